This is an optimization exercise on Yosys and OpenROAD, whose aim is small area, not a production implementation.
RTL that was checked went through simulation tests only; none was proved equivalent to the original.
Runs are listed by start time; runs that overlapped did not see each other's results, and the first one shown may already differ from the original design.
The series may have gaps, and a smaller design here may also do less where the tests do not look.
No functional check of the RTL was part of run 1.
Power and IR drop assume default switching activity.

<file path="flow/design.v">
`timescale 1ns / 1ps
module RNG(
    input               CLK,
    input               RST,
    input               RND_IN,
    output reg [7:0]    OUT,
    output reg          WE,
    input               FULL
);
reg [7:0]           RND_DAT;
reg [2:0]           RND_SHIFT;
reg                 RND_CNT;
reg [15:0]          start;
reg                 tog;
reg                 rd;
reg                 rd_ok;
reg                 init;
reg [63:0]          l0_0;
reg [64:0]          l0_1;
reg [65:0]          l0_2;
reg [63:0]          l1_0;
reg [64:0]          l1_1;
reg [65:0]          l1_2;
reg [63:0]          l2_0;
reg [64:0]          l2_1;
reg [65:0]          l2_2;
reg [63:0]          l3_0;
reg [64:0]          l3_1;
reg [65:0]          l3_2;
reg [63:0]          l4_0;
reg [64:0]          l4_1;
reg [65:0]          l4_2;
reg [63:0]          l5_0;
reg [64:0]          l5_1;
reg [65:0]          l5_2;
reg [63:0]          l6_0;
reg [64:0]          l6_1;
reg [65:0]          l6_2;
reg [63:0]          l7_0;
reg [64:0]          l7_1;
reg [65:0]          l7_2;
reg [15:0]          i_cnt;
reg [3:0]           upd;
always @(posedge CLK)
begin
    if (!RST) begin
        rd_ok <= 0;
        i_cnt <= 0;
        init <= 0;
        upd <= 0;
        WE <= 0;
    end else begin
        if (init == 0) begin
            rd_ok <= 0;
            if (i_cnt == 208)
                init = 1;
            else if (rd == 1) begin
                rd_ok <= 1;
                i_cnt <= i_cnt + 1;
                case (i_cnt)
                    0:   l0_0[7:0]   <= RND_DAT;
                    1:   l0_0[15:8]  <= RND_DAT;
                    2:   l0_0[23:16] <= RND_DAT;
                    3:   l0_0[31:24] <= RND_DAT;
                    4:   l0_0[39:32] <= RND_DAT;
                    5:   l0_0[47:40] <= RND_DAT;
                    6:   l0_0[55:48] <= RND_DAT;
                    7:   l0_0[63:56] <= RND_DAT;
                    8:   l0_1[7:0]   <= RND_DAT;
                    9:   l0_1[15:8]  <= RND_DAT;
                    10:  l0_1[23:16] <= RND_DAT;
                    11:  l0_1[31:24] <= RND_DAT;
                    12:  l0_1[39:32] <= RND_DAT;
                    13:  l0_1[47:40] <= RND_DAT;
                    14:  l0_1[55:48] <= RND_DAT;
                    15:  l0_1[63:56] <= RND_DAT;
                    16:  l0_1[64]    <= RND_DAT[3];
                    17:  l0_2[7:0]   <= RND_DAT;
                    18:  l0_2[15:8]  <= RND_DAT;
                    19:  l0_2[23:16] <= RND_DAT;
                    20:  l0_2[31:24] <= RND_DAT;
                    21:  l0_2[39:32] <= RND_DAT;
                    22:  l0_2[47:40] <= RND_DAT;
                    23:  l0_2[55:48] <= RND_DAT;
                    24:  l0_2[63:56] <= RND_DAT;
                    25:  l0_2[65:64] <= RND_DAT[5:4];
                    26:  l1_0[7:0]   <= RND_DAT;
                    27:  l1_0[15:8]  <= RND_DAT;
                    28:  l1_0[23:16] <= RND_DAT;
                    29:  l1_0[31:24] <= RND_DAT;
                    30:  l1_0[39:32] <= RND_DAT;
                    31:  l1_0[47:40] <= RND_DAT;
                    32:  l1_0[55:48] <= RND_DAT;
                    33:  l1_0[63:56] <= RND_DAT;
                    34:  l1_1[7:0]   <= RND_DAT;
                    35:  l1_1[15:8]  <= RND_DAT;
                    36:  l1_1[23:16] <= RND_DAT;
                    37:  l1_1[31:24] <= RND_DAT;
                    38:  l1_1[39:32] <= RND_DAT;
                    39:  l1_1[47:40] <= RND_DAT;
                    40:  l1_1[55:48] <= RND_DAT;
                    41:  l1_1[63:56] <= RND_DAT;
                    42:  l1_1[64]    <= RND_DAT[1];
                    43:  l1_2[7:0]   <= RND_DAT;
                    44:  l1_2[15:8]  <= RND_DAT;
                    45:  l1_2[23:16] <= RND_DAT;
                    46:  l1_2[31:24] <= RND_DAT;
                    47:  l1_2[39:32] <= RND_DAT;
                    48:  l1_2[47:40] <= RND_DAT;
                    49:  l1_2[55:48] <= RND_DAT;
                    50:  l1_2[63:56] <= RND_DAT;
                    51:  l1_2[65:64] <= RND_DAT[7:6];
                    52:  l2_0[7:0]   <= RND_DAT;
                    53:  l2_0[15:8]  <= RND_DAT;
                    54:  l2_0[23:16] <= RND_DAT;
                    55:  l2_0[31:24] <= RND_DAT;
                    56:  l2_0[39:32] <= RND_DAT;
                    57:  l2_0[47:40] <= RND_DAT;
                    58:  l2_0[55:48] <= RND_DAT;
                    59:  l2_0[63:56] <= RND_DAT;
                    60:  l2_1[7:0]   <= RND_DAT;
                    61:  l2_1[15:8]  <= RND_DAT;
                    62:  l2_1[23:16] <= RND_DAT;
                    63:  l2_1[31:24] <= RND_DAT;
                    64:  l2_1[39:32] <= RND_DAT;
                    65:  l2_1[47:40] <= RND_DAT;
                    66:  l2_1[55:48] <= RND_DAT;
                    67:  l2_1[63:56] <= RND_DAT;
                    68:  l2_1[64]    <= RND_DAT[0];
                    69:  l2_2[7:0]   <= RND_DAT;
                    70:  l2_2[15:8]  <= RND_DAT;
                    71:  l2_2[23:16] <= RND_DAT;
                    72:  l2_2[31:24] <= RND_DAT;
                    73:  l2_2[39:32] <= RND_DAT;
                    74:  l2_2[47:40] <= RND_DAT;
                    75:  l2_2[55:48] <= RND_DAT;
                    76:  l2_2[63:56] <= RND_DAT;
                    77:  l2_2[65:64] <= RND_DAT[3:2];
                    78:  l3_0[7:0]   <= RND_DAT;
                    79:  l3_0[15:8]  <= RND_DAT;
                    80:  l3_0[23:16] <= RND_DAT;
                    81:  l3_0[31:24] <= RND_DAT;
                    82:  l3_0[39:32] <= RND_DAT;
                    83:  l3_0[47:40] <= RND_DAT;
                    84:  l3_0[55:48] <= RND_DAT;
                    85:  l3_0[63:56] <= RND_DAT;
                    86:  l3_1[7:0]   <= RND_DAT;
                    87:  l3_1[15:8]  <= RND_DAT;
                    88:  l3_1[23:16] <= RND_DAT;
                    89:  l3_1[31:24] <= RND_DAT;
                    90:  l3_1[39:32] <= RND_DAT;
                    91:  l3_1[47:40] <= RND_DAT;
                    92:  l3_1[55:48] <= RND_DAT;
                    93:  l3_1[63:56] <= RND_DAT;
                    94:  l3_1[64]    <= RND_DAT[7];
                    95:  l3_2[7:0]   <= RND_DAT;
                    96:  l3_2[15:8]  <= RND_DAT;
                    97:  l3_2[23:16] <= RND_DAT;
                    98:  l3_2[31:24] <= RND_DAT;
                    99:  l3_2[39:32] <= RND_DAT;
                    100: l3_2[47:40] <= RND_DAT;
                    101: l3_2[55:48] <= RND_DAT;
                    102: l3_2[63:56] <= RND_DAT;
                    103: l3_2[65:64] <= RND_DAT[1:0];
                    104:  l4_0[7:0]   <= RND_DAT;
                    105: l4_0[15:8]  <= RND_DAT;
                    106: l4_0[23:16] <= RND_DAT;
                    107: l4_0[31:24] <= RND_DAT;
                    108: l4_0[39:32] <= RND_DAT;
                    109: l4_0[47:40] <= RND_DAT;
                    110: l4_0[55:48] <= RND_DAT;
                    111: l4_0[63:56] <= RND_DAT;
                    112: l4_1[7:0]   <= RND_DAT;
                    113: l4_1[15:8]  <= RND_DAT;
                    114: l4_1[23:16] <= RND_DAT;
                    115: l4_1[31:24] <= RND_DAT;
                    116: l4_1[39:32] <= RND_DAT;
                    117: l4_1[47:40] <= RND_DAT;
                    118: l4_1[55:48] <= RND_DAT;
                    119: l4_1[63:56] <= RND_DAT;
                    120: l4_1[64]    <= RND_DAT[3];
                    121: l4_2[7:0]   <= RND_DAT;
                    122: l4_2[15:8]  <= RND_DAT;
                    123: l4_2[23:16] <= RND_DAT;
                    124: l4_2[31:24] <= RND_DAT;
                    125: l4_2[39:32] <= RND_DAT;
                    126: l4_2[47:40] <= RND_DAT;
                    127: l4_2[55:48] <= RND_DAT;
                    128: l4_2[63:56] <= RND_DAT;
                    129: l4_2[65:64] <= RND_DAT[5:4];
                    130: l5_0[7:0]   <= RND_DAT;
                    131: l5_0[15:8]  <= RND_DAT;
                    132: l5_0[23:16] <= RND_DAT;
                    133: l5_0[31:24] <= RND_DAT;
                    134: l5_0[39:32] <= RND_DAT;
                    135: l5_0[47:40] <= RND_DAT;
                    136: l5_0[55:48] <= RND_DAT;
                    137: l5_0[63:56] <= RND_DAT;
                    138: l5_1[7:0]   <= RND_DAT;
                    139: l5_1[15:8]  <= RND_DAT;
                    140: l5_1[23:16] <= RND_DAT;
                    141: l5_1[31:24] <= RND_DAT;
                    142: l5_1[39:32] <= RND_DAT;
                    143: l5_1[47:40] <= RND_DAT;
                    144: l5_1[55:48] <= RND_DAT;
                    145: l5_1[63:56] <= RND_DAT;
                    146: l5_1[64]    <= RND_DAT[1];
                    147: l5_2[7:0]   <= RND_DAT;
                    148: l5_2[15:8]  <= RND_DAT;
                    149: l5_2[23:16] <= RND_DAT;
                    150: l5_2[31:24] <= RND_DAT;
                    151: l5_2[39:32] <= RND_DAT;
                    152: l5_2[47:40] <= RND_DAT;
                    153: l5_2[55:48] <= RND_DAT;
                    154: l5_2[63:56] <= RND_DAT;
                    155: l5_2[65:64] <= RND_DAT[7:6];
                    156: l6_0[7:0]   <= RND_DAT;
                    157: l6_0[15:8]  <= RND_DAT;
                    158: l6_0[23:16] <= RND_DAT;
                    159: l6_0[31:24] <= RND_DAT;
                    160: l6_0[39:32] <= RND_DAT;
                    161: l6_0[47:40] <= RND_DAT;
                    162: l6_0[55:48] <= RND_DAT;
                    163: l6_0[63:56] <= RND_DAT;
                    164: l6_1[7:0]   <= RND_DAT;
                    165: l6_1[15:8]  <= RND_DAT;
                    166: l6_1[23:16] <= RND_DAT;
                    167: l6_1[31:24] <= RND_DAT;
                    168: l6_1[39:32] <= RND_DAT;
                    169: l6_1[47:40] <= RND_DAT;
                    170: l6_1[55:48] <= RND_DAT;
                    171: l6_1[63:56] <= RND_DAT;
                    172: l6_1[64]    <= RND_DAT[0];
                    173: l6_2[7:0]   <= RND_DAT;
                    174: l6_2[15:8]  <= RND_DAT;
                    175: l6_2[23:16] <= RND_DAT;
                    176: l6_2[31:24] <= RND_DAT;
                    177: l6_2[39:32] <= RND_DAT;
                    178: l6_2[47:40] <= RND_DAT;
                    179: l6_2[55:48] <= RND_DAT;
                    180: l6_2[63:56] <= RND_DAT;
                    181: l6_2[65:64] <= RND_DAT[3:2];
                    182: l7_0[7:0]   <= RND_DAT;
                    183: l7_0[15:8]  <= RND_DAT;
                    184: l7_0[23:16] <= RND_DAT;
                    185: l7_0[31:24] <= RND_DAT;
                    186: l7_0[39:32] <= RND_DAT;
                    187: l7_0[47:40] <= RND_DAT;
                    188: l7_0[55:48] <= RND_DAT;
                    189: l7_0[63:56] <= RND_DAT;
                    190: l7_1[7:0]   <= RND_DAT;
                    191: l7_1[15:8]  <= RND_DAT;
                    192: l7_1[23:16] <= RND_DAT;
                    193: l7_1[31:24] <= RND_DAT;
                    194: l7_1[39:32] <= RND_DAT;
                    195: l7_1[47:40] <= RND_DAT;
                    196: l7_1[55:48] <= RND_DAT;
                    197: l7_1[63:56] <= RND_DAT;
                    198: l7_1[64]    <= RND_DAT[7];
                    199: l7_2[7:0]   <= RND_DAT;
                    200: l7_2[15:8]  <= RND_DAT;
                    201: l7_2[23:16] <= RND_DAT;
                    202: l7_2[31:24] <= RND_DAT;
                    203: l7_2[39:32] <= RND_DAT;
                    204: l7_2[47:40] <= RND_DAT;
                    205: l7_2[55:48] <= RND_DAT;
                    206: l7_2[63:56] <= RND_DAT;
                    207: l7_2[65:64] <= RND_DAT[1:0];
                endcase
            end
        end else begin
            rd_ok <= 0;
            WE <= 0;
            if (FULL == 0) begin
                WE <= 1;
                OUT <= { l7_0[0] ^ l7_1[0], l6_0[0] ^ l6_1[0], l5_0[0] ^ l5_1[0], l4_0[0] ^ l4_1[0], l3_0[0] ^ l3_1[0], l2_0[0] ^ l2_1[0], l1_0[0] ^ l1_1[0], l0_0[0] ^ l0_1[0]};
                l7_2 <= (l7_2 >> 1) | ((l7_2[0] ^ l7_2[1] ^ l7_2[9] ^ l7_2[10]) << 65);
                l6_2 <= (l6_2 >> 1) | ((l6_2[0] ^ l6_2[1] ^ l6_2[9] ^ l6_2[10]) << 65);
                l5_2 <= (l5_2 >> 1) | ((l5_2[0] ^ l5_2[1] ^ l5_2[9] ^ l5_2[10]) << 65);
                l4_2 <= (l4_2 >> 1) | ((l4_2[0] ^ l4_2[1] ^ l4_2[9] ^ l4_2[10]) << 65);
                l3_2 <= (l3_2 >> 1) | ((l3_2[0] ^ l3_2[1] ^ l3_2[9] ^ l3_2[10]) << 65);
                l2_2 <= (l2_2 >> 1) | ((l2_2[0] ^ l2_2[1] ^ l2_2[9] ^ l2_2[10]) << 65);
                l1_2 <= (l1_2 >> 1) | ((l1_2[0] ^ l1_2[1] ^ l1_2[9] ^ l1_2[10]) << 65);
                l0_2 <= (l0_2 >> 1) | ((l0_2[0] ^ l0_2[1] ^ l0_2[9] ^ l0_2[10]) << 65);
                if (l7_2[0] == 0)
                    l7_0 <= (l7_0 >> 1) | ((l7_0[0] ^ l7_0[1] ^ l7_0[3] ^ l7_0[4]) << 63);
                else
                    l7_1 <= (l7_1 >> 1) | ((l7_1[0] ^ l7_1[18]) << 64);
                if (l6_2[0] == 0)
                    l6_0 <= (l6_0 >> 1) | ((l6_0[0] ^ l6_0[1] ^ l6_0[3] ^ l6_0[4]) << 63);
                else
                    l6_1 <= (l6_1 >> 1) | ((l6_1[0] ^ l6_1[18]) << 64);
                if (l5_2[0] == 0)
                    l5_0 <= (l5_0 >> 1) | ((l5_0[0] ^ l5_0[1] ^ l5_0[3] ^ l5_0[4]) << 63);
                else
                    l5_1 <= (l5_1 >> 1) | ((l5_1[0] ^ l5_1[18]) << 64);
                if (l4_2[0] == 0)
                    l4_0 <= (l4_0 >> 1) | ((l4_0[0] ^ l4_0[1] ^ l4_0[3] ^ l4_0[4]) << 63);
                else
                    l4_1 <= (l4_1 >> 1) | ((l4_1[0] ^ l4_1[18]) << 64);
                if (l3_2[0] == 0)
                    l3_0 <= (l3_0 >> 1) | ((l3_0[0] ^ l3_0[1] ^ l3_0[3] ^ l3_0[4]) << 63);
                else
                    l3_1 <= (l3_1 >> 1) | ((l3_1[0] ^ l3_1[18]) << 64);
                if (l2_2[0] == 0)
                    l2_0 <= (l2_0 >> 1) | ((l2_0[0] ^ l2_0[1] ^ l2_0[3] ^ l2_0[4]) << 63);
                else
                    l2_1 <= (l2_1 >> 1) | ((l2_1[0] ^ l2_1[18]) << 64);
                if (l1_2[0] == 0)
                    l1_0 <= (l1_0 >> 1) | ((l1_0[0] ^ l1_0[1] ^ l1_0[3] ^ l1_0[4]) << 63);
                else
                    l1_1 <= (l1_1 >> 1) | ((l1_1[0] ^ l1_1[18]) << 64);
                if (l0_2[0] == 0)
                    l0_0 <= (l0_0 >> 1) | ((l0_0[0] ^ l0_0[1] ^ l0_0[3] ^ l0_0[4]) << 63);
                else
                    l0_1 <= (l0_1 >> 1) | ((l0_1[0] ^ l0_1[18]) << 64);
            end else begin
                if (rd == 1) begin
                    rd_ok <= 1;
                    upd <= upd + 1;
                    case (upd)
                        0:  l0_0[9:2] <= RND_DAT;
                        1:  l1_0[9:2] <= RND_DAT;
                        2:  l2_0[9:2] <= RND_DAT;
                        3:  l3_0[9:2] <= RND_DAT;
                        4:  l4_0[9:2] <= RND_DAT;
                        5:  l5_0[9:2] <= RND_DAT;
                        6:  l6_0[9:2] <= RND_DAT;
                        7:  l7_0[9:2] <= RND_DAT;
                        8:  l0_1[9:2] <= RND_DAT;
                        9:  l1_1[9:2] <= RND_DAT;
                        10: l2_1[9:2] <= RND_DAT;
                        11: l3_1[9:2] <= RND_DAT;
                        12: l4_1[9:2] <= RND_DAT;
                        13: l5_1[9:2] <= RND_DAT;
                        14: l6_1[9:2] <= RND_DAT;
                        15: l7_1[9:2] <= RND_DAT;
                    endcase
                end
            end
        end
    end
end
always @(posedge CLK)
begin
    if (!RST) begin
        RND_SHIFT <= 0;
        start <= 0;
        tog <= 0;
        rd <= 0;
        RND_CNT <= 0;
        RND_DAT <= 0;
    end else begin
        RND_CNT <= !RND_CNT;
        if (rd_ok)
            rd <= 0;
        if (RND_IN == 0) begin
            tog <= 0;
        end else if (tog == 0) begin
            tog <= 1;
            RND_SHIFT <= RND_SHIFT + 1;
            RND_DAT[RND_SHIFT] <= RND_DAT[RND_SHIFT] ^ RND_CNT;
            if (RND_SHIFT == 0) begin
                if (start < 1024)
                    start <= start + 1;
                else begin
                    rd <= 1;
                end
            end
        end
    end
end
endmodule
</file>
<file path="flow/run.sh">
#!/bin/bash
# synth_recipe.tcl (not shown) runs the flow's synth.tcl, then flattens the netlist and writes it again
# the make line also repeats each setting of config.mk as NAME=value (left out here)
make -C /OpenROAD-flow-scripts/flow DESIGN_CONFIG=/design/flow/config.mk WORK_HOME=/design/flow/orfs CLKGATE_MAP_FILE= SYNTH_SCRIPT=/design/flow/synth_recipe.tcl finish
</file>
<file path="flow/config.mk">
export PLATFORM = sky130hd
export DESIGN_NAME = RNG
export DESIGN_NICKNAME = RNG
export VERILOG_FILES = /design/flow/design.v
export SDC_FILE = /design/flow/constraint.sdc
export NUM_CORES = 4
export LEC_CHECK = 0
export CAP_MARGIN = 20
export CORE_MARGIN = 2
export CORE_UTILIZATION = 40
export PLACE_DENSITY = 0.6
export SLEW_MARGIN = 20
</file>
<file path="flow/constraint.sdc">
create_clock -name core_clock -period 5.0 [get_ports {CLK}]
set_input_delay 1.0000 -clock core_clock [delete_from_list [all_inputs] [get_ports {CLK}]]
set_output_delay 1.0000 -clock core_clock [all_outputs]
set_load 0.01 [all_outputs]
</file>
==> metrics.csv, run 1 <==
stage,metric,value,unit
clock_network,cts_root_buffer,clkbuf_16,
power,p_leak,32.4,nW
grt,grt_max_degree,184,
synthesis,ys_warn_count,1,
synthesis,ys_seq_area_frac,0.719,
die,fp.dieW,413,um
grt,grt_pass1_vias,41300,
synthesis,synth_nets,6018,
routing,viasPerCell,5.22,
critical_path,worstPathMaxFanout,15,
worst_hold_path,hp-class,flip-flop to flip-flop,
finish,nets,5851,
grt,grt.overflow.total,0,
critical_path,crit_slowest_cell,or4_1,
synthesis,yosysMostFrequentCell,nand2_1,
routing,wirelength,164000,um
critical_path,arrival,3.99,ns
timing,skew,0.0256,ns
timing,period_needed,3.57,ns
timing,fin_crit_sh,0.715,
synthesis,synth_top_area_frac,0.703,
synthesis,ys.flop_type,edfxtp_1,
synthesis,yosys_register_bits,1621,
timing,tightest_slew,1.20,ns
status,status,no timing/DRC/antenna violations,
routing,drc_errors,0,
die,start_util,0.402,
routing,vias,42700,
synthesis,syn_inst,5999,
synthesis,synth_common_cells,"nand2_1, edfxtp_1, clkbuf_1, a21oi_1, nor2_1",
critical_path,critPathMaxStageDelay,0.94,ns
timing,hold_violations,0,
grt,grt_pass1_wl,251000,um
power,p_per_area,365,nW/um2
critical_path,worstPathCellList,or4_1 > nor4_2 > buf_12 > nand2_1 > a21oi_1,
clock_network,post_cts_buffers,0,
timing,maxSlewViolCount,0,
placement,io_buffers,12,
routing,firstDrtPassIters,6,
die,dieArea,171000,um2
clock_network,clk_latency,0.80,ns
finish,syn2layout_area_growth,11.1,%
timing,finalSetupViolCount,0,
die,core_area,167000,um2
clock_network,clk_path_buf_depth,3,
grt,grt_usage,0.191,
routing,drt-wirelength-per-cell,20.1,um
grt,grt_antenna_before_repair,1,
synthesis,yosys.area.top_type,edfxtp_1,
clock_network,cts_buffers,164,
power,ir_worst_vdd,0.000278,V
routing,drt_iter0_drc,4187,
synthesis,syn_area,67000,um2
die,ios,13,
synthesis,ys_async_sr_fraction,0,
critical_path,worst-setup-path-type,flip-flop to flip-flop,
timing,rsz0062_at_grt,no,
synthesis,synth_edf_count,1568,
timing,slew-limit-headroom,0.202,
placement,dp_hpwl,89100,um
finish,post-route-util,0.446,
clock_network,cts_num_sinks,1621,
synthesis,postSynthAreaPerCell,11.2,um2
clock_network,clkTransAtPathRegs,0.06,ns
die,rows,150,
clock_network,cts-hold-fix-buffers,0,
finish,diodes,0,
die,die_h,413,um
critical_path,worstSetupEndpointType,flip-flop,
placement,place_congestion,0.835,
run,max_cap_viol_count,0,
critical_path,required,5.42,ns
synthesis,synth_area_leaders,"edfxtp_1, nand2_1, clkbuf_1",
finish,drive_gt1_frac,0.0617,
synthesis,ys_types,52,
timing,tns,0,ns
clock_network,cts_resized,0,
timing,max_freq,280,MHz
clock_network,h-tree-depth,4,
routing,antenna_left,0,
clock_network,cts_tree,built,
critical_path,critPathLaunchType,flip-flop,
finish,n_fill_cell,15600,
per-stage QoR:
stage	cell area [um2]	std cells	hold slack [ns]	total power (W)	worst slack, ns
finish	74400	8168	0.462	0.0271	1.43
global route	74400	8168	0.473	0.0279	1.32
CTS	74400	8168	0.460	0.0273	1.41
detailed placement	69200	7870	0.447	0.0155	1.12
global placement	69200	7870	0.442	0.0154	1.10
floorplan	67000	5999	0.430	0.0153	2.24
layer usage:
layer / track usage / part of all wire
met4: 0.0534 / 0.022
met1: 0.275 / 0.45
met3: 0.0274 / 0.066
met2: 0.301 / 0.46
met5: 0 / 0
layout by cell type (no fill, tap or decap), types with 52 or more instances in the layout:
master,instances
buf_4,86
nor2_1,172
clkbuf_16,172
and2_1,54
edfxtp_1,1568
a21oi_1,190
a21o_1,128
dfxtp_1,52
o21ai_0,56
nand2_1,2959
worst paths after layout:
| path | from | end | slack (ns) | cells after the start |
|---|---|---|---|---|
| setup / recovery | i_cnt[8] | l7_1[51] | 1.43 | 5 |
| hold / removal | start[13] | start[13] | 0.46 | 1 |
| setup reg to reg | i_cnt[8] | l7_1[51] | 1.43 | 5 |
| hold reg to reg | start[13] | start[13] | 0.46 | 1 |
layout make-up:
type | count | area [um2] | area share
clock inverters | 91 | 738 | 0.00992
well taps | 2204 | 2760 | 0.0371
flip-flops and latches | 1621 | 48100 | 0.647
repair buffers | 111 | 1030 | 0.0138
clock buffers | 207 | 4440 | 0.0596
multi-input cells | 3912 | 17200 | 0.231
inverters | 22 | 82.6 | 0.00111
critical path, delay by kind of cell, from the launching register on:
family,cells,cell delay [ns]
and+or+nand+nor,3,1.90
AOI/OAI and AO/OA,1,0.68
DFF,1,0.36
buffers and inverters,1,0.25
flip-flops by register name, indices dropped and copies added, names as in the netlist, 64 cells and up:
register  flops
l0_2         66
l1_2         66
l2_2         66
l3_2         66
l4_2         66
l5_2         66
l6_2         66
l7_2         66
l0_1         65
l1_1         65
l2_1         65
l3_1         65
l4_1         65
l5_1         65
l6_1         65
l7_1         65
l0_0         64
l1_0         64
l2_0         64
l3_0         64
l4_0         64
l5_0         64
l6_0         64
l7_0         64
cell families (layout without fill, tap and decap cells):
| logic type | count (synthesis) | in the layout | share of synthesized area |
|---|---|---|---|
| XOR/XNOR | 81 | 81 | 0.0106 |
| flip-flops | 1621 | 1621 | 0.719 |
| AND/OR/NAND/NOR | 3365 | 3365 | 0.199 |
| adder cells (fa/ha/maj) | 15 | 15 | 0.00280 |
| AO/OA/AOI/OAI | 441 | 441 | 0.0406 |
| buffers and inverters | 466 | 431 | 0.0266 |
| multiplexers | 10 | 10 | 0.00189 |
power by group:
group	leakage [nW]	total, W	switching, W	internal [W]
combinational	14.9	0.000391	0.000289	0.000102
clock	2.54	0.0120	0.00519	0.00679
sequential	14.9	0.0148	0.0000119	0.0148
==> run 2: changes to the inputs <==
==> flow/design.v (replaced) <==
`timescale 1ns / 1ps
module RNG(
    input               CLK,
    input               RST,
    input               RND_IN,
    output reg [7:0]    OUT,
    output reg          WE,
    input               FULL
);
reg [7:0]           RND_DAT;
reg [2:0]           RND_SHIFT;
reg                 RND_CNT;
reg                 tog;
reg                 rd;
reg                 rd_ok;
reg                 init;
reg [10:0]          C;
wire                h    = C[0];
wire [3:0]          Q    = C[4:1];
wire [3:0]          G    = C[8:5];
wire                warm = C[10];
reg [7:0]           sbuf;        
reg [3:0]           sc;          
reg                 sact;        
wire edge_in  = RND_IN && !tog;
wire done     = warm && G[3];
wire cons     = !init && !done && rd;
wire cap      = cons && h;
wire cap_last = cap && (Q == 4'd12) && (G == 4'd7);
wire step     = init && !FULL;
wire mix      = init && FULL && rd;
always @(posedge CLK)
begin
    if (!RST) begin
        rd_ok <= 0;
        init <= 0;
        WE <= 0;
    end else begin
        rd_ok <= cons | mix;
        WE <= step;
        if (done)
            init <= 1;
    end
end
always @(posedge CLK)
begin
    if (!RST)
        C <= 0;
    else if (edge_in && RND_SHIFT == 0 && !warm)
        C <= C + 1;
    else if (cons) begin
        C[0] <= !h;
        if (h) begin
            if (Q == 4'd12) begin
                C[4:1] <= 0;
                C[8:5] <= G + 1;
            end else
                C[4:1] <= Q + 1;
        end
    end else if (mix)
        C[4:1] <= Q + 1;
end
always @(posedge CLK)
begin
    if (!RST) begin
        RND_SHIFT <= 0;
        tog <= 0;
        rd <= 0;
        RND_CNT <= 0;
        RND_DAT <= 0;
    end else begin
        RND_CNT <= !RND_CNT;
        if (rd_ok)
            rd <= 0;
        if (RND_IN == 0) begin
            tog <= 0;
        end else if (tog == 0) begin
            tog <= 1;
            RND_SHIFT <= RND_SHIFT + 1;
            RND_DAT[RND_SHIFT] <= RND_DAT[RND_SHIFT] ^ RND_CNT;
            if (RND_SHIFT == 0 && warm)
                rd <= 1;
        end
    end
end
always @(posedge CLK)
begin
    if (!RST)
        sact <= 0;
    else if (cap)
        sact <= 1;
    else if (sc == 4'd15)
        sact <= 0;
end
always @(posedge CLK)
begin
    sc <= cap ? 4'd0 : sc + 4'd1;
    sbuf <= cap ? RND_DAT : {sbuf[0], sbuf[7:1]};
end
wire [7:0] o_bit;
genvar g;
generate
for (g = 0; g < 8; g = g + 1) begin : gen
    localparam [3:0] B1 = (g % 4 == 0) ? 3 : (g % 4 == 1) ? 1 : (g % 4 == 2) ? 0 : 7;
    localparam [3:0] B2 = (g % 4 == 0) ? 4 : (g % 4 == 1) ? 6 : (g % 4 == 2) ? 2 : 0;
    reg [63:0] r0;
    reg [64:0] r1;
    reg [65:0] r2;
    wire here  = sact && (G == g) && (Q != 0);
    wire here12 = sact && (G == g + 1) && (Q == 0);
    wire s0 = here && (Q <= 4'd4);
    wire s1 = here && ((Q >= 4'd5 && Q <= 4'd8) || (Q == 4'd9 && sc == B1));
    wire s2 = (here && ((Q == 4'd9 && !sc[3]) || Q >= 4'd10)) ||
              (g != 7 && here12 && (!sc[3] || sc == B2 + 8 || sc == B2 + 9));
    wire e2 = step || s2;
    wire e0 = (step && !r2[0]) || s0;
    wire e1 = (step && r2[0]) || s1;
    wire m0 = mix && (Q == g);
    wire m1 = mix && (Q == g + 8);
    wire f0 = r0[0] ^ r0[1] ^ r0[3] ^ r0[4];
    wire f1 = r1[0] ^ r1[18];
    wire f2 = r2[0] ^ r2[1] ^ r2[9] ^ r2[10];
    assign o_bit[g] = r0[0] ^ r1[0];
    always @(posedge CLK) begin
        if (e0) begin
            r0[63] <= init ? f0 : sbuf[0];
            r0[62:10] <= r0[63:11];
            r0[1:0] <= r0[2:1];
        end
        if (e0 || m0)
            r0[9:2] <= ({8{e0}} & r0[10:3]) | ({8{m0}} & RND_DAT);
        if (e1) begin
            r1[64] <= init ? f1 : sbuf[0];
            r1[63:10] <= r1[64:11];
            r1[1:0] <= r1[2:1];
        end
        if (e1 || m1)
            r1[9:2] <= ({8{e1}} & r1[10:3]) | ({8{m1}} & RND_DAT);
    end
    if (g != 7) begin : l2
        always @(posedge CLK)
            if (e2)
                r2 <= {init ? f2 : sbuf[0], r2[65:1]};
    end else begin : l2
        always @(posedge CLK) begin
            if (e2)
                r2[55:0] <= {init ? r2[56] : sbuf[0], r2[55:1]};
            if (cap_last)
                r2[65:56] <= {RND_DAT[1:0], RND_DAT};
            else if (e2)
                r2[65:56] <= {f2, r2[65:57]};
        end
    end
end
endgenerate
always @(posedge CLK)
    OUT <= o_bit;
endmodule
--- a/flow/config.mk
+++ b/flow/config.mk
@@ -8,5 +8,8 @@
 export CAP_MARGIN = 20
 export CORE_MARGIN = 2
 export CORE_UTILIZATION = 40
+export CTS_BUF_LIST = sky130_fd_sc_hd__clkbuf_8
+export CTS_CLUSTER_DIAMETER = 80
+export CTS_CLUSTER_SIZE = 16
 export PLACE_DENSITY = 0.6
 export SLEW_MARGIN = 20
==> metrics.csv, run 2 <==
stage,metric,value,unit
finish,layout_common_cells,"edfxtp_1, a22o_1, clkbuf_8",
clock_network,post_cts_buffers,0,
synthesis,synth_top_area_frac,0.897,
power,p_per_area,365,nW/um2
synthesis,yosys.area.top_type,edfxtp_1,
finish,drive_gt1_frac,0.102,
synthesis,ys_seq_area_frac,0.916,
synthesis,yosysMostFrequentCell,edfxtp_1,
critical_path,worst-r2r-cell-count,7,
worst_hold_path,min_from,gen[4].r1[16],
finish,nets,2322,
run,max_cap_viol_count,0,
critical_path,critPathMaxStageDelay,0.76,ns
die,rows,132,
grt,grt.overflow.total,0,
grt,grt_pass1_wl,111000,um
timing,skew,0.0681,ns
critical_path,arrival,3.89,ns
routing,vias,19500,
die,start_util,0.403,
clock_network,cts_tree,built,
clock_network,cts-hold-fix-buffers,0,
routing,drt_iter0_drc,1934,
timing,fin_ws,1.56,ns
routing,firstDrtPassIters,5,
placement,postPlaceCellArea,54600,um2
synthesis,syn_area,52200,um2
grt,grt_usage,0.106,
synthesis,postSynthAreaPerCell,23.8,um2
finish,regMostFlops,gen.r2,
worst_hold_path,hp-class,flip-flop to flip-flop,
synthesis,ys_types,68,
critical_path,crit_slowest_cell,o41ai_2,
synthesis,ys_warn_count,1,
finish,largest_reg_flops,528,
synthesis,ys.flop_type,edfxtp_1,
power,p_leak,16.7,nW
synthesis,synth_nets,2218,
critical_path,worstPathMaxFanout,66,
timing,tns,0,ns
synthesis,synth_edf_count,1560,
placement,io_buffers,12,
clock_network,clkTransAtPathRegs,0.12,ns
routing,drt-wirelength-per-cell,17.2,um
critical_path,r2r_setup_slack,1.56,ns
timing,holdWs,0.396,ns
power,p_total,0.0206,W
synthesis,syn_inst,2195,
timing,period_needed,3.44,ns
power,ir_worst_vdd,0.000196,V
critical_path,reg2reg_to,gen[6].r2[34],
routing,antenna_left,0,
finish,reg.largest.list,"gen.r2 (528), gen.r1 (520), gen.r0 (512)",
timing,slew-limit-headroom,0.361,
timing,fin_crit_sh,0.689,
critical_path,required,5.44,ns
critical_path,reg2reg_from,C[2],
finish,syn2layout_area_growth,8.21,%
finish,mostFrequentLayoutCell,edfxtp_1,
timing,maxSlewViolCount,0,
grt,grt_max_degree,67,
grt,grt_pass1_vias,19300,
die,core_area,129000,um2
worst_hold_path,holdPathEnd,gen[4].r1[15],
critical_path,worst-setup-path-type,flip-flop to flip-flop,
routing,drc_errors,0,
timing,finalSetupViolCount,0,
grt,grt_antenna_before_repair,2,
finish,final_area,56500,um2
synthesis,synth_common_cells,"edfxtp_1, a22o_1, dfxtp_1, xor2_1, nand2_1",
die,ios,13,
clock_network,cts_resized,0,
die,dieArea,133000,um2
placement,place_ws,1.30,ns
critical_path,worstSetupEndpointType,flip-flop,
timing,tightest_slew,0.945,ns
placement,place_congestion,0.820,
die,die_h,365,um
clock_network,clk_path_buf_depth,3,
die,fp.dieW,365,um
critical_path,critPathLaunchType,flip-flop,
worst_hold_path,holdPathStages,0,
timing,max_freq,290,MHz
clock_network,h-tree-depth,3,
clock_network,cts_num_sinks,1609,
placement,dp_hpwl,35200,um
status,status,no timing/DRC/antenna violations,
timing,rsz0062_at_grt,no,
critical_path,worstPathCellList,inv_1 > ha_1 > nor2b_1 > o41ai_2 > nor2_1 > a221o_2 > buf_4,
synthesis,synth_area_leaders,"edfxtp_1, a22o_1, dfxtp_1",
clock_network,clk_latency,0.84,ns
clock_network,cts_root_buffer,clkbuf_8,
routing,viasPerCell,4.72,
timing,hold_violations,0,
clock_network,cts_buffers,111,
synthesis,ys_async_sr_fraction,0,
routing,wirelength,71100,um
synthesis,yosys_register_bits,1609,
-- run 2: cell types whose count changed after synthesis, sizes merged, moves of 21 or more --
cell,previous run,this run
nand2,2960,40
clkbuf,383,31
a21oi,190,32
nor2,172,25
a22o,0,129
a21o,128,0
buf,61,27
o21ai,56,24
o21a,28,1
and2,54,28
nand4,27,3
nor4,23,2
-- run 2: critical path: cells and delay by family, from the launching register on --
family,cells,cell delay (ns)
adders and majority gates,1,0.30
DFF,1,0.60
and+or+nand+nor,2,0.36
buffers and inverters,2,0.48
AOI/OAI and AO/OA,2,1.24
-- run 2: metal layers --
metal,routed length (um),part of all wire,vias to the layer above,track usage
met5,13,0.00018,-,0
met4,2060,0.029,2,0.0433
met3,3380,0.048,140,0.0230
met2,30400,0.43,393,0.150
met1,35300,0.50,10000,0.159
li1,-,-,8894,-
-- run 2: through the flow --
stage / std cells / utilization
after floorplan: 2195 / -
after global placement: 3928 / 0.422
after detailed placement: 3928 / 0.422
after CTS: 4124 / 0.436
after global routing: 4125 / 0.436
final: 4125 / 0.436
-- run 2: worst max-delay path by stage --
stage | start | end | slack [ns] | cells past startpoint
floorplan | C[1] | gen[3].r2[0] | 0.18 | 6
global placement | FULL | gen[0].r0[43] | 1.45 | 5
detailed placement | FULL | gen[0].r0[42] | 1.30 | 5
CTS | C[2] | gen[6].r2[23] | 1.62 | 7
global route | C[2] | gen[3].r2[42] | 1.37 | 7
finish | C[2] | gen[6].r2[34] | 1.56 | 7
-- run 2: power by group --
| part | internal [W] | leakage (nW) | switching [W] |
|---|---|---|---|
| clock | 0.00212 | 1.24 | 0.00382 |
| sequential | 0.0145 | 13.7 | 0.0000196 |
| combinational | 0.0000391 | 1.71 | 0.0000691 |
| total | 0.0167 | 16.7 | 0.00391 |
-- run 2: layout make-up --
| cell class | instances | area (um2) |
|---|---|---|
| fillers | 10800 | 73000 |
| flip-flops and latches | 1609 | 47800 |
| multi-input cells | 514 | 4150 |
| well taps | 1742 | 2180 |
| clock buffers | 113 | 1560 |
| repair buffers | 49 | 398 |
| clock inverters | 83 | 344 |
| inverters | 14 | 52.6 |
| diodes | 1 | 2.50 |
-- run 2: cells by family after synthesis --
logic type | Yosys count | synth area share
DFF | 1609 | 0.916
AOI/OAI and AO/OA | 223 | 0.0370
and+or+nand+nor | 175 | 0.0188
xor gates and xnor gates | 74 | 0.0126
buffers and inverters | 72 | 0.00597
muxes | 23 | 0.00537
adders and majority gates | 19 | 0.00455
==> run 3: changes to the inputs <==
--- a/flow/config.mk
+++ b/flow/config.mk
@@ -10,6 +10,6 @@
 export CORE_UTILIZATION = 40
 export CTS_BUF_LIST = sky130_fd_sc_hd__clkbuf_8
 export CTS_CLUSTER_DIAMETER = 80
-export CTS_CLUSTER_SIZE = 16
+export CTS_CLUSTER_SIZE = 14
 export PLACE_DENSITY = 0.6
 export SLEW_MARGIN = 20
==> metrics.csv, run 3 <==
stage,metric,value,unit
synthesis,synth_nets,2218,
timing,tns,0,ns
worst_hold_path,hp-class,flip-flop to flip-flop,
clock_network,cts_tree,built,
timing,skew,0.0493,ns
finish,layout_common_cells,"edfxtp_1, clkbuf_8, a22o_1",
run,max_cap_viol_count,0,
grt,grt_pass1_wl,112000,um
critical_path,worst-setup-path-type,flip-flop to flip-flop,
timing,finalSetupViolCount,0,
synthesis,synth_edf_count,1560,
clock_network,cts_buffers,133,
finish,nets,2344,
die,core_area,129000,um2
routing,wirelength,71300,um
die,die_h,365,um
finish,drive_gt1_frac,0.113,
power,p_per_area,373,nW/um2
power,ir_worst_vdd,0.000252,V
grt,grt_max_degree,67,
routing,antenna_left,0,
clock_network,clk_latency,0.85,ns
routing,drt-wirelength-per-cell,17.2,um
timing,holdWs,0.390,ns
synthesis,ys_warn_count,1,
placement,io_buffers,12,
clock_network,cts_root_buffer,clkbuf_8,
critical_path,required,5.49,ns
die,fp.dieW,365,um
clock_network,cts-hold-fix-buffers,0,
critical_path,reg2reg_from,C[2],
timing,slew-limit-headroom,0.367,
timing,fin_crit_sh,0.686,
synthesis,synth_area_leaders,"edfxtp_1, a22o_1, dfxtp_1",
clock_network,clk_path_buf_depth,3,
synthesis,ys_types,68,
worst_hold_path,holdPathEnd,gen[3].r1[31],
worst_hold_path,min_from,gen[3].r1[32],
grt,grt_pass1_vias,19400,
finish,regMostFlops,gen.r2,
status,status,no timing/DRC/antenna violations,
critical_path,worstPathMaxFanout,66,
synthesis,yosys_register_bits,1609,
clock_network,h-tree-depth,4,
synthesis,ys_seq_area_frac,0.916,
critical_path,critPathMaxStageDelay,0.76,ns
critical_path,worst-r2r-cell-count,7,
clock_network,clkTransAtPathRegs,0.10,ns
placement,place_congestion,0.820,
timing,maxSlewViolCount,0,
synthesis,yosysMostFrequentCell,edfxtp_1,
clock_network,cts_num_sinks,1609,
synthesis,yosys.area.top_type,edfxtp_1,
routing,drc_errors,0,
die,dieArea,133000,um2
synthesis,postSynthAreaPerCell,23.8,um2
synthesis,syn_inst,2195,
routing,firstDrtPassIters,5,
timing,rsz0062_at_grt,no,
die,ios,13,
critical_path,r2r_setup_slack,1.57,ns
critical_path,reg2reg_to,gen[6].r2[34],
placement,dp_hpwl,35200,um
finish,mostFrequentLayoutCell,edfxtp_1,
finish,reg.largest.list,"gen.r2 (528), gen.r1 (520), gen.r0 (512)",
timing,fin_ws,1.57,ns
timing,hold_violations,0,
routing,viasPerCell,4.72,
synthesis,synth_common_cells,"edfxtp_1, a22o_1, dfxtp_1, xor2_1, nand2_1",
grt,grt_usage,0.107,
die,start_util,0.403,
clock_network,cts_resized,0,
worst_hold_path,holdPathStages,0,
finish,largest_reg_flops,528,
critical_path,crit_slowest_cell,o41ai_2,
grt,grt.overflow.total,0,
grt,grt_antenna_before_repair,2,
routing,drt_iter0_drc,1926,
synthesis,ys_async_sr_fraction,0,
finish,finalNonFillerCells,4141,
synthesis,ys.flop_type,edfxtp_1,
synthesis,syn_area,52200,um2
placement,dp_cells,3928,
synthesis,synth_top_area_frac,0.897,
clock_network,post_cts_buffers,0,
placement,place_ws,1.30,ns
critical_path,critPathLaunchType,flip-flop,
critical_path,worstSetupEndpointType,flip-flop,
critical_path,worstPathCellList,inv_1 > ha_1 > nor2b_1 > o41ai_2 > nor2_1 > a221o_2 > buf_4,
die,rows,132,
power,p_leak,16.8,nW
finish,syn2layout_area_growth,8.84,%
routing,vias,19500,
critical_path,arrival,3.92,ns
timing,period_needed,3.43,ns
timing,max_freq,292,MHz
timing,tightest_slew,0.939,ns
==> run 3: cell counts after synthesis <==
Identical to the previous run, type by type.
==> run 3: worst max path at each step <==
stage / from / slack, ns / to
after CTS: C[2] / 1.65 / gen[6].r2[54]
after floorplan: C[1] / 0.18 / gen[3].r2[0]
after detailed placement: FULL / 1.30 / gen[0].r0[42]
final: C[2] / 1.57 / gen[6].r2[34]
after global placement: FULL / 1.45 / gen[0].r0[43]
after global routing: C[2] / 1.43 / gen[3].r2[43]
==> run 3: where the power goes <==
| group | total (W) | leakage, nW | switching, W | internal (W) |
|---|---|---|---|---|
| Combinational | 0.000107 | 1.71 | 0.0000684 | 0.0000391 |
| Clock | 0.00652 | 1.36 | 0.00398 | 0.00254 |
| Sequential | 0.0146 | 13.7 | 0.0000197 | 0.0145 |
==> run 3: logic make-up after synthesis <==
group                      count (synthesis)  synth area share
xor gates and xnor gates                  74            0.0126
muxes                                     23           0.00537
DFF                                     1609             0.916
buffers and inverters                     72           0.00597
adders and majority gates                 19           0.00455
AOI/OAI and AO/OA                        223            0.0370
and+or+nand+nor                          175            0.0188
==> run 3: final cells by class <==
class	instances	area, um2
clock inverter	77	374
fill	10800	72600
sequential	1609	47800
timing repair buffer	49	398
multi-input combinational	514	4150
inverter	14	52.6
tap	1742	2180
antenna	1	2.50
clock buffer	135	1860
==> run 3: worst max-delay path, delay by kind of cell (launching register included) <==
kind | cells | cell delay (ns)
AOI/OAI and AO/OA | 2 | 1.25
DFF | 1 | 0.60
buffers and inverters | 2 | 0.50
and+or+nand+nor | 2 | 0.38
adders and majority gates | 1 | 0.30
==> run 3: metal layers <==
layer / global-route usage / vias to the layer above / share of wire
met2: 0.150 / 423 / 0.43
li1: - / 8930 / -
met4: 0.0474 / 2 / 0.031
met1: 0.160 / 10000 / 0.49
met5: 0 / - / 0.00018
met3: 0.0260 / 159 / 0.046
==> run 3: through the flow <==
stage               area, um2  total power (W)  utilization
global placement        54600           0.0150        0.422
CTS                     56800           0.0216        0.439
global route            56800           0.0220        0.439
finish                  56800           0.0212        0.439
floorplan               52200           0.0149            -
detailed placement      54600           0.0150        0.422
==> run 4: changes to the inputs <==
--- a/flow/design.v
+++ b/flow/design.v
@@ -19,6 +19,7 @@
 wire [3:0]          Q    = C[4:1];
 wire [3:0]          G    = C[8:5];
 wire                warm = C[10];
+wire                P    = RND_CNT;
 reg [7:0]           sbuf;        
 reg [3:0]           sc;          
 reg                 sact;        
@@ -29,6 +30,8 @@
 wire cap_last = cap && (Q == 4'd12) && (G == 4'd7);
 wire step     = init && !FULL;
 wire mix      = init && FULL && rd;
+wire [7:0] RP = RND_DAT ^ {8{P}};
+wire       SP = sbuf[0] ^ P;
 always @(posedge CLK)
 begin
     if (!RST) begin
@@ -112,43 +115,36 @@
     wire s1 = here && ((Q >= 4'd5 && Q <= 4'd8) || (Q == 4'd9 && sc == B1));
     wire s2 = (here && ((Q == 4'd9 && !sc[3]) || Q >= 4'd10)) ||
               (g != 7 && here12 && (!sc[3] || sc == B2 + 8 || sc == B2 + 9));
+    wire sel = r2[0] ^ P;
     wire e2 = step || s2;
-    wire e0 = (step && !r2[0]) || s0;
-    wire e1 = (step && r2[0]) || s1;
+    wire e0 = (step && !sel) || s0;
+    wire e1 = (step && sel) || s1;
     wire m0 = mix && (Q == g);
     wire m1 = mix && (Q == g + 8);
     wire f0 = r0[0] ^ r0[1] ^ r0[3] ^ r0[4];
     wire f1 = r1[0] ^ r1[18];
     wire f2 = r2[0] ^ r2[1] ^ r2[9] ^ r2[10];
     assign o_bit[g] = r0[0] ^ r1[0];
+    wire [63:0] n0 = {init ? f0 ^ P : SP, r0[63:1]};
+    wire [64:0] n1 = {init ? f1 ^ P : SP, r1[64:1]};
     always @(posedge CLK) begin
-        if (e0) begin
-            r0[63] <= init ? f0 : sbuf[0];
-            r0[62:10] <= r0[63:11];
-            r0[1:0] <= r0[2:1];
-        end
-        if (e0 || m0)
-            r0[9:2] <= ({8{e0}} & r0[10:3]) | ({8{m0}} & RND_DAT);
-        if (e1) begin
-            r1[64] <= init ? f1 : sbuf[0];
-            r1[63:10] <= r1[64:11];
-            r1[1:0] <= r1[2:1];
-        end
-        if (e1 || m1)
-            r1[9:2] <= ({8{e1}} & r1[10:3]) | ({8{m1}} & RND_DAT);
+        r0[63:10] <= ~(e0 ? n0[63:10] : r0[63:10]);
+        r0[1:0]   <= ~(e0 ? n0[1:0]   : r0[1:0]);
+        r0[9:2]   <= ~(e0 ? n0[9:2]   : m0 ? RP : r0[9:2]);
+        r1[64:10] <= ~(e1 ? n1[64:10] : r1[64:10]);
+        r1[1:0]   <= ~(e1 ? n1[1:0]   : r1[1:0]);
+        r1[9:2]   <= ~(e1 ? n1[9:2]   : m1 ? RP : r1[9:2]);
     end
     if (g != 7) begin : l2
+        wire [65:0] n2 = {init ? f2 ^ P : SP, r2[65:1]};
         always @(posedge CLK)
-            if (e2)
-                r2 <= {init ? f2 : sbuf[0], r2[65:1]};
+            r2 <= ~(e2 ? n2 : r2);
     end else begin : l2
+        wire [55:0] n2l = {init ? r2[56] : SP, r2[55:1]};
+        wire [9:0]  n2h = {f2 ^ P, r2[65:57]};
         always @(posedge CLK) begin
-            if (e2)
-                r2[55:0] <= {init ? r2[56] : sbuf[0], r2[55:1]};
-            if (cap_last)
-                r2[65:56] <= {RND_DAT[1:0], RND_DAT};
-            else if (e2)
-                r2[65:56] <= {f2, r2[65:57]};
+            r2[55:0] <= ~(e2 ? n2l : r2[55:0]);
+            r2[65:56] <= ~(cap_last ? {RP[1:0], RP} : e2 ? n2h : r2[65:56]);
         end
     end
 end
==> flow/flow/run.sh (new file) <==
#!/bin/bash
# Standard layout, with one extra step between synthesis and floorplan:
# flow/remap.py maps each 2:1 mux of the synthesized netlist (mostly the
# flip-flops' next-state muxes) to an OR-AND-invert cell with a shared
# select inverter, which is smaller than the mux cell ABC picks.
# Registers and the rest of the flow are the standard ones.
set -euo pipefail
R=orfs/results/sky130hd/RNG/base

bash standard.sh synth > synth.log 2>&1
cp $R/1_2_yosys.v 1_2_yosys.orig.v
python3 flow/remap.py $R/1_2_yosys.v > remap.log 2>&1
rm -f $R/1_synth.odb $R/1_synth.sdc
bash standard.sh > layout.log 2>&1
==> flow/flow/remap.py (new file) <==
#!/usr/bin/env python3
"""Remap 2:1 muxes of a synthesized sky130hd netlist to OR-AND cells.

mux2i_N (Y = ~(S ? A1 : A0)) becomes o22ai_1 (Y = ~((A1|A2) & (B1|B2)))
with A1 = ~S, A2 = A1, B1 = S, B2 = A0; mux2_N becomes o22a_1 the same way.
~S comes from one inverter per select net, shared by all its muxes.
The function of every cell output is unchanged; registers are untouched.
usage: remap.py NETLIST (rewritten in place)
"""
import re
import sys

path = sys.argv[1]
text = open(path).read()

inst_re = re.compile(r"^(\s*)sky130_fd_sc_hd__(mux2i|mux2)_(\d+)\s+(\S+)\s*\((.*?)\);",
                     re.M | re.S)
pin_re = re.compile(r"\.(\w+)\((.*?)\)\s*(?:,|$)", re.S)

inv_of = {}
counts = {"mux2i": 0, "mux2": 0}


def net(v):
    # an escaped identifier keeps the space that ends it
    v = v.strip()
    return v + " " if v.startswith("\\") else v


def sn(net):
    if net not in inv_of:
        inv_of[net] = "remap_sn_%d" % len(inv_of)
    return inv_of[net]


def repl(m):
    ind, kind, _, name, body = m.groups()
    pins = {p: net(v) for p, v in pin_re.findall(body.strip())}
    s, a0, a1 = pins["S"], pins["A0"], pins["A1"]
    counts[kind] += 1
    if kind == "mux2i":
        cell, out = "o22ai_1", ("Y", pins["Y"])
    else:
        cell, out = "o22a_1", ("X", pins["X"])
    conn = [("A1", sn(s)), ("A2", a1), ("B1", s), ("B2", a0), out]
    body = ",\n".join("%s    .%s(%s)" % (ind, p, v) for p, v in conn)
    return "%ssky130_fd_sc_hd__%s %s (\n%s\n%s);" % (ind, cell, name, body, ind)


text = inst_re.sub(repl, text)

decl = "".join("  wire %s;\n" % w for w in inv_of.values())
invs = "".join(
    "  sky130_fd_sc_hd__inv_1 remap_inv_%d (\n    .A(%s),\n    .Y(%s)\n  );\n" % (i, net, w)
    for i, (net, w) in enumerate(inv_of.items()))
m = re.search(r"^module\s+\w+\s*\(.*?\);\n", text, re.M | re.S)
text = text[:m.end()] + decl + text[m.end():]
text = re.sub(r"^endmodule", invs + "endmodule", text, count=1, flags=re.M)
open(path, "w").write(text)
print("remapped %d mux2i and %d mux2 cells, added %d inverters"
      % (counts["mux2i"], counts["mux2"], len(inv_of)))
==> flow/standard.sh (new file) <==
#!/bin/bash
# synth_recipe.tcl (not shown) runs the flow's synth.tcl, then flattens the netlist and writes it again
# the make line also repeats each setting of config.mk as NAME=value (left out here)
make -C /OpenROAD-flow-scripts/flow DESIGN_CONFIG=/design/flow/config.mk WORK_HOME=/design/flow/orfs CLKGATE_MAP_FILE= SYNTH_SCRIPT=/design/flow/synth_recipe.tcl "${@:-finish}"
removed: flow/run.sh
==> metrics.csv, run 4 <==
stage,metric,value,unit
clock_network,clk_path_buf_depth,3,
clock_network,clkTransAtPathRegs,0.09,ns
power,p_sw_frac,0.222,
routing,drt-wirelength-per-cell,14.2,um
critical_path,required,5.72,ns
routing,antenna_left,0,
timing,skew,0.0335,ns
grt,grt_usage,0.133,
die,core_area,119000,um2
status,status,no timing/DRC/antenna violations,
critical_path,critPathTopFamily,simple AND/OR/NAND/NOR gates,
synthesis,synth_nets,4204,
clock_network,cts_buffers,134,
placement,io_buffers,12,
die,start_util,0.402,
critical_path,critPathMaxStageDelay,0.73,ns
clock_network,clk_latency,0.81,ns
finish,drive_gt1_frac,0.0649,
power,switching_power,0.00470,W
timing,tns,0,ns
power,p_per_area,409,nW/um2
routing,vias,31100,
power,internal_power,0.0165,W
critical_path,crit_path_frequent_cell,inv_1,
clock_network,h-tree-depth,4,
critical_path,critPathLaunchType,flip-flop,
timing,tightest_slew,1.15,ns
finish,largest_reg_flops,528,
synthesis,ys_warn_count,1,
finish,syn2layout_area_growth,7.90,%
timing,fin_ws,1.37,ns
clock_network,post_cts_buffers,0,
finish,reg.largest.list,"gen.r2 (528), gen.r1 (520), gen.r0 (512)",
grt,grt_antenna_before_repair,3,
finish,n_fill_cell,11300,
die,fp.dieW,351,um
finish,nets,4214,
routing,viasPerCell,5.33,
critical_path,worstPathCellList,inv_1 > ha_1 > nor3b_2 > nor3_2 > nand2_1 > o221ai_4 > inv_1 > o22ai_1,
critical_path,worst-setup-path-type,flip-flop to flip-flop,
timing,rsz0062_at_grt,no,
clock_network,cts_resized,0,
finish,layout_common_cells,"dfxtp_1, o22ai_1, inv_1",
critical_path,worstPathMaxFanout,32,
critical_path,critical_path_buf_inv_count,2,
timing,max_freq,275,MHz
placement,place_congestion,0.823,
grt,grt_pass1_wl,141000,um
clock_network,cts_root_buffer,clkbuf_8,
timing,hold_violations,0,
die,dieArea,123000,um2
placement,postPlaceCellArea,49800,um2
timing,maxSlewViolCount,0,
die,die_h,351,um
timing,period_needed,3.63,ns
power,p_total,0.0212,W
routing,drc_errors,0,
routing,firstDrtPassIters,5,
timing,slew-limit-headroom,0.227,
synthesis,syn_area,48000,um2
synthesis,postSynthAreaPerCell,11.5,um2
timing,finalSetupViolCount,0,
synthesis,syn_inst,4181,
worst_hold_path,hp-class,flip-flop to flip-flop,
die,rows,127,
critical_path,crit_slowest_cell,o221ai_4,
clock_network,cts-hold-fix-buffers,0,
clock_network,cts_tree,built,
placement,place_ws,1.17,ns
placement,dp_hpwl,51700,um
grt,grt_pass1_vias,29000,
finish,mostFrequentLayoutCell,dfxtp_1,
run,max_cap_viol_count,0,
power,p_clk_frac,0.307,
routing,drt_iter0_drc,1660,
grt,grt_max_degree,74,
critical_path,worstSetupEndpointType,flip-flop,
power,ir_worst_vdd,0.000224,V
routing,wirelength,82900,um
finish,final_area,51800,um2
timing,fin_crit_sh,0.726,
finish,regMostFlops,gen.r2,
power,p_leak,19.7,nW
critical_path,arrival,4.35,ns
grt,grt.overflow.total,0,
die,ios,13,
power,p_comb_frac,0.036,
power,pwr-share-seq,0.656,
clock_network,cts_num_sinks,1609,
## run 4: area by class of cell
type                    instances  area (um2)  share of cell area
repair buffers                 90         768              0.0148
multi-input cells            2156       14000               0.270
inverters                     200         751              0.0145
well taps                    1612        2020              0.0389
flip-flops and latches       1609       32200               0.621
diodes                          5        12.5            0.000241
clock inverters                17         184             0.00355
clock buffers                 137        1890              0.0364
## run 4: final timing paths
check	cells past startpoint	to	startpoint	slack, ns
min	1	gen[1].r1[28]	gen[1].r1[29]	0.41
max reg2reg	8	gen[2].r2[8]	C[2]	1.37
max	8	gen[2].r2[8]	C[2]	1.37
min reg2reg	1	gen[1].r1[28]	gen[1].r1[29]	0.41
## run 4: through the flow
stage,cells,hold slack (ns),utilization
finish,5826,0.407,0.434
global route,5826,0.423,0.434
CTS,5821,0.402,0.434
detailed placement,5667,0.422,0.416
global placement,5667,0.415,0.416
floorplan,4181,0.409,-
## run 4: worst reg2reg max path, stage by stage, from the launching register on
cell and delay [ns]:
dfxtp_1 0.45, inv_1 0.17, ha_1 0.33, nor3b_2 0.25
nor3_2 0.68, nand2_1 0.29, o221ai_4 0.73, inv_1 0.37
o22ai_1 0.26
## run 4: layer usage
layer	part of all wire	global-route usage	vias to the layer above
met4	0.026	0.0499	4
met1	0.52	0.187	14500
met2	0.42	0.201	331
met5	0.00033	0	-
li1	-	-	16100
met3	0.035	0.0263	150
## run 4: power by group through the flow
stage	logic [W]	clock network, W	registers, W
finish	0.000772	0.00651	0.0139
global placement	0.000742	0	0.0142
detailed placement	0.000778	0	0.0142
floorplan	0.000604	0	0.0141
CTS	0.000778	0.00687	0.0139
global route	0.000870	0.00732	0.0140
==> run 5: changes to the inputs <==
==> flow/flow/remap.py (replaced) <==
#!/usr/bin/env python3
"""Remap 2:1 muxes of a synthesized sky130hd netlist to OR-AND cells.

mux2i_N (Y = ~(S ? A1 : A0)) becomes o22ai_1 (Y = ~((A1|A2) & (B1|B2)))
with A1 = ~S, A2 = A1, B1 = S, B2 = A0; mux2_N becomes o22a_1 the same way.
A select net driven through a tree of buffers is traced back to the
tree's root, which then drives the muxes directly, and ~S comes from one
inverter per root; buffers left without loads are removed.  The placer's
repair step buffers these nets again as their loads need.
The function of every cell output is unchanged; registers are untouched.
usage: remap.py NETLIST (rewritten in place)
"""
import re
import sys

path = sys.argv[1]
text = open(path).read()

inst_re = re.compile(r"^([ \t]*)sky130_fd_sc_hd__(\w+)\s+(\\\S+\s|\S+)\s*\((.*?)\);[ \t]*\n",
                     re.M | re.S)
pin_re = re.compile(r"\.(\w+)\((.*?)\)\s*(?:,|$)", re.S)
OUTS = ("X", "Y", "Q", "Q_N", "HI", "LO", "COUT", "SUM")


def net(v):
    # an escaped identifier keeps the space that ends it
    v = v.strip()
    return v + " " if v.startswith("\\") else v


insts = []
for m in inst_re.finditer(text):
    ind, cell, name, body = m.groups()
    pins = [(p, net(v)) for p, v in pin_re.findall(body.strip())]
    insts.append({"span": m.span(), "ind": ind, "cell": cell, "name": name.strip(),
                  "pins": pins, "keep": True})

driver = {}
loads = {}
for i, ins in enumerate(insts):
    for p, v in ins["pins"]:
        if p in OUTS:
            driver[v] = i
        else:
            loads.setdefault(v, []).append(i)

# nets used outside cell instances (ports, assigns) must stay
other = "\n".join(re.findall(r"^\s*(?:assign|input|output)\b.*$", text, re.M))


def is_buf(i):
    return re.fullmatch(r"(clk)?buf_\d+", insts[i]["cell"]) is not None


def root(s):
    while s in driver and is_buf(driver[s]):
        s = dict(insts[driver[s]]["pins"])["A"]
    return s


inv_of = {}
counts = {"mux2i": 0, "mux2": 0}


def sn(r):
    if r not in inv_of:
        inv_of[r] = "remap_sn_%d" % len(inv_of)
    return inv_of[r]


for ins in insts:
    kind = ins["cell"].rsplit("_", 1)[0]
    if kind not in counts:
        continue
    pins = dict(ins["pins"])
    counts[kind] += 1
    s = pins["S"]
    r = root(s)
    if r != s:
        loads[s].remove(insts.index(ins))
        loads.setdefault(r, []).append(insts.index(ins))
    if kind == "mux2i":
        ins["cell"], out = "o22ai_1", ("Y", pins["Y"])
    else:
        ins["cell"], out = "o22a_1", ("X", pins["X"])
    ins["pins"] = [("A1", sn(r)), ("A2", pins["A1"]), ("B1", r), ("B2", pins["A0"]), out]

# drop buffers that no longer drive anything
removed = 0
changed = True
while changed:
    changed = False
    for i, ins in enumerate(insts):
        if not ins["keep"] or not is_buf(i):
            continue
        o = dict(ins["pins"])
        o = o.get("X", o.get("Y"))
        if loads.get(o) or re.search(r"(?<![\w$\\.\[])" + re.escape(o.strip()) + r"(?![\w$\[])", other):
            continue
        ins["keep"] = False
        removed += 1
        a = dict(ins["pins"])["A"]
        loads[a] = [j for j in loads[a] if j != i]
        changed = True

out = []
pos = 0
for ins in insts:
    a, b = ins["span"]
    out.append(text[pos:a])
    pos = b
    if ins["keep"]:
        body = ",\n".join("%s    .%s(%s)" % (ins["ind"], p, v) for p, v in ins["pins"])
        out.append("%ssky130_fd_sc_hd__%s %s (\n%s\n%s);\n"
                   % (ins["ind"], ins["cell"], ins["name"] + (" " if ins["name"].startswith("\\") else ""),
                      body, ins["ind"]))
out.append(text[pos:])
text = "".join(out)

decl = "".join("  wire %s;\n" % w for w in inv_of.values())
invs = "".join(
    "  sky130_fd_sc_hd__inv_1 remap_inv_%d (\n    .A(%s),\n    .Y(%s)\n  );\n" % (i, r, w)
    for i, (r, w) in enumerate(inv_of.items()))
m = re.search(r"^module\s+\w+\s*\(.*?\);\n", text, re.M | re.S)
text = text[:m.end()] + decl + text[m.end():]
m = re.search(r"^endmodule", text, re.M)
text = text[:m.start()] + invs + text[m.start():]
open(path, "w").write(text)
print("remapped %d mux2i and %d mux2 cells, added %d inverters, removed %d buffers"
      % (counts["mux2i"], counts["mux2"], len(inv_of), removed))
==> metrics.csv, run 5 <==
stage,metric,value,unit
status,status,no timing/DRC/antenna violations,
timing,max_freq,293,MHz
die,die_h,345,um
timing,hold_violations,0,
timing,tns,0,ns
finish,nets,4056,
die,start_util,0.405,
die,ios,13,
synthesis,synth_nets,3899,
critical_path,arrival,4.07,ns
timing,finalSetupViolCount,0,
worst_hold_path,min_from,gen[6].r1[7],
timing,holdWs,0.406,ns
timing,skew,0.0351,ns
routing,firstDrtPassIters,6,
finish,reg.largest.list,"gen.r2 (528), gen.r1 (520), gen.r0 (512)",
critical_path,worst-setup-path-type,flip-flop to flip-flop,
power,pwr-share-seq,0.658,
finish,syn2layout_area_growth,10.1,%
die,fp.dieW,345,um
clock_network,cts_tree,built,
clock_network,h-tree-depth,4,
synthesis,ys_warn_count,1,
clock_network,cts_num_sinks,1609,
placement,place_congestion,0.831,
critical_path,required,5.66,ns
clock_network,cts_resized,0,
routing,viasPerCell,5.50,
timing,slew-limit-headroom,0.292,
critical_path,crit_start,C[4],
grt,grt_antenna_before_repair,3,
critical_path,worstPathMaxFanout,50,
placement,io_buffers,12,
routing,vias,30600,
die,rows,124,
finish,largest_reg_flops,528,
die,core_area,115000,um2
synthesis,postSynthAreaPerCell,12.0,um2
timing,fin_crit_sh,0.683,
finish,drive_gt1_frac,0.0674,
grt,grt_usage,0.136,
timing,rsz0062_at_grt,no,
clock_network,clkTransAtPathRegs,0.09,ns
placement,dp_hpwl,47700,um
grt,grt_max_degree,73,
power,internal_power,0.0165,W
critical_path,critPathLaunchType,flip-flop,
routing,antenna_left,0,
power,p_leak,18.8,nW
finish,mostFrequentLayoutCell,dfxtp_1,
clock_network,cts-hold-fix-buffers,0,
routing,drt_iter0_drc,1740,
power,switching_power,0.00467,W
clock_network,post_cts_buffers,0,
power,p_per_area,414,nW/um2
grt,grt_pass1_wl,138000,um
clock_network,cts_buffers,133,
synthesis,syn_area,46400,um2
clock_network,clk_path_buf_depth,3,
critical_path,worstSetupEndpointType,flip-flop,
timing,maxSlewViolCount,0,
power,p_clk_frac,0.304,
worst_hold_path,hp-class,flip-flop to flip-flop,
clock_network,cts_root_buffer,clkbuf_8,
power,ir_worst_vdd,0.000179,V
routing,wirelength,82900,um
run,max_cap_viol_count,0,
finish,final_area,51100,um2
critical_path,reg2reg_from,C[4],
grt,grt.overflow.total,0,
routing,drt-wirelength-per-cell,14.9,um
routing,drc_errors,0,
placement,postPlaceCellArea,49000,um2
power,p_comb_frac,0.038,
timing,period_needed,3.42,ns
finish,n_fill_cell,10700,
timing,tightest_slew,1.06,ns
power,p_sw_frac,0.221,
finish,regMostFlops,gen.r2,
grt,grt_pass1_vias,28300,
synthesis,syn_inst,3876,
die,dieArea,119000,um2
finish,layout_common_cells,"dfxtp_1, o22ai_1, clkbuf_8",
clock_network,clk_latency,0.82,ns
power,p_total,0.0212,W
-- run 5: power by group through the flow --
stage	Clock (W)	Combinational [W]	Sequential, W
floorplan	0	0.000609	0.0141
global placement	0	0.000766	0.0142
detailed placement	0	0.000799	0.0142
CTS	0.00678	0.000802	0.0139
global route	0.00720	0.000894	0.0140
finish	0.00644	0.000794	0.0139
-- run 5: cell type report --
class / instances / area (um2) / area share
clock inverter: 18 / 176 / 0.00345
multi-input combinational: 2156 / 14100 / 0.275
inverter: 54 / 208 / 0.00407
sequential: 1609 / 32200 / 0.631
clock buffer: 135 / 1860 / 0.0364
antenna: 2 / 5.00 / 0.0000980
tap: 1512 / 1890 / 0.0370
timing repair buffer: 79 / 656 / 0.0128
-- run 5: final timing paths --
path	to	slack [ns]	depth (start not counted)
min reg2reg	gen[6].r1[6]	0.41	1
max reg2reg	gen[2].r2[35]	1.58	6
max	gen[2].r2[35]	1.58	6
min	gen[6].r1[6]	0.41	1
-- run 5: critical path, stage by stage, from the launching register on --
cell and delay (ns):
dfxtp_1 0.78, nor3b_4 0.18, nor3_2 0.69, nand2_1 0.30, o221ai_4 0.59, buf_4 0.54, o22ai_1 0.16
-- run 5: per-stage QoR --
stage               std cells  setup WS [ns]  utilization
floorplan                3876          -1.06            -
detailed placement       5409           1.16        0.427
CTS                      5562           1.61        0.445
global placement         5409           1.20        0.427
finish                   5565           1.58        0.445
global route             5564           1.38        0.445
-- run 5: per-layer routing --
layer	vias up	routed length, um	GRT usage
met3	144	3150	0.0274
met5	-	27	0
met4	4	1990	0.0484
met2	367	35500	0.210
met1	14300	42300	0.190
li1	15800	-	-
==> run 6: changes to the inputs <==
--- a/flow/config.mk
+++ b/flow/config.mk
@@ -7,9 +7,9 @@
 export LEC_CHECK = 0
 export CAP_MARGIN = 20
 export CORE_MARGIN = 2
-export CORE_UTILIZATION = 40
+export CORE_UTILIZATION = 55
 export CTS_BUF_LIST = sky130_fd_sc_hd__clkbuf_8
-export CTS_CLUSTER_DIAMETER = 80
-export CTS_CLUSTER_SIZE = 14
-export PLACE_DENSITY = 0.6
+export CTS_CLUSTER_DIAMETER = 60
+export CTS_CLUSTER_SIZE = 18
+export PLACE_DENSITY = 0.7
 export SLEW_MARGIN = 20
==> metrics.csv, run 6 <==
stage,metric,value,unit
finish,n_fill_cell,6808,
clock_network,h-tree-depth,3,
routing,vias,30700,
critical_path,critical_path_buf_inv_count,3,
routing,firstDrtPassIters,5,
clock_network,clkTransAtPathRegs,0.10,ns
placement,dp_hpwl,47200,um
power,p_leak,18.8,nW
clock_network,cts_resized,0,
placement,place_congestion,0.861,
routing,viasPerCell,5.98,
timing,hold_violations,0,
clock_network,cts_buffers,106,
finish,regMostFlops,gen.r2,
timing,skew,0.0375,ns
grt,grt_pass1_vias,28200,
grt,grt.overflow.total,0,
finish,syn2layout_area_growth,8.78,%
die,dieArea,86700,um2
timing,fin_crit_sh,0.700,
finish,drive_gt1_frac,0.0638,
routing,drc_errors,0,
critical_path,arrival,4.15,ns
timing,finalSetupViolCount,0,
clock_network,clk_path_buf_depth,3,
worst_hold_path,hp-class,flip-flop to flip-flop,
routing,antenna_left,0,
finish,reg.largest.list,"gen.r2 (528), gen.r1 (520), gen.r0 (512)",
critical_path,critPathMaxStageDelay,0.66,ns
critical_path,critPathLaunchType,flip-flop,
die,start_util,0.555,
clock_network,cts_root_buffer,clkbuf_8,
clock_network,clk_latency,0.76,ns
run,max_cap_viol_count,0,
critical_path,worst-setup-path-type,flip-flop to flip-flop,
timing,maxSlewViolCount,0,
synthesis,postSynthAreaPerCell,12.0,um2
clock_network,cts_tree,built,
synthesis,ys_warn_count,1,
routing,drt_iter0_drc,1769,
critical_path,worstPathCellList,inv_4 > ha_1 > nand2b_1 > a31oi_2 > nand2_1 > o221ai_4 > clkinv_1 > buf_4 > o22ai_1,
die,core_area,83600,um2
grt,grt_pass1_wl,136000,um
finish,final_area,50500,um2
finish,mostFrequentLayoutCell,dfxtp_1,
timing,rsz0062_at_grt,no,
routing,drt-wirelength-per-cell,15.8,um
finish,nets,4030,
placement,dp_cells,4978,
status,status,no timing/DRC/antenna violations,
synthesis,syn_area,46400,um2
die,rows,106,
critical_path,required,5.65,ns
power,p_per_area,416,nW/um2
critical_path,worstPathMaxFanout,37,
critical_path,worstSetupEndpointType,flip-flop,
critical_path,critPathTopFamily,buffers and inverters,
timing,tightest_slew,1.13,ns
die,die_h,294,um
grt,grt_usage,0.183,
routing,wirelength,81200,um
placement,postPlaceCellArea,48500,um2
clock_network,cts-hold-fix-buffers,0,
grt,grt_antenna_before_repair,2,
timing,slew-limit-headroom,0.244,
power,ir_worst_vdd,0.000249,V
timing,max_freq,286,MHz
grt,grt_max_degree,73,
die,fp.dieW,294,um
finish,finalNonFillerCells,5127,
finish,post-route-util,0.604,
synthesis,synth_nets,3899,
critical_path,crit_slowest_cell,clkinv_1,
timing,period_needed,3.50,ns
placement,io_buffers,12,
synthesis,syn_inst,3876,
die,ios,13,
finish,layout_common_cells,"dfxtp_1, o22ai_1, clkbuf_8",
finish,largest_reg_flops,528,
clock_network,post_cts_buffers,0,
clock_network,cts_num_sinks,1609,
run 6: worst paths after layout:
kind / startpoint / endpoint / slack [ns] / cells past startpoint
hold reg to reg: gen[0].r1[45] / gen[0].r1[44] / 0.42 / 1
hold / removal: gen[0].r1[45] / gen[0].r1[44] / 0.42 / 1
setup / recovery: C[2] / gen[2].r2[21] / 1.50 / 9
setup reg to reg: C[2] / gen[2].r2[21] / 1.50 / 9
run 6: final cells by class:
class | count | area [um2] | share of cell area
multi-input combinational | 2156 | 14000 | 0.278
clock inverter | 31 | 373 | 0.00739
inverter | 54 | 208 | 0.00412
timing repair buffer | 80 | 668 | 0.0132
sequential | 1609 | 32200 | 0.638
tap | 1080 | 1350 | 0.0268
clock buffer | 116 | 1600 | 0.0316
antenna | 1 | 2.50 | 0.0000496
run 6: report_power, final:
| group | total, W | internal (W) | switching [W] | leakage, nW |
|---|---|---|---|---|
| Sequential | 0.0139 | 0.0135 | 0.000395 | 14.4 |
| Clock | 0.00628 | 0.00250 | 0.00378 | 1.03 |
| Combinational | 0.000794 | 0.000422 | 0.000372 | 3.33 |
run 6: routing by layer:
| layer | GRT usage | vias up | share of wire |
|---|---|---|---|
| met4 | 0.0508 | 2 | 0.022 |
| li1 | - | 15700 | - |
| met2 | 0.292 | 324 | 0.44 |
| met5 | 0 | - | 0.00016 |
| met1 | 0.259 | 14500 | 0.51 |
| met3 | 0.0298 | 125 | 0.031 |
run 6: worst register-to-register path: cells and delay by family, from the launching register on:
family	cells	cell delay [ns]
buffers and inverters	3	1.30
AO/OA/AOI/OAI	3	0.95
AND/OR/NAND/NOR	2	0.40
flip-flops	1	0.39
adder cells (fa/ha/maj)	1	0.36
run 6: through the flow:
stage	TNS (ns)	power (W)	setup slack (ns)	hold slack, ns
2_1_floorplan	-294.53	0.0147	-1.06	0.408
3_3_place_gp	0	0.0150	1.05	0.415
3_5_place_dp	0	0.0150	1.02	0.420
4_1_cts	0	0.0212	1.50	0.419
5_1_grt	0	0.0219	1.23	0.428
6_report	0	0.0210	1.50	0.419
==> run 7: changes to the inputs <==
--- a/flow/design.v
+++ b/flow/design.v
@@ -121,6 +121,8 @@
     wire e1 = (step && sel) || s1;
     wire m0 = mix && (Q == g);
     wire m1 = mix && (Q == g + 8);
+    wire h0 = !(e0 || m0);
+    wire h1 = !(e1 || m1);
     wire f0 = r0[0] ^ r0[1] ^ r0[3] ^ r0[4];
     wire f1 = r1[0] ^ r1[18];
     wire f2 = r2[0] ^ r2[1] ^ r2[9] ^ r2[10];
@@ -130,10 +132,10 @@
     always @(posedge CLK) begin
         r0[63:10] <= ~(e0 ? n0[63:10] : r0[63:10]);
         r0[1:0]   <= ~(e0 ? n0[1:0]   : r0[1:0]);
-        r0[9:2]   <= ~(e0 ? n0[9:2]   : m0 ? RP : r0[9:2]);
+        r0[9:2]   <= ~(({8{e0}} & n0[9:2]) | ({8{m0}} & RP) | ({8{h0}} & r0[9:2]));
         r1[64:10] <= ~(e1 ? n1[64:10] : r1[64:10]);
         r1[1:0]   <= ~(e1 ? n1[1:0]   : r1[1:0]);
-        r1[9:2]   <= ~(e1 ? n1[9:2]   : m1 ? RP : r1[9:2]);
+        r1[9:2]   <= ~(({8{e1}} & n1[9:2]) | ({8{m1}} & RP) | ({8{h1}} & r1[9:2]));
     end
     if (g != 7) begin : l2
         wire [65:0] n2 = {init ? f2 ^ P : SP, r2[65:1]};
==> metrics.csv, run 7 <==
stage,metric,value,unit
status,status,no timing/DRC/antenna violations,
power,p_total,0.0209,W
timing,slew-limit-headroom,0.248,
finish,layout_common_cells,"dfxtp_1, o22ai_1, nor2_1",
finish,nets,3999,
routing,antenna_left,0,
power,p_clk_frac,0.296,
critical_path,arrival,4.46,ns
timing,skew,0.0526,ns
timing,fin_crit_sh,0.754,
timing,rsz0062_at_grt,no,
routing,viasPerCell,5.99,
power,ir_worst_vdd,0.000274,V
power,p_comb_frac,0.035,
timing,max_freq,265,MHz
clock_network,cts_buffers,106,
critical_path,worstSetupEndpointType,flip-flop,
die,start_util,0.555,
grt,grt_pass1_wl,136000,um
routing,drt_iter0_drc,1658,
clock_network,cts_resized,0,
power,internal_power,0.0163,W
placement,dp_hpwl,47500,um
grt,grt_max_degree,68,
timing,maxSlewViolCount,0,
die,core_area,83600,um2
grt,grt.overflow.total,0,
worst_hold_path,hp-class,flip-flop to flip-flop,
routing,wirelength,80800,um
clock_network,cts-hold-fix-buffers,0,
power,p_per_area,415,nW/um2
synthesis,syn_inst,3855,
clock_network,cts_root_buffer,clkbuf_8,
power,p_leak,18.6,nW
die,fp.dieW,294,um
timing,tightest_slew,1.11,ns
clock_network,cts_tree,built,
power,switching_power,0.00455,W
routing,drt-wirelength-per-cell,15.9,um
synthesis,postSynthAreaPerCell,12.0,um2
clock_network,post_cts_buffers,0,
grt,grt_pass1_vias,28500,
critical_path,worstPathMaxFanout,37,
placement,place_congestion,0.864,
critical_path,worst-setup-path-type,flip-flop to flip-flop,
finish,drive_gt1_frac,0.0664,
placement,postPlaceCellArea,48400,um2
routing,drc_errors,0,
synthesis,syn_area,46300,um2
run,max_cap_viol_count,0,
critical_path,required,5.69,ns
power,pwr-share-seq,0.669,
routing,firstDrtPassIters,7,
die,ios,13,
finish,largest_reg_flops,528,
die,die_h,294,um
critical_path,reg2reg_from,C[2],
grt,grt_usage,0.182,
critical_path,crit_start,C[2],
finish,final_area,50300,um2
worst_hold_path,min_from,gen[6].r1[43],
timing,finalSetupViolCount,0,
clock_network,cts_num_sinks,1609,
timing,hold_violations,0,
clock_network,clkTransAtPathRegs,0.10,ns
critical_path,critPathLaunchType,flip-flop,
synthesis,ys_warn_count,1,
finish,syn2layout_area_growth,8.53,%
die,dieArea,86600,um2
grt,grt_antenna_before_repair,2,
routing,vias,30500,
finish,n_fill_cell,6748,
finish,post-route-util,0.602,
die,rows,106,
finish,mostFrequentLayoutCell,dfxtp_1,
placement,io_buffers,12,
finish,regMostFlops,gen.r2,
timing,period_needed,3.77,ns
finish,reg.largest.list,"gen.r2 (528), gen.r1 (520), gen.r0 (512)",
synthesis,synth_nets,3877,
clock_network,h-tree-depth,3,
power,p_sw_frac,0.218,
clock_network,clk_path_buf_depth,3,
clock_network,clk_latency,0.76,ns
==> run 7: worst paths after layout <==
kind	to	slack [ns]	cells after the start
hold / removal	gen[6].r1[42]	0.41	1
setup reg to reg	gen[4].r2[21]	1.23	10
hold reg to reg	gen[6].r1[42]	0.41	1
setup / recovery	gen[4].r2[21]	1.23	10
==> run 7: critical path: stages, from the launching register on <==
cell and delay (ns):
dfxtp_1 0.57, inv_1 0.12, ha_1 0.35, nor2b_1 0.22
o41ai_4 0.21, buf_4 0.26, o21ai_1 0.17, a21oi_4 0.29
clkinv_1 0.77, buf_4 0.53, o22ai_1 0.20
==> run 7: layout make-up <==
type / count / area [um2] / area share
multi-input cells: 2117 / 13900 / 0.276
well taps: 1080 / 1350 / 0.0269
clock buffers: 111 / 1530 / 0.0304
clock inverters: 29 / 375 / 0.00746
flip-flops and latches: 1609 / 32200 / 0.640
inverters: 53 / 199 / 0.00396
diodes: 2 / 5.00 / 0.0000995
repair buffers: 90 / 751 / 0.0149
==> run 7: power by group through the flow <==
| stage | clock network [W] | registers (W) | logic [W] |
|---|---|---|---|
| 2_1_floorplan | 0 | 0.0141 | 0.000565 |
| 3_3_place_gp | 0 | 0.0142 | 0.000697 |
| 3_5_place_dp | 0 | 0.0143 | 0.000733 |
| 4_1_cts | 0.00640 | 0.0140 | 0.000736 |
| 5_1_grt | 0.00687 | 0.0141 | 0.000820 |
| 6_report | 0.00617 | 0.0140 | 0.000732 |
==> run 7: per-layer routing <==
layer,global-route usage,part of all wire,routed length (um),vias up
met3,0.0324,0.036,2940,116
met4,0.0495,0.022,1800,0
met5,0,0,0,-
met2,0.289,0.43,35100,380
met1,0.256,0.51,41000,14400
li1,-,-,-,15500
==> run 7: per-stage QoR <==
step / setup slack, ns / hold slack (ns) / std cells / TNS [ns]
global route: 0.937 / 0.425 / 5090 / 0
detailed placement: 1.07 / 0.423 / 4948 / 0
finish: 1.23 / 0.407 / 5091 / 0
CTS: 1.24 / 0.402 / 5088 / 0
global placement: 1.08 / 0.416 / 4948 / 0
floorplan: -1.21 / 0.412 / 3855 / -387.87
==> run 8: changes to the inputs <==
==> flow/flow/run.sh (replaced) <==
#!/bin/bash
# Standard layout, with one extra step between synthesis and floorplan:
# flow/resyn.ys re-maps the combinational logic of the standard synthesis
# for area (see there); the registers and the rest of the flow are
# the standard ones.
set -euo pipefail
R=orfs/results/sky130hd/RNG/base
YOSYS=$FLOW_HOME/../tools/install/yosys/bin/yosys
[[ -x $YOSYS ]] || YOSYS=yosys

bash standard.sh synth > synth.log 2>&1
cp $R/1_2_yosys.v 1_2_yosys.std.v
$YOSYS -l resyn.log -s flow/resyn.ys > /dev/null 2>&1
cp 1_2_yosys.resyn.v $R/1_2_yosys.v
rm -f $R/1_synth.odb $R/1_synth.sdc
bash standard.sh > layout.log 2>&1
==> flow/flow/area.abc (new file) <==
strash; dch; amap; topo
==> flow/flow/resyn.ys (new file) <==
# Re-map the combinational logic of the standard synthesis for area.
# The flip-flops are kept as they are (same instances, names and cells):
# their cells are read as black boxes, every other cell as its liberty
# function, and ABC maps the logic between them with an area-oriented
# script.  The 2:1 mux cells are left out of the mapping, which makes ABC
# build the flip-flops' next-state muxes from OR-AND-invert cells with a
# shared inverted select, which are smaller.
read_liberty -ignore_miss_func /OpenROAD-flow-scripts/flow/platforms/sky130hd/lib/sky130_fd_sc_hd__tt_025C_1v80.lib
blackbox sky130_fd_sc_hd__df* sky130_fd_sc_hd__edf* sky130_fd_sc_hd__sdf* sky130_fd_sc_hd__dl*
read_verilog 1_2_yosys.std.v
hierarchy -top RNG
flatten
opt_clean
stat
abc -liberty /OpenROAD-flow-scripts/flow/platforms/sky130hd/lib/sky130_fd_sc_hd__tt_025C_1v80.lib -dont_use *mux2* -dont_use *lpflow* -dont_use *probe* -script flow/area.abc
opt_clean
stat -liberty /OpenROAD-flow-scripts/flow/platforms/sky130hd/lib/sky130_fd_sc_hd__tt_025C_1v80.lib
write_verilog -noattr 1_2_yosys.resyn.v
removed: flow/flow/remap.py
==> metrics.csv, run 8 <==
stage,metric,value,unit
placement,dp_hpwl,44600,um
finish,drive_gt1_frac,0.0587,
synthesis,postSynthAreaPerCell,12.2,um2
die,rows,104,
timing,skew,0.0414,ns
routing,firstDrtPassIters,13,
placement,postPlaceCellArea,47300,um2
synthesis,syn_inst,3697,
synthesis,ys_warn_count,1,
die,dieArea,84100,um2
clock_network,cts-hold-fix-buffers,0,
grt,grt_antenna_before_repair,4,
clock_network,cts_num_sinks,1609,
die,core_area,80700,um2
placement,place_ws,0.765,ns
routing,vias,30300,
routing,antenna_left,0,
critical_path,critPathLaunchType,flip-flop,
routing,drt_iter0_drc,2292,
clock_network,post_cts_buffers,0,
clock_network,cts_tree,built,
placement,place_congestion,0.825,
synthesis,synth_nets,3701,
grt,grt_max_degree,69,
worst_hold_path,min_from,sbuf[2],
status,status,no timing/DRC/antenna violations,
routing,viasPerCell,6.10,
finish,nets,3881,
finish,regMostFlops,gen.r2,
timing,fin_crit_sh,0.724,
grt,grt.overflow.total,0,
finish,largest_reg_flops,528,
critical_path,worst-setup-path-type,flip-flop to flip-flop,
clock_network,cts_resized,0,
die,fp.dieW,290,um
timing,maxSlewViolCount,0,
power,p_per_area,422,nW/um2
finish,syn2layout_area_growth,8.99,%
critical_path,reg2reg_from,C[1],
clock_network,h-tree-depth,3,
critical_path,arrival,4.21,ns
critical_path,worstSetupEndpointType,flip-flop,
clock_network,cts_buffers,103,
power,p_leak,18.0,nW
timing,fin_ws,1.38,ns
critical_path,worstPathMaxFanout,38,
clock_network,cts_root_buffer,clkbuf_8,
die,die_h,290,um
timing,tightest_slew,1.15,ns
grt,grt_usage,0.180,
timing,holdWs,0.433,ns
run,max_cap_viol_count,0,
timing,finalSetupViolCount,0,
timing,period_needed,3.62,ns
timing,slew-limit-headroom,0.233,
placement,io_buffers,12,
grt,grt_pass1_wl,133000,um
die,ios,13,
finish,layout_common_cells,"dfxtp_1, o22ai_1, nor2_1",
finish,mostFrequentLayoutCell,dfxtp_1,
grt,grt_pass1_vias,27900,
critical_path,required,5.59,ns
routing,wirelength,77600,um
clock_network,clk_path_buf_depth,3,
routing,drc_errors,0,
finish,post-route-util,0.607,
clock_network,clk_latency,0.77,ns
critical_path,crit_start,C[1],
critical_path,worst-r2r-cell-count,12,
timing,max_freq,276,MHz
synthesis,syn_area,45000,um2
die,start_util,0.557,
timing,hold_violations,0,
power,ir_worst_vdd,0.000276,V
worst_hold_path,hp-class,flip-flop to flip-flop,
finish,final_area,49000,um2
worst_hold_path,holdPathStages,2,
timing,rsz0062_at_grt,no,
clock_network,clkTransAtPathRegs,0.12,ns
finish,reg.largest.list,"gen.r2 (528), gen.r1 (520), gen.r0 (512)",
routing,drt-wirelength-per-cell,15.6,um
run 8: where the power goes:
part	internal [W]	total [W]	switching, W
logic	0.000405	0.000752	0.000347
registers	0.0137	0.0141	0.000450
clock network	0.00210	0.00580	0.00370
run 8: final timing paths:
path	to	slack, ns
worst max-delay path	gen[0].r1[4]	1.38
worst min-delay path	sbuf[1]	0.43
worst min register to register	sbuf[1]	0.43
worst max register to register	gen[0].r1[4]	1.38
run 8: final cells by class:
type | count | area, um2
flip-flops and latches | 1609 | 32200
clock buffers | 108 | 1490
clock inverters | 21 | 213
fillers | 6609 | 31700
multi-input cells | 2004 | 12800
diodes | 1 | 2.50
inverters | 84 | 319
repair buffers | 75 | 612
well taps | 1060 | 1330
run 8: critical path: stages (launching register included):
cell and delay [ns]:
dfxtp_1 0.41, nor2_1 0.25, clkinv_1 0.22, nor2_1 0.19
nand2_1 0.22, clkinv_1 0.12, nor2_1 0.07, nand2_1 0.13
nor2_1 0.09, a21oi_4 0.16, clkinv_1 0.74, nor2_1 0.72
a222oi_1 0.14
run 8: per-layer routing:
metal,global-route usage,share of wire,vias to the layer above
met4,0.0485,0.020,4
met1,0.260,0.50,14300
met3,0.0290,0.045,118
li1,-,-,15400
met5,0,0.00034,-
met2,0.282,0.43,459
run 8: stage by stage:
stage | power [W] | setup TNS (ns) | instances
5_1_grt | 0.0216 | 0 | 4962
2_1_floorplan | 0.0149 | -295.30 | 3697
6_report | 0.0207 | 0 | 4962
3_5_place_dp | 0.0151 | 0 | 4830
3_3_place_gp | 0.0151 | 0 | 4829
4_1_cts | 0.0209 | 0 | 4959
==> run 9: changes to the inputs <==
--- a/flow/config.mk
+++ b/flow/config.mk
@@ -7,9 +7,9 @@
 export LEC_CHECK = 0
 export CAP_MARGIN = 20
 export CORE_MARGIN = 2
-export CORE_UTILIZATION = 55
+export CORE_UTILIZATION = 62
 export CTS_BUF_LIST = sky130_fd_sc_hd__clkbuf_8
-export CTS_CLUSTER_DIAMETER = 60
-export CTS_CLUSTER_SIZE = 18
-export PLACE_DENSITY = 0.7
+export CTS_CLUSTER_DIAMETER = 50
+export CTS_CLUSTER_SIZE = 22
+export PLACE_DENSITY = 0.75
 export SLEW_MARGIN = 20
==> metrics.csv, run 9 <==
stage,metric,value,unit
routing,vias,30700,
clock_network,post_cts_buffers,0,
power,p_total,0.0221,W
finish,regMostFlops,gen.r2,
critical_path,critPathMaxStageDelay,0.52,ns
clock_network,cts_root_buffer,clkbuf_8,
routing,drt_iter0_drc,2371,
clock_network,cts_num_sinks,1609,
run,max_cap_viol_count,0,
worst_hold_path,holdPathEnd,gen[6].r2[65],
clock_network,cts_buffers,109,
clock_network,cts_tree,built,
finish,reg.largest.list,"gen.r2 (528), gen.r1 (520), gen.r0 (512)",
timing,finalSetupViolCount,0,
critical_path,reg2reg_to,gen[1].r2[60],
worst_hold_path,holdPathStages,1,
die,ios,13,
grt,grt_antenna_before_repair,5,
finish,nets,3887,
timing,rsz0062_at_grt,no,
synthesis,syn_area,45000,um2
grt,grt.overflow.total,0,
clock_network,clk_path_buf_depth,3,
clock_network,clk_latency,0.75,ns
timing,fin_crit_sh,0.710,
critical_path,worstSetupEndpointType,flip-flop,
grt,grt_usage,0.208,
placement,place_ws,0.763,ns
critical_path,r2r_setup_slack,1.49,ns
clock_network,h-tree-depth,3,
power,p_leak,18.4,nW
timing,tns,0,ns
critical_path,critPathLaunchType,input port,
critical_path,worst-r2r-cell-count,10,
die,dieArea,74700,um2
grt,grt_max_degree,69,
routing,viasPerCell,6.24,
die,core_area,71600,um2
critical_path,worst-setup-path-type,input port to flip-flop,
finish,largest_reg_flops,528,
grt,grt_pass1_vias,28200,
placement,dp_hpwl,45600,um
timing,hold_violations,0,
synthesis,synth_nets,3701,
routing,wirelength,79800,um
timing,slew-limit-headroom,0.218,
timing,skew,0.0418,ns
finish,drive_gt1_frac,0.0755,
die,die_h,273,um
timing,max_freq,282,MHz
clock_network,clkTransAtPathRegs,0.12,ns
critical_path,worstPathMaxFanout,7,
power,ir_worst_vdd,0.000435,V
finish,syn2layout_area_growth,10.7,%
timing,period_needed,3.55,ns
routing,drt-wirelength-per-cell,16.2,um
worst_hold_path,hp-class,flip-flop to flip-flop,
timing,fin_ws,1.45,ns
clock_network,cts-hold-fix-buffers,0,
power,p_per_area,445,nW/um2
die,fp.dieW,273,um
worst_hold_path,min_from,gen[6].r2[65],
synthesis,syn_inst,3697,
synthesis,ys_warn_count,1,
critical_path,worstPathCellList,clkdlybuf4s50_1 > clkinv_1 > nor2_1 > clkinv_1 > or2_0 > nor3_1 > clkinv_1 > nor2_1 > nand3_1 > o21ai_0 > and3_1 > nand2_1 > a221oi_1,
routing,antenna_left,0,
placement,place_congestion,0.856,
routing,firstDrtPassIters,10,
critical_path,reg2reg_from,C[1],
die,rows,98,
clock_network,cts_resized,0,
die,start_util,0.628,
critical_path,crit_path_frequent_cell,clkinv_1,
finish,n_fill_cell,5169,
critical_path,arrival,4.20,ns
finish,seq_area,32200,um2
critical_path,crit_slowest_cell,clkdlybuf4s50_1,
placement,io_buffers,12,
routing,drc_errors,0,
synthesis,postSynthAreaPerCell,12.2,um2
timing,tightest_slew,1.17,ns
timing,maxSlewViolCount,0,
finish,multi_input_area,12800,um2
critical_path,required,5.65,ns
finish,mostFrequentLayoutCell,dfxtp_1,
grt,grt_pass1_wl,134000,um
finish,layout_common_cells,"dfxtp_1, o22ai_1, nor2_1",
status,status,no timing/DRC/antenna violations,
## run 9: cell types whose count changed in the layout (fill, tap and decap cells not counted), moves of 2 or more
cell,delta
inv_12,+2
clkinv_2,+5
bufinv_16,+9
clkbuf_8,+10
buf_8,-2
inv_8,+11
clkinv_4,+5
clkinv_8,+2
inv_6,+19
clkinvlp_4,+8
## run 9: cell type report
class,count,area share
flip-flops and latches,1609,0.647
multi-input cells,2004,0.258
clock buffers,118,0.0326
well taps,950,0.0239
clock inverters,81,0.0194
repair buffers,75,0.0126
inverters,84,0.00641
diodes,1,0.0000503
## run 9: metal layers
metal  part of all wire  GRT usage  vias up  wire length, um
met5            0.00051          0        -               41
met4              0.023     0.0627        6             1860
met3              0.050     0.0371      134             3960
met2               0.44      0.327      580            35300
met1               0.48      0.294    14500            38600
li1                   -          -    15500                -
## run 9: how the worst max path moves through the flow
stage,from,slack [ns],to
6_report,RND_IN,1.45,C[8]
5_1_grt,RND_IN,1.08,C[8]
4_1_cts,C[1],1.24,gen[6].r2[19]
3_5_place_dp,RND_IN,0.76,C[8]
3_3_place_gp,RND_IN,0.84,C[8]
2_1_floorplan,FULL,-0.66,gen[2].r0[63]
## run 9: per-stage QoR
step	instance area (um2)	std cells	utilization	hold WS, ns
3_3_place_gp	47100	4721	0.658	0.409
6_report	49800	4922	0.695	0.438
2_1_floorplan	45200	3697	-	0.401
3_5_place_dp	47100	4721	0.658	0.418
4_1_cts	49700	4920	0.695	0.444
5_1_grt	49800	4922	0.695	0.459
## run 9: worst max-delay path: cells and delay by family
family / cells / cell delay (ns)
AND/OR/NAND/NOR: 7 / 1.68
buffers and inverters: 4 / 0.92
AO/OA/AOI/OAI: 2 / 0.58
## run 9: where the power goes
part	internal, W	switching, W	leakage, nW
clock network	0.00298	0.00428	1.29
registers	0.0137	0.000457	14.3
logic	0.000402	0.000358	2.78
==> run 10: changes to the inputs <==
==> flow/config.mk (replaced) <==
export PLATFORM = sky130hd
export DESIGN_NAME = RNG
export DESIGN_NICKNAME = RNG
export VERILOG_FILES = /design/flow/design.v
export SDC_FILE = /design/flow/constraint.sdc
export NUM_CORES = 4
export LEC_CHECK = 0
export CAP_MARGIN = 0
export CORE_MARGIN = 2
export CORE_UTILIZATION = 62
export CTS_BUF_LIST = sky130_fd_sc_hd__clkbuf_8
export CTS_CLUSTER_DIAMETER = 50
export CTS_CLUSTER_SIZE = 20
export PLACE_DENSITY = 0.75
export SLEW_MARGIN = 0
==> metrics.csv, run 10 <==
stage,metric,value,unit
clock_network,cts_tree,built,
critical_path,critPathLaunchType,flip-flop,
die,ios,13,
finish,regMostFlops,gen.r2,
finish,nets,3888,
clock_network,cts_root_buffer,clkbuf_8,
die,die_h,273,um
die,core_area,71600,um2
status,status,no timing/DRC/antenna violations,
timing,period_needed,3.85,ns
synthesis,syn_area,45000,um2
routing,drt-wirelength-per-cell,16.3,um
critical_path,crit_path_frequent_cell,clkinv_1,
synthesis,syn_inst,3697,
worst_hold_path,hp-class,flip-flop to flip-flop,
grt,grt_usage,0.208,
routing,viasPerCell,6.23,
finish,reg.largest.list,"gen.r2 (528), gen.r1 (520), gen.r0 (512)",
routing,wl_met1,38800,um
routing,wl_met2,35300,um
timing,fin_crit_sh,0.770,
critical_path,critPathMaxStageDelay,0.84,ns
critical_path,worstPathCellList,nor2_1 > clkinv_1 > nor2_1 > nand2_1 > clkinv_1 > o21ai_0 > nand3b_1 > o221ai_4 > clkinv_1 > buf_4 > o22ai_1,
routing,wl_met3,3700,um
die,start_util,0.628,
critical_path,required,5.65,ns
finish,syn2layout_area_growth,10.4,%
finish,n_fill_cell,5200,
critical_path,worst-setup-path-type,flip-flop to flip-flop,
clock_network,cts_buffers,111,
routing,vias,30600,
finish,drive_gt1_frac,0.0734,
synthesis,ys_warn_count,1,
clock_network,clkTransAtPathRegs,0.12,ns
critical_path,arrival,4.50,ns
clock_network,cts-hold-fix-buffers,0,
synthesis,postSynthAreaPerCell,12.2,um2
clock_network,post_cts_buffers,0,
grt,grt_pass1_vias,28100,
clock_network,clk_path_buf_depth,3,
routing,wirelength,79900,um
grt,grt_antenna_before_repair,5,
timing,tns,0,ns
power,ir_worst_vdd,0.000377,V
clock_network,cts_num_sinks,1609,
critical_path,worstSetupEndpointType,flip-flop,
finish,mostFrequentLayoutCell,dfxtp_1,
finish,post-route-util,0.693,
clock_network,clk_latency,0.76,ns
routing,highest_layer,met5,
finish,largest_reg_flops,528,
placement,place_congestion,0.856,
clock_network,cts_resized,0,
finish,layout_common_cells,"dfxtp_1, o22ai_1, nor2_1",
timing,skew,0.0456,ns
die,rows,98,
synthesis,synth_nets,3701,
finish,finalNonFillerCells,4916,
timing,hold_violations,0,
grt,grt_pass1_wl,134000,um
timing,tightest_slew,1.18,ns
power,p_leak,18.3,nW
placement,io_buffers,12,
grt,grt_max_degree,69,
power,p_per_area,442,nW/um2
grt,grt.overflow.total,0,
timing,finalSetupViolCount,0,
timing,maxSlewViolCount,0,
critical_path,crit_slowest_cell,clkinv_1,
critical_path,critical_path_buf_inv_count,4,
critical_path,critPathTopFamily,buffers and inverters,
clock_network,h-tree-depth,3,
placement,dp_cells,4721,
finish,final_area,49600,um2
critical_path,worstPathMaxFanout,40,
die,dieArea,74700,um2
die,fp.dieW,273,um
routing,drc_errors,0,
routing,antenna_left,0,
placement,postPlaceCellArea,47100,um2
routing,drt_iter0_drc,2470,
timing,slew-limit-headroom,0.216,
placement,dp_hpwl,45600,um
timing,max_freq,260,MHz
routing,firstDrtPassIters,9,
timing,rsz0062_at_grt,no,
run,max_cap_viol_count,0,
-- run 10: layout make-up --
| cell class | count | area (um2) | share of cell area |
|---|---|---|---|
| Sequential cell | 1609 | 32200 | 0.649 |
| Antenna cell | 1 | 2.50 | 0.0000504 |
| Tap cell | 950 | 1190 | 0.0239 |
| Multi-Input combinational cell | 2004 | 12800 | 0.258 |
| Clock buffer | 121 | 1670 | 0.0335 |
| Clock inverter | 73 | 831 | 0.0167 |
| Timing Repair Buffer | 74 | 598 | 0.0120 |
| Inverter | 84 | 319 | 0.00643 |
-- run 10: routing by layer --
metal | track usage | vias up
li1 | - | 15500
met1 | 0.297 | 14500
met2 | 0.324 | 500
met3 | 0.0371 | 147
met4 | 0.0631 | 6
met5 | 0 | -
-- run 10: worst paths after layout --
check	depth (start not counted)	startpoint	slack (ns)	to
setup / recovery	11	C[1]	1.15	gen[6].r2[21]
hold / removal	1	gen[5].r0[12]	0.43	gen[5].r0[11]
setup reg to reg	11	C[1]	1.15	gen[6].r2[21]
hold reg to reg	1	gen[5].r0[12]	0.43	gen[5].r0[11]
-- run 10: worst reg2reg max path: cells and delay by family, from the launching register on --
family / cells / cell delay, ns
buffers and inverters: 4 / 1.75
AO/OA/AOI/OAI: 3 / 0.63
flip-flops: 1 / 0.40
AND/OR/NAND/NOR: 4 / 0.96
-- run 10: power by group --
group	internal [W]	switching, W
clock network	0.00290	0.00418
logic	0.000402	0.000357
registers	0.0137	0.000457
-- run 10: metrics by stage --
step                total power, W  hold slack [ns]  setup WS [ns]
floorplan                   0.0149            0.401         -0.663
global placement            0.0151            0.409          0.842
detailed placement          0.0152            0.418          0.763
CTS                         0.0221            0.443           1.22
global route                0.0228            0.459          0.838
finish                      0.0220            0.428           1.15
==> run 11: changes to the inputs <==
==> flow/config.mk (replaced) <==
export PLATFORM = sky130hd
export DESIGN_NAME = RNG
export DESIGN_NICKNAME = RNG
export VERILOG_FILES = /design/flow/design.v
export SDC_FILE = /design/flow/constraint.sdc
export NUM_CORES = 4
export LEC_CHECK = 0
export CAP_MARGIN = 10
export CORE_MARGIN = 2
export CORE_UTILIZATION = 50
export CTS_BUF_LIST = sky130_fd_sc_hd__clkbuf_8
export CTS_CLUSTER_DIAMETER = 60
export CTS_CLUSTER_SIZE = 18
export PLACE_DENSITY = 0.65
export SLEW_MARGIN = 10
==> metrics.csv, run 11 <==
stage,metric,value,unit
status,status,no timing/DRC/antenna violations,
timing,period_needed,3.61,ns
die,die_h,304,um
synthesis,ys_warn_count,1,
timing,holdWs,0.435,ns
grt,grt_max_degree,69,
timing,maxSlewViolCount,0,
timing,rsz0062_at_grt,no,
grt,grt_usage,0.165,
critical_path,critical_path_buf_inv_count,4,
routing,viasPerCell,5.95,
routing,firstDrtPassIters,9,
critical_path,crit_path_frequent_cell,clkinv_1,
timing,finalSetupViolCount,0,
finish,largest_reg_flops,528,
die,fp.dieW,304,um
critical_path,crit_slowest_cell,clkinv_1,
critical_path,arrival,4.26,ns
grt,grt_pass1_wl,133000,um
synthesis,postSynthAreaPerCell,12.2,um2
finish,drive_gt1_frac,0.0601,
placement,place_congestion,0.823,
critical_path,critPathMaxStageDelay,0.68,ns
die,dieArea,92300,um2
critical_path,worstPathCellList,nor2_1 > clkinv_1 > nor2_1 > nand2_1 > clkinv_1 > o21ai_0 > nand3b_1 > o221ai_4 > clkinv_1 > buf_4 > o22ai_1,
grt,grt_pass1_vias,27400,
die,ios,13,
placement,place_ws,0.729,ns
critical_path,critPathLaunchType,flip-flop,
worst_hold_path,hp-class,flip-flop to flip-flop,
routing,drt-wirelength-per-cell,15.5,um
routing,drt_iter0_drc,2456,
power,ir_worst_vdd,0.000267,V
synthesis,synth_nets,3701,
synthesis,syn_area,45000,um2
placement,dp_hpwl,44300,um
routing,wirelength,78800,um
clock_network,clk_latency,0.77,ns
clock_network,cts_buffers,105,
clock_network,cts_tree,built,
critical_path,worstPathMaxFanout,37,
routing,drc_errors,0,
synthesis,syn_inst,3697,
finish,post-route-util,0.554,
run,max_cap_viol_count,0,
grt,grt_antenna_before_repair,2,
timing,hold_violations,0,
finish,nets,3883,
timing,fin_crit_sh,0.722,
clock_network,cts-hold-fix-buffers,0,
finish,reg.largest.list,"gen.r2 (528), gen.r1 (520), gen.r0 (512)",
grt,grt.overflow.total,0,
clock_network,clk_path_buf_depth,3,
die,rows,109,
timing,skew,0.0528,ns
clock_network,cts_num_sinks,1609,
finish,final_area,49200,um2
finish,multi_input_area,12800,um2
critical_path,required,5.65,ns
timing,tightest_slew,1.13,ns
critical_path,worst-setup-path-type,flip-flop to flip-flop,
clock_network,cts_root_buffer,clkbuf_8,
timing,fin_ws,1.39,ns
finish,n_fill_cell,7572,
routing,antenna_left,0,
clock_network,h-tree-depth,3,
routing,vias,30200,
timing,tns,0,ns
placement,io_buffers,12,
clock_network,post_cts_buffers,0,
timing,slew-limit-headroom,0.245,
finish,seq_area,32200,um2
clock_network,clkTransAtPathRegs,0.10,ns
clock_network,cts_resized,0,
die,core_area,88800,um2
finish,layout_common_cells,"dfxtp_1, o22ai_1, nor2_1",
placement,postPlaceCellArea,47400,um2
finish,regMostFlops,gen.r2,
power,p_per_area,421,nW/um2
die,start_util,0.506,
critical_path,worstSetupEndpointType,flip-flop,
finish,mostFrequentLayoutCell,dfxtp_1,
timing,max_freq,277,MHz
finish,syn2layout_area_growth,9.40,%
critical_path,critPathTopFamily,buffers and inverters,
power,p_leak,18.0,nW
## run 11: cell types whose count changed in the layout (fill, tap and decap cells not counted), moves of 2 or more
| cell | before | now |
|---|---|---|
| inv_6 | 14 | 6 |
| clkinv_4 | 7 | 2 |
| clkinvlp_4 | 20 | 6 |
| clkinv_2 | 8 | 6 |
| inv_8 | 6 | 1 |
| clkbuf_8 | 121 | 110 |
| clkinv_8 | 4 | 2 |
| bufinv_16 | 10 | 0 |
## run 11: final cells by class
class,instances,share of cell area
Clock inverter,26,0.00425
Sequential cell,1609,0.655
Timing Repair Buffer,75,0.0130
Inverter,84,0.00649
Antenna cell,2,0.000102
Clock buffer,110,0.0308
Multi-Input combinational cell,2004,0.261
Tap cell,1165,0.0296
## run 11: worst register-to-register path, delay by kind of cell, from the launching register on
kind | cells | cell delay, ns
compound gates | 3 | 0.56
simple gates | 4 | 0.96
buf+inv | 4 | 1.58
flops | 1 | 0.39
## run 11: metrics by stage
step	total power, W	std cells
5_1_grt	0.0217	5074
6_report	0.0207	5075
3_5_place_dp	0.0151	4936
2_1_floorplan	0.0149	3697
4_1_cts	0.0210	5072
3_3_place_gp	0.0151	4936
## run 11: where the power goes
part,switching (W),internal (W),total (W),leakage [nW]
Combinational,0.000350,0.000403,0.000753,2.79
Clock,0.00380,0.00205,0.00585,0.893
Sequential,0.000447,0.0137,0.0141,14.3
## run 11: final timing paths
kind	depth (start not counted)	endpoint	startpoint	slack, ns
setup / recovery	11	gen[6].r2[38]	C[1]	1.39
hold / removal	1	gen[4].r2[62]	gen[4].r2[63]	0.43
hold reg to reg	1	gen[4].r2[62]	gen[4].r2[63]	0.43
setup reg to reg	11	gen[6].r2[38]	C[1]	1.39
## run 11: routing by layer
| metal | share of wire | track usage | vias to the layer above |
|---|---|---|---|
| met2 | 0.43 | 0.256 | 394 |
| met1 | 0.51 | 0.236 | 14200 |
| met5 | 0.00010 | 0 | - |
| met3 | 0.036 | 0.0274 | 126 |
| met4 | 0.024 | 0.0472 | 2 |
| li1 | - | - | 15400 |
==> run 12: changes to the inputs <==
==> flow/flow/run.sh (replaced) <==
#!/bin/bash
# Standard layout, with one extra step between synthesis and floorplan:
# flow/resyn.ys re-maps the combinational logic of the standard synthesis
# for area (see there); the clock tree is built without dummy loads;
# the registers and the rest of the flow are the standard ones.
set -euo pipefail
R=orfs/results/sky130hd/RNG/base
YOSYS=$FLOW_HOME/../tools/install/yosys/bin/yosys
[[ -x $YOSYS ]] || YOSYS=yosys

bash standard.sh synth > synth.log 2>&1
cp $R/1_2_yosys.v 1_2_yosys.std.v
$YOSYS -l resyn.log -s flow/resyn.ys > /dev/null 2>&1
cp 1_2_yosys.resyn.v $R/1_2_yosys.v
rm -f $R/1_synth.odb $R/1_synth.sdc
# clock tree: the standard flow's settings from config.mk, without the dummy loads
# CTS adds to balance the tree
CTS="-sink_clustering_enable -repair_clock_nets -sink_clustering_size 18"
CTS="$CTS -sink_clustering_max_diameter 60 -buf_list sky130_fd_sc_hd__clkbuf_8"
CTS="$CTS -dont_use_dummy_load"
bash standard.sh "CTS_ARGS=$CTS" finish > layout.log 2>&1
==> flow/config.mk (replaced) <==
export PLATFORM = sky130hd
export DESIGN_NAME = RNG
export DESIGN_NICKNAME = RNG
export VERILOG_FILES = /design/flow/design.v
export SDC_FILE = /design/flow/constraint.sdc
export NUM_CORES = 4
export LEC_CHECK = 0
export CAP_MARGIN = 20
export CORE_MARGIN = 2
export CORE_UTILIZATION = 55
export CTS_BUF_LIST = sky130_fd_sc_hd__clkbuf_8
export CTS_CLUSTER_DIAMETER = 60
export CTS_CLUSTER_SIZE = 18
export PLACE_DENSITY = 0.7
export SLEW_MARGIN = 20
==> metrics.csv, run 12 <==
stage,metric,value,unit
status,status,no timing/DRC/antenna violations,
synthesis,ys_warn_count,1,
timing,fin_crit_sh,0.727,
critical_path,worstPathMaxFanout,7,
timing,rsz0062_at_grt,no,
critical_path,required,5.62,ns
die,die_h,290,um
routing,drt-wirelength-per-cell,15.7,um
timing,maxSlewViolCount,0,
finish,n_fill_cell,6651,
critical_path,critPathTopFamily,simple AND/OR/NAND/NOR gates,
grt,grt_usage,0.180,
placement,place_congestion,0.825,
finish,regMostFlops,gen.r2,
finish,syn2layout_area_growth,8.36,%
grt,top_usage_layer,met2,
clock_network,clkTransAtPathRegs,0.10,ns
clock_network,cts_num_sinks,1609,
placement,io_buffers,12,
die,fp.dieW,290,um
grt,grt_pass1_wl,133000,um
die,start_util,0.557,
routing,vias,30200,
finish,multi_input_area,12800,um2
die,core_area,80700,um2
finish,largest_reg_flops,528,
timing,finalSetupViolCount,0,
critical_path,critPathLaunchType,input port,
finish,nets,3881,
power,p_leak,17.8,nW
die,dieArea,84100,um2
finish,seq_area,32200,um2
grt,grt_antenna_before_repair,4,
clock_network,clk_latency,0.75,ns
clock_network,cts_resized,0,
synthesis,syn_area,45000,um2
routing,viasPerCell,6.13,
grt,grt_pass1_vias,27900,
synthesis,synth_nets,3701,
clock_network,cts-hold-fix-buffers,0,
worst_hold_path,hp-class,flip-flop to flip-flop,
power,p_total,0.0203,W
clock_network,post_cts_buffers,0,
timing,slew-limit-headroom,0.236,
timing,skew,0.0655,ns
timing,hold_violations,0,
critical_path,critPathMaxStageDelay,0.52,ns
routing,drt_iter0_drc,2485,
routing,firstDrtPassIters,7,
critical_path,worstSetupEndpointType,flip-flop,
routing,antenna_left,0,
timing,tightest_slew,1.15,ns
placement,dp_hpwl,44600,um
clock_network,clk_path_buf_depth,3,
finish,drive_gt1_frac,0.0534,
die,rows,104,
routing,drc_errors,0,
run,max_cap_viol_count,0,
grt,use_met1,0.259,
grt,grt.overflow.total,0,
critical_path,critical_path_buf_inv_count,4,
routing,wirelength,77500,um
grt,grt_max_degree,69,
clock_network,cts_tree,built,
finish,reg.largest.list,"gen.r2 (528), gen.r1 (520), gen.r0 (512)",
clock_network,h-tree-depth,3,
finish,post-route-util,0.604,
timing,period_needed,3.63,ns
critical_path,worstPathCellList,clkdlybuf4s50_1 > clkinv_1 > nor2_1 > clkinv_1 > or2_0 > nor3_1 > clkinv_1 > nor2_1 > nand3_1 > o21ai_0 > and3_1 > nand2_1 > a221oi_1,
critical_path,arrival,4.26,ns
grt,use_met3,0.0288,
clock_network,cts_buffers,103,
die,ios,13,
grt,grt_util_met2,0.282,
clock_network,cts_root_buffer,clkbuf_8,
critical_path,worst-setup-path-type,input port to flip-flop,
finish,layout_common_cells,"dfxtp_1, o22ai_1, nor2_1",
critical_path,crit_slowest_cell,clkdlybuf4s50_1,
finish,mostFrequentLayoutCell,dfxtp_1,
timing,max_freq,275,MHz
power,p_per_area,416,nW/um2
power,ir_worst_vdd,0.000275,V
synthesis,postSynthAreaPerCell,12.2,um2
synthesis,syn_inst,3697,
critical_path,crit_path_frequent_cell,clkinv_1,
==> run 12: final timing paths <==
path / slack, ns / endpoint / cells past startpoint / start
max: 1.37 / C[8] / 13 / RND_IN
min: 0.39 / gen[4].r0[39] / 1 / gen[4].r0[40]
max reg2reg: 1.38 / gen[6].r2[33] / 11 / C[1]
min reg2reg: 0.39 / gen[4].r0[39] / 1 / gen[4].r0[40]
==> run 12: through the flow <==
stage | cells | worst slack (ns) | TNS [ns] | hold slack [ns] | cell area, um2
after global routing | 4936 | 1.02 | 0 | 0.413 | 48700
after CTS | 4933 | 1.41 | 0 | 0.390 | 48700
final | 4936 | 1.37 | 0 | 0.392 | 48700
after floorplan | 3697 | -0.663 | -295.30 | 0.401 | 45200
after detailed placement | 4830 | 0.765 | 0 | 0.416 | 47300
after global placement | 4829 | 0.874 | 0 | 0.405 | 47300
==> run 12: area by class of cell <==
cell class,instances,share of cell area
diodes,1,0.0000514
clock buffers,103,0.0291
inverters,84,0.00655
multi-input cells,2004,0.263
flip-flops and latches,1609,0.661
well taps,1060,0.0272
repair buffers,75,0.0126
==> run 12: layer usage <==
metal | vias to the layer above | wire (um)
met5 | - | 26
met4 | 4 | 1580
met3 | 120 | 3020
met2 | 408 | 33300
met1 | 14300 | 39600
li1 | 15400 | -
==> run 12: power by group <==
part / switching [W] / internal, W
Sequential: 0.000450 / 0.0137
Combinational: 0.000347 / 0.000405
Clock: 0.00355 / 0.00185
==> run 13: changes to the inputs <==
--- a/flow/design.v
+++ b/flow/design.v
@@ -20,18 +20,17 @@
 wire [3:0]          G    = C[8:5];
 wire                warm = C[10];
 wire                P    = RND_CNT;
-reg [7:0]           sbuf;        
 reg [3:0]           sc;          
 reg                 sact;        
 wire edge_in  = RND_IN && !tog;
 wire done     = warm && G[3];
 wire cons     = !init && !done && rd;
 wire cap      = cons && h;
-wire cap_last = cap && (Q == 4'd12) && (G == 4'd7);
+wire rot      = sact && !G[3];      
 wire step     = init && !FULL;
 wire mix      = init && FULL && rd;
 wire [7:0] RP = RND_DAT ^ {8{P}};
-wire       SP = sbuf[0] ^ P;
+wire       SP;                       
 always @(posedge CLK)
 begin
     if (!RST) begin
@@ -98,7 +97,6 @@
 always @(posedge CLK)
 begin
     sc <= cap ? 4'd0 : sc + 4'd1;
-    sbuf <= cap ? RND_DAT : {sbuf[0], sbuf[7:1]};
 end
 wire [7:0] o_bit;
 genvar g;
@@ -142,11 +140,11 @@
         always @(posedge CLK)
             r2 <= ~(e2 ? n2 : r2);
     end else begin : l2
-        wire [55:0] n2l = {init ? r2[56] : SP, r2[55:1]};
-        wire [9:0]  n2h = {f2 ^ P, r2[65:57]};
+        wire [9:0]  n2h = {f2 ^ P, r2[65], init ? r2[64] : r2[56], r2[63:57]};
+        assign SP = r2[56];
         always @(posedge CLK) begin
-            r2[55:0] <= ~(e2 ? n2l : r2[55:0]);
-            r2[65:56] <= ~(cap_last ? {RP[1:0], RP} : e2 ? n2h : r2[65:56]);
+            r2[55:0] <= ~(e2 ? r2[56:1] : r2[55:0]);
+            r2[65:56] <= ~(cap ? {RP[1:0], RP} : (e2 || rot) ? n2h : r2[65:56]);
         end
     end
 end
--- a/flow/flow/run.sh
+++ b/flow/flow/run.sh
@@ -15,7 +15,7 @@
 rm -f $R/1_synth.odb $R/1_synth.sdc
 # clock tree: the standard flow's settings from config.mk, without the dummy loads
 # CTS adds to balance the tree
-CTS="-sink_clustering_enable -repair_clock_nets -sink_clustering_size 18"
-CTS="$CTS -sink_clustering_max_diameter 60 -buf_list sky130_fd_sc_hd__clkbuf_8"
+CTS="-sink_clustering_enable -repair_clock_nets -sink_clustering_size 12"
+CTS="$CTS -sink_clustering_max_diameter 40 -buf_list sky130_fd_sc_hd__clkbuf_4"
 CTS="$CTS -dont_use_dummy_load"
 bash standard.sh "CTS_ARGS=$CTS" finish > layout.log 2>&1
==> metrics.csv, run 13 <==
stage,metric,value,unit
synthesis,ys_warn_count,1,
power,p_per_area,417,nW/um2
grt,grt_usage,0.185,
routing,wl_met1,40000,um
clock_network,clkTransAtPathRegs,0.12,ns
clock_network,clk_path_buf_depth,3,
timing,max_freq,275,MHz
critical_path,path_depth,10,
routing,wl_met3,3840,um
critical_path,reg2reg_to,gen[0].r2[53],
critical_path,r2r_setup_slack,1.36,ns
critical_path,reg2reg_from,C[1],
finish,regMostFlops,gen.r2,
finish,reg.largest.list,"gen.r2 (528), gen.r1 (520), gen.r0 (512)",
critical_path,required,5.86,ns
grt,grt_pass1_wl,133000,um
critical_path,endpoint,gen[0].r2[53],
grt,grt.overflow.total,0,
grt,grt_antenna_before_repair,3,
run,max_cap_viol_count,0,
critical_path,arrival,4.50,ns
timing,fin_crit_sh,0.728,
finish,layout_common_cells,"dfxtp_1, o22ai_1, clkbuf_4",
placement,place_ws,0.702,ns
critical_path,worstPathMaxFanout,36,
die,fp.dieW,290,um
clock_network,clk_latency,1.10,ns
clock_network,cts_root_buffer,clkbuf_4,
routing,firstDrtPassIters,9,
routing,drc_errors,0,
critical_path,worst-setup-path-type,flip-flop to flip-flop,
timing,period_needed,3.64,ns
grt,grt_pass1_vias,28100,
routing,wirelength,78600,um
clock_network,cts_resized,0,
die,start_util,0.556,
routing,viasPerCell,6.14,
clock_network,h-tree-depth,4,
critical_path,critPathMaxStageDelay,0.52,ns
placement,io_buffers,12,
worst_hold_path,hp-class,flip-flop to flip-flop,
die,core_area,80700,um2
timing,fin_ws,1.36,ns
critical_path,crit_slowest_cell,clkinv_1,
finish,nets,3927,
clock_network,cts_tree,built,
timing,maxSlewViolCount,0,
critical_path,worstSetupEndpointType,flip-flop,
status,status,no timing/DRC/antenna violations,
timing,tightest_slew,1.12,ns
finish,n_fill_cell,6751,
timing,rsz0062_at_grt,no,
routing,wl_met2,32900,um
critical_path,worstPathCellList,nor2_1 > clkinv_1 > nor2_1 > o21ai_0 > or2_0 > a211oi_1 > nor3_4 > clkinv_1 > buf_4 > o22ai_1,
die,rows,104,
critical_path,critPathTopFamily,simple AND/OR/NAND/NOR gates,
clock_network,cts_num_sinks,1601,
critical_path,worst-r2r-cell-count,10,
placement,place_congestion,0.829,
finish,multi_input_area,12800,um2
power,p_leak,17.9,nW
critical_path,crit_start,C[1],
synthesis,syn_inst,3679,
critical_path,critical_path_buf_inv_count,3,
timing,finalSetupViolCount,0,
critical_path,critPathLaunchType,flip-flop,
finish,seq_area,32100,um2
finish,syn2layout_area_growth,8.04,%
timing,slew-limit-headroom,0.250,
finish,mostFrequentLayoutCell,dfxtp_1,
die,die_h,290,um
power,ir_worst_vdd,0.000260,V
routing,drt_iter0_drc,2273,
synthesis,postSynthAreaPerCell,12.2,um2
clock_network,cts_buffers,167,
synthesis,synth_nets,3683,
timing,holdWs,0.325,ns
synthesis,syn_area,44800,um2
finish,drive_gt1_frac,0.0678,
finish,largest_reg_flops,528,
die,dieArea,83800,um2
routing,vias,30700,
clock_network,post_cts_buffers,0,
grt,grt_max_degree,67,
timing,skew,0.184,ns
routing,antenna_left,0,
timing,hold_violations,0,
clock_network,cts-hold-fix-buffers,0,
placement,dp_hpwl,43600,um
routing,drt-wirelength-per-cell,15.7,um
routing,highest_layer,met5,
die,ios,13,
[run 13: cell type report]
cell class,count,share of cell area
diodes,7,0.000362
clock buffers,167,0.0259
inverters,88,0.00692
multi-input cells,1990,0.265
flip-flops and latches,1601,0.662
well taps,1060,0.0274
repair buffers,75,0.0127
[run 13: worst reg2reg max path: cells and delay by family, from the launching register on]
kind	cells	cell delay, ns
and+or+nand+nor	4	1.25
buffers and inverters	3	1.15
DFF	1	0.37
AOI/OAI and AO/OA	3	0.75
[run 13: per-layer routing]
| metal | vias to the layer above | track usage |
|---|---|---|
| li1 | 15600 | - |
| met1 | 14400 | 0.271 |
| met2 | 521 | 0.272 |
| met3 | 153 | 0.0406 |
| met4 | 2 | 0.0649 |
| met5 | - | 0 |
[run 13: worst min path at each step]
| stage | start | depth (start not counted) | endpoint | slack, ns |
|---|---|---|---|---|
| final | gen[3].r2[45] | 1 | gen[3].r2[44] | 0.32 |
| after global routing | gen[3].r2[45] | 1 | gen[3].r2[44] | 0.32 |
| after CTS | gen[3].r2[45] | 1 | gen[3].r2[44] | 0.30 |
| after detailed placement | gen[0].r1[5] | 1 | gen[0].r1[5] | 0.43 |
| after global placement | gen[1].r0[9] | 1 | gen[1].r0[9] | 0.43 |
| after floorplan | gen[0].r0[5] | 1 | gen[0].r0[5] | 0.42 |
[run 13: through the flow]
| stage | util | power (W) | std cells | instance area [um2] | TNS, ns |
|---|---|---|---|---|---|
| after floorplan | - | 0.0150 | 3679 | 45100 | -3.40 |
| final | 0.600 | 0.0202 | 4988 | 48400 | 0 |
| after CTS | 0.600 | 0.0204 | 4980 | 48400 | 0 |
| after detailed placement | 0.584 | 0.0153 | 4813 | 47100 | 0 |
| after global routing | 0.600 | 0.0212 | 4986 | 48400 | 0 |
| after global placement | 0.584 | 0.0153 | 4813 | 47100 | 0 |
[run 13: where the power goes]
group | internal (W) | leakage, nW | switching (W) | total (W)
Sequential | 0.0137 | 14.2 | 0.000504 | 0.0142
Combinational | 0.000439 | 2.87 | 0.000391 | 0.000829
Clock | 0.00154 | 0.768 | 0.00361 | 0.00515
Total | 0.0157 | 17.9 | 0.00450 | 0.0202
==> run 14: changes to the inputs <==
--- a/flow/flow/run.sh
+++ b/flow/flow/run.sh
@@ -15,7 +15,7 @@
 rm -f $R/1_synth.odb $R/1_synth.sdc
 # clock tree: the standard flow's settings from config.mk, without the dummy loads
 # CTS adds to balance the tree
-CTS="-sink_clustering_enable -repair_clock_nets -sink_clustering_size 12"
-CTS="$CTS -sink_clustering_max_diameter 40 -buf_list sky130_fd_sc_hd__clkbuf_4"
+CTS="-sink_clustering_enable -repair_clock_nets -sink_clustering_size 22"
+CTS="$CTS -sink_clustering_max_diameter 45 -buf_list sky130_fd_sc_hd__clkbuf_8"
 CTS="$CTS -dont_use_dummy_load"
 bash standard.sh "CTS_ARGS=$CTS" finish > layout.log 2>&1
==> metrics.csv, run 14 <==
stage,metric,value,unit
clock_network,cts_resized,0,
power,p_total,0.0211,W
clock_network,cts_buffers,132,
critical_path,worst-r2r-cell-count,9,
power,p_sw_frac,0.217,
die,rows,104,
grt,grt_usage,0.183,
timing,skew,0.0742,ns
die,fp.dieW,290,um
finish,syn2layout_area_growth,9.26,%
routing,wirelength,78200,um
timing,tns,0,ns
placement,dp_hpwl,43600,um
routing,drt_iter0_drc,2331,
worst_hold_path,holdPathStages,1,
critical_path,worstPathCellList,nor2_1 > clkinv_1 > nor2_1 > o21ai_0 > or2_0 > o221ai_4 > clkinv_1 > buf_4 > o22ai_1,
placement,io_buffers,12,
power,ir_worst_vdd,0.000304,V
finish,n_fill_cell,6643,
routing,viasPerCell,6.12,
clock_network,clkTransAtPathRegs,0.12,ns
worst_hold_path,hp-class,flip-flop to flip-flop,
power,p_clk_frac,0.286,
critical_path,r2r_setup_slack,1.37,ns
finish,reg.largest.list,"gen.r2 (528), gen.r1 (520), gen.r0 (512)",
run,max_cap_viol_count,0,
synthesis,ys_warn_count,1,
grt,grt_pass1_wl,132000,um
critical_path,critPathLaunchType,flip-flop,
synthesis,synth_nets,3683,
clock_network,cts_root_buffer,clkbuf_8,
finish,multi_input_area,12800,um2
die,ios,13,
synthesis,postSynthAreaPerCell,12.2,um2
die,start_util,0.556,
routing,vias,30300,
placement,place_congestion,0.829,
grt,grt_antenna_before_repair,2,
critical_path,required,5.71,ns
finish,final_area,49000,um2
grt,grt_max_degree,67,
status,status,no timing/DRC/antenna violations,
power,internal_power,0.0165,W
clock_network,clk_path_buf_depth,3,
clock_network,h-tree-depth,4,
finish,mostFrequentLayoutCell,dfxtp_1,
power,switching_power,0.00456,W
clock_network,cts_num_sinks,1601,
critical_path,worstSetupEndpointType,flip-flop,
finish,nets,3892,
placement,postPlaceCellArea,47100,um2
routing,firstDrtPassIters,8,
finish,regMostFlops,gen.r2,
die,core_area,80700,um2
critical_path,worstPathMaxFanout,35,
timing,rsz0062_at_grt,no,
grt,grt.overflow.total,0,
timing,tightest_slew,1.13,ns
finish,layout_common_cells,"dfxtp_1, o22ai_1, nor2_1",
clock_network,cts_tree,built,
timing,max_freq,275,MHz
finish,drive_gt1_frac,0.0594,
timing,maxSlewViolCount,0,
clock_network,cts-hold-fix-buffers,0,
die,dieArea,83800,um2
critical_path,critPathTopFamily,buffers and inverters,
critical_path,arrival,4.34,ns
power,p_comb_frac,0.039,
critical_path,crit_slowest_cell,clkinv_1,
power,p_per_area,430,nW/um2
die,die_h,290,um
clock_network,post_cts_buffers,0,
timing,slew-limit-headroom,0.243,
timing,period_needed,3.63,ns
finish,seq_area,32100,um2
critical_path,critical_path_buf_inv_count,3,
timing,hold_violations,0,
timing,fin_crit_sh,0.727,
finish,largest_reg_flops,528,
synthesis,syn_inst,3679,
routing,antenna_left,0,
routing,drt-wirelength-per-cell,15.8,um
critical_path,path_depth,9,
grt,grt_pass1_vias,27600,
timing,finalSetupViolCount,0,
power,p_leak,18.1,nW
routing,drc_errors,0,
synthesis,syn_area,44800,um2
clock_network,clk_latency,0.81,ns
critical_path,worst-setup-path-type,flip-flop to flip-flop,
power,pwr-share-seq,0.674,
critical_path,critPathMaxStageDelay,0.69,ns
-- run 14: through the flow --
| step | setup slack (ns) | hold WS (ns) | util | instances |
|---|---|---|---|---|
| detailed placement | 0.702 | 0.430 | 0.584 | 4813 |
| global route | 0.981 | 0.385 | 0.607 | 4947 |
| CTS | 1.40 | 0.372 | 0.607 | 4945 |
| global placement | 0.751 | 0.428 | 0.584 | 4813 |
| finish | 1.37 | 0.371 | 0.607 | 4947 |
| floorplan | -0.106 | 0.416 | - | 3679 |
-- run 14: final cells by class --
class                           instances  area share
Timing Repair Buffer                   75      0.0125
Inverter                               88     0.00684
Sequential cell                      1601       0.654
Antenna cell                            1   0.0000511
Clock buffer                          132      0.0371
Multi-Input combinational cell       1990       0.262
Tap cell                             1060      0.0271
-- run 14: worst paths after layout --
path,start,endpoint
max,C[1],gen[4].r2[12]
min,gen[5].r2[38],gen[5].r2[37]
max reg2reg,C[1],gen[4].r2[12]
min reg2reg,gen[5].r2[38],gen[5].r2[37]
-- run 14: routing by layer --
| metal | vias up | routed length (um) | track usage |
|---|---|---|---|
| met5 | - | 13 | 0 |
| met4 | 2 | 1800 | 0.0641 |
| met3 | 134 | 3470 | 0.0351 |
| met2 | 463 | 33100 | 0.271 |
| met1 | 14300 | 39800 | 0.269 |
| li1 | 15400 | - | - |
-- run 14: worst reg2reg max path, stage by stage (launching register included) --
cell      delay (ns)
dfxtp_1         0.36
nor2_1          0.33
clkinv_1        0.20
nor2_1          0.47
o21ai_0         0.21
or2_0           0.34
o221ai_4        0.25
clkinv_1        0.69
buf_4           0.53
o22ai_1         0.20
-- run 14: power groups by stage --
| stage | Clock [W] | Sequential [W] | Combinational [W] |
|---|---|---|---|
| 2_1_floorplan | 0 | 0.0144 | 0.000632 |
| 3_3_place_gp | 0 | 0.0145 | 0.000784 |
| 3_5_place_dp | 0 | 0.0145 | 0.000835 |
| 4_1_cts | 0.00629 | 0.0142 | 0.000834 |
| 5_1_grt | 0.00673 | 0.0143 | 0.000940 |
| 6_report | 0.00603 | 0.0142 | 0.000828 |
==> run 15: changes to the inputs <==
--- a/flow/flow/run.sh
+++ b/flow/flow/run.sh
@@ -15,7 +15,7 @@
 rm -f $R/1_synth.odb $R/1_synth.sdc
 # clock tree: the standard flow's settings from config.mk, without the dummy loads
 # CTS adds to balance the tree
-CTS="-sink_clustering_enable -repair_clock_nets -sink_clustering_size 22"
-CTS="$CTS -sink_clustering_max_diameter 45 -buf_list sky130_fd_sc_hd__clkbuf_8"
+CTS="-sink_clustering_enable -repair_clock_nets -sink_clustering_size 18"
+CTS="$CTS -sink_clustering_max_diameter 60 -buf_list sky130_fd_sc_hd__clkbuf_8"
 CTS="$CTS -dont_use_dummy_load"
 bash standard.sh "CTS_ARGS=$CTS" finish > layout.log 2>&1
==> metrics.csv, run 15 <==
stage,metric,value,unit
synthesis,syn_inst,3679,
finish,drive_gt1_frac,0.0526,
run,max_cap_viol_count,0,
power,p_per_area,421,nW/um2
power,p_leak,17.9,nW
critical_path,crit_path_frequent_cell,nor2_1,
timing,slew-limit-headroom,0.245,
clock_network,cts_resized,0,
critical_path,worstPathCellList,clkdlybuf4s50_1 > clkinv_1 > nor2_1 > o221ai_1 > nor2_1 > clkinv_1 > nor2_1 > clkinv_1 > nor4_1 > nor2_1 > nor2_1 > clkinv_1 > nor2_1 > nor2_1 > a211oi_1,
power,p_total,0.0205,W
timing,fin_crit_sh,0.732,
clock_network,clk_path_buf_depth,3,
clock_network,cts_buffers,104,
placement,io_buffers,12,
clock_network,cts_root_buffer,clkbuf_8,
routing,drc_errors,0,
clock_network,cts_num_sinks,1601,
critical_path,critPathLaunchType,input port,
critical_path,arrival,4.29,ns
grt,grt_antenna_before_repair,2,
timing,max_freq,273,MHz
timing,finalSetupViolCount,0,
finish,nets,3864,
grt,grt_max_degree,67,
timing,tns,0,ns
clock_network,cts-hold-fix-buffers,0,
finish,reg.largest.list,"gen.r2 (528), gen.r1 (520), gen.r0 (512)",
die,ios,13,
critical_path,worst-setup-path-type,input port to flip-flop,
finish,layout_common_cells,"dfxtp_1, o22ai_1, nor2_1",
critical_path,crit_slowest_cell,clkdlybuf4s50_1,
synthesis,ys_warn_count,1,
finish,largest_reg_flops,528,
finish,regMostFlops,gen.r2,
clock_network,cts_tree,built,
critical_path,worstSetupEndpointType,flip-flop,
die,fp.dieW,290,um
worst_hold_path,hp-class,flip-flop to flip-flop,
timing,maxSlewViolCount,0,
routing,wirelength,77900,um
critical_path,critPathMaxStageDelay,0.46,ns
routing,vias,30300,
routing,drt-wirelength-per-cell,15.8,um
routing,antenna_left,0,
finish,syn2layout_area_growth,8.40,%
die,start_util,0.556,
die,dieArea,83800,um2
timing,hold_violations,0,
timing,rsz0062_at_grt,no,
synthesis,synth_nets,3683,
routing,viasPerCell,6.15,
grt,grt.overflow.total,0,
clock_network,h-tree-depth,3,
routing,drt_iter0_drc,2255,
placement,place_congestion,0.829,
finish,mostFrequentLayoutCell,dfxtp_1,
power,ir_worst_vdd,0.000285,V
grt,grt_pass1_wl,132000,um
die,die_h,290,um
placement,dp_hpwl,43600,um
grt,grt_pass1_vias,27500,
timing,tightest_slew,1.13,ns
status,status,no timing/DRC/antenna violations,
timing,period_needed,3.66,ns
clock_network,clkTransAtPathRegs,0.10,ns
critical_path,required,5.63,ns
die,core_area,80700,um2
clock_network,post_cts_buffers,0,
clock_network,clk_latency,0.75,ns
finish,n_fill_cell,6663,
synthesis,postSynthAreaPerCell,12.2,um2
die,rows,104,
grt,grt_usage,0.182,
timing,skew,0.0933,ns
critical_path,worstPathMaxFanout,10,
routing,firstDrtPassIters,9,
synthesis,syn_area,44800,um2
## run 15: area by class of cell
class / count / area, um2 / area share
flip-flops and latches: 1601 / 32100 / 0.659
multi-input cells: 1990 / 12800 / 0.264
clock buffers: 104 / 1430 / 0.0294
well taps: 1060 / 1330 / 0.0273
repair buffers: 75 / 613 / 0.0126
inverters: 88 / 335 / 0.00690
diodes: 1 / 2.50 / 0.0000515
## run 15: power by group
part	leakage, nW	switching (W)	internal, W
sequential	14.2	0.000503	0.0137
clock	0.748	0.00357	0.00187
combinational	2.87	0.000390	0.000439
total	17.9	0.00446	0.0160
## run 15: stage by stage
stage | util | setup WS [ns] | cell area, um2 | instances | hold slack (ns)
after global routing | 0.602 | 0.998 | 48600 | 4919 | 0.414
after floorplan | - | -0.106 | 45100 | 3679 | 0.416
after global placement | 0.584 | 0.751 | 47100 | 4813 | 0.428
after CTS | 0.602 | 1.38 | 48600 | 4917 | 0.385
final | 0.602 | 1.34 | 48600 | 4919 | 0.382
after detailed placement | 0.584 | 0.702 | 47100 | 4813 | 0.430
## run 15: final timing paths
| path | from | to | slack [ns] | cells past startpoint |
|---|---|---|---|---|
| max reg2reg | C[3] | gen[4].r2[12] | 1.35 | 9 |
| max | RND_IN | C[8] | 1.34 | 15 |
| min reg2reg | gen[5].r2[38] | gen[5].r2[37] | 0.38 | 1 |
| min | gen[5].r2[38] | gen[5].r2[37] | 0.38 | 1 |
## run 15: routing by layer
metal / GRT usage / vias to the layer above / share of wire / routed length [um]
met3: 0.0328 / 132 / 0.045 / 3490
met4: 0.0509 / 2 / 0.024 / 1860
met5: 0 / - / 0.00015 / 12
met2: 0.274 / 491 / 0.42 / 32600
met1: 0.270 / 14300 / 0.51 / 39900
li1: - / 15400 / - / -
## run 15: critical path, delay by kind of cell
family | cells | cell delay [ns]
AND/OR/NAND/NOR | 8 | 1.86
buffers and inverters | 5 | 0.96
AO/OA/AOI/OAI | 2 | 0.46
==> run 16: changes to the inputs <==
--- a/flow/config.mk
+++ b/flow/config.mk
@@ -11,5 +11,7 @@
 export CTS_BUF_LIST = sky130_fd_sc_hd__clkbuf_8
 export CTS_CLUSTER_DIAMETER = 60
 export CTS_CLUSTER_SIZE = 18
+export GPL_ROUTABILITY_DRIVEN = 0
+export GPL_TIMING_DRIVEN = 0
 export PLACE_DENSITY = 0.7
 export SLEW_MARGIN = 20
==> metrics.csv, run 16 <==
stage,metric,value,unit
finish,regMostFlops,gen.r2,
timing,holdWs,0.387,ns
synthesis,postSynthAreaPerCell,12.2,um2
status,status,no timing/DRC/antenna violations,
power,ir_worst_vdd,0.000299,V
critical_path,worst-setup-path-type,flip-flop to flip-flop,
timing,finalSetupViolCount,0,
routing,drc_errors,0,
routing,antenna_left,0,
routing,drt-wirelength-per-cell,15.8,um
timing,slew-limit-headroom,0.407,
clock_network,cts_buffers,105,
grt,grt_antenna_before_repair,3,
finish,syn2layout_area_growth,11.1,%
routing,firstDrtPassIters,9,
finish,layout_common_cells,"dfxtp_1, o22ai_1, nor2_1",
run,max_cap_viol_count,0,
die,core_area,80700,um2
grt,grt.overflow.total,0,
grt,grt_pass1_wl,132000,um
critical_path,arrival,5.25,ns
finish,seq_area,32100,um2
die,die_h,290,um
die,start_util,0.556,
die,rows,104,
die,ios,13,
critical_path,critPathLaunchType,flip-flop,
clock_network,clk_latency,0.74,ns
routing,wirelength,77900,um
placement,io_buffers,12,
clock_network,clkTransAtPathRegs,0.10,ns
timing,skew,0.0734,ns
clock_network,cts_root_buffer,clkbuf_8,
power,p_per_area,411,nW/um2
clock_network,cts_tree,built,
routing,vias,30100,
finish,mostFrequentLayoutCell,dfxtp_1,
timing,period_needed,4.64,ns
grt,grt_pass1_vias,27500,
clock_network,h-tree-depth,3,
routing,viasPerCell,6.11,
grt,grt_usage,0.182,
grt,grt_max_degree,60,
critical_path,required,5.61,ns
synthesis,synth_nets,3683,
timing,max_freq,216,MHz
timing,maxSlewViolCount,0,
finish,nets,3875,
clock_network,cts_num_sinks,1601,
clock_network,clk_path_buf_depth,3,
die,fp.dieW,290,um
critical_path,worstSetupEndpointType,flip-flop,
die,dieArea,83800,um2
finish,largest_reg_flops,528,
critical_path,worstPathMaxFanout,56,
synthesis,syn_inst,3679,
timing,tns,0,ns
routing,drt_iter0_drc,2171,
timing,tightest_slew,0.885,ns
power,p_leak,18.3,nW
timing,rsz0062_at_grt,no,
finish,reg.largest.list,"gen.r2 (528), gen.r1 (520), gen.r0 (512)",
clock_network,cts-hold-fix-buffers,0,
synthesis,syn_area,44800,um2
worst_hold_path,hp-class,flip-flop to flip-flop,
clock_network,post_cts_buffers,0,
synthesis,ys_warn_count,1,
timing,fin_crit_sh,0.928,
finish,multi_input_area,12900,um2
timing,hold_violations,0,
clock_network,cts_resized,2,
placement,dp_hpwl,46400,um
power,p_total,0.0205,W
finish,drive_gt1_frac,0.0631,
finish,n_fill_cell,6458,
run 16: final cells by class:
class	instances	share of cell area
multi-input combinational	1990	0.258
antenna	3	0.000151
inverter	88	0.00738
timing repair buffer	85	0.0355
clock buffer	105	0.0290
sequential	1601	0.643
tap	1060	0.0266
run 16: power breakdown:
part	switching [W]	internal, W	total (W)
registers	0.000513	0.0137	0.0142
clock network	0.00356	0.00188	0.00545
logic	0.000383	0.000452	0.000835
run 16: worst max-delay path, cell delays in order (launching register included):
cell and delay (ns):
dfxtp_4 0.84, clkinv_2 0.72, a21oi_1 0.63, clkinv_1 0.38
o22ai_4 0.51, buf_16 0.23, buf_16 0.18, clkinv_2 0.54
o32ai_1 0.44
run 16: metal layers:
layer  track usage  vias up  routed length [um]
met2         0.279      430               33600
met4        0.0537        0                1650
met1         0.267    14200               39600
met5             0        -                   0
met3        0.0266      110                3020
li1              -    15400                   -
run 16: metrics by stage:
stage,instances,utilization,cell area (um2),setup slack [ns]
after floorplan,3679,-,45100,-0.106
after global routing,4930,0.618,49800,0.127
after detailed placement,4824,0.600,48400,-0.670
after global placement,4751,0.577,46500,-3.19
final,4932,0.618,49800,0.362
after CTS,4929,0.618,49800,0.402
run 16: path summary, 6_finish.rpt:
kind	start	end	slack, ns	cells past startpoint
max	RND_CNT	gen[3].r0[63]	0.36	8
min	gen[3].r2[36]	gen[3].r2[35]	0.39	1
max reg2reg	RND_CNT	gen[3].r0[63]	0.36	8
min reg2reg	gen[3].r2[36]	gen[3].r2[35]	0.39	1
==> run 17: changes to the inputs <==
--- a/flow/config.mk
+++ b/flow/config.mk
@@ -7,11 +7,9 @@
 export LEC_CHECK = 0
 export CAP_MARGIN = 20
 export CORE_MARGIN = 2
-export CORE_UTILIZATION = 55
+export CORE_UTILIZATION = 45
 export CTS_BUF_LIST = sky130_fd_sc_hd__clkbuf_8
 export CTS_CLUSTER_DIAMETER = 60
 export CTS_CLUSTER_SIZE = 18
-export GPL_ROUTABILITY_DRIVEN = 0
-export GPL_TIMING_DRIVEN = 0
-export PLACE_DENSITY = 0.7
+export PLACE_DENSITY = 0.6
 export SLEW_MARGIN = 20
==> metrics.csv, run 17 <==
stage,metric,value,unit
grt,grt_pass1_vias,27700,
finish,syn2layout_area_growth,9.31,%
timing,skew,0.0662,ns
routing,vias,30000,
grt,grt_antenna_before_repair,3,
timing,max_freq,271,MHz
die,dieArea,102000,um2
power,internal_power,0.0161,W
clock_network,post_cts_buffers,0,
run,max_cap_viol_count,0,
placement,dp_cells,5043,
timing,slew-limit-headroom,0.258,
placement,place_congestion,0.781,
critical_path,worstPathMaxFanout,58,
clock_network,cts_num_sinks,1601,
clock_network,cts_tree,built,
finish,largest_reg_flops,528,
status,status,no timing/DRC/antenna violations,
placement,place_ws,0.872,ns
routing,antenna_left,0,
die,rows,115,
clock_network,cts_resized,0,
die,die_h,320,um
timing,finalSetupViolCount,0,
placement,io_buffers,12,
placement,dp_hpwl,44100,um
clock_network,h-tree-depth,3,
die,start_util,0.455,
timing,period_needed,3.68,ns
finish,nets,3873,
clock_network,cts_buffers,109,
critical_path,critPathLaunchType,flip-flop,
grt,grt_usage,0.150,
clock_network,cts-hold-fix-buffers,0,
critical_path,required,5.57,ns
critical_path,r2r_setup_slack,1.32,ns
power,p_leak,17.9,nW
finish,mostFrequentLayoutCell,dfxtp_1,
synthesis,syn_area,44800,um2
timing,rsz0062_at_grt,no,
timing,fin_ws,1.32,ns
finish,reg.largest.list,"gen.r2 (528), gen.r1 (520), gen.r0 (512)",
timing,hold_violations,0,
critical_path,arrival,4.25,ns
synthesis,synth_nets,3683,
grt,grt.overflow.total,0,
worst_hold_path,hp-class,flip-flop to flip-flop,
timing,tightest_slew,1.11,ns
power,ir_worst_vdd,0.000300,V
critical_path,worstSetupEndpointType,flip-flop,
routing,drt_iter0_drc,2303,
routing,firstDrtPassIters,11,
grt,grt_pass1_wl,134000,um
power,switching_power,0.00449,W
synthesis,postSynthAreaPerCell,12.2,um2
routing,viasPerCell,5.82,
finish,final_area,49000,um2
routing,wirelength,78900,um
routing,drc_errors,0,
grt,grt_max_degree,68,
finish,regMostFlops,gen.r2,
timing,tns,0,ns
placement,postPlaceCellArea,47500,um2
power,pwr-share-seq,0.690,
die,core_area,98600,um2
power,p_total,0.0206,W
finish,layout_common_cells,"dfxtp_1, o22ai_1, nor2_1",
clock_network,clk_path_buf_depth,3,
finish,drive_gt1_frac,0.0548,
die,ios,13,
synthesis,ys_warn_count,1,
power,p_sw_frac,0.218,
die,fp.dieW,320,um
synthesis,syn_inst,3679,
clock_network,clkTransAtPathRegs,0.10,ns
power,p_per_area,420,nW/um2
power,p_comb_frac,0.040,
routing,drt-wirelength-per-cell,15.3,um
finish,finalNonFillerCells,5155,
clock_network,cts_root_buffer,clkbuf_8,
critical_path,worst-setup-path-type,flip-flop to flip-flop,
timing,fin_crit_sh,0.737,
timing,maxSlewViolCount,0,
power,p_clk_frac,0.270,
clock_network,clk_latency,0.76,ns
==> run 17: cell types whose count changed in the layout (fill, tap and decap cells not counted), sizes merged <==
cell	delta
clkbuf	+4
diode	-2
buf	-6
==> run 17: cell type report <==
type                            instances  area (um2)
Clock buffer                          109        1500
Tap cell                             1287        1610
Multi-Input combinational cell       1990       12800
Fill cell                            8851       49500
Sequential cell                      1601       32100
Inverter                               88         335
Timing Repair Buffer                   79         667
Antenna cell                            1        2.50
==> run 17: metal layers <==
metal  track usage  vias to the layer above  share of wire
met3        0.0268                      134          0.042
met4        0.0410                        4          0.022
met1         0.219                    14000           0.52
met5             0                        -        0.00034
met2         0.230                      434           0.42
li1              -                    15400              -
==> run 17: worst paths after layout <==
path / start / endpoint / cells after the start
setup / recovery: C[1] / gen[4].r1[3] / 10
hold / removal: gen[5].r1[42] / gen[5].r1[41] / 1
setup reg to reg: C[1] / gen[4].r1[3] / 10
hold reg to reg: gen[5].r1[42] / gen[5].r1[41] / 1
==> run 17: power groups by stage <==
stage / combinational [W] / clock [W] / sequential [W]
3_5_place_dp: 0.000832 / 0 / 0.0145
4_1_cts: 0.000831 / 0.00587 / 0.0142
3_3_place_gp: 0.000781 / 0 / 0.0145
2_1_floorplan: 0.000632 / 0 / 0.0144
6_report: 0.000824 / 0.00556 / 0.0142
5_1_grt: 0.000940 / 0.00632 / 0.0143
==> run 17: stage by stage <==
stage	util	hold slack, ns
floorplan	-	0.416
global placement	0.481	0.428
detailed placement	0.482	0.431
CTS	0.497	0.403
global route	0.497	0.401
finish	0.497	0.399
==> run 17: worst max-delay path, stage by stage (launching register included) <==
cell,delay (ns)
dfxtp_1,0.36
nor2_1,0.30
clkinv_1,0.17
nor2_1,0.49
or3_1,0.37
nor2_1,0.12
a21oi_4,0.11
buf_4,0.48
clkinv_1,0.44
nor2_1,0.53
a222oi_1,0.13

## port drivers added, routing unchanged
How much do the figures lean on ideal ports? The routed layouts below were timed once more, with nothing changed but the port constraints.
Step 1: set_driving_cell puts a clkbuf_16 on CLK and a buf_2 on each other input, an assumption about the parent block.
Step 2 moves the port delays by t, midway between the first and last clock arrival at a register: inputs arrive t later, outputs are due t later. That takes back most of the time a late clock gives input paths.
Slacks: ideal ports / drivers / drivers and shift; pairs: ideal ports / drivers.
run	t, ns	slack for setup (ns)	hold slack, ns
run 1	0.869	1.425 / 1.425 / 1.055	0.462 / 0.462 / 0.462
run 2	0.868	1.555 / 1.555 / 1.265	0.396 / 0.396 / 0.396
run 3	0.894	1.571 / 1.571 / 1.273	0.390 / 0.390 / 0.390
run 4	0.863	1.370 / 1.370 / 1.114	0.407 / 0.407 / 0.407
run 5	0.861	1.584 / 1.584 / 1.085	0.406 / 0.406 / 0.406
run 6	0.796	1.500 / 1.500 / 0.988	0.419 / 0.419 / 0.419
run 7	0.797	1.231 / 1.231 / 0.923	0.407 / 0.407 / 0.407
run 8	0.810	1.380 / 1.380 / 0.635	0.433 / 0.433 / 0.433
run 9	0.803	1.448 / 1.485 / 0.683	0.438 / 0.438 / 0.438
run 10	0.807	1.150 / 1.150 / 0.675	0.428 / 0.428 / 0.428
run 11	0.808	1.391 / 1.391 / 0.679	0.435 / 0.435 / 0.435
run 12	0.786	1.365 / 1.380 / 0.621	0.392 / 0.392 / 0.392
run 13	1.067	1.360 / 1.360 / 0.574	0.325 / 0.325 / 0.325
run 14	0.823	1.366 / 1.366 / 0.570	0.371 / 0.371 / 0.371
run 15	0.763	1.338 / 1.336 / 0.573	0.382 / 0.382 / 0.382
run 16	0.766	0.362 / 0.362 / 0.287	0.387 / 0.387 / 0.387
run 17	0.795	1.315 / 1.315 / 0.771	0.399 / 0.399 / 0.399
After both steps every run listed still meets setup and hold. For run 14, which loses most, drivers alone change the setup slack by 0.000 ns; drivers and shift together by -0.796 ns.
